What follows belongs to an exercise in optimizing a design on an open flow for small area; a production flow would make more cautious choices. RTL that was checked went through simulation tests only; none was proved equivalent to the original. Runs are listed by start time; runs that overlapped did not see each other's results, and the first one shown may already differ from the original design. The series may have gaps, and a smaller design here may also do less where the tests do not look. The RTL of runs 6 and 7 was laid out without a check of its function. Power is estimated from default activity; no workload was simulated.

<file path="flow/run.sh">
#!/bin/bash
# synth_recipe.tcl (not shown) runs the flow's synth.tcl, then flattens the netlist and writes it again
# the make line also repeats each setting of config.mk as NAME=value (left out here)
make -C /OpenROAD-flow-scripts/flow DESIGN_CONFIG=/design/flow/config.mk WORK_HOME=/design/flow/orfs CLKGATE_MAP_FILE= SYNTH_SCRIPT=/design/flow/synth_recipe.tcl finish
</file>
<file path="flow/design.v">
`timescale  100 ps / 10 ps
module M2_1B1_HXILINX_ssl (O, D0, D1, S0);
   output O;
   input  D0;
   input  D1;
   input  S0;
   reg O;
   always @ ( D0 or D1 or S0)
   begin
      case(S0)
      1'b0 : O <= !D0;
      1'b1 : O <=  D1;
      endcase
   end
endmodule
`timescale 1ns / 1ps
module openloop7bit_MUSER_ssl(CLK, 
                              reset, 
                              DIR, 
                              H1, 
                              H2, 
                              H3, 
                              PWM, 
                              A, 
                              AA, 
                              B, 
                              BB, 
                              C, 
                              CC);
    input CLK;
    input reset;
    input DIR;
    input H1;
    input H2;
    input H3;
    input [7:0] PWM;
   output A;
   output AA;
   output B;
   output BB;
   output C;
   output CC;
   wire H_1;
   wire H_2;
   wire H_3;
   wire XLXN_7;
   wire XLXN_8;
   wire XLXN_9;
   wire XLXN_10;
   wire XLXN_11;
   wire XLXN_12;
   wire XLXN_13;
   wire XLXN_15;
   wire XLXN_29;
   wire XLXN_31;
   wire XLXN_29_rise;
   OR2B1  XLXI_1 (.I0(H_1), 
                 .I1(H_2), 
                 .O(XLXN_7));
   AND2B1  XLXI_2 (.I0(H_1), 
                  .I1(H_2), 
                  .O(XLXN_10));
   OR2B1  XLXI_3 (.I0(H_3), 
                 .I1(H_1), 
                 .O(XLXN_9));
   OR2B1  XLXI_4 (.I0(H_2), 
                 .I1(H_3), 
                 .O(XLXN_8));
   AND2B1  XLXI_5 (.I0(H_2), 
                  .I1(H_3), 
                  .O(XLXN_11));
   AND2B1  XLXI_6 (.I0(H_3), 
                  .I1(H_1), 
                  .O(XLXN_12));
   AND2  XLXI_7 (.I0(XLXN_13), 
                .I1(XLXN_10), 
                .O(AA));
   AND2  XLXI_9 (.I0(XLXN_13), 
                .I1(XLXN_12), 
                .O(CC));
   AND2  XLXI_14 (.I0(XLXN_13), 
                 .I1(XLXN_11), 
                 .O(BB));
   VCC  XLXI_27 (.P(XLXN_15));
   (* HU_SET = "XLXI_70_0" *) 
   M2_1B1_HXILINX_ssl  XLXI_70 (.D0(H1), 
                               .D1(H1), 
                               .S0(DIR), 
                               .O(H_1));
   (* HU_SET = "XLXI_71_1" *) 
   M2_1B1_HXILINX_ssl  XLXI_71 (.D0(H2), 
                               .D1(H2), 
                               .S0(DIR), 
                               .O(H_2));
   (* HU_SET = "XLXI_72_2" *) 
   M2_1B1_HXILINX_ssl  XLXI_72 (.D0(H3), 
                               .D1(H3), 
                               .S0(DIR), 
                               .O(H_3));
   OR2B1  XLXI_81 (.I0(XLXN_13), 
                  .I1(XLXN_7), 
                  .O(A));
   OR2B1  XLXI_82 (.I0(XLXN_13), 
                  .I1(XLXN_8), 
                  .O(B));
   OR2B1  XLXI_84 (.I0(XLXN_13), 
                  .I1(XLXN_9), 
                  .O(C));
   pwm7bit  XLXI_85 (.clk(CLK), 
                    .ce(XLXN_29_rise), 
                    .rst_n(reset), 
                    .en(XLXN_15), 
                    .pwm_in(PWM[7:0]), 
                    .pwm_out(XLXN_13));
   Clock_Divider  XLXI_86 (.clk(CLK), 
                          .rst_n(reset), 
                          .en(XLXN_31), 
                          .clk_out(XLXN_29), 
                          .clk_rise(XLXN_29_rise));
   VCC  XLXI_87 (.P(XLXN_31));
endmodule
`timescale 1ns / 1ps
module closed_loop_MUSER_ssl(CLK, 
                             DIR, 
                             E1, 
                             E2, 
                             H1, 
                             H2, 
                             H3, 
                             pwm_in, 
                             reset, 
                             A, 
                             AA, 
                             B, 
                             BB, 
                             C, 
                             CC, 
                             speed);
    input CLK;
    input DIR;
    input E1;
    input E2;
    input H1;
    input H2;
    input H3;
    input [7:0] pwm_in;
    input reset;
   output A;
   output AA;
   output B;
   output BB;
   output C;
   output CC;
   output [7:0] speed;
   wire [7:0] XLXN_143;
   wire [7:0] speed_DUMMY;
   assign speed[7:0] = speed_DUMMY[7:0];
   openloop7bit_MUSER_ssl  XLXI_17 (.CLK(CLK), 
                                   .reset(reset), 
                                   .DIR(DIR), 
                                   .H1(H1), 
                                   .H2(H2), 
                                   .H3(H3), 
                                   .PWM(XLXN_143[7:0]), 
                                   .A(A), 
                                   .AA(AA), 
                                   .B(B), 
                                   .BB(BB), 
                                   .C(C), 
                                   .CC(CC));
   pid  XLXI_21 (.clk(CLK), 
                .enc(speed_DUMMY[7:0]), 
                .rst_n(reset), 
                .set_val(pwm_in[7:0]), 
                .pwm(XLXN_143[7:0]));
   decoder  XLXI_22 (.clk(CLK), 
                    .quadA(E1), 
                    .quadB(E2), 
                    .reset(reset), 
                    .total(speed_DUMMY[7:0]));
endmodule
`timescale 1ns / 1ps
module ssl(CLK, 
           DIR1, 
           DIR2, 
           DIR3, 
           DIR4, 
           E1_1, 
           E1_2, 
           E1_3, 
           E1_4, 
           E2_1, 
           E2_2, 
           E2_3, 
           E2_4, 
           H1_1, 
           H1_2, 
           H1_3, 
           H1_4, 
           H2_1, 
           H2_2, 
           H2_3, 
           H2_4, 
           H3_1, 
           H3_2, 
           H3_3, 
           H3_4, 
           reset, 
           Rx, 
           An1, 
           An2, 
           An3, 
           An4, 
           Ap1, 
           Ap2, 
           Ap3, 
           Ap4, 
           Bn1, 
           Bn2, 
           Bn3, 
           Bn4, 
           Bp1, 
           Bp2, 
           Bp3, 
           Bp4, 
           Cn1, 
           Cn2, 
           Cn3, 
           Cn4, 
           Cp1, 
           Cp2, 
           Cp3, 
           Cp4, 
           speed1, 
           speed2, 
           speed3, 
           speed4);
    input CLK;
    input DIR1;
    input DIR2;
    input DIR3;
    input DIR4;
    input E1_1;
    input E1_2;
    input E1_3;
    input E1_4;
    input E2_1;
    input E2_2;
    input E2_3;
    input E2_4;
    input H1_1;
    input H1_2;
    input H1_3;
    input H1_4;
    input H2_1;
    input H2_2;
    input H2_3;
    input H2_4;
    input H3_1;
    input H3_2;
    input H3_3;
    input H3_4;
    input reset;
    input Rx;
   output An1;
   output An2;
   output An3;
   output An4;
   output Ap1;
   output Ap2;
   output Ap3;
   output Ap4;
   output Bn1;
   output Bn2;
   output Bn3;
   output Bn4;
   output Bp1;
   output Bp2;
   output Bp3;
   output Bp4;
   output Cn1;
   output Cn2;
   output Cn3;
   output Cn4;
   output Cp1;
   output Cp2;
   output Cp3;
   output Cp4;
   output speed1;
   output speed2;
   output speed3;
   output speed4;
   wire XLXN_1;
   wire [7:0] XLXN_2;
   wire [7:0] XLXN_7;
   wire [7:0] XLXN_9;
   wire [7:0] XLXN_11;
   wire [7:0] XLXN_13;
   wire [7:0] XLXN_506;
   wire [7:0] XLXN_526;
   wire [7:0] XLXN_527;
   wire [7:0] XLXN_528;
   wire XLXN_529;
   wire XLXN_530;
   wire XLXN_531;
   wire XLXN_532;
   closed_loop_MUSER_ssl  XLXI_3 (.CLK(CLK), 
                                 .DIR(DIR4), 
                                 .E1(E1_4), 
                                 .E2(E2_4), 
                                 .H1(H1_4), 
                                 .H2(H2_4), 
                                 .H3(H3_4), 
                                 .pwm_in(XLXN_7[7:0]), 
                                 .reset(reset), 
                                 .A(Ap4), 
                                 .AA(An4), 
                                 .B(Bp4), 
                                 .BB(Bn4), 
                                 .C(Cp4), 
                                 .CC(Cn4), 
                                 .speed(XLXN_506[7:0]));
   closed_loop_MUSER_ssl  XLXI_4 (.CLK(CLK), 
                                 .DIR(DIR3), 
                                 .E1(E1_3), 
                                 .E2(E2_3), 
                                 .H1(H1_3), 
                                 .H2(H2_3), 
                                 .H3(H3_3), 
                                 .pwm_in(XLXN_9[7:0]), 
                                 .reset(reset), 
                                 .A(Ap3), 
                                 .AA(An3), 
                                 .B(Bp3), 
                                 .BB(Bn3), 
                                 .C(Cp3), 
                                 .CC(Cn3), 
                                 .speed(XLXN_526[7:0]));
   closed_loop_MUSER_ssl  XLXI_5 (.CLK(CLK), 
                                 .DIR(DIR2), 
                                 .E1(E1_2), 
                                 .E2(E2_2), 
                                 .H1(H1_2), 
                                 .H2(H2_2), 
                                 .H3(H3_2), 
                                 .pwm_in(XLXN_11[7:0]), 
                                 .reset(reset), 
                                 .A(Ap2), 
                                 .AA(An2), 
                                 .B(Bp2), 
                                 .BB(Bn2), 
                                 .C(Cp2), 
                                 .CC(Cn2), 
                                 .speed(XLXN_527[7:0]));
   closed_loop_MUSER_ssl  XLXI_6 (.CLK(CLK), 
                                 .DIR(DIR1), 
                                 .E1(E1_1), 
                                 .E2(E2_1), 
                                 .H1(H1_1), 
                                 .H2(H2_1), 
                                 .H3(H3_1), 
                                 .pwm_in(XLXN_13[7:0]), 
                                 .reset(reset), 
                                 .A(Ap1), 
                                 .AA(An1), 
                                 .B(Bp1), 
                                 .BB(Bn1), 
                                 .C(Cp1), 
                                 .CC(Cn1), 
                                 .speed(XLXN_528[7:0]));
   speed4motor  XLXI_15 (.clk(CLK), 
                        .received(XLXN_1), 
                        .rst_n(reset), 
                        .serial(XLXN_2[7:0]), 
                        .motor1(XLXN_13[7:0]), 
                        .motor2(XLXN_11[7:0]), 
                        .motor3(XLXN_9[7:0]), 
                        .motor4(XLXN_7[7:0]));
   UART_RX  XLXI_16 (.i_Clk(CLK), 
                    .i_Rst_n(reset), 
                    .i_RX_Serial(Rx), 
                    .o_RX_Byte(XLXN_2[7:0]), 
                    .o_RX_DV(XLXN_1));
   UART_TX  XLXI_48 (.i_Clk(CLK), 
                    .i_Rst_n(reset), 
                    .i_TX_Byte(XLXN_506[7:0]), 
                    .i_TX_DV(XLXN_529), 
                    .o_TX_Active(), 
                    .o_TX_Done(), 
                    .o_TX_Serial(speed4));
   UART_TX  XLXI_49 (.i_Clk(CLK), 
                    .i_Rst_n(reset), 
                    .i_TX_Byte(XLXN_526[7:0]), 
                    .i_TX_DV(XLXN_530), 
                    .o_TX_Active(), 
                    .o_TX_Done(), 
                    .o_TX_Serial(speed3));
   UART_TX  XLXI_50 (.i_Clk(CLK), 
                    .i_Rst_n(reset), 
                    .i_TX_Byte(XLXN_527[7:0]), 
                    .i_TX_DV(XLXN_531), 
                    .o_TX_Active(), 
                    .o_TX_Done(), 
                    .o_TX_Serial(speed2));
   UART_TX  XLXI_51 (.i_Clk(CLK), 
                    .i_Rst_n(reset), 
                    .i_TX_Byte(XLXN_528[7:0]), 
                    .i_TX_DV(XLXN_532), 
                    .o_TX_Active(), 
                    .o_TX_Done(), 
                    .o_TX_Serial(speed1));
   VCC  XLXI_56 (.P(XLXN_529));
   VCC  XLXI_57 (.P(XLXN_530));
   VCC  XLXI_58 (.P(XLXN_531));
   VCC  XLXI_59 (.P(XLXN_532));
endmodule
module OR2B1 (O, I0, I1);
   output O;
   input  I0, I1;
   assign O = !I0 | I1;
endmodule
module AND2B1 (O, I0, I1);
   output O;
   input  I0, I1;
   assign O = !I0 & I1;
endmodule
module AND2 (O, I0, I1);
   output O;
   input  I0, I1;
   assign O = I0 & I1;
endmodule
module VCC (P);
   output P;
   assign P = 1'b1;
endmodule
`timescale 1ns / 1ps
module pid(pwm, enc, set_val, clk, rst_n);
	parameter N = 8;
	output reg [N-1 : 0] pwm; 
	input [N-1 : 0] enc; 
	input [N-1 : 0] set_val;
	input clk;
	input rst_n;
	localparam signed [N-1 : 0] k1 = 40;				 
	localparam signed [N-1 : 0] k2 = 8;				 
	localparam signed [N-1 : 0] k3 = 2;				 
	reg signed [N-1 : 0] error;
	integer pwm_mid;
	integer pwm_old ;
	integer e_prev[1:2];
	integer actual ;
	integer target ;
always @ (posedge clk)
	begin
	 if(set_val[N-1])
		begin
			target[31 : N-1] <= {(33 - N){1'b1}};
			target[N-2 : 0] <= set_val[N-2 : 0];
		end
	 else
		begin
			target[31 : N-1] <= {(33 - N){1'b0}};
			target[N-2 : 0] <= set_val[N-2 : 0];
		end
	 if(enc[N-1])
		begin
			actual[31 : N-1] <= {(33 - N){1'b1}};
			actual[N-2 : 0] <= enc[N-2 : 0];
		end
	 else
		begin
			actual[31 : N-1] <= {(33 - N){1'b0}};
			actual[N-2 : 0] <= enc[N-2 : 0];
		end
	end
reg [17:0] ticker ;
wire click ;
always @ (posedge clk)
	begin
	 if(!rst_n)	ticker <= 0;
	 else if(ticker == 74999) 								 
		ticker <= 0;
	 else 
		ticker <= ticker + 1;
	end
assign click = ((ticker == 74998)||(ticker == 74999) ? 1'b1 : 1'b0);  
	always @ (posedge clk)
	begin
		error <= target - actual ;
		if (!rst_n)
		 begin
			pwm_old <= 0;
			pwm_mid <= 0;
			pwm <= 0;
			e_prev[1] <= 0;
			e_prev[2] <= 0;
		 end
		else if (click)
		 begin
			e_prev[2] <= e_prev[1];
			e_prev[1] <= error;
			pwm_old <= pwm_mid;
			pwm_mid <= pwm_old + k1*error - k2*e_prev[1] + k3*e_prev[2];		 
			if(pwm_mid[31])	pwm <= 0;
			else if(pwm_mid > 127) pwm <= 127;
			else pwm[N-1 : 0] <= pwm_mid[N-1 : 0] ;
		 end
	end
endmodule 
`timescale 1ns / 1ps
module decoder(clk, quadA, quadB, reset, total);
input clk, quadA, quadB, reset;
output [7:0]total;
reg [7:0] count;
reg [7:0] total;
reg [2:0] quadA_delayed, quadB_delayed;
always @(posedge clk) quadA_delayed <= {quadA_delayed[1:0], quadA};
always @(posedge clk) quadB_delayed <= {quadB_delayed[1:0], quadB};
wire count_enable = quadA_delayed[1] ^ quadA_delayed[2] ^ quadB_delayed[1] ^ quadB_delayed[2];
	 reg [17:0] ticker ;
	 wire click1 ;
	 wire click2 ;
always @ (posedge clk)
	begin
	 if(!reset)
		ticker <= 0;
	 else if(ticker == 74999) 								 
		ticker <= 0;
	 else 
		ticker <= ticker + 1;
	end
assign click1 = ((ticker == 74998)||(ticker == 74999) ? 1'b1 : 1'b0);  
assign click2 = ((ticker == 0) ? 1'b1 : 1'b0 ) ; 	  
always @ (posedge clk)
	begin
	 if(!reset)			total <= 0 ;
	 else if(click1)	total <= count ;
	end
always @ (posedge clk)
	if(!reset)			count <= 0;
	else if(click2)	count <= 8'b0 ;
	else
begin
  if(count_enable)
  begin
	 count <= count+1;
  end
end
endmodule
`timescale 1ns / 1ps
module pwm7bit(en , clk , ce , rst_n , pwm_out , pwm_in);
	input en ;
   input clk ;
   input ce ;
   input rst_n ;
   output wire pwm_out ;
   input [7:0] pwm_in ;
	reg [6:0] count ;
	reg pwm_out_r ;
   assign pwm_out = pwm_out_r;
  	always @(posedge clk)
	begin
	if (!rst_n)
	begin
		count <= 0 ;
		pwm_out_r <= 0;
	end
	else if (ce)
	begin
	if(en)
	begin
		count <= count + 1 ;
		pwm_out_r <= (pwm_in > count) ? 1 : 0 ;
	end
	else
		pwm_out_r <= 0 ;
	end
	end
endmodule
`timescale 1ns / 1ps
module Clock_Divider(en , clk , rst_n , clk_out , clk_rise);
	input en ;
   input clk ;
   input rst_n ;
   output wire clk_out ;
   output wire clk_rise ;
	reg [7:0] count ;
	reg clk_out_r ;
   assign clk_out = clk_out_r;
   assign clk_rise = en ? ((count > 40) && !clk_out_r) : !clk_out_r;
  	always @(posedge clk)
	begin
	if (!rst_n)
	begin
		count <= 0 ;
		clk_out_r <= 0;
	end
	else if(en)
	begin
		count <= count + 7'b1 ;
		if (count > 40)				 
		begin
		clk_out_r <= ~clk_out_r ;
		count <= 0 ;
		end
	end
	else								 
		clk_out_r <= ~clk_out_r ;
	end
endmodule
`timescale 1ns / 1ps
module speed4motor( serial, received, clk, rst_n, motor1, motor2, motor3, motor4 );
input clk;
input rst_n;
input received;
input wire [7 : 0] serial;
output reg [7 : 0] motor1 ;
output reg [7 : 0] motor2 ;
output reg [7 : 0] motor3 ;
output reg [7 : 0] motor4 ;
reg [1 : 0] count;
always @ (posedge clk)
	begin
	if (!rst_n)	begin
		motor1 <= 0;
		motor2 <= 0;
		motor3 <= 0;
		motor4 <= 0;
		count <= 0;
		end
	else	if(received)	begin
			count <= count + 1 ;
			case (count)
				2'b00 : motor1 <= serial ;
				2'b01 : motor2 <= serial ;
				2'b10 : motor3 <= serial ;
				2'b11 : motor4 <= serial ;
			endcase
			end
	end
endmodule 
`timescale 1ns / 1ps
module UART_RX #(parameter g_CLKS_PER_BIT = 868)
  (input i_Clk,
   input i_Rst_n,
   input i_RX_Serial,
   output o_RX_DV,
   output [7:0] o_RX_Byte);
  localparam s_Idle         = 3'd0;
  localparam s_RX_Start_Bit = 3'd1;
  localparam s_RX_Data_Bits = 3'd2;
  localparam s_RX_Stop_Bit  = 3'd3;
  localparam s_Cleanup      = 3'd4;
  reg [2:0] r_SM_Main;
  reg       r_RX_Data_R;
  reg       r_RX_Data;
  reg [9:0] r_Clk_Count;
  reg [2:0] r_Bit_Index;
  reg [7:0] r_RX_Byte;
  reg       r_RX_DV;
  always @(posedge i_Clk) begin
    r_RX_Data_R <= i_RX_Serial;
    r_RX_Data   <= r_RX_Data_R;
  end
  always @(posedge i_Clk) begin
    if (!i_Rst_n) begin
      r_SM_Main   <= s_Idle;
      r_Clk_Count <= 0;
      r_Bit_Index <= 0;
      r_RX_Byte   <= 0;
      r_RX_DV     <= 1'b0;
    end else begin
      case (r_SM_Main)
        s_Idle: begin
          r_RX_DV     <= 1'b0;
          r_Clk_Count <= 0;
          r_Bit_Index <= 0;
          if (r_RX_Data == 1'b0)
            r_SM_Main <= s_RX_Start_Bit;
          else
            r_SM_Main <= s_Idle;
        end
        s_RX_Start_Bit: begin
          if (r_Clk_Count == (g_CLKS_PER_BIT-1)/2) begin
            if (r_RX_Data == 1'b0) begin
              r_Clk_Count <= 0;
              r_SM_Main   <= s_RX_Data_Bits;
            end else
              r_SM_Main   <= s_Idle;
          end else begin
            r_Clk_Count <= r_Clk_Count + 1;
            r_SM_Main   <= s_RX_Start_Bit;
          end
        end
        s_RX_Data_Bits: begin
          if (r_Clk_Count < g_CLKS_PER_BIT-1) begin
            r_Clk_Count <= r_Clk_Count + 1;
            r_SM_Main   <= s_RX_Data_Bits;
          end else begin
            r_Clk_Count            <= 0;
            r_RX_Byte[r_Bit_Index] <= r_RX_Data;
            if (r_Bit_Index < 7) begin
              r_Bit_Index <= r_Bit_Index + 1;
              r_SM_Main   <= s_RX_Data_Bits;
            end else begin
              r_Bit_Index <= 0;
              r_SM_Main   <= s_RX_Stop_Bit;
            end
          end
        end
        s_RX_Stop_Bit: begin
          if (r_Clk_Count < g_CLKS_PER_BIT-1) begin
            r_Clk_Count <= r_Clk_Count + 1;
            r_SM_Main   <= s_RX_Stop_Bit;
          end else begin
            r_RX_DV     <= 1'b1;
            r_Clk_Count <= 0;
            r_SM_Main   <= s_Cleanup;
          end
        end
        s_Cleanup: begin
          r_SM_Main <= s_Idle;
          r_RX_DV   <= 1'b0;
        end
        default: r_SM_Main <= s_Idle;
      endcase
    end
  end
  assign o_RX_DV   = r_RX_DV;
  assign o_RX_Byte = r_RX_Byte;
endmodule
`timescale 1ns / 1ps
module UART_TX #(parameter g_CLKS_PER_BIT = 868)
  (input i_Clk,
   input i_Rst_n,
   input i_TX_DV,
   input [7:0] i_TX_Byte,
   output reg o_TX_Active,
   output reg o_TX_Serial,
   output o_TX_Done);
  localparam s_Idle         = 3'd0;
  localparam s_TX_Start_Bit = 3'd1;
  localparam s_TX_Data_Bits = 3'd2;
  localparam s_TX_Stop_Bit  = 3'd3;
  localparam s_Cleanup      = 3'd4;
  reg [2:0] r_SM_Main;
  reg [9:0] r_Clk_Count;
  reg [2:0] r_Bit_Index;
  reg [7:0] r_TX_Data;
  reg       r_TX_Done;
  always @(posedge i_Clk) begin
    if (!i_Rst_n) begin
      r_SM_Main   <= s_Idle;
      r_Clk_Count <= 0;
      r_Bit_Index <= 0;
      r_TX_Data   <= 0;
      r_TX_Done   <= 1'b0;
      o_TX_Active <= 1'b0;
      o_TX_Serial <= 1'b1;
    end else begin
      case (r_SM_Main)
        s_Idle: begin
          o_TX_Active <= 1'b0;
          o_TX_Serial <= 1'b1;          
          r_TX_Done   <= 1'b0;
          r_Clk_Count <= 0;
          r_Bit_Index <= 0;
          if (i_TX_DV == 1'b1) begin
            r_TX_Data <= i_TX_Byte;
            r_SM_Main <= s_TX_Start_Bit;
          end else
            r_SM_Main <= s_Idle;
        end
        s_TX_Start_Bit: begin
          o_TX_Active <= 1'b1;
          o_TX_Serial <= 1'b0;
          if (r_Clk_Count < g_CLKS_PER_BIT-1) begin
            r_Clk_Count <= r_Clk_Count + 1;
            r_SM_Main   <= s_TX_Start_Bit;
          end else begin
            r_Clk_Count <= 0;
            r_SM_Main   <= s_TX_Data_Bits;
          end
        end
        s_TX_Data_Bits: begin
          o_TX_Serial <= r_TX_Data[r_Bit_Index];
          if (r_Clk_Count < g_CLKS_PER_BIT-1) begin
            r_Clk_Count <= r_Clk_Count + 1;
            r_SM_Main   <= s_TX_Data_Bits;
          end else begin
            r_Clk_Count <= 0;
            if (r_Bit_Index < 7) begin
              r_Bit_Index <= r_Bit_Index + 1;
              r_SM_Main   <= s_TX_Data_Bits;
            end else begin
              r_Bit_Index <= 0;
              r_SM_Main   <= s_TX_Stop_Bit;
            end
          end
        end
        s_TX_Stop_Bit: begin
          o_TX_Serial <= 1'b1;
          if (r_Clk_Count < g_CLKS_PER_BIT-1) begin
            r_Clk_Count <= r_Clk_Count + 1;
            r_SM_Main   <= s_TX_Stop_Bit;
          end else begin
            r_TX_Done   <= 1'b1;
            r_Clk_Count <= 0;
            r_SM_Main   <= s_Cleanup;
          end
        end
        s_Cleanup: begin
          o_TX_Active <= 1'b0;
          r_TX_Done   <= 1'b1;
          r_SM_Main   <= s_Idle;
        end
        default: r_SM_Main <= s_Idle;
      endcase
    end
  end
  assign o_TX_Done = r_TX_Done;
endmodule
</file>
<file path="flow/config.mk">
export PLATFORM = sky130hd
export DESIGN_NAME = ssl
export DESIGN_NICKNAME = ssl
export VERILOG_FILES = /design/flow/design.v
export SDC_FILE = /design/flow/constraint.sdc
export NUM_CORES = 4
export LEC_CHECK = 0
export CAP_MARGIN = 20
export CORE_MARGIN = 2
export CORE_UTILIZATION = 40
export PLACE_DENSITY = 0.6
export SLEW_MARGIN = 20
</file>
<file path="flow/constraint.sdc">
create_clock -name core_clock -period 10.0 [get_ports {CLK}]
set_input_delay 2.0000 -clock core_clock [delete_from_list [all_inputs] [get_ports {CLK}]]
set_output_delay 2.0000 -clock core_clock [all_outputs]
set_load 0.01 [all_outputs]
</file>
==> notes.md, run 1 <==
Status
The run finished with no timing, DRC or antenna violations.

Detailed routing
The routed via count is roughly 37,000. Dividing the detail-routed wire length by the instance count gives 13.3 um. The first routing iteration left 1,933 violations.

The average via count per standard cell is ~5. The final layout contains routed wiring with a total length of 99,000 um. The number of nets with antenna violations after routing is 0. The remaining routing DRC violations is 0. The pre-antenna-repair detailed-routing pass consisted of 5 iterations.

Timing
The worst slew slack as a fraction of its limit is 0.315. Hold timing on the final database bottoms out at a slack of 0.326 ns. For this run, the top clock speed supported by timing is 0.171 GHz. At the pin with the least slew margin, the transition time is just over 1 ns. The minimum clock period after layout is 5.85 ns. In the post-route analysis, the smallest setup slack over all paths is 4.15 ns. Across the routed clock network, the largest skew measured is 0.0375 ns. The max-slew violation count is 0. The final cycle utilization of the critical path is 0.585.

The count of endpoints failing hold in the final timing report was 0. Setup violations remaining at the end of the flow were counted as 0. Summed over all failing endpoints, the final setup total negative slack is 0 ns. Setup repair after global routing left no endpoint under its margin.

Floorplanning
The overall die area is 0.126 sq mm. Pin placement for this block handled 55 I/O pins. From bottom edge to top edge, the die measures 354 um.

The core region is 0.122 sq mm. For this configuration, the core starts out at a cell density of 0.403. The floorplan has approximately 130 rows.

Measured along the x axis, the die boundary spans 354 um.

Placement
The quantity of I/O buffers inserted on ports is 54. The pre-CTS setup slack is approximately 4.1 ns. The routability-driven placement congestion ratio is 0.856. Detailed placement finished with a half-perimeter wire length of 68,000 um.

Synth
Of the post-synthesis cell area, the dominant cell type holds 0.371. Ranked by instance count, the synthesized netlist is headed by 909 x sky130_fd_sc_hd__dfxtp_1, 833 x sky130_fd_sc_hd__nand2_1, 563 x sky130_fd_sc_hd__nor2_1. The most instantiated library cell after synthesis is sky130_fd_sc_hd__dfxtp_1. During synthesis, Yosys emitted a total of 9 warnings. The cell type contributing the most total cell area after synthesis is sky130_fd_sc_hd__dfxtp_1. The proportion of synthesized chip area in sequential cells is 0.371.

In the synthesized netlist the async set-or-reset flop fraction comes to 0. Synthesis inferred 909 register bits. After synthesis, the mean cell area works out to roughly 8.5 sq um. The number of synthesized flops with an enable pin is 0. The post-synthesis cell type count is 76. The cell area after synthesis is 0.0491 sq mm.

The synthesized netlist cell count is 5,769. Among all flip-flop cells after synthesis, the most frequent one is sky130_fd_sc_hd__dfxtp_1. In the post-synthesis netlist, the biggest area contributors are sky130_fd_sc_hd__dfxtp_1 37%, sky130_fd_sc_hd__fa_1 9.6%, sky130_fd_sc_hd__ha_1 7.4%, sky130_fd_sc_hd__nand2_1 6.4%, sky130_fd_sc_hd__a21oi_1 5.4%.

Setup path
The setup path with the least slack is of type flop to flop. Grouping stages by cell kind, the critical path spends the most delay in compound AO/OA/AOI/OAI gates. STA classifies the critical path endpoint as a flop. Data on the critical path arrives at its endpoint at 6.37 ns. Walking the worst path, the cells encountered are ha_1, ha_1, fa_1, a21o_1, a21oi_1, nor2b_1, o21a_1, o21ai_0, xor2_1, inv_1, fa_1, ha_1, a21o_1, a21o_1, a21oi_1, a21oi_1, a211oi_1, nand2_1, a41oi_1, xor2_1, a21oi_1.

Along the worst path, the maximum fanout reaches 9. The largest individual stage delay along the critical path comes from the cell sky130_fd_sc_hd__fa_1. For flop-to-flop paths, the worst setup slack is 4.15 ns. The kind of launch point of the worst setup path is a flop.

The cell that appears most often on the critical path is sky130_fd_sc_hd__a21oi_1. For this run, the slowest stage of the critical path takes roughly 0.57 ns. The data required time of the worst path is 10.52 ns. Counting both buffers and inverters, the worst setup path holds a total of 1.

Power
In this run the static leakage power is roughly 22 nW. The highest ir drop seen on vdd is 134 uV. Dividing total power by cell area gives a power density of 145 mW/mm^2. Power comes to roughly 0.008 W.

Clock tree
The maximum clock insertion buffer count is 3. The register clock-pin slew on the reported worst setup and hold paths is 0.06 ns. The root buffer cell chosen for the clock tree is sky130_fd_sc_hd__clkbuf_16. In this run the post-CTS setup repair buffer count came out at 0. The clock tree from TritonCTS is done. Clock tree synthesis found a total of just over 900 sinks. The worst-skew pair later-pin latency is 0.69 ns. The H-tree generated during clock tree synthesis spans 3 levels.

Once the clock tree was built, the resizer swapped 0 gates to a different size. The number of hold-repair buffers added at the cts stage is 0. The number of buffers created by CTS is 101.

Global routing
The wire length of the first global-routing pass is ~170,000 um. Across every metal layer, demand over resource in global routing totals 0.158. The number of global-route vias before repair was 36,000.

Entering global routing, the biggest net connects around 190 pins. The number of antenna violations at the first check in global routing is 0. For this run the aggregate overflow at the end of global routing stands at 0.

Cells and area
The synthesis-to-finish area growth is 12.0%. In the final layout, the share of cells above drive strength 1 is 0.0428. The filler cell count is 11,800. The core occupancy in the finished layout is 0.451. The final layout net count is 6,305. The repair_antennas step left the layout with diodes totalling 0.

Worst hold path
The min-delay analysis places its worst path in the category flop to flop.

Run
Max-cap violations in this run came to 0.
==> stage by stage <==
step | instance area, sq um | std cells
after floorplan | 49100 | 5776
after global placement | 51200 | 7274
after detailed placement | 51300 | 7274
after CTS | 55000 | 7463
after global routing | 55000 | 7464
final | 55000 | 7464
==> worst reg2reg max path, delay by kind of cell, from the launching register on <==
family	cells	cell delay, ns
xor gates and xnor gates	2	0.59
AOI/OAI and AO/OA	11	2.11
DFF	1	0.39
adders and majority gates	5	1.89
buffers and inverters	1	0.42
and+or+nand+nor	2	0.28
==> registers in the layout, indices dropped and copies added (netlist names), 16 cells and up <==
register	cells
XLXI_5.XLXI_22.ticker	18
XLXI_6.XLXI_21.e_prev	16
XLXI_3.XLXI_22.ticker	18
XLXI_5.XLXI_21.pwm_old	32
XLXI_5.XLXI_21.e_prev	16
XLXI_4.XLXI_21.pwm_mid	32
XLXI_4.XLXI_21.e_prev	16
XLXI_3.XLXI_21.e_prev	16
XLXI_6.XLXI_22.ticker	18
XLXI_5.XLXI_21.ticker	18
XLXI_3.XLXI_21.pwm_old	32
XLXI_5.XLXI_21.pwm_mid	32
XLXI_6.XLXI_21.pwm_old	32
XLXI_4.XLXI_22.ticker	18
XLXI_6.XLXI_21.ticker	18
XLXI_4.XLXI_21.ticker	18
XLXI_4.XLXI_21.pwm_old	32
XLXI_3.XLXI_21.pwm_mid	32
XLXI_6.XLXI_21.pwm_mid	32
XLXI_3.XLXI_21.ticker	18
==> kinds of logic after synthesis <==
group	share of synthesized area
and+or+nand+nor	0.194
xor gates and xnor gates	0.0680
other	0.0000764
muxes	0.0206
DFF	0.371
adders and majority gates	0.170
AOI/OAI and AO/OA	0.120
buffers and inverters	0.0571
==> per-layer routing <==
metal / vias up / track usage / part of all wire
met5: - / 0 / 0
met4: 0 / 0.0370 / 0.020
met3: 137 / 0.0223 / 0.030
met2: 410 / 0.263 / 0.46
met1: 17500 / 0.218 / 0.49
li1: 19200 / - / -
==> layout make-up <==
cell class / instances / area [sq um] / share of cell area
clock buffer: 138 / 2910 / 0.0529
clock inverter: 51 / 807 / 0.0147
inverter: 535 / 2020 / 0.0367
multi-input combinational: 4120 / 28200 / 0.513
sequential: 909 / 18200 / 0.331
tap: 1625 / 2030 / 0.0370
timing repair buffer: 86 / 788 / 0.0143
==> power breakdown <==
part / internal, W / switching (W)
Sequential: 0.00366 / 0.0000336
Combinational: 0.0000910 / 0.000146
Clock: 0.00247 / 0.00159
==> layout by cell type, fill, tap and decap left out, types with 14 or more instances in the layout <==
cell	Yosys	final
sky130_fd_sc_hd__dfxtp_1	909	906
sky130_fd_sc_hd__nand2_1	833	833
sky130_fd_sc_hd__nor2_1	563	562
sky130_fd_sc_hd__inv_1	534	534
sky130_fd_sc_hd__a21oi_1	525	525
sky130_fd_sc_hd__ha_1	290	290
sky130_fd_sc_hd__fa_1	235	235
sky130_fd_sc_hd__xnor2_1	211	209
sky130_fd_sc_hd__o21ai_0	182	181
sky130_fd_sc_hd__nand3_1	179	179
sky130_fd_sc_hd__xor2_1	170	169
sky130_fd_sc_hd__clkbuf_16	0	102
sky130_fd_sc_hd__a21o_1	98	98
sky130_fd_sc_hd__nor3_1	96	96
sky130_fd_sc_hd__mux2i_1	83	83
sky130_fd_sc_hd__and3_1	73	73
sky130_fd_sc_hd__nand4_1	71	71
sky130_fd_sc_hd__nor4_1	54	53
sky130_fd_sc_hd__clkdlybuf4s50_1	0	53
sky130_fd_sc_hd__and2_1	38	38
sky130_fd_sc_hd__nor2b_1	34	34
sky130_fd_sc_hd__a31oi_1	32	32
sky130_fd_sc_hd__nand2b_1	31	31
sky130_fd_sc_hd__buf_4	0	31
sky130_fd_sc_hd__nand3b_1	28	28
sky130_fd_sc_hd__or3_1	28	28
sky130_fd_sc_hd__a211oi_1	24	24
sky130_fd_sc_hd__o21a_1	24	23
sky130_fd_sc_hd__clkbuf_8	0	22
sky130_fd_sc_hd__and4_1	21	21
sky130_fd_sc_hd__o21bai_1	20	20
sky130_fd_sc_hd__o211ai_1	19	19
sky130_fd_sc_hd__nand4b_1	18	18
sky130_fd_sc_hd__clkinv_2	0	17
sky130_fd_sc_hd__bufinv_16	0	16
sky130_fd_sc_hd__clkbuf_1	195	14
==> final timing paths <==
| path | start | end | cells after the start |
|---|---|---|---|
| max | XLXI_4.XLXI_21.error[1] | XLXI_4.XLXI_21.pwm_mid[29] | 21 |
| max reg2reg | XLXI_4.XLXI_21.error[1] | XLXI_4.XLXI_21.pwm_mid[29] | 21 |
| min reg2reg | XLXI_6.XLXI_22.quadA_delayed[0] | XLXI_6.XLXI_22.quadA_delayed[1] | 0 |
| min | XLXI_6.XLXI_22.quadA_delayed[0] | XLXI_6.XLXI_22.quadA_delayed[1] | 0 |
==> run 2: changes to the inputs <==
==> flow/design.v (replaced) <==
module ssl(CLK, DIR1, DIR2, DIR3, DIR4, E1_1, E1_2, E1_3, E1_4,
           E2_1, E2_2, E2_3, E2_4, H1_1, H1_2, H1_3, H1_4,
           H2_1, H2_2, H2_3, H2_4, H3_1, H3_2, H3_3, H3_4,
           reset, Rx,
           An1, An2, An3, An4, Ap1, Ap2, Ap3, Ap4,
           Bn1, Bn2, Bn3, Bn4, Bp1, Bp2, Bp3, Bp4,
           Cn1, Cn2, Cn3, Cn4, Cp1, Cp2, Cp3, Cp4,
           speed1, speed2, speed3, speed4);
  input CLK;
  input DIR1, DIR2, DIR3, DIR4;
  input E1_1, E1_2, E1_3, E1_4;
  input E2_1, E2_2, E2_3, E2_4;
  input H1_1, H1_2, H1_3, H1_4;
  input H2_1, H2_2, H2_3, H2_4;
  input H3_1, H3_2, H3_3, H3_4;
  input reset;
  input Rx;
  output An1, An2, An3, An4, Ap1, Ap2, Ap3, Ap4;
  output Bn1, Bn2, Bn3, Bn4, Bp1, Bp2, Bp3, Bp4;
  output Cn1, Cn2, Cn3, Cn4, Cp1, Cp2, Cp3, Cp4;
  output speed1, speed2, speed3, speed4;
  wire [3:0] dir = {DIR4, DIR3, DIR2, DIR1};
  wire [3:0] qa  = {E1_4, E1_3, E1_2, E1_1};
  wire [3:0] qb  = {E2_4, E2_3, E2_2, E2_1};
  wire [3:0] h1i = {H1_4, H1_3, H1_2, H1_1};
  wire [3:0] h2i = {H2_4, H2_3, H2_2, H2_1};
  wire [3:0] h3i = {H3_4, H3_3, H3_2, H3_1};
  reg [16:0] tk;
  wire [16:0] tk_inc;
  rinc #(17) u_tkinc (.a(tk), .ci(1'b1), .s(tk_inc));
  always @(posedge CLK)
    if (!reset || tk == 17'd74999) tk <= 17'd0;
    else tk <= tk_inc;
  wire tk_lat = (tk == 17'd74997);    
  wire tk_clr = (tk == 17'd74998);    
  wire tk_ea  = (tk == 17'd74996);    
  wire tk_s0  = (tk == 17'd74994);
  wire tk_s1  = (tk == 17'd74995);
  wire tk_s3  = (tk == 17'd74997);
  wire tk_s4  = (tk == 17'd74998);
  wire tk_eb  = (tk == 17'd74997);    
  reg [6:0] pre;                      
  reg [6:0] pc;
  wire [6:0] pre_inc, pc_inc;
  rinc #(7) u_preinc (.a(pre), .ci(1'b1), .s(pre_inc));
  rinc #(7) u_pcinc (.a(pc), .ci(1'b1), .s(pc_inc));
  always @(posedge CLK)
    if (!reset || pre == 7'd83) pre <= 7'd0;
    else pre <= pre_inc;
  wire rise = (pre == 7'd41);
  always @(posedge CLK)
    if (!reset) pc <= 7'd0;
    else if (rise) pc <= pc_inc;
  reg r1, r2;
  always @(posedge CLK) begin r1 <= Rx; r2 <= r1; end
  reg [3:0] rph;                      
  wire [3:0] rph_inc;
  rinc #(4) u_rphinc (.a(rph), .ci(1'b1), .s(rph_inc));
  reg [9:0] rcnt;
  reg [7:0] rbyte;
  wire rend = (rcnt == 10'd867);
  wire [9:0] rcnt_inc, tq_inc;
  rinc #(10) u_rinc (.a(rcnt), .ci(1'b1), .s(rcnt_inc));
  rinc #(10) u_tinc (.a(tq), .ci(1'b1), .s(tq_inc));
  always @(posedge CLK) begin
    if (!reset) rph <= 4'd0;
    else case (rph)
      4'd0: if (!r2) rph <= 4'd1;
      4'd1: if (rcnt == 10'd433) rph <= r2 ? 4'd0 : 4'd2;
      4'd11: rph <= 4'd0;
      default: if (rend) rph <= rph_inc;
    endcase
    if (rph == 4'd0 || (rph == 4'd1 && rcnt == 10'd433) || rend) rcnt <= 10'd0;
    else rcnt <= rcnt_inc;
    if (rend && rph >= 4'd2 && rph <= 4'd9) rbyte <= {r2, rbyte[7:1]};
  end
  wire rdv = (rph == 4'd11);
  reg [1:0] spi;
  reg [7:0] sp [0:3];
  integer i;
  always @(posedge CLK)
    if (!reset) begin
      spi <= 2'd0;
      for (i = 0; i < 4; i = i + 1) sp[i] <= 8'd0;
    end else if (rdv) begin
      spi <= {spi[1] ^ spi[0], ~spi[0]};
      sp[spi] <= rbyte;
    end
  reg [3:0] seg;
  reg [9:0] tq;
  wire [3:0] seg_inc;
  rinc #(4) u_seginc (.a(seg), .ci(1'b1), .s(seg_inc));
  wire tseg_end = (seg == 4'd8) ? (tq == 10'd869) : (tq == 10'd867);
  always @(posedge CLK)
    if (!reset) begin seg <= 4'd8; tq <= 10'd868; end
    else if (tseg_end) begin
      tq <= 10'd0;
      seg <= (seg == 4'd9) ? 4'd0 : seg_inc;
    end else tq <= tq_inc;
  wire tx_load = (seg == 4'd8) && (tq == 10'd868);
  wire [3:0] pwm_o;
  wire [3:0] spd;
  wire [3:0] Ap, An, Bp, Bn, Cp, Cn;
  genvar m;
  generate for (m = 0; m < 4; m = m + 1) begin : mot
    reg x0;
    reg [7:0] cnt, total, txd;
    wire xe = qa[m] ^ qb[m];
    wire en = xe ^ x0;
    wire [7:0] cnt_inc;
    rinc #(8) u_cinc (.a(cnt), .ci(en), .s(cnt_inc));
    always @(posedge CLK) begin
      x0 <= xe;
      if (!reset) cnt <= {7'd0, en};
      else if (tk_clr) cnt <= 8'd0;
      else cnt <= cnt_inc;
      if (!reset) total <= 8'd0;
      else if (tk_lat) total <= cnt;
      if (tx_load) txd <= total;
    end
    assign spd[m] = seg[3] ? ~seg[0] : txd[seg[2:0]];
    wire [7:0] err;
    rsub #(8) u_err (.a(sp[m]), .b(total), .s(err));
    reg [7:0] e1, e2;
    reg [31:0] acc;
    wire [7:0] v = tk_s0 ? ~e1 : e2;
    wire [31:0] vx = {{24{v[7]}}, v};
    wire [31:0] op = tk_s0 ? {vx[28:0], 3'b0} :
                     tk_s1 ? {vx[30:0], 1'b0} :
                     tk_s3 ? {vx[26:0], 5'b0} :
                     tk_s4 ? {vx[28:0], 3'b0} : 32'd0;
    wire [31:0] acc_n;
    radd #(31) u_acc (.a(acc[31:1]), .b(op[31:1]), .ci(1'b0), .c3(tk_s0), .s(acc_n[31:1]));
    assign acc_n[0] = acc[0];
    always @(posedge CLK)
      if (!reset) begin
        acc <= 32'd0; e1 <= 8'd0; e2 <= 8'd0;
      end else begin
        acc <= acc_n;
        if (tk_ea) e2 <= err;
        if (tk_eb) e1 <= err;
      end
    wire [6:0] lvl = acc[31] ? 7'd0 : (|acc[30:7]) ? 7'd127 : acc[6:0];
    wire lgt;
    rgt #(7) u_gt (.a(lvl), .b(pc), .gt(lgt));
    reg po;
    always @(posedge CLK)
      if (!reset) po <= 1'b0;
      else if (rise) po <= lgt;
    wire h1 = dir[m] ? h1i[m] : ~h1i[m];
    wire h2 = dir[m] ? h2i[m] : ~h2i[m];
    wire h3 = dir[m] ? h3i[m] : ~h3i[m];
    assign Ap[m] = ~po | ~h1 | h2;
    assign An[m] =  po & ~h1 & h2;
    assign Bp[m] = ~po | ~h2 | h3;
    assign Bn[m] =  po & ~h2 & h3;
    assign Cp[m] = ~po | ~h3 | h1;
    assign Cn[m] =  po & ~h3 & h1;
  end endgenerate
  assign {Ap4, Ap3, Ap2, Ap1} = Ap;
  assign {An4, An3, An2, An1} = An;
  assign {Bp4, Bp3, Bp2, Bp1} = Bp;
  assign {Bn4, Bn3, Bn2, Bn1} = Bn;
  assign {Cp4, Cp3, Cp2, Cp1} = Cp;
  assign {Cn4, Cn3, Cn2, Cn1} = Cn;
  assign {speed4, speed3, speed2, speed1} = spd;
endmodule
module rinc #(parameter W = 8) (input [W-1:0] a, input ci, output [W-1:0] s);
  wire [W:0] c;
  assign c[0] = ci;
  genvar i;
  generate for (i = 0; i < W; i = i + 1) begin : b
    assign s[i] = a[i] ^ c[i];
    assign c[i+1] = a[i] & c[i];
  end endgenerate
endmodule
module radd #(parameter W = 8) (input [W-1:0] a, input [W-1:0] b, input ci, input c3, output [W-1:0] s);
  wire [W:0] c;
  assign c[0] = ci;
  genvar i;
  generate for (i = 0; i < W; i = i + 1) begin : b_
    wire cc = (i == 2) ? (c[i] | c3) : c[i];
    assign s[i] = a[i] ^ b[i] ^ cc;
    assign c[i+1] = (a[i] & b[i]) | (cc & (a[i] ^ b[i]));
  end endgenerate
endmodule
module rsub #(parameter W = 8) (input [W-1:0] a, input [W-1:0] b, output [W-1:0] s);
  wire [W:0] c;
  assign c[0] = 1'b1;
  genvar i;
  generate for (i = 0; i < W; i = i + 1) begin : b_
    wire nb = ~b[i];
    assign s[i] = a[i] ^ nb ^ c[i];
    assign c[i+1] = (a[i] & nb) | (c[i] & (a[i] ^ nb));
  end endgenerate
endmodule
module rgt #(parameter W = 8) (input [W-1:0] a, input [W-1:0] b, output gt);
  wire [W:0] g;
  assign g[0] = 1'b0;
  genvar i;
  generate for (i = 0; i < W; i = i + 1) begin : b_
    assign g[i+1] = (a[i] & ~b[i]) | (~(a[i] ^ b[i]) & g[i]);
  end endgenerate
  assign gt = g[W];
endmodule
==> notes.md, run 2 <==
Status
The flow ran to the end, but the layout failed its checks. The checks that failed: setup timing.

Detailed routing
The remaining routing DRC violations is 0 (unchanged). The number of iterations in the first detailed-routing pass came to 6 (+1). The routed via count is 13,500 (-64%). The number of design-rule violations left by the first detailed-router iteration is 739 (-62%). The number of nets with antenna violations after routing is 0 (unchanged).

The average via count per standard cell came to 4.95 (-0.76%). The routed length per instance was 15.1 um (+14%). The wire length reported by the detailed router came to 41,100 um (-58%).

Floorplanning
The area of the placeable core is 0.0486 sq mm (-60%). The boundary pin count is 55 (unchanged). The overall die area is 0.0507 sq mm (-60%).

The chip height was 225 um (-36%). The x dimension of the die is 225 um (-36%). The number of rows created at floorplan is 81 (-37%). The initial core utilization came to 0.402 (-0.000486).

Clock tree
The number of hold-repair buffers added at the cts stage is 0 (unchanged). The tree is rooted in a sky130_fd_sc_hd__clkbuf_16. The post-CTS setup repair buffer count came to 0 (unchanged). The H-tree level count is 2 (-1).

The number of buffers created by CTS is 45 (-55%). The sink count of the clock tree is 395 (-57%). The worst-skew pair later-pin latency is 0.58 ns (-0.11 ns). The register clock-pin slew on the reported worst setup and hold paths is 0.06 ns (about the same). The maximum clock insertion buffer count is 3 (unchanged). The clock tree from TritonCTS is done.

Global routing
The wire length of the first global-routing pass was 68,100 um (-61%). The number of global-route vias before repair was 13,400 (-63%). The total routing resource utilization after global routing came to 0.168 (+0.00931). The total congestion overflow is 0 (unchanged).

The number of antenna violations at the first check in global routing is 0 (unchanged). The maximum number of pins on one net before global-route repair was 99 (-46%).

Timing
The setup slack after layout is -3.15 ns (-7.30 ns). The count of endpoints failing hold in the final timing report is 0 (unchanged). The final cycle utilization of the critical path is 1.32 (+0.730). The slew at the pin closest to its max-slew limit came to 1.04 ns (+0.0119 ns). The minimum clock period after layout came to 13.15 ns (+7.30 ns). Setup repair after global routing could not meet its margin everywhere. The setup skew after layout is 0.0155 ns (-0.0220 ns).

The worst slew slack as a fraction of its limit is 0.301 (-0.0143). The achievable clock frequency is 0.0760 GHz (-56%). The total of endpoints with negative setup slack in the final report is 36 (+36). The max-slew violation count is 0 (unchanged).

Setup path
STA classifies the critical path startpoint as a flop. The delay of the slowest cell on the worst path is 0.55 ns (-0.02 ns). The buffer and inverter count on the worst path is 0 (-1).

The arrival time of the worst setup path is 13.61 ns (+7.24 ns). The cell with the largest stage delay on the worst path is sky130_fd_sc_hd__or4b_4. The maximum fanout encountered on the critical timing path came to 2 (-7). The worst setup path is of the flop to flop kind.

The data required time of the worst path was 10.46 ns (-0.06 ns). The most numerous cell type found on the critical path is sky130_fd_sc_hd__fa_2. The worst setup path is captured at a flop. The critical path's top delay family is adder cells.

Power
The post-route total power is 0.00387 W (-51%). The internal power summed over all cells was 0.00294 W (-53%). The highest ir drop seen on vdd was 161 uV (+21%). The sequential share of power is 0.469 (+0.007).

The total power divided by cell area is 166 mW/mm^2 (+15%). The net switching share of the total power is 0.242 (+0.0211). The part of the power in the clock network came to 0.429 (-0.079). The fraction of power consumed by combinational cells came to 0.102 (+0.072). The net load switching power was 0.000939 W (-47%). The total leakage power is 8.77 nW (-59%).

Synth
The flip-flop and latch count after synthesis is 395 (-57%). The flip-flop cell with the highest count after synthesis is sky130_fd_sc_hd__dfxtp_1. Sorting the synthesized cells by area gives the leading types as sky130_fd_sc_hd__dfxtp_1 33%, sky130_fd_sc_hd__fa_1 14%, sky130_fd_sc_hd__edfxtp_1 11%, sky130_fd_sc_hd__ha_1 7.2%, sky130_fd_sc_hd__nor2_1 5.0%. The top-area cell type share of the netlist area came to 0.330 (-0.0403). After synthesis, the most frequently instantiated cells are 323 x sky130_fd_sc_hd__dfxtp_1, 263 x sky130_fd_sc_hd__nor2_1, 174 x sky130_fd_sc_hd__inv_1. The proportion of register bits with asynchronous set or reset after synthesis is 0 (unchanged). The post-synthesis cell type count came to 66 (-13%). The cell area after synthesis was 0.0196 sq mm (-60%). The total of warnings raised by yosys is 1 (-8). The number of synthesized flops with an enable pin was 72 (+72).

The proportion of synthesized chip area in sequential cells is 0.441 (+0.0702). The cell type contributing the most total cell area after synthesis is sky130_fd_sc_hd__dfxtp_1. The synthesized netlist cell count is 1,933 (-66%). By instance count, the leading cell after synthesis is sky130_fd_sc_hd__dfxtp_1. The synthesized area divided by synthesized cell count is 10.1 sq um (+19%).

Cells and area
The layout cell share with drive strength beyond 1 was 0.159 (+0.116). The number of antenna cells inserted is 0 (unchanged). The final layout net count is 2,356 (-63%). The cell area after layout is 0.0233 sq mm (-58%). mot.acc holds more flip-flops than any other register.

The final cell count without fillers is 2,733 (-63%). The most common cell after layout, fill and taps aside is sky130_fd_sc_hd__dfxtp_1. The register with the most flip-flops in the layout has 124 of them.

The synthesis-to-finish area growth is 19.0%. In the layout the commonest cells are 323 x sky130_fd_sc_hd__dfxtp_1, 263 x sky130_fd_sc_hd__nor2_1, 174 x sky130_fd_sc_hd__inv_1.

Placement
The cell count after placement is 2,650 (-64%). The quantity of I/O buffers inserted on ports is 54 (unchanged). The routability-driven placement congestion ratio is 0.861 (+0.64%). The half-perimeter wire length after detailed placement is 29,600 um (-56%). The total placed instance area is 0.0217 sq mm (-58%).

Worst hold path
The kind of path behind the tightest hold check is flop to flop.

Run
The count of maximum capacitance violations is 0 (unchanged).
==> run 2: changes by cell type after synthesis, sizes merged, moves of 136 or more <==
cell	delta
xor2	-154
dfxtp	-586
clkbuf	-136
xnor2	-193
inv	-359
nor2	-299
nand2	-669
a21oi	-432
ha	-177
nand3	-168
==> run 2: worst paths after layout <==
| check | endpoint | slack, ns | from | depth (start not counted) |
|---|---|---|---|---|
| worst max register to register | mot[1].acc[31] | -3.15 | tk[11] | 38 |
| worst max-delay path | mot[1].acc[31] | -3.15 | tk[11] | 38 |
| worst min register to register | r2 | 0.33 | r1 | 0 |
| worst min-delay path | r2 | 0.33 | r1 | 0 |
==> run 2: layer usage <==
| layer | global-route usage | routed length (um) |
|---|---|---|
| met5 | 0 | 0 |
| met4 | 0.0498 | 934 |
| met2 | 0.276 | 19100 |
| met1 | 0.225 | 19400 |
| met3 | 0.0310 | 1700 |
==> run 2: worst reg2reg max path, delay by kind of cell, from the launching register on <==
kind / cells / cell delay [ns]
flops: 1 / 0.31
fa+ha+maj: 30 / 10.85
xor+xnor: 1 / 0.14
mux: 1 / 0.26
simple gates: 6 / 1.47
==> run 2: logic make-up after synthesis <==
family	after synthesis	share of synthesized area
multiplexers	29	0.0159
flip-flops	395	0.441
AO/OA/AOI/OAI	308	0.101
XOR/XNOR	34	0.0152
buffers and inverters	263	0.0531
AND/OR/NAND/NOR	651	0.159
adder cells (fa/ha/maj)	253	0.215
==> run 2: power groups by stage <==
stage          sequential [W]  combinational [W]  clock [W]
2_1_floorplan         0.00183           0.000281          0
4_1_cts               0.00182           0.000394    0.00171
5_1_grt               0.00183           0.000448    0.00178
6_report              0.00182           0.000394    0.00166
3_3_place_gp          0.00185           0.000386          0
3_5_place_dp          0.00185           0.000392          0
==> run 2: cell type report <==
class	count	area [sq um]
well taps	622	778
clock buffers	70	1290
clock inverters	12	196
multi-input cells	1275	10200
repair buffers	184	1520
fillers	4503	25400
inverters	175	662
flip-flops and latches	395	8630
==> run 2: repair_timing <==
item | in CTS | in global routing
pin swaps | 3 | 1
gates resized for setup | 45 | 3
setup endpoints to repair | 39 | 39
==> run 2: per-stage QoR <==
stage               hold WS (ns)  utilization  TNS, ns  worst slack (ns)
floorplan                  0.310            -   -67.46             -4.07
global placement           0.313        0.445   -74.28             -4.08
detailed placement         0.316        0.445   -77.38             -4.23
CTS                        0.326        0.478   -60.84             -3.26
global route               0.333        0.479   -70.18             -3.57
finish                     0.326        0.479   -58.15             -3.15
==> run 3: changes to the inputs <==
--- a/flow/design.v
+++ b/flow/design.v
@@ -32,12 +32,14 @@
     if (!reset || tk == 17'd74999) tk <= 17'd0;
     else tk <= tk_inc;
-  wire tk_lat = (tk == 17'd74997);    
-  wire tk_clr = (tk == 17'd74998);    
-  wire tk_ea  = (tk == 17'd74996);    
-  wire tk_s0  = (tk == 17'd74994);
-  wire tk_s1  = (tk == 17'd74995);
-  wire tk_s3  = (tk == 17'd74997);
-  wire tk_s4  = (tk == 17'd74998);
-  wire tk_eb  = (tk == 17'd74997);    
+  wire tk_hi  = (tk[16:3] == 14'd9374);           
+  wire tk_lo  = (tk[16:2] == 15'd0);              
+  wire tk_ea  = tk_hi & (tk[2:0] == 3'd4);        
+  wire tk_eb  = tk_hi & (tk[2:0] == 3'd5);        
+  wire tk_clr = tk_hi & (tk[2:0] == 3'd6);        
+  wire pa = tk_hi & (tk[2:1] == 2'd1);            
+  wire pb = tk_hi & (tk[2:1] == 2'd2);            
+  wire pc_ = tk_hi & (tk[2:1] == 2'd3);           
+  wire pd = tk_lo & ~tk[1];                       
+  wire podd = tk[0];
   reg [6:0] pre;                      
   reg [6:0] pc;
@@ -58,18 +60,18 @@
   rinc #(4) u_rphinc (.a(rph), .ci(1'b1), .s(rph_inc));
   reg [9:0] rcnt;
+  wire [9:0] rcnt_inc;
+  rinc #(10) u_rinc (.a(rcnt), .ci(1'b1), .s(rcnt_inc));
   reg [7:0] rbyte;
   wire rend = (rcnt == 10'd867);
-  wire [9:0] rcnt_inc, tq_inc;
-  rinc #(10) u_rinc (.a(rcnt), .ci(1'b1), .s(rcnt_inc));
-  rinc #(10) u_tinc (.a(tq), .ci(1'b1), .s(tq_inc));
+  wire rmid = (rcnt == 10'd433);
   always @(posedge CLK) begin
     if (!reset) rph <= 4'd0;
     else case (rph)
       4'd0: if (!r2) rph <= 4'd1;
-      4'd1: if (rcnt == 10'd433) rph <= r2 ? 4'd0 : 4'd2;
+      4'd1: if (rmid) rph <= r2 ? 4'd0 : 4'd2;
       4'd11: rph <= 4'd0;
       default: if (rend) rph <= rph_inc;
     endcase
-    if (rph == 4'd0 || (rph == 4'd1 && rcnt == 10'd433) || rend) rcnt <= 10'd0;
+    if (rph == 4'd0 || (rph == 4'd1 && rmid) || rend) rcnt <= 10'd0;
     else rcnt <= rcnt_inc;
     if (rend && rph >= 4'd2 && rph <= 4'd9) rbyte <= {r2, rbyte[7:1]};
@@ -77,31 +79,36 @@
   wire rdv = (rph == 4'd11);
   reg [1:0] spi;
-  reg [7:0] sp [0:3];
-  integer i;
-  always @(posedge CLK)
-    if (!reset) begin
-      spi <= 2'd0;
-      for (i = 0; i < 4; i = i + 1) sp[i] <= 8'd0;
-    end else if (rdv) begin
-      spi <= {spi[1] ^ spi[0], ~spi[0]};
-      sp[spi] <= rbyte;
-    end
+  always @(posedge CLK)
+    if (!reset) spi <= 2'd0;
+    else if (rdv) spi <= {spi[1] ^ spi[0], ~spi[0]};
+  wire [7:0] spd_in = rbyte & {8{reset}};
   reg [3:0] seg;
   reg [9:0] tq;
-  wire [3:0] seg_inc;
-  rinc #(4) u_seginc (.a(seg), .ci(1'b1), .s(seg_inc));
-  wire tseg_end = (seg == 4'd8) ? (tq == 10'd869) : (tq == 10'd867);
-  always @(posedge CLK)
-    if (!reset) begin seg <= 4'd8; tq <= 10'd868; end
-    else if (tseg_end) begin
-      tq <= 10'd0;
-      seg <= (seg == 4'd9) ? 4'd0 : seg_inc;
-    end else tq <= tq_inc;
-  wire tx_load = (seg == 4'd8) && (tq == 10'd868);
-  wire [3:0] pwm_o;
+  wire [9:0] tq_inc;
+  rinc #(10) u_tinc (.a(tq), .ci(1'b1), .s(tq_inc));
+  wire tseg_end = (seg == 4'd0) ? (tq == 10'd1) : (tq == 10'd867);
+  reg [3:0] seg_n;
+  always @(*)
+    case (seg)
+      4'd0: seg_n = 4'd1;
+      4'd1: seg_n = 4'd8;
+      4'd15: seg_n = 4'd2;
+      4'd2: seg_n = 4'd0;
+      default: seg_n = {1'b1, seg[2:0] + 3'd1};
+    endcase
+  always @(posedge CLK) begin
+    if (!reset || tseg_end) tq <= 10'd0;
+    else tq <= tq_inc;
+    if (!reset) seg <= 4'd0;
+    else if (tseg_end) seg <= seg_n;
+  end
+  wire tx_load = (seg == 4'd0) && (tq == 10'd0);
   wire [3:0] spd;
   wire [3:0] Ap, An, Bp, Bn, Cp, Cn;
   genvar m;
   generate for (m = 0; m < 4; m = m + 1) begin : mot
+    reg [7:0] sp;
+    always @(posedge CLK)
+      if (!reset || (rdv && spi == m)) sp <= spd_in;
     reg x0;
     reg [7:0] cnt, total, txd;
@@ -109,43 +116,45 @@
     wire en = xe ^ x0;
     wire [7:0] cnt_inc;
-    rinc #(8) u_cinc (.a(cnt), .ci(en), .s(cnt_inc));
+    wire cclr = tk_clr | !reset;
+    rinc #(8) u_cinc (.a(cnt & {8{~cclr}}), .ci(en & ~tk_clr), .s(cnt_inc));
     always @(posedge CLK) begin
       x0 <= xe;
-      if (!reset) cnt <= {7'd0, en};
-      else if (tk_clr) cnt <= 8'd0;
-      else cnt <= cnt_inc;
-      if (!reset) total <= 8'd0;
-      else if (tk_lat) total <= cnt;
+      cnt <= cnt_inc;
+      if (tk_eb || !reset) total <= {cnt[7:1], cnt[0] & reset};
       if (tx_load) txd <= total;
     end
-    assign spd[m] = seg[3] ? ~seg[0] : txd[seg[2:0]];
+    assign spd[m] = seg[3] ? txd[seg[2:0]] : (seg != 4'd1);
     wire [7:0] err;
-    rsub #(8) u_err (.a(sp[m]), .b(total), .s(err));
-    reg [7:0] e1, e2;
-    reg [31:0] acc;
-    wire [7:0] v = tk_s0 ? ~e1 : e2;
-    wire [31:0] vx = {{24{v[7]}}, v};
-    wire [31:0] op = tk_s0 ? {vx[28:0], 3'b0} :
-                     tk_s1 ? {vx[30:0], 1'b0} :
-                     tk_s3 ? {vx[26:0], 5'b0} :
-                     tk_s4 ? {vx[28:0], 3'b0} : 32'd0;
-    wire [31:0] acc_n;
-    radd #(31) u_acc (.a(acc[31:1]), .b(op[31:1]), .ci(1'b0), .c3(tk_s0), .s(acc_n[31:1]));
-    assign acc_n[0] = acc[0];
-    always @(posedge CLK)
-      if (!reset) begin
-        acc <= 32'd0; e1 <= 8'd0; e2 <= 8'd0;
-      end else begin
-        acc <= acc_n;
-        if (tk_ea) e2 <= err;
-        if (tk_eb) e1 <= err;
-      end
-    wire [6:0] lvl = acc[31] ? 7'd0 : (|acc[30:7]) ? 7'd127 : acc[6:0];
+    rsub #(8) u_err (.a(sp), .b(total), .s(err));
+    reg [7:0] ex, ey;
+    always @(posedge CLK) begin
+      ex <= ey;
+      ey <= (tk_ea || tk_eb || !reset) ? err : ex;
+    end
+    reg [15:0] s0, s1;
+    reg cy;
+    wire use_e1 = pb;
+    wire [7:0] v = use_e1 ? ~ey : ex;            
+    wire sgn = use_e1 ? ~ex[7] : ey[7];           
+    wire act = pa | pb | pc_ | pd;
+    wire [15:0] vx = {{8{v[7]}}, v};
+    wire [15:0] lo_op = pa ? {vx[14:0], 1'b0} :
+                        pc_ ? {vx[10:0], 5'b0} : {vx[12:0], 3'b0};
+    wire [15:0] op = !act ? 16'd0 : podd ? {16{sgn}} : lo_op;
+    wire inj = !podd & pb;                        
+    wire [15:0] sum;
+    wire co;
+    radd16 u_acc (.a(s1), .b(op), .ci(podd & cy), .c3(inj), .s(sum), .co(co));
+    always @(posedge CLK) begin
+      s1 <= s0;
+      s0 <= sum & {16{reset}};
+      cy <= co;
+    end
+    wire [6:0] lvl = s1[15] ? 7'd0 : ((|s1[14:0]) | (|s0[15:7])) ? 7'd127 : s0[6:0];
     wire lgt;
     rgt #(7) u_gt (.a(lvl), .b(pc), .gt(lgt));
     reg po;
     always @(posedge CLK)
-      if (!reset) po <= 1'b0;
-      else if (rise) po <= lgt;
+      if (rise || !reset) po <= lgt & reset;
     wire h1 = dir[m] ? h1i[m] : ~h1i[m];
     wire h2 = dir[m] ? h2i[m] : ~h2i[m];
@@ -166,4 +175,15 @@
   assign {speed4, speed3, speed2, speed1} = spd;
 endmodule
+module radd16 (input [15:0] a, input [15:0] b, input ci, input c3, output [15:0] s, output co);
+  wire [16:0] c;
+  assign c[0] = ci;
+  genvar i;
+  generate for (i = 0; i < 16; i = i + 1) begin : b_
+    wire cc = (i == 3) ? (c[i] | c3) : c[i];
+    assign s[i] = a[i] ^ b[i] ^ cc;
+    assign c[i+1] = (a[i] & b[i]) | (cc & (a[i] ^ b[i]));
+  end endgenerate
+  assign co = c[16];
+endmodule
 module rinc #(parameter W = 8) (input [W-1:0] a, input ci, output [W-1:0] s);
   wire [W:0] c;
==> notes.md, run 3 <==
Cells and area
The area used by sequential logic in the layout is 0.00915 sq mm (+6.0%). The final cell count without fillers was 2,306 (-16%). The layout cell share with drive strength beyond 1 is 0.0758 (-0.0833). The cell area after layout is 0.0207 sq mm (-11%). The number of antenna cells inserted is 0 (unchanged).

The most common cell after layout, fill and taps aside is sky130_fd_sc_hd__dfxtp_1. The area growth from synthesis to layout is 15.0%. The filler cell count is 4,022 (-11%).

The total area of multi-input combinational cells is 0.00809 sq mm (-21%). In the final layout, the registers with the most flip-flops are mot.s0: 64 flops, mot.s1: 64 flops. Leaving out fill and tap cells, the most frequent cells in the layout are 295 x sky130_fd_sc_hd__dfxtp_1, 189 x sky130_fd_sc_hd__nor2_1, 134 x sky130_fd_sc_hd__inv_1. The final layout net count is 1,909 (-19%).

Setup path
The kind of launch point of the worst setup path is a flop. In this run the critical register-to-register path is launched from tk[1]. The arrival time of the worst setup path is 9.50 ns (-4.11 ns).

Counting stages on the worst path, the most repeated cell is sky130_fd_sc_hd__fa_1. The reg2reg setup slack is 0.96 ns (+4.11 ns). The endpoint kind of the worst setup timing path is a flop. The delay of the slowest cell on the worst path was 0.55 ns (about the same). The terminus of the critical flop-to-flop path is mot[1].s0[15]. The count of cells along the worst register-to-register path was 27 (-29%).

The data required time of the worst path came to 10.46 ns (about the same). On the critical path, the stage with the largest delay is an instance of sky130_fd_sc_hd__and4_1. The maximum fanout encountered on the critical timing path was 17 (+15). The class of the most critical setup path is flop to flop.

Power
The total leakage power came to 8.40 nW (-4.2%). The fraction of power consumed by combinational cells is 0.206 (+0.104). The sequential share of power was 0.462 (-0.007). The part of the power in the clock network came to 0.331 (-0.098). The highest ir drop seen on vdd is 134 uV (-17%). The net switching share of the total power came to 0.295 (+0.0523). The net load switching power was 0.00144 W (+53%).

The total power divided by cell area is 236 mW/mm^2 (+42%). The internal power summed over all cells is 0.00344 W (+17%).

Synth
The proportion of register bits with asynchronous set or reset after synthesis is 0 (unchanged). The top-area cell type share of the netlist area is 0.329 (-0.00155). The proportion of synthesized chip area in sequential cells is 0.509 (+0.0685). The cell area after synthesis is 0.0180 sq mm (-8.2%). Yosys attributes the largest share of cell area to sky130_fd_sc_hd__dfxtp_1 33%, sky130_fd_sc_hd__edfxtp_1 18%, sky130_fd_sc_hd__fa_1 9.8%, sky130_fd_sc_hd__ha_1 8.0%, sky130_fd_sc_hd__nor2_1 3.9%. The synthesized area divided by synthesized cell count is 11.1 sq um (+9.8%).

The number of synthesized flops with an enable pin came to 108 (+50%). Summed over all instances, the cell type with the most area after synthesis is sky130_fd_sc_hd__dfxtp_1. In the synthesized netlist the dominant register cell turns out to be sky130_fd_sc_hd__dfxtp_1. The post-synthesis cell type count is 70 (+6.1%). The total of warnings raised by yosys is 1 (unchanged). In the post-synthesis netlist, the cell with the most instances is sky130_fd_sc_hd__dfxtp_1. The synthesized netlist cell count is 1,615 (-16%). After synthesis, the most frequently instantiated cells are 295 x sky130_fd_sc_hd__dfxtp_1, 189 x sky130_fd_sc_hd__nor2_1, 135 x sky130_fd_sc_hd__inv_1.

The flip-flop and latch count after synthesis is 403 (+2.0%).

Run
The count of maximum capacitance violations was 0 (unchanged).

Clock tree
The quantity of gates resized following cts was 0 (-100%). The H-tree level count was 2 (unchanged). The register clock-pin slew on the reported worst setup and hold paths came to 0.06 ns (about the same). The buffer cell driving the clock tree root is sky130_fd_sc_hd__clkbuf_16.

The clock tree from TritonCTS is done. The maximum clock insertion buffer count is 3 (unchanged). The worst-skew pair later-pin latency was 0.57 ns (about the same).

The number of hold-repair buffers added at the cts stage came to 0 (unchanged). The post-CTS setup repair buffer count is 0 (unchanged). The number of buffers created by CTS is 44 (-2.2%).

The sink count of the clock tree is 403 (+2.0%).

Floorplanning
The overall die area is 0.0466 sq mm (-8.1%). The area of the placeable core is 0.0443 sq mm (-8.9%). The initial core utilization is 0.405 (+0.00292).

The x dimension of the die is 216 um (-4.1%). The boundary pin count was 55 (unchanged). The chip height is 216 um (-4.1%). The number of rows created at floorplan is 77 (-4.9%).

Worst hold path
The worst hold path belongs to the class flop to flop. The end point of the most critical hold path is r2. In this run the most critical hold path is launched from r1.

The number of cells on the worst hold path is 0 (unchanged).

Placement
The pre-CTS setup slack is 0.895 ns (+5.12 ns). The total placed instance area is 0.0192 sq mm (-12%). The half-perimeter wire length after detailed placement is 27,400 um (-7.6%). The quantity of I/O buffers inserted on ports is 54 (unchanged). The routability-driven placement congestion ratio is 0.905 (+5.0%).

The cell count after placement is 2,225 (-16%).

Detailed routing
The wire length reported by the detailed router came to 37,000 um (-10%). The number of iterations in the first detailed-routing pass is 5 (-1). The remaining routing DRC violations is 0 (unchanged).

The routed length per instance is 16.0 um (+6.6%). The number of nets with antenna violations after routing is 0 (unchanged). The routed via count is 11,400 (-16%).

The average via count per standard cell is 4.95 (about the same). The number of design-rule violations left by the first detailed-router iteration was 557 (-25%).

Global routing
The total routing resource utilization after global routing is 0.164 (-0.00386). The number of global-route vias before repair is 11,500 (-14%). The number of antenna violations at the first check in global routing is 0 (unchanged). The total congestion overflow came to 0 (unchanged). The maximum number of pins on one net before global-route repair is 76 (-23%). The wire length of the first global-routing pass is 61,100 um (-10%).

Timing
The setup skew after layout is 0.0112 ns (-0.00429 ns). The minimum clock period after layout is 9.04 ns (-4.11 ns). The setup TNS after final layout is 0 ns (+58.15 ns). The count of endpoints failing hold in the final timing report is 0 (unchanged).

The max-slew violation count is 0 (unchanged). Setup repair after global routing left no endpoint under its margin. The worst slew slack as a fraction of its limit came to 0.394 (+0.0927). The total of endpoints with negative setup slack in the final report was 0 (-100%). The setup slack after layout is 0.956 ns (+4.11 ns). The slew at the pin closest to its max-slew limit is 0.908 ns (-0.131 ns).

The achievable clock frequency came to 0.111 GHz (+45%). The final cycle utilization of the critical path was 0.904 (-0.411).

Status
The run finished with no timing, DRC or antenna violations.
## run 3: kinds of logic (layout without fill, tap and decap cells)
family | Yosys count | in the layout | share of synthesized area
AO/OA/AOI/OAI | 225 | 225 | 0.0841
AND/OR/NAND/NOR | 528 | 528 | 0.148
buffers and inverters | 193 | 292 | 0.0417
multiplexers | 36 | 36 | 0.0257
flip-flops | 403 | 403 | 0.509
XOR/XNOR | 27 | 27 | 0.0132
adder cells (fa/ha/maj) | 203 | 203 | 0.178
## run 3: cell type report
class | instances | share of cell area
Sequential cell | 403 | 0.443
Multi-Input combinational cell | 1019 | 0.392
Clock buffer | 64 | 0.0634
Tap cell | 592 | 0.0359
Timing Repair Buffer | 74 | 0.0332
Inverter | 137 | 0.0249
Clock inverter | 17 | 0.00800
## run 3: worst max path at each step
stage / start / end / cells past startpoint
after floorplan: tk[15] / mot[0].s0[15] / 27
final: tk[1] / mot[1].s0[15] / 27
after detailed placement: tk[15] / mot[0].s0[15] / 26
after CTS: tk[15] / mot[2].s0[15] / 26
after global routing: tk[15] / mot[2].s0[15] / 26
after global placement: tk[15] / mot[0].s0[15] / 26
## run 3: layer usage
layer,share of wire,track usage
met3,0.047,0.0285
met2,0.46,0.264
met5,0,0
met4,0.030,0.0623
met1,0.47,0.221
## run 3: power by group through the flow
stage / Clock [W] / Sequential (W) / Combinational (W)
floorplan: 0 / 0.00219 / 0.000763
global placement: 0 / 0.00228 / 0.000983
detailed placement: 0 / 0.00228 / 0.00101
CTS: 0.00166 / 0.00226 / 0.00102
global route: 0.00173 / 0.00230 / 0.00118
finish: 0.00162 / 0.00225 / 0.00101
## run 3: critical path: cells and delay by family, from the launching register on
family	cells	cell delay, ns
compound gates	1	0.15
simple gates	5	1.39
flops	1	0.30
mux	1	0.29
fa+ha+maj	15	6.03
buf+inv	5	0.73
## run 3: through the flow
step,util,total power (W),hold WS [ns]
6_report,0.466,0.00488,0.326
3_3_place_gp,0.433,0.00326,0.315
2_1_floorplan,-,0.00295,0.310
3_5_place_dp,0.433,0.00329,0.316
5_1_grt,0.466,0.00520,0.335
4_1_cts,0.466,0.00494,0.330
==> run 4: changes to the inputs <==
--- a/flow/config.mk
+++ b/flow/config.mk
@@ -8,5 +8,7 @@
 export CAP_MARGIN = 20
 export CORE_MARGIN = 2
-export CORE_UTILIZATION = 40
-export PLACE_DENSITY = 0.6
+export CORE_UTILIZATION = 60
+export CTS_BUF_LIST = sky130_fd_sc_hd__clkbuf_8
+export CTS_CLUSTER_SIZE = 30
+export PLACE_DENSITY = 0.7
 export SLEW_MARGIN = 20
==> notes.md, run 4 <==
Status
The flow ran to the end and the layout has no timing, DRC or antenna violations.

Clock tree
The number of hold-repair buffers added at the cts stage was 0 (unchanged). The sink count of the clock tree is 403 (unchanged). The number of buffers created by CTS is 61 (+39%). The post-CTS setup repair buffer count is 0 (unchanged). The clock tree from TritonCTS is done.

The H-tree level count is 2 (unchanged). The quantity of gates resized following cts is 0 (unchanged). The root buffer cell chosen for the clock tree is sky130_fd_sc_hd__clkbuf_8. The maximum clock insertion buffer count is 3 (unchanged). The worst-skew pair later-pin latency is 0.61 ns (+0.04 ns). The register clock-pin slew on the reported worst setup and hold paths came to 0.06 ns (about the same).

Setup path
The startpoint identified for the worst register-to-register timing path is tk[1]. The critical path's top delay family is adder cells. The delay of the slowest cell on the worst path is 0.71 ns (+0.16 ns). The critical path depth came to 25 (-7.4%). The arrival time of the worst setup path was 9.67 ns (+0.17 ns). The slowest stage of the critical path is the sky130_fd_sc_hd__and4_1 cell.

The endpoint kind of the worst setup timing path is a flop. The critical path startpoint is tk[1]. The count of cells along the worst register-to-register path is 25 (-7.4%). The kind of launch point of the worst setup path is a flop. The data required time of the worst path is 10.50 ns (+0.04 ns). The most frequent cell on the critical path is sky130_fd_sc_hd__fa_1.

The last element of the critical path is mot[0].s0[15]. The class of the most critical setup path is flop to flop. The buffer and inverter count on the worst path was 4 (-1).

In this run the critical register-to-register path is captured at mot[0].s0[15]. The reg2reg setup slack was 0.83 ns (-0.13 ns). The maximum fanout encountered on the critical timing path is 17 (unchanged).

Placement
The quantity of I/O buffers inserted on ports is 54 (unchanged). The half-perimeter wire length after detailed placement was 26,800 um (-2.2%). The routability-driven placement congestion ratio was 0.935 (+3.3%).

Synth
The total of warnings raised by yosys is 1 (unchanged). The synthesized area divided by synthesized cell count was 11.1 sq um (unchanged). The synthesized-area fraction occupied by xor and xnor cells is 0.0132 (unchanged). The synthesized netlist cell count is 1,615 (unchanged).

The number of synthesized flops with an enable pin is 108 (unchanged). The share of synthesized cell area in and, or, nand and nor gates was 0.148 (unchanged). The synthesized design spends more area on one cell type than any other, namely sky130_fd_sc_hd__dfxtp_1.

The cell area after synthesis came to 0.0180 sq mm (unchanged). The proportion of register bits with asynchronous set or reset after synthesis is 0 (unchanged). The post-synthesis compound-gate area fraction is 0.0841 (unchanged). The post-synthesis cell type count is 70 (unchanged). The top-area cell type share of the netlist area was 0.329 (unchanged). The proportion of synthesized chip area in sequential cells came to 0.509 (unchanged). The share of synthesized cell area in full adder, half adder and majority cells is 0.178 (unchanged). The most instantiated library cell after synthesis is sky130_fd_sc_hd__dfxtp_1.

The fraction of synthesized area in multiplexers is 0.0257 (unchanged). Counting instances in the post-synthesis netlist gives the leading cell types as 295 x sky130_fd_sc_hd__dfxtp_1, 189 x sky130_fd_sc_hd__nor2_1, 135 x sky130_fd_sc_hd__inv_1. Sorting the synthesized cells by area gives the leading types as sky130_fd_sc_hd__dfxtp_1 33%, sky130_fd_sc_hd__edfxtp_1 18%, sky130_fd_sc_hd__fa_1 9.8%, sky130_fd_sc_hd__ha_1 8.0%, sky130_fd_sc_hd__nor2_1 3.9%. The flip-flop cell with the highest count after synthesis is sky130_fd_sc_hd__dfxtp_1. The dominant combinational cell family by area after synthesis is adder cells. The flip-flop and latch count after synthesis was 403 (unchanged).

Detailed routing
The number of iterations in the first detailed-routing pass is 5 (unchanged). The number of design-rule violations left by the first detailed-router iteration is 665 (+19%). The average via count per standard cell is 5.39 (+8.9%). The routed length per instance is 16.9 um (+5.4%). The remaining routing DRC violations is 0 (unchanged).

The routed via count is 11,500 (+0.83%). The number of nets with antenna violations after routing was 0 (unchanged). The wire length reported by the detailed router was 36,100 um (-2.4%).

Power
The net switching share of the total power is 0.303 (+0.00773). The sequential share of power is 0.485 (+0.023). The highest ir drop seen on vdd came to 131 uV (-2.4%). The part of the power in the clock network is 0.300 (-0.031). The internal power summed over all cells is 0.00325 W (-5.4%).

The total power divided by cell area is 231 mW/mm^2 (-2.3%). The net load switching power came to 0.00141 W (-1.8%). The fraction of power consumed by combinational cells is 0.216 (+0.010). The total leakage power was 8.40 nW (about the same).

Floorplanning
The area of the placeable core was 0.0296 sq mm (-33%). The number of rows created at floorplan was 63 (-18%). The boundary pin count came to 55 (unchanged).

The chip height is 177 um (-18%). The x dimension of the die is 177 um (-18%). The initial core utilization is 0.608 (+0.202).

The overall die area was 0.0313 sq mm (-33%).

Timing
The max-slew violation count is 0 (unchanged). The setup skew after layout is 0.0177 ns (+0.00650 ns). The worst slew slack as a fraction of its limit came to 0.356 (-0.0380).

Setup repair after global routing left no endpoint under its margin. The count of endpoints failing hold in the final timing report is 0 (unchanged). The achievable clock frequency is 0.109 GHz (-1.4%). The setup TNS after final layout is 0 ns (unchanged). The final cycle utilization of the critical path is 0.917 (+0.0128). The minimum clock period after layout is 9.17 ns (+0.128 ns). The slew at the pin closest to its max-slew limit was 0.966 ns (+0.0582 ns).

The total of endpoints with negative setup slack in the final report is 0 (unchanged).

Cells and area
The layout cell share with drive strength beyond 1 is 0.0831 (+0.00725). The filler cell count is 2,253 (-44%). The number of antenna cells inserted came to 0 (unchanged). The most common cell after layout, fill and taps aside is sky130_fd_sc_hd__dfxtp_1. In the layout the commonest cells are 295 x sky130_fd_sc_hd__dfxtp_1, 189 x sky130_fd_sc_hd__nor2_1, 152 x sky130_fd_sc_hd__inv_1. The core occupancy in the finished layout came to 0.684 (+0.218). The final layout net count came to 1,924 (+0.79%). The area growth from synthesis to layout is 12.6%. The largest registers in the layout are mot.s0: 64 flops, mot.s1: 64 flops.

Global routing
The total congestion overflow is 0 (unchanged). The maximum number of pins on one net before global-route repair is 77 (+1.3%). The number of global-route vias before repair is 11,500 (-0.19%). The number of antenna violations at the first check in global routing came to 0 (unchanged).

The total routing resource utilization after global routing is 0.239 (+0.0750). The wire length of the first global-routing pass came to 58,800 um (-3.8%).

Worst hold path
The path class of the tightest hold or removal check is flop to flop. The worst hold path begins at r1.

Run
The count of maximum capacitance violations is 0 (unchanged).
[run 4: cell counts after synthesis]
Identical to the previous run, type by type.
[run 4: metal layers]
layer,up-vias,GRT usage,wire length (um)
li1,5685,-,-
met1,5481,0.327,16800
met2,273,0.394,16900
met3,70,0.0397,1580
met4,0,0.0709,848
met5,-,0,0
[run 4: power by group through the flow]
stage,Clock (W),Combinational [W],Sequential (W)
2_1_floorplan,0,0.000763,0.00219
3_5_place_dp,0,0.00101,0.00229
6_report,0.00140,0.00101,0.00226
4_1_cts,0.00143,0.00102,0.00226
5_1_grt,0.00150,0.00118,0.00230
3_3_place_gp,0,0.000978,0.00228
[run 4: how the worst min path moves through the flow]
stage / slack (ns) / cells after the start / endpoint
floorplan: 0.31 / 0 / r2
global placement: 0.31 / 0 / r2
detailed placement: 0.32 / 0 / r2
CTS: 0.33 / 0 / r2
global route: 0.33 / 0 / r2
finish: 0.33 / 0 / r2
[run 4: worst register-to-register path, delay by kind of cell, from the launching register on]
kind	cells	cell delay [ns]
buffers and inverters	4	0.51
adders and majority gates	15	5.98
DFF	1	0.49
and+or+nand+nor	5	1.66
AOI/OAI and AO/OA	1	0.41
[run 4: cells by family after synthesis]
group | after synthesis
AOI/OAI and AO/OA | 225
adders and majority gates | 203
xor gates and xnor gates | 27
DFF | 403
and+or+nand+nor | 528
buffers and inverters | 193
muxes | 36
[run 4: layout make-up]
class                      count  area, sq um  area share
tap                          390          488      0.0241
timing repair buffer          72          676      0.0334
clock buffer                  81         1110      0.0551
multi-input combinational   1019         8080       0.399
sequential                   403         9150       0.452
clock inverter                33          213      0.0105
inverter                     137          514      0.0254
[run 4: per-stage QoR]
step | hold WS (ns) | cells | worst slack (ns) | instance area [sq um] | power (W)
2_1_floorplan | 0.310 | 1615 | 1.47 | 18000 | 0.00295
3_3_place_gp | 0.314 | 2021 | 0.873 | 18900 | 0.00326
3_5_place_dp | 0.318 | 2021 | 0.836 | 18900 | 0.00330
4_1_cts | 0.332 | 2135 | 0.822 | 20200 | 0.00471
5_1_grt | 0.334 | 2135 | 0.304 | 20200 | 0.00497
6_report | 0.327 | 2135 | 0.829 | 20200 | 0.00466
==> run 5: changes to the inputs <==
--- a/flow/config.mk
+++ b/flow/config.mk
@@ -9,6 +9,5 @@
 export CORE_MARGIN = 2
 export CORE_UTILIZATION = 60
-export CTS_BUF_LIST = sky130_fd_sc_hd__clkbuf_8
-export CTS_CLUSTER_SIZE = 30
+export CTS_BUF_LIST = sky130_fd_sc_hd__clkbuf_4
 export PLACE_DENSITY = 0.7
 export SLEW_MARGIN = 20
==> notes.md, run 5 <==
Synth
The flip-flop and latch count after synthesis is 403 (unchanged). The number of synthesized flops with an enable pin came to 108 (unchanged). Sorting the synthesized cells by how often they occur yields 295 x sky130_fd_sc_hd__dfxtp_1, 189 x sky130_fd_sc_hd__nor2_1, 135 x sky130_fd_sc_hd__inv_1. The flip-flop cell with the highest count after synthesis is sky130_fd_sc_hd__dfxtp_1.

Of all cell types, the one taking the most synthesized area is sky130_fd_sc_hd__dfxtp_1. The synthesized area divided by synthesized cell count is 11.1 sq um (unchanged). The proportion of register bits with asynchronous set or reset after synthesis was 0 (unchanged). The top-area cell type share of the netlist area was 0.329 (unchanged). The synthesized netlist cell count was 1,615 (unchanged). The post-synthesis cell type count was 70 (unchanged).

The proportion of synthesized chip area in sequential cells is 0.509 (unchanged). By area the synthesized netlist is led by sky130_fd_sc_hd__dfxtp_1 33%, sky130_fd_sc_hd__edfxtp_1 18%, sky130_fd_sc_hd__fa_1 9.8%, sky130_fd_sc_hd__ha_1 8.0%, sky130_fd_sc_hd__nor2_1 3.9%. The total of warnings raised by yosys is 1 (unchanged). Among all cell types in the netlist, the one instantiated most often is sky130_fd_sc_hd__dfxtp_1.

The cell area after synthesis came to 0.0180 sq mm (unchanged).

Clock tree
The maximum clock insertion buffer count is 3 (unchanged). The post-CTS setup repair buffer count is 0 (unchanged). The number of buffers created by CTS is 100 (+64%). The sink count of the clock tree is 403 (unchanged). The number of hold-repair buffers added at the cts stage came to 0 (unchanged).

The worst-skew pair later-pin latency is 0.76 ns (+0.15 ns). The H-tree level count was 3 (+1). The clock tree from TritonCTS is done. The tree is rooted in a sky130_fd_sc_hd__clkbuf_4. The register clock-pin slew on the reported worst setup and hold paths is 0.07 ns (about the same). The quantity of gates resized following cts is 0 (unchanged).

Global routing
The number of global-route vias before repair was 11,900 (+3.2%). The total routing resource utilization after global routing is 0.244 (+0.00493). The wire length of the first global-routing pass is 59,700 um (+1.5%).

The maximum number of pins on one net before global-route repair was 77 (unchanged). The total congestion overflow is 0 (unchanged). The number of antenna violations at the first check in global routing is 1 (+1).

Cells and area
The library cell used most frequently in the layout, excluding fill and tap cells, is sky130_fd_sc_hd__dfxtp_1. The layout cell share with drive strength beyond 1 came to 0.118 (+0.0349). The final layout net count is 1,963 (+2.0%). The largest registers in the layout are mot.s0: 64 flops, mot.s1: 64 flops. The synthesis-to-finish area growth was 12.6% (about the same). The filler cell count is 2,329 (+3.4%). The top cell types in the final layout, fill and taps aside, are 295 x sky130_fd_sc_hd__dfxtp_1, 189 x sky130_fd_sc_hd__nor2_1, 149 x sky130_fd_sc_hd__clkbuf_4.

Timing
The final cycle utilization of the critical path is 0.919 (+0.00187). The minimum hold slack came to 0.322 ns (-0.00584 ns). The setup skew after layout is 0.0637 ns (+0.0460 ns).

The worst slew slack as a fraction of its limit is 0.361 (+0.00553). The slew at the pin closest to its max-slew limit is 0.958 ns (-0.00830 ns). The total of endpoints with negative setup slack in the final report is 0 (unchanged). The minimum clock period after layout is 9.19 ns (+0.0187 ns).

The max-slew violation count is 0 (unchanged). The count of endpoints failing hold in the final timing report was 0 (unchanged). The setup TNS after final layout came to 0 ns (unchanged).

The achievable clock frequency came to 0.109 GHz (-0.20%). Setup repair after global routing left no endpoint under its margin.

Placement
The quantity of I/O buffers inserted on ports came to 54 (unchanged). The routability-driven placement congestion ratio is 0.935 (unchanged). The half-perimeter wire length after detailed placement came to 26,800 um (unchanged).

Detailed routing
The routed via count is 11,800 (+2.2%). The number of iterations in the first detailed-routing pass is 5 (unchanged). The number of nets with antenna violations after routing is 0 (unchanged).

The wire length reported by the detailed router is 36,500 um (+1.1%). The average via count per standard cell is 5.34 (-0.99%). The number of design-rule violations left by the first detailed-router iteration is 719 (+8.1%). The remaining routing DRC violations came to 0 (unchanged).

The routed length per instance is 16.6 um (-2.1%).

Run
The count of maximum capacitance violations came to 0 (unchanged).

Setup path
The class of the most critical setup path is flop to flop. The endpoint kind of the worst setup timing path is a flop. The maximum fanout encountered on the critical timing path was 17 (unchanged). The worst setup path is launched from a flop. The arrival time of the worst setup path came to 9.80 ns (+0.13 ns). The data required time of the worst path came to 10.61 ns (+0.11 ns).

Floorplanning
The overall die area is 0.0313 sq mm (unchanged). The number of rows created at floorplan is 63 (unchanged). The initial core utilization is 0.608 (unchanged). The area of the placeable core was 0.0296 sq mm (unchanged). The boundary pin count is 55 (unchanged). The chip height is 177 um (unchanged).

The x dimension of the die came to 177 um (unchanged).

Power
The total power divided by cell area was 230 mW/mm^2 (-0.44%). The total leakage power is 8.44 nW (+0.52%). The highest ir drop seen on vdd was 128 uV (-2.1%).

Worst hold path
The kind of path behind the tightest hold check is flop to flop.

Status
The flow ran to the end and the layout has no timing, DRC or antenna violations.
==> run 5: routing by layer <==
metal	vias up	wire length (um)	part of all wire	global-route usage
met5	-	0	0	0
met4	0	845	0.023	0.0868
met3	74	1640	0.045	0.0518
met2	306	17200	0.47	0.399
met1	5558	16800	0.46	0.322
li1	5825	-	-	-
==> run 5: per-stage QoR <==
step	setup slack, ns	instance area, sq um	cells	total power (W)	util
after floorplan	1.47	18000	1615	0.00295	-
after detailed placement	0.836	18900	2021	0.00330	0.640
final	0.810	20200	2204	0.00464	0.684
after global placement	0.873	18900	2021	0.00326	0.640
after global routing	0.323	20200	2204	0.00499	0.684
after CTS	0.828	20200	2203	0.00471	0.684
==> run 5: path summary, 6_finish.rpt <==
check | startpoint | to | slack, ns | depth (start not counted)
hold / removal | mot[3].s0[10] | mot[3].s1[10] | 0.32 | 0
setup / recovery | tk[1] | mot[2].s0[15] | 0.81 | 24
setup reg to reg | tk[1] | mot[2].s0[15] | 0.81 | 24
hold reg to reg | mot[3].s0[10] | mot[3].s1[10] | 0.32 | 0
==> run 5: kinds of logic (layout without fill, tap and decap cells) <==
| kind of cell | after synthesis | after routing | share of synthesized area |
|---|---|---|---|
| AOI/OAI and AO/OA | 225 | 225 | 0.0841 |
| xor gates and xnor gates | 27 | 27 | 0.0132 |
| other | 0 | 1 | 0 |
| DFF | 403 | 403 | 0.509 |
| and+or+nand+nor | 528 | 528 | 0.148 |
| adders and majority gates | 203 | 203 | 0.178 |
| muxes | 36 | 36 | 0.0257 |
| buffers and inverters | 193 | 391 | 0.0417 |
==> run 5: worst max-delay path: stages, from the launching register on <==
cell and delay, ns:
sky130_fd_sc_hd__dfxtp_1 0.50, sky130_fd_sc_hd__nor4b_1 0.51, sky130_fd_sc_hd__and4_1 0.71, sky130_fd_sc_hd__o2bb2ai_1 0.42, sky130_fd_sc_hd__or2_2 0.41, sky130_fd_sc_hd__fa_1 0.40
sky130_fd_sc_hd__fa_1 0.39, sky130_fd_sc_hd__nor2b_1 0.15, sky130_fd_sc_hd__fa_1 0.44, sky130_fd_sc_hd__fa_1 0.43, sky130_fd_sc_hd__fa_1 0.42, sky130_fd_sc_hd__fa_1 0.42
sky130_fd_sc_hd__fa_1 0.42, sky130_fd_sc_hd__fa_1 0.43, sky130_fd_sc_hd__fa_1 0.43, sky130_fd_sc_hd__fa_1 0.43, sky130_fd_sc_hd__fa_1 0.43, sky130_fd_sc_hd__fa_1 0.40
sky130_fd_sc_hd__inv_1 0.09, sky130_fd_sc_hd__fa_1 0.17, sky130_fd_sc_hd__inv_1 0.05, sky130_fd_sc_hd__fa_1 0.38, sky130_fd_sc_hd__inv_1 0.08, sky130_fd_sc_hd__fa_1 0.40
sky130_fd_sc_hd__and2_1 0.16
==> run 5: area by class of cell <==
| cell class | instances | area [sq um] | area share |
|---|---|---|---|
| Clock inverter | 33 | 204 | 0.0101 |
| Inverter | 137 | 514 | 0.0254 |
| Clock buffer | 149 | 1120 | 0.0553 |
| Tap cell | 390 | 488 | 0.0241 |
| Multi-Input combinational cell | 1019 | 8080 | 0.399 |
| Sequential cell | 403 | 9150 | 0.452 |
| Timing Repair Buffer | 72 | 676 | 0.0334 |
| Antenna cell | 1 | 2.50 | 0.000124 |
==> run 5: power breakdown <==
part	switching [W]	internal (W)
clock network	0.000639	0.000737
registers	0.000233	0.00202
logic	0.000557	0.000452
==> run 6: changes to the inputs <==
--- a/flow/design.v
+++ b/flow/design.v
@@ -44,11 +44,10 @@
   reg [6:0] pre;                      
   reg [6:0] pc;
-  wire [6:0] pre_inc, pc_inc;
-  rinc #(7) u_preinc (.a(pre), .ci(1'b1), .s(pre_inc));
+  wire [6:0] pc_inc;
   rinc #(7) u_pcinc (.a(pc), .ci(1'b1), .s(pc_inc));
   always @(posedge CLK)
-    if (!reset || pre == 7'd83) pre <= 7'd0;
-    else pre <= pre_inc;
-  wire rise = (pre == 7'd41);
+    if (!reset || pre == 7'd41) pre <= 7'd0;
+    else pre <= {pre[5:0], ~(pre[6] ^ pre[5])};
+  wire rise = (pre == 7'd38);
   always @(posedge CLK)
     if (!reset) pc <= 7'd0;
@@ -60,9 +59,8 @@
   rinc #(4) u_rphinc (.a(rph), .ci(1'b1), .s(rph_inc));
   reg [9:0] rcnt;
-  wire [9:0] rcnt_inc;
-  rinc #(10) u_rinc (.a(rcnt), .ci(1'b1), .s(rcnt_inc));
+  wire [9:0] rcnt_inc = {rcnt[8:0], ~(rcnt[9] ^ rcnt[6])};
   reg [7:0] rbyte;
-  wire rend = (rcnt == 10'd867);
-  wire rmid = (rcnt == 10'd433);
+  wire rend = (rcnt == 10'd358);
+  wire rmid = (rcnt == 10'd641);
   always @(posedge CLK) begin
     if (!reset) rph <= 4'd0;
@@ -85,7 +83,6 @@
   reg [3:0] seg;
   reg [9:0] tq;
-  wire [9:0] tq_inc;
-  rinc #(10) u_tinc (.a(tq), .ci(1'b1), .s(tq_inc));
-  wire tseg_end = (seg == 4'd0) ? (tq == 10'd1) : (tq == 10'd867);
+  wire [9:0] tq_inc = {tq[8:0], ~(tq[9] ^ tq[6])};
+  wire tseg_end = (seg == 4'd0) ? (tq == 10'd1) : (tq == 10'd358);
   reg [3:0] seg_n;
   always @(*)
@@ -215,4 +212,22 @@
   end endgenerate
 endmodule
+module rdec #(parameter W = 8) (input [W-1:0] a, input bi, output [W-1:0] s);
+  wire [W:0] c;
+  assign c[0] = bi;
+  genvar i;
+  generate for (i = 0; i < W; i = i + 1) begin : b_
+    assign s[i] = a[i] ^ c[i];
+    assign c[i+1] = ~a[i] & c[i];
+  end endgenerate
+endmodule
+module radd8 (input [7:0] a, input [7:0] b, output [7:0] s);
+  wire [8:0] c;
+  assign c[0] = 1'b1;
+  genvar i;
+  generate for (i = 0; i < 8; i = i + 1) begin : b_
+    assign s[i] = a[i] ^ b[i] ^ c[i];
+    assign c[i+1] = (a[i] & b[i]) | (c[i] & (a[i] ^ b[i]));
+  end endgenerate
+endmodule
 module rgt #(parameter W = 8) (input [W-1:0] a, input [W-1:0] b, output gt);
   wire [W:0] g;
@@ -220,5 +235,5 @@
   genvar i;
   generate for (i = 0; i < W; i = i + 1) begin : b_
-    assign g[i+1] = (a[i] & ~b[i]) | (~(a[i] ^ b[i]) & g[i]);
+    assign g[i+1] = (a[i] & ~b[i]) | (a[i] & g[i]) | (~b[i] & g[i]);
   end endgenerate
   assign gt = g[W];
--- a/flow/config.mk
+++ b/flow/config.mk
@@ -8,6 +8,7 @@
 export CAP_MARGIN = 20
 export CORE_MARGIN = 2
-export CORE_UTILIZATION = 60
-export CTS_BUF_LIST = sky130_fd_sc_hd__clkbuf_4
-export PLACE_DENSITY = 0.7
+export CORE_UTILIZATION = 40
+export CTS_CLUSTER_DIAMETER = 100
+export CTS_CLUSTER_SIZE = 30
+export PLACE_DENSITY = 0.6
 export SLEW_MARGIN = 20
==> notes.md, run 6 <==
Cells and area
The layout cell share with drive strength beyond 1 is 0.0522 (-0.0659). The final layout net count is 1,802 (-8.2%). In the layout the commonest cells are 295 x sky130_fd_sc_hd__dfxtp_1, 155 x sky130_fd_sc_hd__nor2_1, 141 x sky130_fd_sc_hd__nand2_1. The core occupancy in the finished layout is 0.444 (-0.241). The final cell count without fillers came to 2,215 (+0.50%). The most common cell after layout, fill and taps aside is sky130_fd_sc_hd__dfxtp_1. The synthesis-to-finish area growth is 9.56%. The largest registers in the layout are mot.s0: 64 flops, mot.s1: 64 flops.

Worst hold path
The worst hold path belongs to the class flop to flop. The start point of the worst min-delay path is r1. The end point of the most critical hold path is r2. The number of cells on the worst hold path was 0 (unchanged).

Clock tree
Clock tree synthesis selected as its root buffer the cell sky130_fd_sc_hd__clkbuf_16. The number of buffers created by CTS came to 18 (-82%). The maximum clock insertion buffer count was 3 (unchanged).

The post-CTS setup repair buffer count was 0 (unchanged). The sink count of the clock tree came to 403 (unchanged). The register clock-pin slew on the reported worst setup and hold paths is 0.11 ns (+0.04 ns). The quantity of gates resized following cts was 0 (unchanged). The number of hold-repair buffers added at the cts stage is 0 (unchanged).

The worst-skew pair later-pin latency is 0.54 ns (-0.22 ns). The clock tree from TritonCTS is done. The H-tree level count is 1 (-2).

Placement
The cell count after placement is 2,183 (+8.0%). The quantity of I/O buffers inserted on ports is 54 (unchanged). The pre-CTS setup slack is 0.889 ns (+0.0531 ns).

The half-perimeter wire length after detailed placement came to 25,500 um (-4.7%). The routability-driven placement congestion ratio came to 0.778 (-17%).

Setup path
The worst register-to-register path ends at mot[2].s0[15]. The data required time of the worst path came to 10.44 ns (-0.17 ns). The maximum fanout encountered on the critical timing path was 9 (-8). The class of the most critical setup path is flop to flop. STA classifies the critical path endpoint as a flop. Among the stages of the critical path, the cell type that occurs most often is sky130_fd_sc_hd__fa_1. The count of cells along the worst register-to-register path came to 26 (+8.3%). The worst register-to-register path begins at tk[15]. The worst setup path is launched from a flop. For this design, the slowest cell found on the critical path is sky130_fd_sc_hd__fa_1. The arrival time of the worst setup path is 9.47 ns (-0.33 ns). The reg2reg setup slack came to 0.97 ns (+0.16 ns). The delay of the slowest cell on the worst path is 0.44 ns (-0.27 ns).

Timing
The count of endpoints failing hold in the final timing report is 0 (unchanged). The total of endpoints with negative setup slack in the final report is 0 (unchanged). The achievable clock frequency is 0.111 GHz (+1.8%). The minimum clock period after layout was 9.03 ns (-0.162 ns). Setup repair after global routing left no endpoint under its margin. The setup skew after layout is 0.0178 ns (-0.0459 ns). The setup TNS after final layout came to 0 ns (unchanged).

The worst slew slack as a fraction of its limit was 0.339 (-0.0220). The final cycle utilization of the critical path is 0.903 (-0.0162). The slew at the pin closest to its max-slew limit is 0.991 ns (+0.0331 ns). The max-slew violation count is 0 (unchanged).

The setup slack after layout is 0.972 ns (+0.162 ns).

Global routing
The maximum number of pins on one net before global-route repair is 71 (-7.8%). The number of antenna violations at the first check in global routing is 0 (-1). The total routing resource utilization after global routing is 0.156 (-0.0880). The total congestion overflow is 0 (unchanged). The wire length of the first global-routing pass is 56,500 um (-5.3%). The number of global-route vias before repair was 10,800 (-8.8%).

Synth
The proportion of register bits with asynchronous set or reset after synthesis is 0 (unchanged). The post-synthesis cell type count was 72 (+2.9%). After synthesis, the most frequently instantiated cells are 295 x sky130_fd_sc_hd__dfxtp_1, 155 x sky130_fd_sc_hd__nor2_1, 141 x sky130_fd_sc_hd__nand2_1.

The top-area cell type share of the netlist area is 0.339 (+0.00983). The number of synthesized flops with an enable pin is 108 (unchanged). Yosys attributes the largest share of cell area to sky130_fd_sc_hd__dfxtp_1 34%, sky130_fd_sc_hd__edfxtp_1 19%, sky130_fd_sc_hd__fa_1 10%, sky130_fd_sc_hd__ha_1 4.9%, sky130_fd_sc_hd__nor2_1 3.3%.

The most instantiated library cell after synthesis is sky130_fd_sc_hd__dfxtp_1. The proportion of synthesized chip area in sequential cells is 0.525 (+0.0152). The flip-flop and latch count after synthesis is 403 (unchanged). The synthesized netlist cell count came to 1,596 (-1.2%).

The flip-flop cell with the highest count after synthesis is sky130_fd_sc_hd__dfxtp_1. The synthesized area divided by synthesized cell count is 10.9 sq um (-1.7%). The cell area after synthesis is 0.0174 sq mm (-2.9%). The total of warnings raised by yosys is 1 (unchanged).

The cell type contributing the most total cell area after synthesis is sky130_fd_sc_hd__dfxtp_1.

Power
The total leakage power was 7.64 nW (-9.4%). The internal power summed over all cells was 0.00291 W (-9.4%). The fraction of power consumed by combinational cells is 0.235 (+0.018). The part of the power in the clock network came to 0.212 (-0.084). The sequential share of power was 0.553 (+0.067).

The net load switching power is 0.00132 W (-7.7%). The total power divided by cell area is 221 mW/mm^2 (-3.5%). The highest ir drop seen on vdd is 146 uV (+14%). The net switching share of the total power is 0.312 (+0.00394). The post-route total power is 0.00423 W (-8.9%).

Floorplanning
The number of rows created at floorplan is 76 (+21%). The overall die area was 0.0453 sq mm (+45%). The chip height is 213 um (+20%).

The x dimension of the die was 213 um (+20%). The initial core utilization is 0.405 (-0.203). The boundary pin count is 55 (unchanged). The area of the placeable core came to 0.0431 sq mm (+46%).

Detailed routing
The number of design-rule violations left by the first detailed-router iteration was 643 (-11%). The number of iterations in the first detailed-routing pass was 5 (unchanged). The wire length reported by the detailed router came to 34,100 um (-6.7%). The number of nets with antenna violations after routing is 0 (unchanged). The routed via count is 10,800 (-7.9%).

The remaining routing DRC violations is 0 (unchanged). The routed length per instance is 15.4 um (-7.2%). The average via count per standard cell is 4.89 (-8.4%).

Status
The run finished with no timing, DRC or antenna violations.

Run
The count of maximum capacitance violations is 0 (unchanged).
[run 6: cell types whose count changed after synthesis, sizes merged, moves of 18 or more]
cell / change
nand2: +53
ha: -47
o21ai: +44
and3: +36
nor2: -33
and2: -26
nor3: -18
[run 6: worst max path at each step]
stage | from | end | slack [ns] | cells past startpoint
2_1_floorplan | tk[11] | mot[0].s0[15] | 1.48 | 28
3_3_place_gp | tk[11] | mot[2].s0[15] | 0.99 | 27
3_5_place_dp | tk[15] | mot[2].s0[15] | 0.89 | 26
4_1_cts | tk[15] | mot[2].s0[15] | 0.87 | 26
5_1_grt | tk[15] | mot[0].s0[15] | 0.45 | 27
6_report | tk[15] | mot[2].s0[15] | 0.97 | 26
[run 6: per-layer routing]
layer	routed length (um)	up-vias	part of all wire	track usage
met5	0	-	0	0
li1	-	5446	-	-
met3	1030	39	0.030	0.0159
met4	619	0	0.018	0.0338
met1	16500	5185	0.48	0.216
met2	15900	162	0.47	0.265
[run 6: layout make-up]
class / count / area [sq um]
fillers: 4018 / 24000
flip-flops and latches: 403 / 9150
multi-input cells: 990 / 7470
well taps: 585 / 732
repair buffers: 72 / 668
clock buffers: 26 / 523
inverters: 134 / 503
clock inverters: 4 / 57.6
diodes: 1 / 2.50
[run 6: cell families (layout without fill, tap and decap cells)]
kind of cell | count (synthesis) | count (layout) | share of synthesized area
AO/OA/AOI/OAI | 241 | 241 | 0.0866
XOR/XNOR | 28 | 28 | 0.0141
adder cells (fa/ha/maj) | 164 | 164 | 0.154
buffers and inverters | 203 | 236 | 0.0478
flip-flops | 403 | 403 | 0.525
multiplexers | 27 | 27 | 0.0216
other | 0 | 1 | 0
AND/OR/NAND/NOR | 530 | 530 | 0.151
[run 6: worst max-delay path: cells and delay by family, from the launching register on]
family | cells | cell delay [ns]
fa+ha+maj | 16 | 6.42
flops | 1 | 0.34
compound gates | 1 | 0.15
simple gates | 6 | 1.83
buf+inv | 3 | 0.21
[run 6: through the flow]
stage	cell area (sq um)	hold WS [ns]
after global placement	18500	0.316
after global routing	19100	0.345
after detailed placement	18500	0.315
after floorplan	17400	0.310
final	19100	0.334
after CTS	19100	0.337
[run 6: power groups by stage]
stage	Combinational (W)	Clock [W]	Sequential, W
final	0.000993	0.000898	0.00234
after global routing	0.00117	0.000986	0.00239
after CTS	0.00101	0.000936	0.00234
after detailed placement	0.00101	0	0.00238
after global placement	0.000989	0	0.00237
after floorplan	0.000786	0	0.00227
==> run 7: changes to the inputs <==
--- a/flow/config.mk
+++ b/flow/config.mk
@@ -9,6 +9,6 @@
 export CORE_MARGIN = 2
 export CORE_UTILIZATION = 40
-export CTS_CLUSTER_DIAMETER = 100
-export CTS_CLUSTER_SIZE = 30
+export CTS_CLUSTER_DIAMETER = 80
+export CTS_CLUSTER_SIZE = 25
 export PLACE_DENSITY = 0.6
 export SLEW_MARGIN = 20
==> notes.md, run 7 <==
Clock tree
The clock tree from TritonCTS is done. The number of buffers created by CTS is 22 (+4). The post-CTS setup repair buffer count is 0 (unchanged). The H-tree level count is 1 (unchanged). The register clock-pin slew on the reported worst setup and hold paths came to 0.09 ns (-0.02 ns).

The sink count of the clock tree is 403 (unchanged). The maximum clock insertion buffer count came to 3 (unchanged). The buffer cell driving the clock tree root is sky130_fd_sc_hd__clkbuf_16.

The quantity of gates resized following cts is 0 (unchanged). The worst-skew pair later-pin latency is 0.54 ns (about the same). The number of hold-repair buffers added at the cts stage came to 0 (unchanged).

Synth
The synthesized area divided by synthesized cell count is 10.9 sq um (unchanged). In the post-synthesis netlist, the biggest area contributors are sky130_fd_sc_hd__dfxtp_1 34%, sky130_fd_sc_hd__edfxtp_1 19%, sky130_fd_sc_hd__fa_1 10%, sky130_fd_sc_hd__ha_1 4.9%, sky130_fd_sc_hd__nor2_1 3.3%. The flip-flop and latch count after synthesis was 403 (unchanged). The post-synthesis cell type count is 72 (unchanged). The number of synthesized flops with an enable pin was 108 (unchanged). The flip-flop cell with the highest count after synthesis is sky130_fd_sc_hd__dfxtp_1. The proportion of synthesized chip area in sequential cells was 0.525 (unchanged).

The most instantiated library cell after synthesis is sky130_fd_sc_hd__dfxtp_1. The total of warnings raised by yosys is 1 (unchanged). The top-area cell type share of the netlist area came to 0.339 (unchanged). Sorting the synthesized cells by how often they occur yields 295 x sky130_fd_sc_hd__dfxtp_1, 155 x sky130_fd_sc_hd__nor2_1, 141 x sky130_fd_sc_hd__nand2_1. The cell area after synthesis is 0.0174 sq mm (unchanged). The proportion of register bits with asynchronous set or reset after synthesis was 0 (unchanged).

The synthesized netlist cell count is 1,596 (unchanged). Of all cell types, the one taking the most synthesized area is sky130_fd_sc_hd__dfxtp_1.

Power
The total leakage power is 7.71 nW (+0.85%). The highest ir drop seen on vdd is 113 uV (-22%). The post-route total power is 0.00436 W (+3.0%). The total power divided by cell area is 226 mW/mm^2 (+2.2%).

Cells and area
The library cell used most frequently in the layout, excluding fill and tap cells, is sky130_fd_sc_hd__dfxtp_1. The area used by sequential logic in the layout is 0.00915 sq mm (unchanged). Leaving out fill and tap cells, the most frequent cells in the layout are 295 x sky130_fd_sc_hd__dfxtp_1, 155 x sky130_fd_sc_hd__nor2_1, 141 x sky130_fd_sc_hd__nand2_1.

The final layout net count came to 1,806 (+0.22%). The total area of multi-input combinational cells is 0.00747 sq mm (unchanged). The largest registers in the layout are mot.s0: 64 flops, mot.s1: 64 flops. The synthesis-to-finish area growth is 10.4%. The layout cell share with drive strength beyond 1 is 0.0580 (+0.00578). The final cell count without fillers is 2,225 (+0.45%).

The filler cell count was 4,012 (-0.15%).

Placement
The half-perimeter wire length after detailed placement is 25,500 um (unchanged). The cell count after placement was 2,183 (unchanged). The routability-driven placement congestion ratio was 0.778 (unchanged). The quantity of I/O buffers inserted on ports was 54 (unchanged).

Floorplanning
The boundary pin count is 55 (unchanged). The chip height was 213 um (unchanged). The overall die area is 0.0453 sq mm (unchanged).

The number of rows created at floorplan is 76 (unchanged). The x dimension of the die is 213 um (unchanged). The initial core utilization is 0.405 (unchanged). The area of the placeable core is 0.0431 sq mm (unchanged).

Timing
The setup TNS after final layout is 0 ns (unchanged). The minimum clock period after layout came to 9.05 ns (+0.0207 ns). Setup repair after global routing left no endpoint under its margin. The achievable clock frequency is 0.111 GHz (-0.23%). The slew at the pin closest to its max-slew limit is 0.984 ns (-0.00768 ns). The total of endpoints with negative setup slack in the final report is 0 (unchanged).

The max-slew violation count is 0 (unchanged). The count of endpoints failing hold in the final timing report is 0 (unchanged). The setup skew after layout is 0.0274 ns (+0.00959 ns). The worst slew slack as a fraction of its limit is 0.344 (+0.00512).

The final cycle utilization of the critical path was 0.905 (+0.00207).

Setup path
The count of cells along the worst register-to-register path came to 26 (unchanged). The terminus of the critical flop-to-flop path is mot[2].s0[15]. STA classifies the critical path startpoint as a flop.

The class of the most critical setup path is flop to flop. The arrival time of the worst setup path was 9.48 ns (about the same). The reg2reg setup slack is 0.95 ns (-0.02 ns).

The endpoint kind of the worst setup timing path is a flop. The data required time of the worst path came to 10.43 ns (about the same). The origin of the critical flop-to-flop path is tk[15]. The maximum fanout encountered on the critical timing path is 9 (unchanged).

Global routing
The wire length of the first global-routing pass came to 56,800 um (+0.55%). The number of global-route vias before repair came to 10,900 (+0.86%). The total routing resource utilization after global routing was 0.157 (+0.000947).

The number of antenna violations at the first check in global routing is 0 (unchanged). The maximum number of pins on one net before global-route repair is 71 (unchanged). The total congestion overflow is 0 (unchanged).

Detailed routing
The number of nets with antenna violations after routing is 0 (unchanged). The number of iterations in the first detailed-routing pass is 5 (unchanged). The average via count per standard cell is 4.91 (+0.44%). The remaining routing DRC violations came to 0 (unchanged).

The routed via count is 10,900 (+0.90%). The routed length per instance is 15.4 um (+0.44%). The wire length reported by the detailed router is 34,400 um (+0.89%). The number of design-rule violations left by the first detailed-router iteration is 624 (-3.0%).

Worst hold path
The worst hold path begins at r1. The number of cells on the worst hold path was 0 (unchanged). The tightest min-delay check is of the flop to flop type. For hold timing, the worst endpoint is r2.

Run
The count of maximum capacitance violations is 0 (unchanged).

Status
The flow ran to the end and the layout has no timing, DRC or antenna violations.
## run 7: cell counts after synthesis
No cell type changed its count.
## run 7: stage by stage
stage	util	area, sq um	hold WS, ns	worst slack, ns
global placement	0.430	18500	0.316	0.994
global route	0.447	19200	0.346	0.444
CTS	0.447	19200	0.337	0.871
detailed placement	0.430	18500	0.315	0.889
finish	0.447	19300	0.336	0.951
floorplan	-	17400	0.310	1.48
## run 7: critical path, cell delays in order (launching register included)
cell	delay (ns)
sky130_fd_sc_hd__dfxtp_1	0.33
sky130_fd_sc_hd__nor3_1	0.35
sky130_fd_sc_hd__nand4_1	0.31
sky130_fd_sc_hd__nor2_2	0.34
sky130_fd_sc_hd__nor2_1	0.25
sky130_fd_sc_hd__or3_1	0.42
sky130_fd_sc_hd__fa_1	0.40
sky130_fd_sc_hd__fa_1	0.43
sky130_fd_sc_hd__fa_1	0.38
sky130_fd_sc_hd__a21boi_0	0.15
sky130_fd_sc_hd__fa_1	0.44
sky130_fd_sc_hd__fa_1	0.43
sky130_fd_sc_hd__fa_1	0.43
sky130_fd_sc_hd__fa_1	0.42
sky130_fd_sc_hd__fa_1	0.42
sky130_fd_sc_hd__fa_1	0.43
sky130_fd_sc_hd__fa_1	0.43
sky130_fd_sc_hd__fa_1	0.42
sky130_fd_sc_hd__fa_1	0.43
sky130_fd_sc_hd__fa_1	0.39
sky130_fd_sc_hd__inv_1	0.08
sky130_fd_sc_hd__fa_1	0.17
sky130_fd_sc_hd__inv_1	0.05
sky130_fd_sc_hd__fa_1	0.38
sky130_fd_sc_hd__inv_1	0.08
sky130_fd_sc_hd__fa_1	0.40
sky130_fd_sc_hd__and2_1	0.16
## run 7: final cells by class
type                            count  area share
Sequential cell                   403       0.475
Multi-Input combinational cell    990       0.388
Tap cell                          585      0.0380
Timing Repair Buffer               72      0.0347
Clock buffer                       29      0.0316
Inverter                          134      0.0261
Clock inverter                     11     0.00591
Antenna cell                        1    0.000130
## run 7: where the power goes
part,internal (W),switching [W]
clock,0.000472,0.000546
sequential,0.00209,0.000251
combinational,0.000442,0.000556
total,0.00300,0.00135
## run 7: kinds of logic after synthesis
| group | after synthesis | share of synthesized area |
|---|---|---|
| flip-flops | 403 | 0.525 |
| AND/OR/NAND/NOR | 530 | 0.151 |
| XOR/XNOR | 28 | 0.0141 |
| multiplexers | 27 | 0.0216 |
| adder cells (fa/ha/maj) | 164 | 0.154 |
| buffers and inverters | 203 | 0.0478 |
| AO/OA/AOI/OAI | 241 | 0.0866 |
## run 7: routing by layer
metal / vias up / part of all wire / GRT usage
met1: 5217 / 0.48 / 0.215
met4: 0 / 0.020 / 0.0359
met2: 209 / 0.46 / 0.268
met5: - / 0 / 0
met3: 48 / 0.035 / 0.0165
li1: 5455 / - / -
## run 7: how the worst max path moves through the flow
stage          cells after the start  slack, ns            end   start
6_report                          26       0.95  mot[2].s0[15]  tk[15]
5_1_grt                           27       0.44  mot[3].s0[15]  tk[15]
4_1_cts                           26       0.87  mot[2].s0[15]  tk[15]
3_5_place_dp                      26       0.89  mot[2].s0[15]  tk[15]
3_3_place_gp                      27       0.99  mot[2].s0[15]  tk[11]
2_1_floorplan                     28       1.48  mot[0].s0[15]  tk[11]
==> run 8: changes to the inputs <==
--- a/flow/design.v
+++ b/flow/design.v
@@ -42,4 +42,10 @@
   wire pd = tk_lo & ~tk[1];                       
   wire podd = tk[0];
+  wire sel1 = pa & ~podd;                           
+  wire sel3a = pb & ~podd;                          
+  wire sel3b = pd & ~podd;                          
+  wire sel5 = pc_ & ~podd;                          
+  wire sha = (pa | pc_ | pd) & podd;              
+  wire shb = pb & podd;                           
   reg [6:0] pre;                      
   reg [6:0] pc;
@@ -131,13 +137,12 @@
     reg [15:0] s0, s1;
     reg cy;
-    wire use_e1 = pb;
-    wire [7:0] v = use_e1 ? ~ey : ex;            
-    wire sgn = use_e1 ? ~ex[7] : ey[7];           
-    wire act = pa | pb | pc_ | pd;
-    wire [15:0] vx = {{8{v[7]}}, v};
-    wire [15:0] lo_op = pa ? {vx[14:0], 1'b0} :
-                        pc_ ? {vx[10:0], 5'b0} : {vx[12:0], 3'b0};
-    wire [15:0] op = !act ? 16'd0 : podd ? {16{sgn}} : lo_op;
-    wire inj = !podd & pb;                        
+    wire [15:0] xa = {{8{ex[7]}}, ex};           
+    wire [15:0] xb = {{8{~ey[7]}}, ~ey};         
+    wire [15:0] op = ({16{sel1}} & {xa[14:0], 1'b0}) |
+                     ({16{sel3a}} & {xb[12:0], 3'b0}) |
+                     ({16{sel3b}} & {xa[12:0], 3'b0}) |
+                     ({16{sel5}} & {xa[10:0], 5'b0}) |
+                     {16{(sha & ey[7]) | (shb & ~ex[7])}};
+    wire inj = sel3a;                               
     wire [15:0] sum;
     wire co;
--- a/flow/config.mk
+++ b/flow/config.mk
@@ -9,6 +9,6 @@
 export CORE_MARGIN = 2
 export CORE_UTILIZATION = 40
-export CTS_CLUSTER_DIAMETER = 80
-export CTS_CLUSTER_SIZE = 25
+export CTS_CLUSTER_DIAMETER = 100
+export CTS_CLUSTER_SIZE = 30
 export PLACE_DENSITY = 0.6
 export SLEW_MARGIN = 20
==> notes.md, run 8 <==
Setup path
The count of cells along the worst register-to-register path is 26 (unchanged). In this run the critical register-to-register path is captured at mot[1].s0[15]. The arrival time of the worst setup path is 8.93 ns (-0.55 ns). The kind of launch point of the worst setup path is a flop.

The endpoint kind of the worst setup timing path is a flop. The reg2reg setup slack was 1.53 ns (+0.58 ns). The maximum fanout encountered on the critical timing path was 9 (unchanged). The class of the most critical setup path is flop to flop. The data required time of the worst path is 10.46 ns (+0.03 ns).

The origin of the critical flop-to-flop path is tk[1].

Synth
The share of synthesized cell area in full adder, half adder and majority cells is 0.159 (+0.00450). By area, the combinational part of the netlist is dominated by adder cells. The proportion of register bits with asynchronous set or reset after synthesis is 0 (unchanged). The post-synthesis cell type count was 62 (-14%).

The largest total area in the synthesized netlist belongs to sky130_fd_sc_hd__dfxtp_1. The fraction of synthesized area in multiplexers was 0.0162 (-0.00535). The post-synthesis compound-gate area fraction was 0.0850 (-0.00161). Sorting the synthesized cells by area gives the leading types as sky130_fd_sc_hd__dfxtp_1 35%, sky130_fd_sc_hd__edfxtp_1 19%, sky130_fd_sc_hd__fa_1 10%, sky130_fd_sc_hd__ha_1 5.0%, sky130_fd_sc_hd__and2_1 4.4%. The cell area after synthesis is 0.0169 sq mm (-2.8%). In the synthesized netlist the dominant register cell turns out to be sky130_fd_sc_hd__dfxtp_1.

The synthesized area divided by synthesized cell count is 11.8 sq um (+7.5%). The share of synthesized cell area in and, or, nand and nor gates is 0.149 (-0.00239). The flip-flop and latch count after synthesis came to 403 (unchanged). The total of warnings raised by yosys is 1 (unchanged).

The synthesized-area fraction occupied by xor and xnor cells is 0.0140 (-0.000107). By count the netlist is led by 295 x sky130_fd_sc_hd__dfxtp_1, 119 x sky130_fd_sc_hd__and2_1, 108 x sky130_fd_sc_hd__edfxtp_1. The most instantiated library cell after synthesis is sky130_fd_sc_hd__dfxtp_1.

The top-area cell type share of the netlist area is 0.348 (+0.00987). The synthesized netlist cell count was 1,442 (-9.6%). The proportion of synthesized chip area in sequential cells is 0.540 (+0.0153). The number of synthesized flops with an enable pin is 108 (unchanged).

Worst hold path
The worst hold path terminates at r2. The tightest min-delay check is of the flop to flop type. The start point of the worst min-delay path is r1. The number of cells on the worst hold path came to 0 (unchanged).

Cells and area
The area used by sequential logic in the layout came to 0.00915 sq mm (unchanged). The core occupancy in the finished layout came to 0.440 (-0.00690). The final layout net count is 1,651 (-8.6%).

The most common cell after layout, fill and taps aside is sky130_fd_sc_hd__dfxtp_1. The synthesis-to-finish area growth is 8.66%. The filler cell count is 3,899 (-2.8%).

The total area of multi-input combinational cells was 0.00717 sq mm (-4.1%). In the final layout, the registers with the most flip-flops are mot.s0: 64 flops, mot.s1: 64 flops. The top cell types in the final layout, fill and taps aside, are 295 x sky130_fd_sc_hd__dfxtp_1, 119 x sky130_fd_sc_hd__and2_1, 108 x sky130_fd_sc_hd__edfxtp_1. The layout cell share with drive strength beyond 1 was 0.0414 (-0.0166).

Global routing
The number of global-route vias before repair is 9,986 (-8.4%). The maximum number of pins on one net before global-route repair is 72 (+1.4%). The total routing resource utilization after global routing is 0.151 (-0.00556).

The wire length of the first global-routing pass was 53,400 um (-5.9%). The total congestion overflow is 0 (unchanged). The number of antenna violations at the first check in global routing is 0 (unchanged).

Floorplanning
The initial core utilization is 0.405 (about the same). The overall die area is 0.0440 sq mm (-2.8%). The number of rows created at floorplan was 75 (-1.3%). The chip height was 210 um (-1.4%).

The x dimension of the die came to 210 um (-1.4%). The area of the placeable core was 0.0419 sq mm (-2.8%). The boundary pin count is 55 (unchanged).

Status
The run finished with no timing, DRC or antenna violations.

Clock tree
The clock tree from TritonCTS is done. The post-CTS setup repair buffer count is 0 (unchanged). The number of buffers created by CTS is 17 (-23%). The number of hold-repair buffers added at the cts stage is 0 (unchanged). The worst-skew pair later-pin latency came to 0.52 ns (-0.02 ns). The sink count of the clock tree came to 403 (unchanged). The maximum clock insertion buffer count is 3 (unchanged). The buffer cell driving the clock tree root is sky130_fd_sc_hd__clkbuf_16. The quantity of gates resized following cts came to 0 (unchanged). The H-tree level count is 1 (unchanged).

The register clock-pin slew on the reported worst setup and hold paths was 0.11 ns (+0.02 ns).

Power
The internal power summed over all cells is 0.00288 W (-4.1%). The net switching share of the total power came to 0.309 (-0.00146). The net load switching power is 0.00129 W (-4.8%).

The part of the power in the clock network is 0.192 (-0.042). The sequential share of power is 0.575 (+0.038). The total power divided by cell area is 226 mW/mm^2 (about the same). The highest ir drop seen on vdd is 108 uV (-4.4%). The fraction of power consumed by combinational cells is 0.233 (+0.004). The total leakage power is 7.59 nW (-1.6%). The post-route total power is 0.00417 W (-4.4%).

Placement
The half-perimeter wire length after detailed placement was 24,200 um (-5.2%). The quantity of I/O buffers inserted on ports is 54 (unchanged). The routability-driven placement congestion ratio is 0.790 (+1.5%).

Timing
The achievable clock frequency is 0.118 GHz (+6.8%). The setup TNS after final layout is 0 ns (unchanged). The minimum hold slack is 0.339 ns (+0.00335 ns). The slew at the pin closest to its max-slew limit is 1.03 ns (+0.0448 ns). The total of endpoints with negative setup slack in the final report came to 0 (unchanged). The count of endpoints failing hold in the final timing report is 0 (unchanged). Setup repair after global routing left no endpoint under its margin. The setup skew after layout was 0.0184 ns (-0.00895 ns). The final cycle utilization of the critical path came to 0.847 (-0.0576). The max-slew violation count came to 0 (unchanged).

The worst slew slack as a fraction of its limit is 0.312 (-0.0327). The minimum clock period after layout was 8.47 ns (-0.576 ns).

Detailed routing
The number of nets with antenna violations after routing came to 0 (unchanged). The routed length per instance is 16.1 um (+4.1%). The average via count per standard cell is 5.02 (+2.2%).

The wire length reported by the detailed router is 32,400 um (-5.7%). The routed via count was 10,100 (-7.4%). The number of design-rule violations left by the first detailed-router iteration is 711 (+14%). The remaining routing DRC violations is 0 (unchanged).

The number of iterations in the first detailed-routing pass is 8 (+3).

Run
The count of maximum capacitance violations is 0 (unchanged).
==> run 8: cell count changes after synthesis, sizes merged, moves of 9 or more <==
cell,before,now
a21o,0,12
a222oi,0,12
a22oi,2,18
and2,72,119
clkbuf,45,36
inv,134,88
mux2i,14,5
nand2,143,100
nor2,156,104
nor3,21,12
o211ai,15,33
o21ai,92,42
o22ai,10,1
==> run 8: metal layers <==
metal	global-route usage	wire length [um]	vias up
met5	0	0	-
met4	0.0298	680	0
met3	0.0151	891	33
met2	0.244	14500	155
met1	0.223	16300	4892
li1	-	-	5035
==> run 8: through the flow <==
step           instance area [sq um]  worst slack [ns]  instances
2_1_floorplan                  16900              2.04       1442
3_3_place_gp                   17900              1.66       1988
3_5_place_dp                   17900              1.49       1988
4_1_cts                        18400              1.45       2014
5_1_grt                        18400              1.11       2014
6_report                       18400              1.53       2015
==> run 8: worst max-delay path by stage <==
stage                     startpoint       endpoint  depth (start not counted)
after floorplan                tk[2]  mot[1].s0[15]                         26
after global placement         tk[1]  mot[1].s0[15]                         26
after detailed placement       tk[1]  mot[1].s0[15]                         26
after CTS                      tk[1]  mot[1].s0[15]                         26
after global routing           tk[1]  mot[1].s0[15]                         26
final                          tk[1]  mot[1].s0[15]                         26
==> run 8: kinds of logic (layout without fill, tap and decap cells) <==
logic type | after synthesis | after routing
mux | 17 | 17
xor+xnor | 27 | 27
fa+ha+maj | 164 | 164
simple gates | 475 | 475
flops | 403 | 403
buf+inv | 145 | 178
other cells | 0 | 1
compound gates | 211 | 211
==> run 8: power groups by stage <==
stage | combinational [W] | sequential, W | clock (W)
finish | 0.000969 | 0.00240 | 0.000802
floorplan | 0.000723 | 0.00233 | 0
detailed placement | 0.000983 | 0.00243 | 0
CTS | 0.000989 | 0.00240 | 0.000837
global placement | 0.000964 | 0.00243 | 0
global route | 0.00112 | 0.00245 | 0.000888
==> run 8: final cells by class <==
class / count / area share
flip-flops and latches: 403 / 0.497
multi-input cells: 894 / 0.389
well taps: 539 / 0.0366
repair buffers: 64 / 0.0332
clock buffers: 24 / 0.0245
inverters: 88 / 0.0179
clock inverters: 2 / 0.00136
diodes: 1 / 0.000136
==> run 8: worst max-delay path, cell delays in order (launching register included) <==
cell,delay [ns]
sky130_fd_sc_hd__dfxtp_1,0.43
sky130_fd_sc_hd__inv_1,0.16
sky130_fd_sc_hd__nand4_1,0.29
sky130_fd_sc_hd__nor2_1,0.09
sky130_fd_sc_hd__a21oi_2,0.32
sky130_fd_sc_hd__inv_1,0.14
sky130_fd_sc_hd__fa_1,0.41
sky130_fd_sc_hd__fa_1,0.47
sky130_fd_sc_hd__fa_1,0.40
sky130_fd_sc_hd__or2b_1,0.24
sky130_fd_sc_hd__fa_1,0.42
sky130_fd_sc_hd__fa_1,0.42
sky130_fd_sc_hd__fa_1,0.43
sky130_fd_sc_hd__fa_1,0.42
sky130_fd_sc_hd__fa_1,0.42
sky130_fd_sc_hd__fa_1,0.42
sky130_fd_sc_hd__fa_1,0.42
sky130_fd_sc_hd__fa_1,0.42
sky130_fd_sc_hd__fa_1,0.42
sky130_fd_sc_hd__fa_1,0.39
sky130_fd_sc_hd__inv_1,0.08
sky130_fd_sc_hd__fa_1,0.16
sky130_fd_sc_hd__inv_1,0.05
sky130_fd_sc_hd__fa_1,0.38
sky130_fd_sc_hd__inv_1,0.08
sky130_fd_sc_hd__fa_1,0.41
sky130_fd_sc_hd__nor2_1,0.10
==> run 9: changes to the inputs <==
--- a/flow/config.mk
+++ b/flow/config.mk
@@ -8,7 +8,7 @@
 export CAP_MARGIN = 20
 export CORE_MARGIN = 2
-export CORE_UTILIZATION = 40
+export CORE_UTILIZATION = 65
 export CTS_CLUSTER_DIAMETER = 100
 export CTS_CLUSTER_SIZE = 30
-export PLACE_DENSITY = 0.6
+export PLACE_DENSITY = 0.75
 export SLEW_MARGIN = 20
==> notes.md, run 9 <==
Status
The flow ran to the end and the layout has no timing, DRC or antenna violations.

Clock tree
The maximum clock insertion buffer count is 3 (unchanged). The root buffer cell chosen for the clock tree is sky130_fd_sc_hd__clkbuf_16. The worst-skew pair later-pin latency is 0.53 ns (about the same).

The sink count of the clock tree is 403 (unchanged). The post-CTS setup repair buffer count is 0 (unchanged). The number of buffers created by CTS came to 17 (unchanged).

TritonCTS built the clock tree. The quantity of gates resized following cts was 0 (unchanged). The H-tree level count is 1 (unchanged).

The number of hold-repair buffers added at the cts stage came to 0 (unchanged). The register clock-pin slew on the reported worst setup and hold paths is 0.12 ns (about the same).

Setup path
The cell with the largest stage delay on the worst path is sky130_fd_sc_hd__dfxtp_1. The maximum fanout encountered on the critical timing path came to 9 (unchanged). The endpoint kind of the worst setup timing path is a flop. The arrival time of the worst setup path is 9.04 ns (+0.11 ns). The delay of the slowest cell on the worst path is 0.45 ns (-0.02 ns).

The kind of launch point of the worst setup path is a flop. The buffer and inverter count on the worst path is 5 (unchanged). The class of the most critical setup path is flop to flop. On the critical path the largest part of the delay comes from adder cells. Among the stages of the critical path, the cell type that occurs most often is sky130_fd_sc_hd__fa_1.

The data required time of the worst path is 10.48 ns (+0.02 ns).

Power
The internal power summed over all cells was 0.00289 W (+0.42%). The sequential share of power is 0.569 (-0.006). The net load switching power is 0.00132 W (+2.3%).

The total power divided by cell area is 232 mW/mm^2 (+2.4%). The total leakage power came to 7.59 nW (about the same). The net switching share of the total power is 0.313 (+0.00390). The post-route total power was 0.00421 W (+0.99%). The fraction of power consumed by combinational cells came to 0.236 (+0.003). The highest ir drop seen on vdd is 182 uV (+69%). The part of the power in the clock network is 0.195 (+0.003).

Synth
The most instantiated library cell after synthesis is sky130_fd_sc_hd__dfxtp_1. The cell type contributing the most total cell area after synthesis is sky130_fd_sc_hd__dfxtp_1. The number of synthesized flops with an enable pin is 108 (unchanged).

The synthesized netlist cell count is 1,442 (unchanged). The top-area cell type share of the netlist area is 0.348 (unchanged). The synthesized area divided by synthesized cell count is 11.8 sq um (unchanged).

For this run, the leading register cell type out of synthesis is sky130_fd_sc_hd__dfxtp_1. The post-synthesis cell type count was 62 (unchanged). The total of warnings raised by yosys is 1 (unchanged).

The proportion of register bits with asynchronous set or reset after synthesis is 0 (unchanged). The flip-flop and latch count after synthesis came to 403 (unchanged). By area the synthesized netlist is led by sky130_fd_sc_hd__dfxtp_1 35%, sky130_fd_sc_hd__edfxtp_1 19%, sky130_fd_sc_hd__fa_1 10%, sky130_fd_sc_hd__ha_1 5.0%, sky130_fd_sc_hd__and2_1 4.4%.

The cell area after synthesis is 0.0169 sq mm (unchanged). By count the netlist is led by 295 x sky130_fd_sc_hd__dfxtp_1, 119 x sky130_fd_sc_hd__and2_1, 108 x sky130_fd_sc_hd__edfxtp_1. The proportion of synthesized chip area in sequential cells came to 0.540 (unchanged).

Timing
The minimum clock period after layout was 8.56 ns (+0.0889 ns). The setup TNS after final layout was 0 ns (unchanged). The slew at the pin closest to its max-slew limit came to 0.967 ns (-0.0617 ns). The achievable clock frequency is 0.117 GHz (-1.0%). Setup repair after global routing left no endpoint under its margin. The setup skew after layout came to 0.0306 ns (+0.0122 ns). The total of endpoints with negative setup slack in the final report came to 0 (unchanged). The worst slew slack as a fraction of its limit is 0.353 (+0.0413). The minimum hold slack was 0.350 ns (+0.0112 ns). The final cycle utilization of the critical path came to 0.856 (+0.00889). The max-slew violation count is 0 (unchanged). The count of endpoints failing hold in the final timing report was 0 (unchanged).

Global routing
The total congestion overflow was 0 (unchanged). The wire length of the first global-routing pass is 52,400 um (-2.0%). The number of antenna violations at the first check in global routing was 0 (unchanged). The total routing resource utilization after global routing is 0.247 (+0.0953).

The number of global-route vias before repair is 10,100 (+0.72%). The maximum number of pins on one net before global-route repair was 86 (+19%).

Floorplanning
The x dimension of the die is 165 um (-21%). The overall die area is 0.0274 sq mm (-38%). The area of the placeable core is 0.0258 sq mm (-38%). The chip height came to 165 um (-21%).

The boundary pin count came to 55 (unchanged). The number of rows created at floorplan was 59 (-21%). The initial core utilization is 0.656 (+0.251).

Detailed routing
The routed length per instance is 18.0 um (+12%). The number of iterations in the first detailed-routing pass came to 6 (-2). The routed via count was 10,300 (+1.9%). The number of design-rule violations left by the first detailed-router iteration is 741 (+4.2%). The average via count per standard cell is 5.69 (+13%). The remaining routing DRC violations is 0 (unchanged). The wire length reported by the detailed router is 32,600 um (+0.59%).

The number of nets with antenna violations after routing is 0 (unchanged).

Cells and area
Leaving out fill and tap cells, the most frequent cell in the layout is sky130_fd_sc_hd__dfxtp_1. The number of antenna cells inserted is 0 (-1). Leaving out fill and tap cells, the most frequent cells in the layout are 295 x sky130_fd_sc_hd__dfxtp_1, 119 x sky130_fd_sc_hd__and2_1, 108 x sky130_fd_sc_hd__edfxtp_1.

The final layout net count is 1,650 (-0.061%). Relative to the synthesized area, the layout overhead comes to 7.16%. The core occupancy in the finished layout is 0.703 (+0.263). The largest registers in the layout are mot.s0: 64 flops, mot.s1: 64 flops. The layout cell share with drive strength beyond 1 is 0.0407 (-0.000706).

Run
The count of maximum capacitance violations is 0 (unchanged).

Placement
The half-perimeter wire length after detailed placement came to 24,100 um (-0.57%). The routability-driven placement congestion ratio came to 0.847 (+7.2%). The quantity of I/O buffers inserted on ports is 54 (unchanged).

Worst hold path
The kind of path behind the tightest hold check is flop to flop.
[run 9: cell count changes in the layout (fill, tap and decap cells not counted), sizes merged]
cell    before  now
clkbuf      24   26
clkinv       2    0
inv         88   90
diode        1    0
buf         11   10
[run 9: kinds of logic (layout without fill, tap and decap cells)]
kind of cell,count (synthesis),after routing,share of synthesized area
adders and majority gates,164,164,0.159
and+or+nand+nor,475,475,0.149
muxes,17,17,0.0162
xor gates and xnor gates,27,27,0.0140
DFF,403,403,0.540
buffers and inverters,145,179,0.0374
AOI/OAI and AO/OA,211,211,0.0850
[run 9: worst paths after layout]
kind,from,endpoint,slack (ns),cells past startpoint
hold reg to reg,mot[0].s0[4],mot[0].s1[4],0.35,0
setup reg to reg,tk[1],mot[1].s0[15],1.44,26
hold / removal,mot[0].s0[4],mot[0].s1[4],0.35,0
setup / recovery,tk[1],mot[1].s0[15],1.44,26
[run 9: final cells by class]
type / instances / area (sq um)
sequential: 403 / 9150
fill: 1850 / 7680
multi-input combinational: 894 / 7170
timing repair buffer: 63 / 603
clock buffer: 26 / 459
tap: 335 / 419
inverter: 88 / 330
clock inverter: 2 / 28.8
[run 9: worst register-to-register path, cell delays in order, from the launching register on]
cell                      delay [ns]
sky130_fd_sc_hd__dfxtp_1        0.45
sky130_fd_sc_hd__inv_1          0.18
sky130_fd_sc_hd__nand4_1        0.30
sky130_fd_sc_hd__nor2_1         0.09
sky130_fd_sc_hd__a21oi_2        0.31
sky130_fd_sc_hd__inv_1          0.15
sky130_fd_sc_hd__fa_1           0.41
sky130_fd_sc_hd__fa_1           0.44
sky130_fd_sc_hd__fa_1           0.39
sky130_fd_sc_hd__or2b_1         0.25
sky130_fd_sc_hd__fa_1           0.41
sky130_fd_sc_hd__fa_1           0.43
sky130_fd_sc_hd__fa_1           0.43
sky130_fd_sc_hd__fa_1           0.43
sky130_fd_sc_hd__fa_1           0.43
sky130_fd_sc_hd__fa_1           0.43
sky130_fd_sc_hd__fa_1           0.43
sky130_fd_sc_hd__fa_1           0.43
sky130_fd_sc_hd__fa_1           0.43
sky130_fd_sc_hd__fa_1           0.39
sky130_fd_sc_hd__inv_1          0.08
sky130_fd_sc_hd__fa_1           0.16
sky130_fd_sc_hd__inv_1          0.05
sky130_fd_sc_hd__fa_1           0.39
sky130_fd_sc_hd__inv_1          0.09
sky130_fd_sc_hd__fa_1           0.43
sky130_fd_sc_hd__nor2_1         0.10
[run 9: stage by stage]
stage | setup WS [ns] | cells | cell area (sq um)
after detailed placement | 1.45 | 1783 | 17700
after global placement | 1.68 | 1783 | 17700
final | 1.44 | 1811 | 18200
after CTS | 1.42 | 1811 | 18200
after global routing | 1.06 | 1811 | 18200
after floorplan | 2.04 | 1442 | 16900
[run 9: routing by layer]
metal	share of wire	up-vias	routed length, um	GRT usage
met3	0.039	35	1280	0.0305
met2	0.48	234	15600	0.413
met5	0	-	0	0
li1	-	5010	-	-
met1	0.46	5032	15100	0.350
met4	0.018	0	589	0.0505
[run 9: power by group through the flow]
stage          sequential (W)  clock (W)  combinational [W]
5_1_grt               0.00245   0.000893            0.00114
6_report              0.00239   0.000822           0.000993
3_5_place_dp          0.00243          0           0.000994
3_3_place_gp          0.00242          0           0.000948
2_1_floorplan         0.00233          0           0.000723
4_1_cts               0.00240   0.000843            0.00100
==> run 10: changes to the inputs <==
==> flow/flow/run.sh (new file) <==
#!/bin/bash
# Standard layout, with small port buffers and no CTS dummy loads.
set -e
cp standard.sh standard_copy.log
export BUFFER_PORTS_ARGS="-buffer_cell sky130_fd_sc_hd__buf_1"
export CTS_ARGS="-sink_clustering_enable -repair_clock_nets -dont_use_dummy_load -sink_clustering_size 30 -sink_clustering_max_diameter 100"
bash standard.sh > standard.log 2>&1
==> flow/standard.sh (new file) <==
#!/bin/bash
# synth_recipe.tcl (not shown) runs the flow's synth.tcl, then flattens the netlist and writes it again
# the make line also repeats each setting of config.mk as NAME=value (left out here)
make -C /OpenROAD-flow-scripts/flow DESIGN_CONFIG=/design/flow/config.mk WORK_HOME=/design/flow/orfs CLKGATE_MAP_FILE= SYNTH_SCRIPT=/design/flow/synth_recipe.tcl "${@:-finish}"
removed: flow/run.sh
==> notes.md, run 10 <==
Status
The run finished with no timing, DRC or antenna violations.

Setup path
Counting stages on the worst path, the most repeated cell is sky130_fd_sc_hd__fa_1. The buffer and inverter count on the worst path came to 4 (-1). The kind of launch point of the worst setup path is a flop. The data required time of the worst path is 10.46 ns (-0.02 ns). The arrival time of the worst setup path came to 8.98 ns (-0.06 ns). The delay of the slowest cell on the worst path is 0.48 ns (+0.03 ns).

The maximum fanout encountered on the critical timing path is 9 (unchanged). The class of the most critical setup path is flop to flop. STA classifies the critical path endpoint as a flop. Among cell families on the critical path, the largest total delay comes from adder cells. The cell with the largest stage delay on the worst path is sky130_fd_sc_hd__dfxtp_1.

Detailed routing
The routed via count was 10,300 (-0.27%). The number of nets with antenna violations after routing was 0 (unchanged). The average via count per standard cell was 5.71 (+0.28%). The number of iterations in the first detailed-routing pass is 5 (-1). The wire length reported by the detailed router came to 32,000 um (-1.9%). The number of design-rule violations left by the first detailed-router iteration was 843 (+14%). The routed length per instance is 17.8 um (-1.3%). The remaining routing DRC violations is 0 (unchanged).

Synth
The total of warnings raised by yosys was 1 (unchanged). The proportion of synthesized chip area in sequential cells is 0.540 (unchanged). The flip-flop and latch count after synthesis is 403 (unchanged).

The synthesized area divided by synthesized cell count is 11.8 sq um (unchanged). Yosys attributes the largest share of cell area to sky130_fd_sc_hd__dfxtp_1 35%, sky130_fd_sc_hd__edfxtp_1 19%, sky130_fd_sc_hd__fa_1 10%, sky130_fd_sc_hd__ha_1 5.0%, sky130_fd_sc_hd__and2_1 4.4%. The post-synthesis cell type count is 62 (unchanged). The proportion of register bits with asynchronous set or reset after synthesis is 0 (unchanged). The cell area after synthesis was 0.0169 sq mm (unchanged). By instance count, the leading cell after synthesis is sky130_fd_sc_hd__dfxtp_1. The top-area cell type share of the netlist area came to 0.348 (unchanged). The most used flip-flop cell after synthesis is sky130_fd_sc_hd__dfxtp_1. In the synthesized netlist, the cells that appear most often are 295 x sky130_fd_sc_hd__dfxtp_1, 119 x sky130_fd_sc_hd__and2_1, 108 x sky130_fd_sc_hd__edfxtp_1. The synthesized netlist cell count came to 1,442 (unchanged).

The number of synthesized flops with an enable pin was 108 (unchanged). The cell type contributing the most total cell area after synthesis is sky130_fd_sc_hd__dfxtp_1.

Clock tree
The sink count of the clock tree is 403 (unchanged). The buffer cell driving the clock tree root is sky130_fd_sc_hd__clkbuf_16. The H-tree level count was 1 (unchanged). TritonCTS built the clock tree. The number of hold-repair buffers added at the cts stage came to 0 (unchanged). The maximum clock insertion buffer count was 3 (unchanged).

The worst-skew pair later-pin latency is 0.52 ns (about the same). The number of buffers created by CTS is 17 (unchanged). The register clock-pin slew on the reported worst setup and hold paths is 0.11 ns (about the same). The post-CTS setup repair buffer count was 0 (unchanged). The quantity of gates resized following cts is 0 (unchanged).

Global routing
The global routing met1 resource utilization is 0.338 (-0.0119). The met2 layer usage reported by global route was 0.401 (-0.0121). The total routing resource utilization after global routing is 0.239 (-0.00713). The number of antenna violations at the first check in global routing came to 1 (+1).

The total congestion overflow came to 0 (unchanged). The maximum number of pins on one net before global-route repair was 64 (-26%). The wire length of the first global-routing pass is 50,800 um (-2.9%).

met2 is the most crowded layer. The fraction of met3 tracks used by global routing is 0.0307 (+0.000250). The number of global-route vias before repair is 9,861 (-2.0%).

Placement
The cell count after placement is 1,784 (+0.056%). The total placed instance area is 0.0173 sq mm (-1.8%). The routability-driven placement congestion ratio is 0.860 (+1.5%). The half-perimeter wire length after detailed placement was 23,400 um (-2.7%). The quantity of I/O buffers inserted on ports is 54 (unchanged).

Run
The count of maximum capacitance violations came to 0 (unchanged).

Cells and area
The core occupancy in the finished layout is 0.688 (-0.0150). The cell area after layout is 0.0178 sq mm (-2.1%). The area growth from synthesis to layout is 4.88%. The filler cell count is 1,957 (+5.8%).

The final cell count without fillers is 1,801 (-0.55%). The top cell types in the final layout, fill and taps aside, are 295 x sky130_fd_sc_hd__dfxtp_1, 119 x sky130_fd_sc_hd__and2_1, 108 x sky130_fd_sc_hd__edfxtp_1. The number of antenna cells inserted is 0 (unchanged). The most common cell after layout, fill and taps aside is sky130_fd_sc_hd__dfxtp_1. The layout cell share with drive strength beyond 1 is 0.0402 (-0.000405). The final layout net count was 1,651 (+0.061%). The largest registers in the layout are mot.s0: 64 flops, mot.s1: 64 flops.

Power
The total power divided by cell area is 233 mW/mm^2 (+0.34%). The fraction of power consumed by combinational cells is 0.232 (-0.004). The highest ir drop seen on vdd came to 144 uV (-21%). The total leakage power came to 7.42 nW (-2.2%). The net switching share of the total power is 0.312 (-0.000755). The internal power summed over all cells is 0.00284 W (-1.7%). The sequential share of power is 0.580 (+0.011). The part of the power in the clock network is 0.188 (-0.007).

The net load switching power is 0.00129 W (-2.0%).

Timing
The achievable clock frequency came to 0.117 GHz (+0.49%). The total of endpoints with negative setup slack in the final report is 0 (unchanged). The worst slew slack as a fraction of its limit came to 0.306 (-0.0473). Setup repair after global routing left no endpoint under its margin. The slew at the pin closest to its max-slew limit came to 1.04 ns (+0.0706 ns).

The setup TNS after final layout is 0 ns (unchanged). The setup skew after layout was 0.0291 ns (-0.00149 ns). The minimum hold slack is 0.340 ns (-0.0106 ns).

The count of endpoints failing hold in the final timing report came to 0 (unchanged). The max-slew violation count is 0 (unchanged). The minimum clock period after layout was 8.52 ns (-0.0421 ns).

The final cycle utilization of the critical path came to 0.852 (-0.00421).

Floorplanning
The overall die area is 0.0274 sq mm (unchanged). The initial core utilization is 0.656 (unchanged). The area of the placeable core is 0.0258 sq mm (unchanged). The x dimension of the die came to 165 um (unchanged). The number of rows created at floorplan came to 59 (unchanged). The chip height is 165 um (unchanged). The boundary pin count is 55 (unchanged).

Worst hold path
The kind of path behind the tightest hold check is flop to flop.
-- run 10: cell types whose count changed in the layout (fill, tap and decap cells not counted) --
| cell | before | now |
|---|---|---|
| sky130_fd_sc_hd__buf_1 | 0 | 53 |
| sky130_fd_sc_hd__buf_4 | 9 | 10 |
| sky130_fd_sc_hd__clkbuf_1 | 9 | 0 |
| sky130_fd_sc_hd__clkdlybuf4s50_1 | 53 | 0 |
| sky130_fd_sc_hd__inv_16 | 1 | 0 |
| sky130_fd_sc_hd__inv_6 | 1 | 0 |
-- run 10: kinds of logic (layout without fill, tap and decap cells) --
| logic type | count (synthesis) | count (layout) | share of synthesized area |
|---|---|---|---|
| AND/OR/NAND/NOR | 475 | 475 | 0.149 |
| flip-flops | 403 | 403 | 0.540 |
| AO/OA/AOI/OAI | 211 | 211 | 0.0850 |
| adder cells (fa/ha/maj) | 164 | 164 | 0.159 |
| buffers and inverters | 145 | 169 | 0.0374 |
| XOR/XNOR | 27 | 27 | 0.0140 |
| multiplexers | 17 | 17 | 0.0162 |
-- run 10: worst reg2reg max path, stage by stage, from the launching register on --
cell and delay (ns):
sky130_fd_sc_hd__dfxtp_1 0.48, sky130_fd_sc_hd__nor4_1 0.11, sky130_fd_sc_hd__nand4_1 0.19, sky130_fd_sc_hd__a21oi_2 0.16
sky130_fd_sc_hd__a21oi_2 0.38, sky130_fd_sc_hd__inv_1 0.13, sky130_fd_sc_hd__fa_1 0.41, sky130_fd_sc_hd__fa_1 0.47
sky130_fd_sc_hd__fa_1 0.39, sky130_fd_sc_hd__nand2b_1 0.16, sky130_fd_sc_hd__fa_1 0.45, sky130_fd_sc_hd__fa_1 0.43
sky130_fd_sc_hd__fa_1 0.42, sky130_fd_sc_hd__fa_1 0.42, sky130_fd_sc_hd__fa_1 0.43, sky130_fd_sc_hd__fa_1 0.43
sky130_fd_sc_hd__fa_1 0.43, sky130_fd_sc_hd__fa_1 0.44, sky130_fd_sc_hd__fa_1 0.43, sky130_fd_sc_hd__fa_1 0.40
sky130_fd_sc_hd__inv_1 0.08, sky130_fd_sc_hd__fa_1 0.16, sky130_fd_sc_hd__inv_1 0.06, sky130_fd_sc_hd__fa_1 0.40
sky130_fd_sc_hd__inv_1 0.09, sky130_fd_sc_hd__fa_1 0.43, sky130_fd_sc_hd__nor2_1 0.09
-- run 10: area by class of cell --
type                       instances  area (sq um)  share of cell area
sequential                       403          9150               0.515
inverter                          88           330              0.0186
tap                              335           419              0.0236
multi-input combinational        894          7170               0.403
clock buffer                      17           425              0.0239
timing repair buffer              64           279              0.0157
-- run 10: path summary, 6_finish.rpt --
check | from | end | slack, ns | depth (start not counted)
min | r1 | r2 | 0.34 | 0
max | tk[2] | mot[2].s0[15] | 1.48 | 26
min reg2reg | r1 | r2 | 0.34 | 0
max reg2reg | tk[2] | mot[2].s0[15] | 1.48 | 26
-- run 10: per-layer routing --
| layer | vias up | wire length [um] |
|---|---|---|
| li1 | 5017 | - |
| met1 | 4999 | 14700 |
| met2 | 227 | 15200 |
| met3 | 38 | 1520 |
| met4 | 2 | 574 |
| met5 | - | 13 |
-- run 10: metrics by stage --
step                setup slack (ns)  total power (W)
floorplan                       2.04          0.00305
global route                    1.07          0.00440
global placement                1.69          0.00334
detailed placement              1.51          0.00339
CTS                             1.46          0.00416
finish                          1.48          0.00413
-- run 10: power groups by stage --
stage / clock network [W] / registers (W) / logic, W
after CTS: 0.000796 / 0.00240 / 0.000969
final: 0.000775 / 0.00240 / 0.000960
after global placement: 0 / 0.00242 / 0.000924
after floorplan: 0 / 0.00233 / 0.000723
after global routing: 0.000845 / 0.00245 / 0.00111
after detailed placement: 0 / 0.00243 / 0.000956
==> run 11: changes to the inputs <==
--- a/flow/design.v
+++ b/flow/design.v
@@ -56,4 +56,5 @@
     else pre <= {pre[5:0], ~(pre[6] ^ pre[5])};
   wire rise = (pre == 7'd38);
+  wire pc_n127 = ~&pc;
   always @(posedge CLK)
     if (!reset) pc <= 7'd0;
@@ -153,7 +154,8 @@
       cy <= co;
     end
-    wire [6:0] lvl = s1[15] ? 7'd0 : ((|s1[14:0]) | (|s0[15:7])) ? 7'd127 : s0[6:0];
-    wire lgt;
-    rgt #(7) u_gt (.a(lvl), .b(pc), .gt(lgt));
+    wire big = (|s1[14:0]) | (|s0[15:7]);
+    wire lgt7;
+    rgt #(7) u_gt (.a(s0[6:0]), .b(pc), .gt(lgt7));
+    wire lgt = ~s1[15] & (big ? pc_n127 : lgt7);
     reg po;
     always @(posedge CLK)
==> notes.md, run 11 <==
Status
The flow ran to the end and the layout has no timing, DRC or antenna violations.

Power
The total leakage power was 7.39 nW (-0.38%). The post-route total power is 0.00416 W (+0.53%). The highest ir drop seen on vdd is 209 uV (+45%). The total power divided by cell area is 233 mW/mm^2 (about the same).

Timing
The setup slack after layout is 1.41 ns (-0.0673 ns). The final cycle utilization of the critical path is 0.859 (+0.00673). The count of endpoints failing hold in the final timing report was 0 (unchanged). The max-slew violation count is 0 (unchanged).

The minimum hold slack is 0.340 ns (+0.0000440 ns). The total of endpoints with negative setup slack in the final report is 0 (unchanged). The setup skew after layout is 0.0472 ns (+0.0180 ns).

The slew at the pin closest to its max-slew limit was 0.959 ns (-0.0777 ns). The setup TNS after final layout is 0 ns (unchanged). The worst slew slack as a fraction of its limit is 0.356 (+0.0505).

The achievable clock frequency was 0.116 GHz (-0.78%). The minimum clock period after layout is 8.59 ns (+0.0673 ns). Setup repair after global routing left no endpoint under its margin.

Floorplanning
The number of rows created at floorplan was 59 (unchanged). The initial core utilization is 0.655 (about the same). The area of the placeable core came to 0.0258 sq mm (unchanged). The boundary pin count is 55 (unchanged). The x dimension of the die is 165 um (about the same). The overall die area is 0.0274 sq mm (about the same). The chip height is 165 um (about the same).

Synth
The flip-flop cell with the highest count after synthesis is sky130_fd_sc_hd__dfxtp_1. The share of synthesized cell area in and, or, nand and nor gates is 0.148 (-0.000396). The share of synthesized cell area in full adder, half adder and majority cells came to 0.162 (+0.00308).

The total of warnings raised by yosys was 1 (unchanged). The synthesized netlist cell count is 1,429 (-0.90%). In the synthesized netlist, the cells that appear most often are 295 x sky130_fd_sc_hd__dfxtp_1, 143 x sky130_fd_sc_hd__and2_1, 115 x sky130_fd_sc_hd__nor2_1. The synthesized design spends more area on one cell type than any other, namely sky130_fd_sc_hd__dfxtp_1. The top-area cell type share of the netlist area was 0.349 (about the same). The proportion of register bits with asynchronous set or reset after synthesis is 0 (unchanged).

The post-synthesis compound-gate area fraction was 0.0742 (-0.0108). The synthesized area divided by synthesized cell count is 11.9 sq um (+0.83%). sky130_fd_sc_hd__dfxtp_1 is the most common cell in the netlist.

The dominant combinational cell family by area after synthesis is adder cells. The cell area after synthesis is 0.0169 sq mm (about the same). The synthesized-area fraction occupied by xor and xnor cells came to 0.0140 (about the same). The proportion of synthesized chip area in sequential cells is 0.540 (about the same). The post-synthesis cell type count is 63 (+1.6%). The fraction of synthesized area in multiplexers is 0.0275 (+0.0112). The flip-flop and latch count after synthesis is 403 (unchanged). By area the synthesized netlist is led by sky130_fd_sc_hd__dfxtp_1 35%, sky130_fd_sc_hd__edfxtp_1 19%, sky130_fd_sc_hd__fa_1 10%, sky130_fd_sc_hd__and2_1 5.3%, sky130_fd_sc_hd__ha_1 5.0%. The number of synthesized flops with an enable pin came to 108 (unchanged).

Placement
The half-perimeter wire length after detailed placement is 23,400 um (about the same). The routability-driven placement congestion ratio came to 0.867 (+0.87%). The pre-CTS setup slack is 1.49 ns (-0.0219 ns).

The quantity of I/O buffers inserted on ports is 54 (unchanged).

Clock tree
The clock tree from TritonCTS is done. The register clock-pin slew on the reported worst setup and hold paths is 0.11 ns (about the same). The sink count of the clock tree is 403 (unchanged).

The quantity of gates resized following cts is 0 (unchanged). The number of hold-repair buffers added at the cts stage is 0 (unchanged). The worst-skew pair later-pin latency is 0.53 ns (about the same). The post-CTS setup repair buffer count was 0 (unchanged). The H-tree level count came to 1 (unchanged). The buffer cell driving the clock tree root is sky130_fd_sc_hd__clkbuf_16. The number of buffers created by CTS is 17 (unchanged).

The maximum clock insertion buffer count is 3 (unchanged).

Worst hold path
The min-delay analysis places its worst path in the category flop to flop.

Setup path
The critical path's top delay family is adder cells. The arrival time of the worst setup path is 9.03 ns (+0.05 ns). STA classifies the critical path endpoint as a flop. The maximum fanout encountered on the critical timing path is 13 (+4). The kind of launch point of the worst setup path is a flop. The data required time of the worst path is 10.45 ns (about the same). For this design, the slowest cell found on the critical path is sky130_fd_sc_hd__dfxtp_1. The class of the most critical setup path is flop to flop. The delay of the slowest cell on the worst path is 0.66 ns (+0.18 ns).

The buffer and inverter count on the worst path is 3 (-1). The most frequent cell on the critical path is sky130_fd_sc_hd__fa_1.

Detailed routing
The average via count per standard cell was 5.65 (-1.0%). The number of iterations in the first detailed-routing pass is 7 (+2). The wire length reported by the detailed router was 31,500 um (-1.4%). The number of nets with antenna violations after routing is 0 (unchanged). The routed via count came to 10,100 (-1.5%). The routed length per instance came to 17.6 um (-0.93%). The remaining routing DRC violations is 0 (unchanged). The number of design-rule violations left by the first detailed-router iteration came to 686 (-19%).

Cells and area
The number of antenna cells inserted came to 0 (unchanged). The most common cell after layout, fill and taps aside is sky130_fd_sc_hd__dfxtp_1. The final layout net count is 1,642 (-0.55%). The layout cell share with drive strength beyond 1 was 0.0398 (-0.000438). In the final layout, the registers with the most flip-flops are mot.s0: 64 flops, mot.s1: 64 flops.

The library cells used most frequently in the layout, excluding fill and tap cells, are 295 x sky130_fd_sc_hd__dfxtp_1, 143 x sky130_fd_sc_hd__and2_1, 115 x sky130_fd_sc_hd__nor2_1. The synthesis-to-finish area growth is 5.52%.

Global routing
The wire length of the first global-routing pass was 50,700 um (-0.35%). The number of global-route vias before repair was 9,866 (+0.051%). The number of antenna violations at the first check in global routing was 0 (-1). The total routing resource utilization after global routing is 0.241 (+0.00121). The maximum number of pins on one net before global-route repair is 95 (+48%). The total congestion overflow was 0 (unchanged).

Run
The count of maximum capacitance violations is 0 (unchanged).
run 11: worst paths after layout:
path                            start             to  slack, ns  cells past startpoint
worst max register to register  tk[2]  mot[1].s0[15]       1.41                     25
worst min register to register     r1             r2       0.34                      0
worst max-delay path            tk[2]  mot[1].s0[15]       1.41                     25
worst min-delay path               r1             r2       0.34                      0
run 11: logic make-up (layout without fill, tap and decap cells):
family	after synthesis	count (layout)
AOI/OAI and AO/OA	178	178
adders and majority gates	169	169
DFF	403	403
buffers and inverters	148	176
muxes	36	36
xor gates and xnor gates	27	27
and+or+nand+nor	468	468
run 11: final cells by class:
cell class,count,area (sq um)
inverter,93,349
clock buffer,17,425
multi-input combinational,878,7230
fill,1914,7970
sequential,403,9150
tap,335,419
timing repair buffer,66,294
run 11: worst register-to-register path, stage by stage, from the launching register on:
cell                       delay, ns
sky130_fd_sc_hd__dfxtp_1        0.66
sky130_fd_sc_hd__nor3_1         0.13
sky130_fd_sc_hd__nand3_1        0.22
sky130_fd_sc_hd__a211oi_1       0.11
sky130_fd_sc_hd__o21a_1         0.32
sky130_fd_sc_hd__fa_1           0.46
sky130_fd_sc_hd__fa_1           0.43
sky130_fd_sc_hd__fa_1           0.38
sky130_fd_sc_hd__nand2b_1       0.17
sky130_fd_sc_hd__fa_1           0.45
sky130_fd_sc_hd__fa_1           0.44
sky130_fd_sc_hd__fa_1           0.46
sky130_fd_sc_hd__fa_1           0.43
sky130_fd_sc_hd__fa_1           0.42
sky130_fd_sc_hd__fa_1           0.45
sky130_fd_sc_hd__fa_1           0.43
sky130_fd_sc_hd__fa_1           0.43
sky130_fd_sc_hd__fa_1           0.45
sky130_fd_sc_hd__fa_1           0.40
sky130_fd_sc_hd__inv_1          0.08
sky130_fd_sc_hd__fa_1           0.17
sky130_fd_sc_hd__inv_1          0.06
sky130_fd_sc_hd__fa_1           0.38
sky130_fd_sc_hd__inv_1          0.09
sky130_fd_sc_hd__fa_1           0.41
sky130_fd_sc_hd__nor2_1         0.09
run 11: metal layers:
layer  share of wire  vias up  GRT usage
met1            0.47     4872      0.342
met3           0.040       55     0.0250
met4           0.029        0     0.0705
met2            0.47      256      0.397
li1                -     4945          -
met5               0        -          0
run 11: where the power goes:
group	internal, W	switching [W]
clock	0.000309	0.000459
combinational	0.000469	0.000513
sequential	0.00211	0.000299
run 11: through the flow:
stage                util  cell area (sq um)  instances
global route        0.692              17900       1792
detailed placement  0.675              17400       1775
global placement    0.675              17400       1775
finish              0.692              17900       1792
floorplan               -              16900       1429
CTS                 0.691              17900       1792
==> run 12: changes to the inputs <==
==> flow/flow/run.sh (replaced) <==
#!/bin/bash
# The standard layout with three changes:
#  - ABC maps the logic with an area-oriented script (flow/abc_area.script);
#    the rest of the synthesis is synth_recipe.tcl unchanged, so the
#    registers are the standard synthesis's;
#  - ports get the smallest buffer (buf_1);
#  - CTS inserts no dummy loads.
set -euo pipefail
here=$(pwd)
# synthesis script: synth_recipe.tcl with abc's -script argument replaced
{
  head -n 1 synth_recipe.tcl
  echo "proc abc {args} { set i [lsearch -exact \$args -script]; if {\$i >= 0} { lset args [expr {\$i + 1}] $here/flow/abc_area.script }; yosys abc {*}\$args }"
  tail -n +2 synth_recipe.tcl
} > my_synth.tcl
sed "s|SYNTH_SCRIPT=[^ ]*|SYNTH_SCRIPT=$here/my_synth.tcl|" standard.sh > my_standard.sh
export BUFFER_PORTS_ARGS="-buffer_cell sky130_fd_sc_hd__buf_1"
export CTS_ARGS="-sink_clustering_enable -repair_clock_nets -dont_use_dummy_load -sink_clustering_size 30 -sink_clustering_max_diameter 100"
bash my_standard.sh > standard.log 2>&1
==> flow/flow/abc_area.script (new file) <==
strash
dc2
dch -f
amap
topo
==> notes.md, run 12 <==
Global routing
The maximum number of pins on one net before global-route repair was 55 (-42%). The number of global-route vias before repair came to 9,711 (-1.6%). The total congestion overflow was 0 (unchanged). The total routing resource utilization after global routing was 0.238 (-0.00213). The wire length of the first global-routing pass is 49,100 um (-3.1%). The met2 layer usage reported by global route was 0.400 (+0.00218).

The global routing met1 resource utilization is 0.331 (-0.0102). The number of antenna violations at the first check in global routing is 0 (unchanged). The layer carrying the most global-route usage is met2.

The fraction of met3 tracks used by global routing is 0.0276 (+0.00266).

Detailed routing
The number of nets with antenna violations after routing is 0 (unchanged). The routed via count was 9,976 (-1.5%). The routed length per instance came to 17.1 um (-2.5%). The number of iterations in the first detailed-routing pass came to 7 (unchanged).

The average via count per standard cell was 5.68 (+0.52%). The remaining routing DRC violations is 0 (unchanged). The wire length reported by the detailed router was 30,100 um (-4.5%). The number of design-rule violations left by the first detailed-router iteration is 713 (+3.9%).

Floorplanning
The chip height is 161 um (-2.8%). The x dimension of the die came to 161 um (-2.8%). The overall die area is 0.0259 sq mm (-5.4%). The area of the placeable core is 0.0242 sq mm (-6.2%). The initial core utilization is 0.659 (+0.00409).

The number of rows created at floorplan is 57 (-3.4%). The boundary pin count is 55 (unchanged).

Placement
The total placed instance area came to 0.0167 sq mm (-4.2%). The half-perimeter wire length after detailed placement was 22,900 um (-2.3%). The quantity of I/O buffers inserted on ports is 54 (unchanged). The routability-driven placement congestion ratio is 0.849 (-2.1%).

Timing
The final cycle utilization of the critical path was 0.879 (+0.0203). Setup repair after global routing left no endpoint under its margin. The setup skew after layout is 0.0426 ns (-0.00451 ns). The worst slew slack as a fraction of its limit is 0.401 (+0.0450). The setup TNS after final layout came to 0 ns (unchanged). The minimum clock period after layout was 8.79 ns (+0.203 ns). The achievable clock frequency is 0.114 GHz (-2.3%). The max-slew violation count is 0 (unchanged). The slew at the pin closest to its max-slew limit is 0.898 ns (-0.0610 ns).

The total of endpoints with negative setup slack in the final report is 0 (unchanged). The count of endpoints failing hold in the final timing report came to 0 (unchanged).

Setup path
The critical path is of the flop to flop type. The worst setup path is launched from a flop. The arrival time of the worst setup path was 9.22 ns (+0.19 ns).

The maximum fanout encountered on the critical timing path is 4 (-9). The endpoint kind of the worst setup timing path is a flop. The data required time of the worst path is 10.43 ns (-0.02 ns).

Synth
The proportion of synthesized chip area in sequential cells is 0.572 (+0.0318). The share of synthesized cell area in and, or, nand and nor gates is 0.130 (-0.0179). The dominant combinational cell family by area after synthesis is adder cells.

In the synthesized netlist, the cells that appear most often are 295 x sky130_fd_sc_hd__dfxtp_1, 144 x sky130_fd_sc_hd__clkinv_1, 121 x sky130_fd_sc_hd__nor2_1. The cell area after synthesis was 0.0160 sq mm (-5.6%). The proportion of register bits with asynchronous set or reset after synthesis came to 0 (unchanged).

The post-synthesis compound-gate area fraction was 0.0959 (+0.0217). The flip-flop and latch count after synthesis is 403 (unchanged). The top-area cell type share of the netlist area is 0.369 (+0.0205). The most instantiated library cell after synthesis is sky130_fd_sc_hd__dfxtp_1.

The cell type contributing the most total cell area after synthesis is sky130_fd_sc_hd__dfxtp_1. The synthesized netlist cell count came to 1,351 (-5.5%). The fraction of synthesized area in multiplexers was 0 (-0.0275). The share of synthesized cell area in full adder, half adder and majority cells is 0.163 (+0.00141). The total of warnings raised by yosys is 1 (unchanged). The number of synthesized flops with an enable pin came to 108 (unchanged). The post-synthesis cell type count is 36 (-43%). The synthesized-area fraction occupied by xor and xnor cells is 0.00438 (-0.00958). In the post-synthesis netlist, the biggest area contributors are sky130_fd_sc_hd__dfxtp_1 37%, sky130_fd_sc_hd__edfxtp_1 20%, sky130_fd_sc_hd__fa_1 11%, sky130_fd_sc_hd__ha_1 5.3%, sky130_fd_sc_hd__nor2b_1 4.1%. In the synthesized netlist the dominant register cell turns out to be sky130_fd_sc_hd__dfxtp_1. The synthesized area divided by synthesized cell count is 11.8 sq um (-0.11%).

Clock tree
The H-tree level count is 1 (unchanged). The post-CTS setup repair buffer count is 0 (unchanged). The clock tree from TritonCTS is done. The number of hold-repair buffers added at the cts stage is 0 (unchanged).

The worst-skew pair later-pin latency came to 0.53 ns (about the same). The maximum clock insertion buffer count is 3 (unchanged). The tree is rooted in a sky130_fd_sc_hd__clkbuf_16. The quantity of gates resized following cts is 0 (unchanged). The register clock-pin slew on the reported worst setup and hold paths is 0.10 ns (about the same). The sink count of the clock tree is 403 (unchanged). The number of buffers created by CTS is 17 (unchanged).

Run
The count of maximum capacitance violations is 0 (unchanged).

Cells and area
The library cells used most frequently in the layout, excluding fill and tap cells, are 295 x sky130_fd_sc_hd__dfxtp_1, 143 x sky130_fd_sc_hd__clkinv_1, 121 x sky130_fd_sc_hd__nor2_1. The number of antenna cells inserted is 0 (unchanged). The synthesis-to-finish area growth is 7.11%. The layout cell share with drive strength beyond 1 is 0.0230 (-0.0168). The final layout net count is 1,617 (-1.5%). Leaving out fill and tap cells, the most frequent cell in the layout is sky130_fd_sc_hd__dfxtp_1. In the final layout, the registers with the most flip-flops are mot.s0: 64 flops, mot.s1: 64 flops. The filler cell count is 1,764 (-7.8%).

The cell area after layout was 0.0171 sq mm (-4.1%).

Status
The flow ran to the end and the layout has no timing, DRC or antenna violations.

Worst hold path
The path class of the tightest hold or removal check is flop to flop.

Power
The total power divided by cell area is 238 mW/mm^2 (+2.2%). The total leakage power was 6.73 nW (-9.0%). The highest ir drop seen on vdd is 172 uV (-17%).
-- run 12: cell types whose count changed in the layout (fill, tap and decap cells not counted), sizes merged, moves of 20 or more --
cell / change
and2: -144
clkinv: +143
nor2b: +98
inv: -92
o22ai: +28
mux2i: -24
or2: +20
-- run 12: layer usage --
layer,part of all wire,wire length (um)
met3,0.049,1480
met4,0.030,918
met2,0.47,14300
met1,0.45,13400
met5,0,0
-- run 12: worst paths after layout --
kind	start	to	slack (ns)	cells past startpoint
max	tk[12]	mot[1].s0[15]	1.21	26
max reg2reg	tk[12]	mot[1].s0[15]	1.21	26
min	r1	r2	0.33	0
min reg2reg	r1	r2	0.33	0
-- run 12: where the power goes --
| group | total, W | internal (W) | switching [W] | leakage, nW |
|---|---|---|---|---|
| Clock | 0.000761 | 0.000308 | 0.000453 | 0.209 |
| Combinational | 0.000952 | 0.000418 | 0.000534 | 3.01 |
| Sequential | 0.00236 | 0.00208 | 0.000280 | 3.51 |
| Total | 0.00407 | 0.00281 | 0.00127 | 6.73 |
-- run 12: worst max-delay path, stage by stage, from the launching register on --
cell                       delay (ns)
sky130_fd_sc_hd__dfxtp_1         0.34
sky130_fd_sc_hd__or2_0           0.19
sky130_fd_sc_hd__or4_1           0.21
sky130_fd_sc_hd__nor2_1          0.05
sky130_fd_sc_hd__o21ai_0         0.54
sky130_fd_sc_hd__o22ai_1         0.27
sky130_fd_sc_hd__fa_1            0.45
sky130_fd_sc_hd__fa_1            0.43
sky130_fd_sc_hd__fa_1            0.39
sky130_fd_sc_hd__or2_0           0.25
sky130_fd_sc_hd__fa_1            0.45
sky130_fd_sc_hd__fa_1            0.43
sky130_fd_sc_hd__fa_1            0.46
sky130_fd_sc_hd__fa_1            0.43
sky130_fd_sc_hd__fa_1            0.43
sky130_fd_sc_hd__fa_1            0.43
sky130_fd_sc_hd__fa_1            0.42
sky130_fd_sc_hd__fa_1            0.42
sky130_fd_sc_hd__fa_1            0.42
sky130_fd_sc_hd__fa_1            0.40
sky130_fd_sc_hd__clkinv_1        0.07
sky130_fd_sc_hd__fa_1            0.17
sky130_fd_sc_hd__clkinv_1        0.08
sky130_fd_sc_hd__fa_1            0.40
sky130_fd_sc_hd__clkinv_1        0.07
sky130_fd_sc_hd__fa_1            0.42
sky130_fd_sc_hd__nor2_1          0.09
-- run 12: cell type report --
cell class                 instances  area, sq um  share of cell area
clock buffer                      17          425              0.0248
timing repair buffer              64          279              0.0163
sequential                       403         9150               0.534
multi-input combinational        804         6330               0.370
inverter                         144          541              0.0316
tap                              324          405              0.0237
-- run 12: kinds of logic after synthesis --
family | count (synthesis)
AND/OR/NAND/NOR | 411
flip-flops | 403
AO/OA/AOI/OAI | 229
adder cells (fa/ha/maj) | 156
buffers and inverters | 144
XOR/XNOR | 8
-- run 12: stage by stage --
| step | total power [W] | cells | setup WS [ns] | utilization | hold slack (ns) |
|---|---|---|---|---|---|
| 2_1_floorplan | 0.00302 | 1351 | 1.97 | - | 0.310 |
| 4_1_cts | 0.00410 | 1756 | 1.20 | 0.706 | 0.331 |
| 5_1_grt | 0.00434 | 1756 | 0.663 | 0.706 | 0.336 |
| 3_5_place_dp | 0.00334 | 1739 | 1.27 | 0.689 | 0.314 |
| 6_report | 0.00407 | 1756 | 1.21 | 0.706 | 0.331 |
| 3_3_place_gp | 0.00329 | 1739 | 1.34 | 0.689 | 0.316 |
==> run 13: changes to the inputs <==
==> flow/flow/abc_area.script (replaced) <==
strash
dc2
dch -f
amap
strash
dch -f
amap
topo
==> notes.md, run 13 <==
Status
The run finished with no timing, DRC or antenna violations.

Cells and area
The layout cell share with drive strength beyond 1 is 0.0227 (-0.000334). The most common cell after layout, fill and taps aside is sky130_fd_sc_hd__dfxtp_1. The largest registers in the layout are mot.s0: 64 flops, mot.s1: 64 flops. In the layout the commonest cells are 295 x sky130_fd_sc_hd__dfxtp_1, 150 x sky130_fd_sc_hd__clkinv_1, 108 x sky130_fd_sc_hd__edfxtp_1. The filler cell count was 1,713 (-2.9%). The final layout net count is 1,594 (-1.4%). The synthesis-to-finish area growth came to 7.02% (about the same). The number of antenna cells inserted is 0 (unchanged).

Setup path
The kind of launch point of the worst setup path is a flop. The critical path is of the flop to flop type. The arrival time of the worst setup path is 9.24 ns (+0.02 ns). The critical path's top delay family is adder cells. The maximum fanout encountered on the critical timing path is 4 (unchanged). The delay of the slowest cell on the worst path was 0.63 ns (+0.09 ns). The reg2reg setup slack is 1.21 ns (about the same). The count of cells along the worst register-to-register path is 26 (unchanged). The most frequent cell on the critical path is sky130_fd_sc_hd__fa_1. The critical path startpoint is tk[14]. The terminus of the critical flop-to-flop path is mot[1].s0[15].

The endpoint kind of the worst setup timing path is a flop. In this run the critical register-to-register path is launched from tk[14]. The critical path depth came to 26 (unchanged).

The buffer and inverter count on the worst path is 3 (unchanged). The data required time of the worst path is 10.45 ns (+0.02 ns). The last element of the critical path is mot[1].s0[15].

The slowest stage of the critical path belongs to the cell sky130_fd_sc_hd__o21ai_0.

Clock tree
The register clock-pin slew on the reported worst setup and hold paths is 0.11 ns (about the same). The worst-skew pair later-pin latency is 0.51 ns (-0.02 ns). The number of hold-repair buffers added at the cts stage is 0 (unchanged). The H-tree level count came to 1 (unchanged).

The sink count of the clock tree is 403 (unchanged). The clock tree from TritonCTS is done. The post-CTS setup repair buffer count is 0 (unchanged). The buffer cell driving the clock tree root is sky130_fd_sc_hd__clkbuf_16. The quantity of gates resized following cts is 0 (unchanged). The maximum clock insertion buffer count was 3 (unchanged). The number of buffers created by CTS is 17 (unchanged).

Floorplanning
The number of rows created at floorplan came to 57 (unchanged). The x dimension of the die is 161 um (-0.17%). The initial core utilization is 0.659 (about the same). The overall die area is 0.0258 sq mm (-0.34%). The boundary pin count is 55 (unchanged). The chip height is 161 um (-0.17%). The area of the placeable core came to 0.0242 sq mm (-0.29%).

Power
The post-route total power is 0.00394 W (-3.3%). The highest ir drop seen on vdd is 202 uV (+17%). The total power divided by cell area is 231 mW/mm^2 (-2.8%).

The total leakage power is 6.75 nW (+0.32%).

Synth
After synthesis, the most frequently instantiated cells are 295 x sky130_fd_sc_hd__dfxtp_1, 152 x sky130_fd_sc_hd__clkinv_1, 108 x sky130_fd_sc_hd__edfxtp_1. The most instantiated library cell after synthesis is sky130_fd_sc_hd__dfxtp_1. The post-synthesis cell type count is 37 (+2.8%). The flip-flop and latch count after synthesis is 403 (unchanged). The proportion of register bits with asynchronous set or reset after synthesis is 0 (unchanged). The synthesized area divided by synthesized cell count is 12.0 sq um (+1.3%).

The number of synthesized flops with an enable pin came to 108 (unchanged). The cell type contributing the most total cell area after synthesis is sky130_fd_sc_hd__dfxtp_1. The flip-flop cell with the highest count after synthesis is sky130_fd_sc_hd__dfxtp_1. Yosys attributes the largest share of cell area to sky130_fd_sc_hd__dfxtp_1 37%, sky130_fd_sc_hd__edfxtp_1 20%, sky130_fd_sc_hd__fa_1 11%, sky130_fd_sc_hd__ha_1 5.3%, sky130_fd_sc_hd__nor2b_1 4.1%. The total of warnings raised by yosys is 1 (unchanged). The top-area cell type share of the netlist area is 0.371 (+0.00130). The cell area after synthesis is 0.0159 sq mm (-0.35%).

The proportion of synthesized chip area in sequential cells is 0.574 (+0.00202). The synthesized netlist cell count came to 1,329 (-1.6%).

Detailed routing
The average via count per standard cell is 5.66 (-0.35%). The number of iterations in the first detailed-routing pass is 6 (-1). The routed via count is 9,811 (-1.7%). The remaining routing DRC violations is 0 (unchanged). The number of nets with antenna violations after routing is 0 (unchanged). The wire length reported by the detailed router is 29,500 um (-1.9%).

The routed length per instance is 17.0 um (-0.57%). The number of design-rule violations left by the first detailed-router iteration is 733 (+2.8%).

Global routing
The wire length of the first global-routing pass is 48,100 um (-2.1%). The number of global-route vias before repair was 9,446 (-2.7%). The maximum number of pins on one net before global-route repair was 85 (+55%).

The total routing resource utilization after global routing came to 0.234 (-0.00469). The number of antenna violations at the first check in global routing is 0 (unchanged). The total congestion overflow was 0 (unchanged).

Timing
The setup TNS after final layout came to 0 ns (unchanged). The final cycle utilization of the critical path is 0.879 (about the same). The count of endpoints failing hold in the final timing report was 0 (unchanged).

The minimum clock period after layout is 8.79 ns (+0.00449 ns). The minimum hold slack is 0.339 ns (+0.00778 ns). The total of endpoints with negative setup slack in the final report was 0 (unchanged). The setup skew after layout was 0.0477 ns (+0.00500 ns). Setup repair after global routing left no endpoint under its margin.

The slew at the pin closest to its max-slew limit is 1.01 ns (+0.113 ns). The worst slew slack as a fraction of its limit is 0.317 (-0.0843). The max-slew violation count is 0 (unchanged).

The achievable clock frequency is 0.114 GHz (about the same).

Placement
The routability-driven placement congestion ratio is 0.861 (+1.4%). The quantity of I/O buffers inserted on ports is 54 (unchanged). The half-perimeter wire length after detailed placement was 22,400 um (-2.1%).

Worst hold path
The path class of the tightest hold or removal check is flop to flop. In this run the most critical hold path is launched from r1.

Run
The count of maximum capacitance violations is 0 (unchanged).
==> run 13: cell types whose count changed after synthesis, moves of 5 or more <==
cell,before,now
sky130_fd_sc_hd__nor2_1,121,107
sky130_fd_sc_hd__a21oi_1,44,49
sky130_fd_sc_hd__o221ai_1,19,13
sky130_fd_sc_hd__a211oi_1,5,11
sky130_fd_sc_hd__o22ai_1,32,49
sky130_fd_sc_hd__nand2_1,62,40
sky130_fd_sc_hd__o21ai_0,52,43
sky130_fd_sc_hd__clkinv_1,144,152
sky130_fd_sc_hd__or2_0,20,7
sky130_fd_sc_hd__and3_1,19,33
==> run 13: how the worst min path moves through the flow <==
stage,to,slack (ns),cells after the start
2_1_floorplan,r2,0.31,0
3_3_place_gp,r2,0.32,0
3_5_place_dp,r2,0.32,0
4_1_cts,r2,0.34,0
5_1_grt,r2,0.35,0
6_report,r2,0.34,0
==> run 13: cell families (layout without fill, tap and decap cells) <==
logic type,after synthesis,count (layout),share of synthesized area
adders and majority gates,156,156,0.164
xor gates and xnor gates,4,4,0.00220
DFF,403,403,0.574
buffers and inverters,152,232,0.0358
and+or+nand+nor,367,367,0.119
AOI/OAI and AO/OA,247,247,0.105
==> run 13: per-layer routing <==
| layer | GRT usage | vias up | routed length (um) |
|---|---|---|---|
| li1 | - | 4843 | - |
| met4 | 0.0541 | 0 | 600 |
| met2 | 0.395 | 237 | 14100 |
| met1 | 0.327 | 4689 | 13400 |
| met3 | 0.0302 | 42 | 1420 |
| met5 | 0 | - | 0 |
==> run 13: cell type report <==
cell class / instances / area [sq um] / share of cell area
multi-input combinational: 774 / 6230 / 0.365
timing repair buffer: 63 / 272 / 0.0159
sequential: 403 / 9150 / 0.536
inverter: 152 / 571 / 0.0335
tap: 324 / 405 / 0.0238
clock buffer: 17 / 425 / 0.0249
==> run 13: per-stage QoR <==
step	instances	setup WS, ns	utilization	cell area, sq um
2_1_floorplan	1329	2.03	-	15900
3_3_place_gp	1716	1.34	0.688	16600
5_1_grt	1733	0.831	0.705	17100
6_report	1733	1.21	0.705	17100
3_5_place_dp	1716	1.19	0.688	16600
4_1_cts	1733	1.16	0.705	17100
==> run 13: worst register-to-register path: stages, from the launching register on <==
cell	delay, ns
sky130_fd_sc_hd__dfxtp_1	0.35
sky130_fd_sc_hd__or4_1	0.15
sky130_fd_sc_hd__or4_1	0.17
sky130_fd_sc_hd__nor2_1	0.05
sky130_fd_sc_hd__o21ai_0	0.63
sky130_fd_sc_hd__o22ai_1	0.28
sky130_fd_sc_hd__fa_1	0.45
sky130_fd_sc_hd__fa_1	0.43
sky130_fd_sc_hd__fa_1	0.39
sky130_fd_sc_hd__or2_0	0.25
sky130_fd_sc_hd__fa_1	0.44
sky130_fd_sc_hd__fa_1	0.47
sky130_fd_sc_hd__fa_1	0.44
sky130_fd_sc_hd__fa_1	0.42
sky130_fd_sc_hd__fa_1	0.43
sky130_fd_sc_hd__fa_1	0.42
sky130_fd_sc_hd__fa_1	0.43
sky130_fd_sc_hd__fa_1	0.45
sky130_fd_sc_hd__fa_1	0.43
sky130_fd_sc_hd__fa_1	0.40
sky130_fd_sc_hd__clkinv_1	0.07
sky130_fd_sc_hd__fa_1	0.16
sky130_fd_sc_hd__clkinv_1	0.08
sky130_fd_sc_hd__fa_1	0.39
sky130_fd_sc_hd__clkinv_1	0.07
sky130_fd_sc_hd__fa_1	0.40
sky130_fd_sc_hd__nor2_1	0.09
==> run 13: power breakdown <==
part,switching [W],leakage (nW),internal (W),total [W]
Sequential,0.000253,3.51,0.00207,0.00232
Combinational,0.000473,3.04,0.000381,0.000854
Clock,0.000455,0.209,0.000308,0.000763
Total,0.00118,6.75,0.00276,0.00394
==> run 14: changes to the inputs <==
--- a/flow/config.mk
+++ b/flow/config.mk
@@ -8,7 +8,7 @@
 export CAP_MARGIN = 20
 export CORE_MARGIN = 2
-export CORE_UTILIZATION = 65
+export CORE_UTILIZATION = 75
 export CTS_CLUSTER_DIAMETER = 100
 export CTS_CLUSTER_SIZE = 30
-export PLACE_DENSITY = 0.75
+export PLACE_DENSITY = 0.85
 export SLEW_MARGIN = 20
==> notes.md, run 14 <==
Cells and area
The number of antenna cells inserted was 0 (unchanged). The largest registers in the layout are mot.s0: 64 flops, mot.s1: 64 flops. The final layout net count is 1,595 (+0.063%). The cell area after layout is 0.0170 sq mm (-0.32%). The library cells used most frequently in the layout, excluding fill and tap cells, are 295 x sky130_fd_sc_hd__dfxtp_1, 150 x sky130_fd_sc_hd__clkinv_1, 108 x sky130_fd_sc_hd__edfxtp_1. Relative to the synthesized area, the layout overhead comes to 6.67%. The layout cell share with drive strength beyond 1 is 0.0227 (about the same). The most common cell after layout, fill and taps aside is sky130_fd_sc_hd__dfxtp_1.

Clock tree
The clock tree from TritonCTS is done. The root buffer cell chosen for the clock tree is sky130_fd_sc_hd__clkbuf_16. The number of hold-repair buffers added at the cts stage is 0 (unchanged).

The maximum clock insertion buffer count is 3 (unchanged). The sink count of the clock tree is 403 (unchanged). The worst-skew pair later-pin latency came to 0.52 ns (about the same).

The post-CTS setup repair buffer count is 0 (unchanged). The register clock-pin slew on the reported worst setup and hold paths was 0.11 ns (about the same). The H-tree level count is 1 (unchanged).

The quantity of gates resized following cts is 0 (unchanged). The number of buffers created by CTS is 17 (unchanged).

Setup path
The slowest stage of the critical path is the sky130_fd_sc_hd__o21ai_0 cell. The critical path in this run is classified as flop to flop. The buffer and inverter count on the worst path came to 3 (unchanged). Among cell families on the critical path, the largest total delay comes from adder cells. The maximum fanout encountered on the critical timing path came to 4 (unchanged).

The arrival time of the worst setup path is 9.15 ns (-0.09 ns). The kind of launch point of the worst setup path is a flop. The delay of the slowest cell on the worst path was 0.49 ns (-0.14 ns). The most frequent cell on the critical path is sky130_fd_sc_hd__fa_1.

The endpoint kind of the worst setup timing path is a flop. The data required time of the worst path was 10.44 ns (about the same).

Synth
The number of synthesized flops with an enable pin was 108 (unchanged). The post-synthesis cell type count is 37 (unchanged). The synthesized area divided by synthesized cell count is 12.0 sq um (unchanged). In the post-synthesis netlist, the biggest area contributors are sky130_fd_sc_hd__dfxtp_1 37%, sky130_fd_sc_hd__edfxtp_1 20%, sky130_fd_sc_hd__fa_1 11%, sky130_fd_sc_hd__ha_1 5.3%, sky130_fd_sc_hd__nor2b_1 4.1%. The proportion of synthesized chip area in sequential cells is 0.574 (unchanged). In the post-synthesis netlist, the cell with the most instances is sky130_fd_sc_hd__dfxtp_1. The synthesized netlist cell count is 1,329 (unchanged). The flip-flop and latch count after synthesis is 403 (unchanged). The proportion of register bits with asynchronous set or reset after synthesis came to 0 (unchanged).

The cell area after synthesis was 0.0159 sq mm (unchanged). The synthesized design spends more area on one cell type than any other, namely sky130_fd_sc_hd__dfxtp_1. Sorting the synthesized cells by how often they occur yields 295 x sky130_fd_sc_hd__dfxtp_1, 152 x sky130_fd_sc_hd__clkinv_1, 108 x sky130_fd_sc_hd__edfxtp_1. The total of warnings raised by yosys was 1 (unchanged). The top-area cell type share of the netlist area is 0.371 (unchanged). For this run, the leading register cell type out of synthesis is sky130_fd_sc_hd__dfxtp_1.

Detailed routing
The routed via count is 10,200 (+4.3%). The remaining routing DRC violations is 0 (unchanged). The number of nets with antenna violations after routing is 0 (unchanged). The wire length reported by the detailed router is 32,000 um (+8.4%). The number of design-rule violations left by the first detailed-router iteration was 861 (+17%).

The routed length per instance is 19.0 um (+11%). The average via count per standard cell is 6.07 (+7.2%). The number of iterations in the first detailed-routing pass was 8 (+2).

Timing
The setup TNS after final layout is 0 ns (unchanged). The slew at the pin closest to its max-slew limit is 1.03 ns (+0.0182 ns). The final cycle utilization of the critical path came to 0.871 (-0.00803).

The worst slew slack as a fraction of its limit came to 0.304 (-0.0123). The setup skew after layout is 0.0366 ns (-0.0110 ns). The achievable clock frequency is 0.115 GHz (+0.92%). The count of endpoints failing hold in the final timing report is 0 (unchanged). The minimum clock period after layout is 8.71 ns (-0.0803 ns). The total of endpoints with negative setup slack in the final report was 0 (unchanged). Setup repair after global routing left no endpoint under its margin. The max-slew violation count was 0 (unchanged).

Power
The highest ir drop seen on vdd is 143 uV (-29%). The total leakage power came to 6.75 nW (about the same). The total power divided by cell area is 235 mW/mm^2 (+1.8%).

Run
The count of maximum capacitance violations is 0 (unchanged).

Placement
The half-perimeter wire length after detailed placement is 23,600 um (+5.4%). The routability-driven placement congestion ratio is 0.867 (+0.65%). The quantity of I/O buffers inserted on ports came to 54 (unchanged). The total placed instance area is 0.0166 sq mm (-0.33%).

Floorplanning
The overall die area is 0.0224 sq mm (-13%). The x dimension of the die is 150 um (-6.7%). The chip height is 150 um (-6.7%). The boundary pin count was 55 (unchanged).

The initial core utilization is 0.760 (+0.101). The area of the placeable core is 0.0210 sq mm (-13%). The number of rows created at floorplan is 53 (-7.0%).

Global routing
The wire length of the first global-routing pass is 51,000 um (+6.1%). The number of global-route vias before repair is 10,200 (+7.6%). The total routing resource utilization after global routing is 0.293 (+0.0591). The maximum number of pins on one net before global-route repair is 85 (unchanged). The number of antenna violations at the first check in global routing is 0 (unchanged). The total congestion overflow is 0 (unchanged).

Worst hold path
The path class of the tightest hold or removal check is flop to flop.

Status
The run finished with no timing, DRC or antenna violations.
==> run 14: cell counts after synthesis <==
No cell type changed its count.
==> run 14: worst register-to-register path, stage by stage, from the launching register on <==
cell and delay [ns]:
sky130_fd_sc_hd__dfxtp_1 0.35, sky130_fd_sc_hd__or2_0 0.15, sky130_fd_sc_hd__or4_1 0.19, sky130_fd_sc_hd__nor2_1 0.05
sky130_fd_sc_hd__o21ai_0 0.49, sky130_fd_sc_hd__o22ai_1 0.26, sky130_fd_sc_hd__fa_1 0.44, sky130_fd_sc_hd__fa_1 0.44
sky130_fd_sc_hd__fa_1 0.39, sky130_fd_sc_hd__or2_0 0.27, sky130_fd_sc_hd__fa_1 0.45, sky130_fd_sc_hd__fa_1 0.44
sky130_fd_sc_hd__fa_1 0.45, sky130_fd_sc_hd__fa_1 0.43, sky130_fd_sc_hd__fa_1 0.45, sky130_fd_sc_hd__fa_1 0.45
sky130_fd_sc_hd__fa_1 0.43, sky130_fd_sc_hd__fa_1 0.43, sky130_fd_sc_hd__fa_1 0.43, sky130_fd_sc_hd__fa_1 0.40
sky130_fd_sc_hd__clkinv_1 0.07, sky130_fd_sc_hd__fa_1 0.16, sky130_fd_sc_hd__clkinv_1 0.08, sky130_fd_sc_hd__fa_1 0.39
sky130_fd_sc_hd__clkinv_1 0.07, sky130_fd_sc_hd__fa_1 0.41, sky130_fd_sc_hd__nor2_1 0.09
==> run 14: report_power, final <==
| part | switching [W] | internal [W] | total (W) |
|---|---|---|---|
| registers | 0.000269 | 0.00207 | 0.00234 |
| clock network | 0.000455 | 0.000308 | 0.000764 |
| logic | 0.000503 | 0.000394 | 0.000898 |
==> run 14: path summary, 6_finish.rpt <==
path              slack, ns       endpoint  cells after the start    from
setup reg to reg       1.29  mot[1].s0[15]                     26  tk[12]
hold / removal         0.35             r2                      0      r1
setup / recovery       1.29  mot[1].s0[15]                     26  tk[12]
hold reg to reg        0.35             r2                      0      r1
==> run 14: final cells by class <==
type                            count  area (sq um)
Tap cell                          275           344
Fill cell                        1225          3960
Clock buffer                       17           425
Sequential cell                   403          9150
Inverter                          152           571
Multi-Input combinational cell    774          6230
Timing Repair Buffer               64           278
==> run 14: layer usage <==
layer,up-vias,global-route usage,wire length [um]
met1,4908,0.386,13200
met5,-,0,0
met4,0,0.0825,907
met3,75,0.0372,1910
met2,412,0.517,16000
li1,4833,-,-
==> run 14: cells by family after synthesis <==
group                    count (synthesis)  share of synthesized area
AND/OR/NAND/NOR                        367                      0.119
flip-flops                             403                      0.574
adder cells (fa/ha/maj)                156                      0.164
AO/OA/AOI/OAI                          247                      0.105
buffers and inverters                  152                     0.0358
XOR/XNOR                                 4                    0.00220
==> run 14: per-stage QoR <==
stage / setup WS, ns / hold slack, ns / util / std cells / power [W]
floorplan: 2.03 / 0.310 / - / 1329 / 0.00292
global placement: 1.48 / 0.317 / 0.791 / 1668 / 0.00317
finish: 1.29 / 0.349 / 0.811 / 1685 / 0.00400
CTS: 1.18 / 0.348 / 0.811 / 1685 / 0.00401
detailed placement: 1.29 / 0.315 / 0.791 / 1668 / 0.00324
global route: 0.883 / 0.352 / 0.811 / 1685 / 0.00422

-- what the ideal ports hide --
Ports are ideal in the flow. The routed layouts listed here were re-timed in OpenROAD.
Step 1 sets driving cells, clkbuf_16 on the clock port and buf_2 on the other inputs (assumed; they add their load-dependent delay and slew).
Step 2 also shifts input and output timing later by t, the mid clock arrival at the registers, as if the neighbouring blocks saw the same clock.
Slacks: ideal ports / drivers / drivers and shift; pairs: ideal ports / drivers.
run | shift t [ns] | setup slack, ns | worst register clock-pin slew, ns | cell pins on the clock port's net
run 1 | 0.740 | 4.148 / 4.148 / 4.148 | 0.07 / 0.07 | 1
run 2 | 0.619 | -3.151 / -3.151 / -3.151 | 0.06 / 0.06 | 1
run 3 | 0.613 | 0.956 / 0.956 / 0.956 | 0.07 / 0.07 | 1
run 4 | 0.649 | 0.829 / 0.829 / 0.829 | 0.07 / 0.07 | 1
run 5 | 0.781 | 0.810 / 0.810 / 0.810 | 0.07 / 0.07 | 1
run 6 | 0.574 | 0.972 / 0.972 / 0.972 | 0.11 / 0.11 | 1
run 7 | 0.579 | 0.951 / 0.951 / 0.951 | 0.10 / 0.10 | 1
run 8 | 0.564 | 1.527 / 1.527 / 1.527 | 0.11 / 0.11 | 1
run 9 | 0.568 | 1.438 / 1.438 / 1.438 | 0.12 / 0.12 | 1
run 10 | 0.554 | 1.480 / 1.480 / 1.480 | 0.11 / 0.11 | 1
run 11 | 0.554 | 1.413 / 1.413 / 1.413 | 0.11 / 0.11 | 1
run 12 | 0.558 | 1.210 / 1.210 / 1.210 | 0.11 / 0.11 | 1
run 13 | 0.541 | 1.205 / 1.205 / 1.205 | 0.11 / 0.11 | 1
run 14 | 0.548 | 1.285 / 1.285 / 1.285 | 0.11 / 0.11 | 1
